This is an optimization exercise on Yosys and OpenROAD, whose aim is small area, a short achievable clock period and few clock cycles, not a production implementation. At most, simulation tests tie the RTL to the original design; equivalence was not proved. Runs are listed by start time; runs that overlapped did not see each other's results, and the first one shown may already differ from the original design. Some runs may be left out. An edit can pass the tests and still lose a function that they never use. Only the layout flow was run in runs 2 to 6; the RTL was not checked for function there.

## flow/run.sh

```bash
#!/bin/bash
# synth_recipe.tcl (not shown) runs the flow's synth.tcl, then flattens the netlist and writes it again
# the make line also repeats each setting of config.mk as NAME=value (left out here)
make -C /OpenROAD-flow-scripts/flow DESIGN_CONFIG=/design/flow/config.mk WORK_HOME=/design/flow/orfs CLKGATE_MAP_FILE= SYNTH_SCRIPT=/design/flow/synth_recipe.tcl finish
```

## flow/config.mk

```make
export PLATFORM = sky130hd
export DESIGN_NAME = fft_radix4_top
export DESIGN_NICKNAME = fft_radix4_top
export VERILOG_FILES = /design/flow/design.v
export SDC_FILE = /design/flow/constraint.sdc
export NUM_CORES = 8
export LEC_CHECK = 0
export CAP_MARGIN = 20
export CORE_MARGIN = 2
export CORE_UTILIZATION = 40
export SLEW_MARGIN = 20
```

## flow/constraint.sdc

```tcl
create_clock -name core_clock -period 20.0 [get_ports {clk}]
set_input_delay 4.0000 -clock core_clock [delete_from_list [all_inputs] [get_ports {clk}]]
set_output_delay 4.0000 -clock core_clock [all_outputs]
set_load 0.01 [all_outputs]
```

## flow/design.v

```verilog
module complex_adder #(
    parameter WIDTH = 16
)(
    input  signed [WIDTH-1:0] a_real,
    input  signed [WIDTH-1:0] a_imag,
    input  signed [WIDTH-1:0] b_real,
    input  signed [WIDTH-1:0] b_imag,
    output signed [WIDTH-1:0] sum_real,
    output signed [WIDTH-1:0] sum_imag,
    output                    overflow
);
    wire signed [WIDTH:0] temp_real;
    wire signed [WIDTH:0] temp_imag;
    assign temp_real = {a_real[WIDTH-1], a_real} + {b_real[WIDTH-1], b_real};
    assign temp_imag = {a_imag[WIDTH-1], a_imag} + {b_imag[WIDTH-1], b_imag};
    wire overflow_real = (temp_real > 17'sd32767) | (temp_real < -17'sd32768);
    wire overflow_imag = (temp_imag > 17'sd32767) | (temp_imag < -17'sd32768);
    assign overflow = overflow_real | overflow_imag;
    assign sum_real = overflow_real ? 
                      (temp_real[WIDTH] ? 16'sh8000 : 16'sh7FFF) :
                      temp_real[WIDTH-1:0];
    assign sum_imag = overflow_imag ? 
                      (temp_imag[WIDTH] ? 16'sh8000 : 16'sh7FFF) :
                      temp_imag[WIDTH-1:0];
endmodule
module complex_subtractor #(
    parameter WIDTH = 16
)(
    input  signed [WIDTH-1:0] a_real,
    input  signed [WIDTH-1:0] a_imag,
    input  signed [WIDTH-1:0] b_real,
    input  signed [WIDTH-1:0] b_imag,
    output signed [WIDTH-1:0] diff_real,
    output signed [WIDTH-1:0] diff_imag,
    output                    overflow
);
    wire signed [WIDTH:0] temp_real;
    wire signed [WIDTH:0] temp_imag;
    assign temp_real = {a_real[WIDTH-1], a_real} - {b_real[WIDTH-1], b_real};
    assign temp_imag = {a_imag[WIDTH-1], a_imag} - {b_imag[WIDTH-1], b_imag};
    wire overflow_real = (temp_real > 17'sd32767) | (temp_real < -17'sd32768);
    wire overflow_imag = (temp_imag > 17'sd32767) | (temp_imag < -17'sd32768);
    assign overflow = overflow_real | overflow_imag;
    assign diff_real = overflow_real ? 
                       (temp_real[WIDTH] ? 16'sh8000 : 16'sh7FFF) :
                       temp_real[WIDTH-1:0];
    assign diff_imag = overflow_imag ? 
                       (temp_imag[WIDTH] ? 16'sh8000 : 16'sh7FFF) :
                       temp_imag[WIDTH-1:0];
endmodule
module complex_multiplier #(
    parameter WIDTH = 16
)(
    input                     clk,
    input                     rst_n,
    input                     enable,
    input  signed [WIDTH-1:0] a_real,
    input  signed [WIDTH-1:0] a_imag,
    input  signed [WIDTH-1:0] b_real,
    input  signed [WIDTH-1:0] b_imag,
    output signed [WIDTH-1:0] result_real,
    output signed [WIDTH-1:0] result_imag,
    output reg                valid
);
    wire signed [31:0] ac, bd, ad, bc;
    assign ac = a_real * b_real;
    assign bd = a_imag * b_imag;
    assign ad = a_real * b_imag;
    assign bc = a_imag * b_real;
    wire signed [32:0] real_temp, imag_temp;
    assign real_temp = ac - bd;
    assign imag_temp = ad + bc;
    wire signed [WIDTH-1:0] real_scaled, imag_scaled;
    assign real_scaled = real_temp[30:15];   
    assign imag_scaled = imag_temp[30:15];
    reg signed [WIDTH-1:0] result_real_reg;
    reg signed [WIDTH-1:0] result_imag_reg;
    always @(posedge clk or negedge rst_n) begin
        if (!rst_n) begin
            result_real_reg <= 16'sd0;
            result_imag_reg <= 16'sd0;
            valid <= 1'b0;
        end else if (enable) begin
            result_real_reg <= real_scaled;
            result_imag_reg <= imag_scaled;
            valid <= 1'b1;
        end else begin
            valid <= 1'b0;
        end
    end
    assign result_real = result_real_reg;
    assign result_imag = result_imag_reg;
endmodule
module register_bank #(
    parameter WIDTH = 16,
    parameter DEPTH = 16
)(
    input wire clk,
    input wire rst_n,
    input wire we,           
    input wire signed [WIDTH*DEPTH-1:0] data_in_real,    
    input wire signed [WIDTH*DEPTH-1:0] data_in_imag,
    output wire signed [WIDTH*DEPTH-1:0] data_out_real,
    output wire signed [WIDTH*DEPTH-1:0] data_out_imag
);
    reg signed [WIDTH-1:0] regs_real [0:DEPTH-1];
    reg signed [WIDTH-1:0] regs_imag [0:DEPTH-1];
    integer i;
    always @(posedge clk or negedge rst_n) begin
        if (!rst_n) begin
            for (i = 0; i < DEPTH; i = i + 1) begin
                regs_real[i] <= {WIDTH{1'b0}};
                regs_imag[i] <= {WIDTH{1'b0}};
            end
        end else if (we) begin
            for (i = 0; i < DEPTH; i = i + 1) begin
                regs_real[i] <= data_in_real[(i+1)*WIDTH-1 -: WIDTH];
                regs_imag[i] <= data_in_imag[(i+1)*WIDTH-1 -: WIDTH];
            end
        end
    end
    genvar j;
    generate
        for (j = 0; j < DEPTH; j = j + 1) begin : flatten_output
            assign data_out_real[(j+1)*WIDTH-1 -: WIDTH] = regs_real[j];
            assign data_out_imag[(j+1)*WIDTH-1 -: WIDTH] = regs_imag[j];
        end
    endgenerate
endmodule
`timescale 1ns / 1ps
module twiddle_rom_radix4 #(
    parameter WIDTH = 16
)(
    input wire [3:0] addr,
    output reg signed [WIDTH-1:0] tw_real,
    output reg signed [WIDTH-1:0] tw_imag
);
    always @(*) begin
        case(addr)
            4'd0: begin   
                tw_real = 16'sd32767;
                tw_imag = 16'sd0;
            end
            4'd1: begin   
                tw_real = 16'sd30273;
                tw_imag = -16'sd12540;
            end
            4'd2: begin   
                tw_real = 16'sd23170;
                tw_imag = -16'sd23170;
            end
            4'd3: begin   
                tw_real = 16'sd12540;
                tw_imag = -16'sd30273;
            end
            4'd4: begin   
                tw_real = 16'sd0;
                tw_imag = -16'sd32767;
            end
            4'd5: begin   
                tw_real = -16'sd12540;
                tw_imag = -16'sd30273;
            end
            4'd6: begin   
                tw_real = -16'sd23170;
                tw_imag = -16'sd23170;
            end
            4'd7: begin   
                tw_real = -16'sd30273;
                tw_imag = -16'sd12540;
            end
            4'd8: begin   
                tw_real = -16'sd32767;
                tw_imag = 16'sd0;
            end
            4'd9: begin   
                tw_real = -16'sd30273;
                tw_imag = 16'sd12540;
            end
            4'd10: begin   
                tw_real = -16'sd23170;
                tw_imag = 16'sd23170;
            end
            4'd11: begin   
                tw_real = -16'sd12540;
                tw_imag = 16'sd30273;
            end
            4'd12: begin   
                tw_real = 16'sd0;
                tw_imag = 16'sd32767;
            end
            4'd13: begin   
                tw_real = 16'sd12540;
                tw_imag = 16'sd30273;
            end
            4'd14: begin   
                tw_real = 16'sd23170;
                tw_imag = 16'sd23170;
            end
            4'd15: begin   
                tw_real = 16'sd30273;
                tw_imag = 16'sd12540;
            end
        endcase
    end
endmodule
`timescale 1ns / 1ps
module butterfly_radix4 #(
    parameter WIDTH = 16
)(
    input wire clk,
    input wire rst_n,
    input wire enable,
    input wire signed [WIDTH-1:0] x0_real, x0_imag,
    input wire signed [WIDTH-1:0] x1_real, x1_imag,
    input wire signed [WIDTH-1:0] x2_real, x2_imag,
    input wire signed [WIDTH-1:0] x3_real, x3_imag,
    input wire signed [WIDTH-1:0] w1_real, w1_imag,
    input wire signed [WIDTH-1:0] w2_real, w2_imag,
    input wire signed [WIDTH-1:0] w3_real, w3_imag,
    output wire signed [WIDTH-1:0] y0_real, y0_imag,
    output wire signed [WIDTH-1:0] y1_real, y1_imag,
    output wire signed [WIDTH-1:0] y2_real, y2_imag,
    output wire signed [WIDTH-1:0] y3_real, y3_imag,
    output wire valid
);
    wire signed [WIDTH-1:0] a_real, a_imag;
    wire signed [WIDTH-1:0] b_real, b_imag;
    wire signed [WIDTH-1:0] c_real, c_imag;
    wire signed [WIDTH-1:0] d_real, d_imag;
    complex_adder #(.WIDTH(WIDTH)) add_a (
        .a_real(x0_real), .a_imag(x0_imag),
        .b_real(x2_real), .b_imag(x2_imag),
        .sum_real(a_real), .sum_imag(a_imag),
        .overflow()
    );
    complex_subtractor #(.WIDTH(WIDTH)) sub_b (
        .a_real(x0_real), .a_imag(x0_imag),
        .b_real(x2_real), .b_imag(x2_imag),
        .diff_real(b_real), .diff_imag(b_imag),
        .overflow()
    );
    complex_adder #(.WIDTH(WIDTH)) add_c (
        .a_real(x1_real), .a_imag(x1_imag),
        .b_real(x3_real), .b_imag(x3_imag),
        .sum_real(c_real), .sum_imag(c_imag),
        .overflow()
    );
    complex_subtractor #(.WIDTH(WIDTH)) sub_d (
        .a_real(x1_real), .a_imag(x1_imag),
        .b_real(x3_real), .b_imag(x3_imag),
        .diff_real(d_real), .diff_imag(d_imag),
        .overflow()
    );
    wire signed [WIDTH-1:0] sum0_real, sum0_imag;     
    wire signed [WIDTH-1:0] diff2_real, diff2_imag;   
    wire signed [WIDTH-1:0] b_jd_real, b_jd_imag;     
    wire signed [WIDTH-1:0] b_njd_real, b_njd_imag;   
    wire signed [WIDTH-1:0] jd_real = -d_imag;
    wire signed [WIDTH-1:0] jd_imag = d_real;
    complex_adder #(.WIDTH(WIDTH)) add_y0 (
        .a_real(a_real), .a_imag(a_imag),
        .b_real(c_real), .b_imag(c_imag),
        .sum_real(sum0_real), .sum_imag(sum0_imag),
        .overflow()
    );
    complex_subtractor #(.WIDTH(WIDTH)) sub_y2 (
        .a_real(a_real), .a_imag(a_imag),
        .b_real(c_real), .b_imag(c_imag),
        .diff_real(diff2_real), .diff_imag(diff2_imag),
        .overflow()
    );
    complex_adder #(.WIDTH(WIDTH)) add_bjd (
        .a_real(b_real), .a_imag(b_imag),
        .b_real(jd_real), .b_imag(jd_imag),
        .sum_real(b_jd_real), .sum_imag(b_jd_imag),
        .overflow()
    );
    complex_subtractor #(.WIDTH(WIDTH)) sub_bnjd (
        .a_real(b_real), .a_imag(b_imag),
        .b_real(jd_real), .b_imag(jd_imag),
        .diff_real(b_njd_real), .diff_imag(b_njd_imag),
        .overflow()
    );
    wire signed [WIDTH-1:0] mult1_real, mult1_imag;
    wire signed [WIDTH-1:0] mult2_real, mult2_imag;
    wire signed [WIDTH-1:0] mult3_real, mult3_imag;
    wire mult1_valid, mult2_valid, mult3_valid;
    assign y0_real = sum0_real;
    assign y0_imag = sum0_imag;
    complex_multiplier #(.WIDTH(WIDTH)) mult_y1 (
        .clk(clk),
        .rst_n(rst_n),
        .enable(enable),
        .a_real(b_njd_real),
        .a_imag(b_njd_imag),
        .b_real(w1_real),
        .b_imag(w1_imag),
        .result_real(mult1_real),
        .result_imag(mult1_imag),
        .valid(mult1_valid)
    );
    assign y1_real = mult1_real;
    assign y1_imag = mult1_imag;
    complex_multiplier #(.WIDTH(WIDTH)) mult_y2 (
        .clk(clk),
        .rst_n(rst_n),
        .enable(enable),
        .a_real(diff2_real),
        .a_imag(diff2_imag),
        .b_real(w2_real),
        .b_imag(w2_imag),
        .result_real(mult2_real),
        .result_imag(mult2_imag),
        .valid(mult2_valid)
    );
    assign y2_real = mult2_real;
    assign y2_imag = mult2_imag;
    complex_multiplier #(.WIDTH(WIDTH)) mult_y3 (
        .clk(clk),
        .rst_n(rst_n),
        .enable(enable),
        .a_real(b_jd_real),
        .a_imag(b_jd_imag),
        .b_real(w3_real),
        .b_imag(w3_imag),
        .result_real(mult3_real),
        .result_imag(mult3_imag),
        .valid(mult3_valid)
    );
    assign y3_real = mult3_real;
    assign y3_imag = mult3_imag;
    assign valid = mult1_valid & mult2_valid & mult3_valid;
endmodule
`timescale 1ns / 1ps
module control_radix4 #(
    parameter WIDTH = 16
)(
    input wire clk,
    input wire rst_n,
    input wire start,
    output reg stage,           
    output reg bf_enable,       
    output reg reg_we,          
    output reg mux_sel,         
    output reg done,
    output reg valid
);
    localparam IDLE      = 4'd0;
    localparam STAGE_0   = 4'd1;
    localparam WAIT_0    = 4'd2;
    localparam STAGE_1   = 4'd3;
    localparam WAIT_1    = 4'd4;
    localparam DONE      = 4'd5;
    reg [3:0] state, next_state;
    always @(posedge clk or negedge rst_n) begin
        if (!rst_n)
            state <= IDLE;
        else
            state <= next_state;
    end
    always @(*) begin
        next_state = state;
        case (state)
            IDLE: begin
                if (start)
                    next_state = STAGE_0;
            end
            STAGE_0: next_state = WAIT_0;
            WAIT_0:  next_state = STAGE_1;
            STAGE_1: next_state = WAIT_1;
            WAIT_1:  next_state = DONE;
            DONE:    next_state = IDLE;
            default: next_state = IDLE;
        endcase
    end
    always @(*) begin
        stage = 1'b0;
        bf_enable = 1'b0;
        reg_we = 1'b0;
        mux_sel = 1'b0;
        done = 1'b0;
        valid = 1'b0;
        case (state)
            IDLE: begin
                stage = 1'b0;
                mux_sel = 1'b0;
            end
            STAGE_0: begin
                stage = 1'b0;
                bf_enable = 1'b1;
                mux_sel = 1'b0;   
            end
            WAIT_0: begin
                stage = 1'b0;
                reg_we = 1'b1;    
                mux_sel = 1'b0;
            end
            STAGE_1: begin
                stage = 1'b1;
                bf_enable = 1'b1;
                mux_sel = 1'b1;   
            end
            WAIT_1: begin
                stage = 1'b1;
                reg_we = 1'b1;    
                mux_sel = 1'b1;
            end
            DONE: begin
                done = 1'b1;
                valid = 1'b1;
            end
            default: begin
                stage = 1'b0;
                bf_enable = 1'b0;
                reg_we = 1'b0;
                mux_sel = 1'b0;
                done = 1'b0;
                valid = 1'b0;
            end
        endcase
    end
endmodule
`timescale 1ns / 1ps
module fft_radix4_top #(
    parameter WIDTH = 16
)(
    input wire clk,
    input wire rst_n,
    input wire start,
    input wire signed [WIDTH*16-1:0] data_in_real,
    input wire signed [WIDTH*16-1:0] data_in_imag,
    output wire signed [WIDTH*16-1:0] data_out_real,
    output wire signed [WIDTH*16-1:0] data_out_imag,
    output wire done,
    output wire valid
);
    wire stage;
    wire bf_enable;
    wire reg_we;
    wire mux_sel;
    control_radix4 #(.WIDTH(WIDTH)) ctrl (
        .clk(clk),
        .rst_n(rst_n),
        .start(start),
        .stage(stage),
        .bf_enable(bf_enable),
        .reg_we(reg_we),
        .mux_sel(mux_sel),
        .done(done),
        .valid(valid)
    );
    wire signed [WIDTH*16-1:0] reg_out_real;
    wire signed [WIDTH*16-1:0] reg_out_imag;
    reg  signed [WIDTH*16-1:0] bf_out_real;
    reg  signed [WIDTH*16-1:0] bf_out_imag;
    wire signed [WIDTH-1:0] y0_real_arr [0:3];
    wire signed [WIDTH-1:0] y0_imag_arr [0:3];
    wire signed [WIDTH-1:0] y1_real_arr [0:3];
    wire signed [WIDTH-1:0] y1_imag_arr [0:3];
    wire signed [WIDTH-1:0] y2_real_arr [0:3];
    wire signed [WIDTH-1:0] y2_imag_arr [0:3];
    wire signed [WIDTH-1:0] y3_real_arr [0:3];
    wire signed [WIDTH-1:0] y3_imag_arr [0:3];
    register_bank #(.WIDTH(WIDTH)) reg_bank (
        .clk(clk),
        .rst_n(rst_n),
        .we(reg_we),
        .data_in_real(bf_out_real),
        .data_in_imag(bf_out_imag),
        .data_out_real(reg_out_real),
        .data_out_imag(reg_out_imag)
    );
    wire signed [WIDTH*16-1:0] mux_out_real = mux_sel ? reg_out_real : data_in_real;
    wire signed [WIDTH*16-1:0] mux_out_imag = mux_sel ? reg_out_imag : data_in_imag;
    wire signed [WIDTH-1:0] tw_real, tw_imag;
    genvar i;
    generate
        for (i = 0; i < 4; i = i + 1) begin : butterfly_array
            wire signed [WIDTH-1:0] x0_real, x0_imag;
            wire signed [WIDTH-1:0] x1_real, x1_imag;
            wire signed [WIDTH-1:0] x2_real, x2_imag;
            wire signed [WIDTH-1:0] x3_real, x3_imag;
            wire signed [WIDTH-1:0] w1_real, w1_imag;
            wire signed [WIDTH-1:0] w2_real, w2_imag;
            wire signed [WIDTH-1:0] w3_real, w3_imag;
            wire signed [WIDTH-1:0] y0_real, y0_imag;
            wire signed [WIDTH-1:0] y1_real, y1_imag;
            wire signed [WIDTH-1:0] y2_real, y2_imag;
            wire signed [WIDTH-1:0] y3_real, y3_imag;
            reg [3:0] idx0, idx1, idx2, idx3;
            always @(*) begin
                if (stage == 0) begin
                    idx0 = i[3:0];           
                    idx1 = i[3:0] + 4'd4;    
                    idx2 = i[3:0] + 4'd8;    
                    idx3 = i[3:0] + 4'd12;   
                end else begin
                    idx0 = {i[1:0], 2'd0};          
                    idx1 = {i[1:0], 2'd0} + 4'd1;   
                    idx2 = {i[1:0], 2'd0} + 4'd2;   
                    idx3 = {i[1:0], 2'd0} + 4'd3;   
                end
            end
            assign x0_real = mux_out_real[(idx0+1)*WIDTH-1 -: WIDTH];
            assign x0_imag = mux_out_imag[(idx0+1)*WIDTH-1 -: WIDTH];
            assign x1_real = mux_out_real[(idx1+1)*WIDTH-1 -: WIDTH];
            assign x1_imag = mux_out_imag[(idx1+1)*WIDTH-1 -: WIDTH];
            assign x2_real = mux_out_real[(idx2+1)*WIDTH-1 -: WIDTH];
            assign x2_imag = mux_out_imag[(idx2+1)*WIDTH-1 -: WIDTH];
            assign x3_real = mux_out_real[(idx3+1)*WIDTH-1 -: WIDTH];
            assign x3_imag = mux_out_imag[(idx3+1)*WIDTH-1 -: WIDTH];
            reg [3:0] tw1_addr, tw2_addr, tw3_addr;
            always @(*) begin
                if (stage == 0) begin
                    tw1_addr = i[3:0];            
                    tw2_addr = (i*2) & 4'hF;      
                    tw3_addr = (i*3) & 4'hF;      
                end else begin
                    tw1_addr = 4'd0;
                    tw2_addr = 4'd0;
                    tw3_addr = 4'd0;
                end
            end
            twiddle_rom_radix4 #(.WIDTH(WIDTH)) tw_rom1 (
                .addr(tw1_addr),
                .tw_real(w1_real),
                .tw_imag(w1_imag)
            );
            twiddle_rom_radix4 #(.WIDTH(WIDTH)) tw_rom2 (
                .addr(tw2_addr),
                .tw_real(w2_real),
                .tw_imag(w2_imag)
            );
            twiddle_rom_radix4 #(.WIDTH(WIDTH)) tw_rom3 (
                .addr(tw3_addr),
                .tw_real(w3_real),
                .tw_imag(w3_imag)
            );
            butterfly_radix4 #(.WIDTH(WIDTH)) butterfly (
                .clk(clk),
                .rst_n(rst_n),
                .enable(bf_enable),
                .x0_real(x0_real), .x0_imag(x0_imag),
                .x1_real(x1_real), .x1_imag(x1_imag),
                .x2_real(x2_real), .x2_imag(x2_imag),
                .x3_real(x3_real), .x3_imag(x3_imag),
                .w1_real(w1_real), .w1_imag(w1_imag),
                .w2_real(w2_real), .w2_imag(w2_imag),
                .w3_real(w3_real), .w3_imag(w3_imag),
                .y0_real(y0_real), .y0_imag(y0_imag),
                .y1_real(y1_real), .y1_imag(y1_imag),
                .y2_real(y2_real), .y2_imag(y2_imag),
                .y3_real(y3_real), .y3_imag(y3_imag),
                .valid()
            );
            assign y0_real_arr[i] = y0_real;
            assign y0_imag_arr[i] = y0_imag;
            assign y1_real_arr[i] = y1_real;
            assign y1_imag_arr[i] = y1_imag;
            assign y2_real_arr[i] = y2_real;
            assign y2_imag_arr[i] = y2_imag;
            assign y3_real_arr[i] = y3_real;
            assign y3_imag_arr[i] = y3_imag;
        end
    endgenerate
    integer k;
    always @(*) begin
        bf_out_real = {(WIDTH*16){1'b0}};
        bf_out_imag = {(WIDTH*16){1'b0}};
        for (k = 0; k < 4; k = k + 1) begin : map_outputs
            reg [3:0] out_idx0, out_idx1, out_idx2, out_idx3;
            if (stage == 0) begin
                out_idx0 = k[3:0];          
                out_idx1 = k[3:0] + 4'd4;   
                out_idx2 = k[3:0] + 4'd8;   
                out_idx3 = k[3:0] + 4'd12;  
            end else begin
                out_idx0 = {k[1:0], 2'd0};          
                out_idx1 = {k[1:0], 2'd0} + 4'd1;   
                out_idx2 = {k[1:0], 2'd0} + 4'd2;   
                out_idx3 = {k[1:0], 2'd0} + 4'd3;   
            end
            bf_out_real[(out_idx0+1)*WIDTH-1 -: WIDTH] = y0_real_arr[k];
            bf_out_imag[(out_idx0+1)*WIDTH-1 -: WIDTH] = y0_imag_arr[k];
            bf_out_real[(out_idx1+1)*WIDTH-1 -: WIDTH] = y1_real_arr[k];
            bf_out_imag[(out_idx1+1)*WIDTH-1 -: WIDTH] = y1_imag_arr[k];
            bf_out_real[(out_idx2+1)*WIDTH-1 -: WIDTH] = y2_real_arr[k];
            bf_out_imag[(out_idx2+1)*WIDTH-1 -: WIDTH] = y2_imag_arr[k];
            bf_out_real[(out_idx3+1)*WIDTH-1 -: WIDTH] = y3_real_arr[k];
            bf_out_imag[(out_idx3+1)*WIDTH-1 -: WIDTH] = y3_imag_arr[k];
        end
    end
    assign data_out_real = reg_out_real;
    assign data_out_imag = reg_out_imag;
endmodule
```

==> results.sh, run 1 <==
export IMPL_gr_total_overflow=0
export IMPL_num_vias=267015
export IMPL_hold_viol=0
export IMPL_cts_root_buf="clkbuf_16"
export IMPL_ys_ff_latch=899
export IMPL_synthArstFlopShare_pct=100.0
export IMPL_min_path_cells=2
export IMPL_grt_pass1_vias=279900
export IMPL_wl_mm=1435
export IMPL_layoutNonFillerInstCount=51541
export IMPL_syn_instance_count=38279
export IMPL_finClkSkew_ps=100.8
export IMPL_tightest_slew_ps=1260
export IMPL_max_slew_margin_pct=15.70
export IMPL_regArea_um2=22500
export IMPL_rsz0062_at_grt="false"
export IMPL_insertion_delay_ps=1010
export IMPL_initial_core_util_pct=40.14
export IMPL_hold_path_class="reg2reg"
export IMPL_port_buffers=1028
export IMPL_design_core_area_um2=867400
export IMPL_clkTransAtPathRegs_ps=70
export IMPL_synth_flop_cell="dfrtp_1"
export IMPL_ys_warnings_count=7
export IMPL_htreeDepth=4
export IMPL_yosysTopAreaCellShare_pct=41.46
export IMPL_area_growth_pct=10.61
export IMPL_multi_input_area_um2=282200
export IMPL_synth_edff_count=0
export IMPL_cpPeakStageDelay_ps=590
export IMPL_crit_required_ps=20830
export IMPL_wl_per_cell_um=27.85
export IMPL_postCtsHoldBufs=0
export IMPL_synthTopCellsByArea="fa_1 41%, ha_1 18%, inv_1 12%"
export IMPL_netlist_area_um2=348200
export IMPL_period_minus_slack_ps=19390
export IMPL_grt_pass1_wl_mm=2045
export IMPL_arrival_ps=20220
export IMPL_hpwl_mm=1298
export IMPL_cts_resized=0
export IMPL_numCtsBuffers=140
export IMPL_crit_type="in2reg"
export IMPL_cp_top_family="compound AO/OA/AOI/OAI gates"
export IMPL_synth_area_leader_cell="fa_1"
export IMPL_final_util_pct=44.40
export IMPL_ant_nets=0
export IMPL_cp_num_buf_inv=13
export IMPL_gp_congestion=1.049
export IMPL_hold_end="reg_bank.regs_real[15][1]$_DFFE_PN0P_"
export IMPL_first_pass_iters=9
export IMPL_setup_viol=0
export IMPL_critPathLaunchType="input pin"
export IMPL_syn_area_per_cell_um2=9.097
export IMPL_design_portCount=1029
export IMPL_max_freq_ghz=0.05157
export IMPL_grt_use_total_pct=32.73
export IMPL_finalMaxSlewViolations=0
export IMPL_num_fill_cells=84924
export IMPL_netlist_cell_type_count=110
export IMPL_largest_registers="reg_bank.regs_imag (256), reg_bank.regs_real (256)"
export IMPL_drt_iter0_markers=23310
export IMPL_regToRegStartpoint="ctrl.state[2]$_DFFE_PN0P_"
export IMPL_min_period_over_period_pct=96.96
export IMPL_die_h_um=937.0
export IMPL_cts_tree="yes"
export IMPL_grt_max_degree=153
export IMPL_layout_drive_gt1_share_pct=4.501
export IMPL_clock_path_buffers=4
export IMPL_cts_sinks=899
export IMPL_row_count=342
export IMPL_final_nets=52447
export IMPL_path_max_fanout=14
export IMPL_crit_slowest_cell="a211oi_1"
export IMPL_rrSetupSlack_ps=1430
export IMPL_vias_per_cell=5.181
export IMPL_drc=0
export IMPL_maxCapViolCount=0
export IMPL_status="timing/DRC/antenna clean"
export IMPL_die_w_um=937.0
export IMPL_die_area_um2=878000
export IMPL_ys_seq_area_share_pct=6.461
export IMPL_place_inst=51153
export IMPL_cp_end_kind="flip-flop"
export IMPL_antenna_found_initial=183
export IMPL_post_cts_setup_buffer_count=0
export IMPL_ff2ff_path_depth=67
[final cells by class]
type                            instances  share of cell area (%)
Inverter                            10784                   10.51
Antenna cell                          138                 0.08966
Timing Repair Buffer                 2287                   5.248
Clock buffer                          172                  0.9902
Tap cell                            11524                   3.744
Multi-Input combinational cell      25661                   73.28
Sequential cell                       899                   5.842
Clock inverter                         76                  0.2950
[layout by cell type, fill, tap and decap left out, drive strengths merged, types with 54 or more instances in the layout]
master	instances
inv	10791
fa	7211
ha	4948
nand2	3805
nor2	1669
xnor2	1380
a21oi	1318
buf	1264
o21ai	1234
clkdlybuf4s50	1021
dfrtp	899
a21o	386
xor2	342
o21bai	311
o21a	295
nor3	286
a31oi	274
nand2b	192
clkbuf	173
nor2b	162
a22oi	157
nand3	148
diode	138
or3	118
o31ai	103
and2	99
and3	92
or2	85
a211oi	74
o211ai	66
mux2i	54
[through the flow]
stage / setup WS [ps] / instance area, um^2 / setup TNS (ps) / hold WS (ps)
6_report: 607.7 / 385100 / 0 / 461.4
5_1_grt: 1.920 / 384900 / 0 / 473.7
4_1_cts: 719.6 / 384600 / 0 / 468.5
3_5_place_dp: -253.3 / 379600 / -2078 / 456.3
3_3_place_gp: -282.5 / 379500 / -2000 / 451.0
2_1_floorplan: 1101 / 348300 / 0 / 434.8
[worst reg2reg max path: cells and delay by family, from the launching register on]
kind,cells,cell delay (ps)
buffers and inverters,13,2700
adders and majority gates,12,5120
DFF,1,560
xor gates and xnor gates,2,250
and+or+nand+nor,12,3220
AOI/OAI and AO/OA,28,6540
[cell usage after synthesis (all sizes together), types with 25 or more instances]
cell type	n
inv	10772
fa	7211
ha	4948
nand2	3805
nor2	1669
xnor2	1380
a21oi	1318
o21ai	1234
dfrtp	899
clkbuf	868
a21o	386
xor2	342
o21bai	311
o21a	295
nor3	286
a31oi	274
nand2b	192
nor2b	162
a22oi	157
nand3	148
or3	118
o31ai	103
and2	99
and3	92
buf	88
or2	85
a211oi	74
o211ai	66
mux2i	54
nor4	45
nor3b	42
o22ai	38
o41ai	38
nand4	36
a2111oi	33
a221oi	33
a211o	30
a21boi	30
a22o	28
a311oi	28
o2111ai	27
a31o	25
[how the worst max path moves through the flow]
| stage | cells past startpoint | to | slack [ps] | startpoint |
|---|---|---|---|---|
| after detailed placement | 61 | flip-flop | -250 | data_in_imag[128] |
| after CTS | 58 | flip-flop | 720 | data_in_real[3] |
| after global routing | 65 | flip-flop | 2 | data_in_imag[96] |
| final | 62 | flip-flop | 610 | data_in_imag[225] |
| after global placement | 57 | flip-flop | -280 | data_in_real[97] |
| after floorplan | 63 | flip-flop | 1100 | data_in_imag[64] |
[layer usage]
metal,global-route usage [%],up-vias,routed length [um]
li1,-,118672,-
met1,44.35,137140,604800
met2,48.54,9476,611200
met3,9.151,1653,134800
met4,15.28,74,84200
met5,0.1580,-,503
[cells by family (layout without fill, tap and decap cells)]
| kind of cell | count (synthesis) | count (layout) | share of synthesized area (%) |
|---|---|---|---|
| fa+ha+maj | 12182 | 12182 | 59.30 |
| buf+inv | 11740 | 13319 | 12.67 |
| simple gates | 6869 | 6869 | 8.322 |
| compound gates | 4791 | 4791 | 8.684 |
| xor+xnor | 1724 | 1724 | 4.346 |
| flops | 899 | 899 | 6.461 |
| mux | 72 | 72 | 0.2134 |
| other cells | 2 | 161 | 0.002157 |
Testbench counts, summed over its fixed seeds: cycles 3,064.
Power of run 1 is left out: the tool's default activity adds up to more than one toggle a clock period on the data nets, which glitch-free logic cannot reach.
==> run 2, diff against run 1 <==
==> flow/design.v (replaced) <==
module complex_adder (
    input  wire [15:0] a,
    input  wire [15:0] b,
    output wire [15:0] y
);
    wire [16:0] t = {a[15], a} + {b[15], b};
    assign y = (t[16] != t[15]) ? {t[16], {15{~t[16]}}} : t[15:0];
endmodule
module complex_subtractor (
    input  wire [15:0] a,
    input  wire [15:0] b,
    output wire [15:0] y
);
    wire [16:0] t = {a[15], a} - {b[15], b};
    assign y = (t[16] != t[15]) ? {t[16], {15{~t[16]}}} : t[15:0];
endmodule
module complex_multiplier #(
    parameter K = 0
)(
    input  wire [15:0] a_real,
    input  wire [15:0] a_imag,
    output wire [15:0] result_real,
    output wire [15:0] result_imag
);
    wire signed [31:0] r = {{16{a_real[15]}}, a_real};
    wire signed [31:0] i = {{16{a_imag[15]}}, a_imag};
    function [15:0] w0;   
        input [15:0] x;
        w0 = (!x[15] && x != 16'd0) ? x - 16'd1 : (x == 16'h8000) ? 16'h8001 : x;
    endfunction
    wire signed [31:0] er, ei;
    generate
        if (K == 0) begin : k0
            assign result_real = w0(a_real);
            assign result_imag = w0(a_imag);
        end else begin : kx
            if (K == 1) begin : k1
                assign er = (r <<< 15) - (r <<< 11) - (r <<< 9) + (r <<< 6) + r
                          + (i <<< 14) - (i <<< 12) + (i <<< 8) - (i <<< 2);
                assign ei = (i <<< 15) - (i <<< 11) - (i <<< 9) + (i <<< 6) + i
                          - (r <<< 14) + (r <<< 12) - (r <<< 8) + (r <<< 2);
            end else if (K == 3) begin : k3
                assign er = (i <<< 15) - (i <<< 11) - (i <<< 9) + (i <<< 6) + i
                          + (r <<< 14) - (r <<< 12) + (r <<< 8) - (r <<< 2);
                assign ei = - (r <<< 15) + (r <<< 11) + (r <<< 9) - (r <<< 6) - r
                          + (i <<< 14) - (i <<< 12) + (i <<< 8) - (i <<< 2);
            end else if (K == 9) begin : k9
                assign er = - (r <<< 15) + (r <<< 11) + (r <<< 9) - (r <<< 6) - r
                          - (i <<< 14) + (i <<< 12) - (i <<< 8) + (i <<< 2);
                assign ei = - (i <<< 15) + (i <<< 11) + (i <<< 9) - (i <<< 6) - i
                          + (r <<< 14) - (r <<< 12) + (r <<< 8) - (r <<< 2);
            end else if (K == 2) begin : k2
                wire signed [31:0] u = r + i;
                wire signed [31:0] v = i - r;
                assign er = (u <<< 14) + (u <<< 13) - (u <<< 11) + (u <<< 9) + (u <<< 7) + (u <<< 1);
                assign ei = (v <<< 14) + (v <<< 13) - (v <<< 11) + (v <<< 9) + (v <<< 7) + (v <<< 1);
            end else if (K == 6) begin : k6
                wire signed [31:0] u = i - r;
                wire signed [31:0] v = - r - i;
                assign er = (u <<< 14) + (u <<< 13) - (u <<< 11) + (u <<< 9) + (u <<< 7) + (u <<< 1);
                assign ei = (v <<< 14) + (v <<< 13) - (v <<< 11) + (v <<< 9) + (v <<< 7) + (v <<< 1);
            end else begin : k4
                assign er = 32'sd0;
                assign ei = 32'sd0;
            end
            if (K == 4) begin : o4
                assign result_real = w0(a_imag);
                assign result_imag = a_real[15] ? ~a_real : -a_real;
            end else begin : ox
                assign result_real = er[30:15];
                assign result_imag = ei[30:15];
            end
        end
    endgenerate
endmodule
module register_bank (
    input wire clk,
    input wire [255:0] data_in_real,
    input wire [255:0] data_in_imag,
    output reg [255:0] data_out_real,
    output reg [255:0] data_out_imag
);
    always @(posedge clk) begin
        data_out_real <= data_in_real;
        data_out_imag <= data_in_imag;
    end
endmodule
`timescale 1ns / 1ps
module twiddle_rom_radix4 #(
    parameter WIDTH = 16
)(
    input wire [3:0] addr,
    output reg signed [WIDTH-1:0] tw_real,
    output reg signed [WIDTH-1:0] tw_imag
);
    always @(*) begin
        case(addr)
            4'd0: begin   
                tw_real = 16'sd32767;
                tw_imag = 16'sd0;
            end
            4'd1: begin   
                tw_real = 16'sd30273;
                tw_imag = -16'sd12540;
            end
            4'd2: begin   
                tw_real = 16'sd23170;
                tw_imag = -16'sd23170;
            end
            4'd3: begin   
                tw_real = 16'sd12540;
                tw_imag = -16'sd30273;
            end
            4'd4: begin   
                tw_real = 16'sd0;
                tw_imag = -16'sd32767;
            end
            4'd5: begin   
                tw_real = -16'sd12540;
                tw_imag = -16'sd30273;
            end
            4'd6: begin   
                tw_real = -16'sd23170;
                tw_imag = -16'sd23170;
            end
            4'd7: begin   
                tw_real = -16'sd30273;
                tw_imag = -16'sd12540;
            end
            4'd8: begin   
                tw_real = -16'sd32767;
                tw_imag = 16'sd0;
            end
            4'd9: begin   
                tw_real = -16'sd30273;
                tw_imag = 16'sd12540;
            end
            4'd10: begin   
                tw_real = -16'sd23170;
                tw_imag = 16'sd23170;
            end
            4'd11: begin   
                tw_real = -16'sd12540;
                tw_imag = 16'sd30273;
            end
            4'd12: begin   
                tw_real = 16'sd0;
                tw_imag = 16'sd32767;
            end
            4'd13: begin   
                tw_real = 16'sd12540;
                tw_imag = 16'sd30273;
            end
            4'd14: begin   
                tw_real = 16'sd23170;
                tw_imag = 16'sd23170;
            end
            4'd15: begin   
                tw_real = 16'sd30273;
                tw_imag = 16'sd12540;
            end
        endcase
    end
endmodule
module butterfly_radix4 (
    input  wire [15:0] x0_real, x0_imag, x1_real, x1_imag,
    input  wire [15:0] x2_real, x2_imag, x3_real, x3_imag,
    output wire [15:0] y0_real, y0_imag, y1_real, y1_imag,
    output wire [15:0] y2_real, y2_imag, y3_real, y3_imag
);
    wire [15:0] ar, ai, br, bi, cr, ci, dr, di;
    complex_adder      a_r (.a(x0_real), .b(x2_real), .y(ar));
    complex_adder      a_i (.a(x0_imag), .b(x2_imag), .y(ai));
    complex_subtractor b_r (.a(x0_real), .b(x2_real), .y(br));
    complex_subtractor b_i (.a(x0_imag), .b(x2_imag), .y(bi));
    complex_adder      c_r (.a(x1_real), .b(x3_real), .y(cr));
    complex_adder      c_i (.a(x1_imag), .b(x3_imag), .y(ci));
    complex_subtractor d_r (.a(x1_real), .b(x3_real), .y(dr));
    complex_subtractor d_i (.a(x1_imag), .b(x3_imag), .y(di));
    wire [15:0] jdr = -di;
    complex_adder      y0r (.a(ar), .b(cr), .y(y0_real));
    complex_adder      y0i (.a(ai), .b(ci), .y(y0_imag));
    complex_subtractor y2r (.a(ar), .b(cr), .y(y2_real));
    complex_subtractor y2i (.a(ai), .b(ci), .y(y2_imag));
    complex_subtractor y1r (.a(br), .b(jdr), .y(y1_real));
    complex_subtractor y1i (.a(bi), .b(dr), .y(y1_imag));
    complex_adder      y3r (.a(br), .b(jdr), .y(y3_real));
    complex_adder      y3i (.a(bi), .b(dr), .y(y3_imag));
endmodule
`timescale 1ns / 1ps
module control_radix4 (
    input wire clk,
    input wire rst_n,
    input wire start,
    output wire stage,
    output wire done,
    output wire valid
);
    reg busy;
    always @(posedge clk or negedge rst_n) begin
        if (!rst_n)
            busy <= 1'b0;
        else
            busy <= start;
    end
    assign stage = busy;
    assign done = busy;
    assign valid = busy;
endmodule
`timescale 1ns / 1ps
module fft_radix4_top #(
    parameter WIDTH = 16
)(
    input wire clk,
    input wire rst_n,
    input wire start,
    input wire signed [WIDTH*16-1:0] data_in_real,
    input wire signed [WIDTH*16-1:0] data_in_imag,
    output wire signed [WIDTH*16-1:0] data_out_real,
    output wire signed [WIDTH*16-1:0] data_out_imag,
    output wire done,
    output wire valid
);
    wire stage;
    control_radix4 ctrl (.clk(clk), .rst_n(rst_n), .start(start), .stage(stage), .done(done), .valid(valid));
    wire [255:0] s_real, s_imag;    
    reg  [255:0] p1_real, p1_imag;  
    genvar b;
    generate
        for (b = 0; b < 4; b = b + 1) begin : bf
            wire [15:0] x0r = stage ? s_real[16*(4*b+0) +: 16] : data_in_real[16*(b+0) +: 16];
            wire [15:0] x1r = stage ? s_real[16*(4*b+1) +: 16] : data_in_real[16*(b+4) +: 16];
            wire [15:0] x2r = stage ? s_real[16*(4*b+2) +: 16] : data_in_real[16*(b+8) +: 16];
            wire [15:0] x3r = stage ? s_real[16*(4*b+3) +: 16] : data_in_real[16*(b+12) +: 16];
            wire [15:0] x0i = stage ? s_imag[16*(4*b+0) +: 16] : data_in_imag[16*(b+0) +: 16];
            wire [15:0] x1i = stage ? s_imag[16*(4*b+1) +: 16] : data_in_imag[16*(b+4) +: 16];
            wire [15:0] x2i = stage ? s_imag[16*(4*b+2) +: 16] : data_in_imag[16*(b+8) +: 16];
            wire [15:0] x3i = stage ? s_imag[16*(4*b+3) +: 16] : data_in_imag[16*(b+12) +: 16];
            wire [15:0] t0r, t0i, t1r, t1i, t2r, t2i, t3r, t3i;
            butterfly_radix4 u (
                .x0_real(x0r), .x0_imag(x0i), .x1_real(x1r), .x1_imag(x1i),
                .x2_real(x2r), .x2_imag(x2i), .x3_real(x3r), .x3_imag(x3i),
                .y0_real(t0r), .y0_imag(t0i), .y1_real(t1r), .y1_imag(t1i),
                .y2_real(t2r), .y2_imag(t2i), .y3_real(t3r), .y3_imag(t3i));
            wire [15:0] o1r, o1i, o2r, o2i, o3r, o3i;
            complex_multiplier #(.K(0)) w01 (.a_real(t1r), .a_imag(t1i), .result_real(o1r), .result_imag(o1i));
            complex_multiplier #(.K(0)) w02 (.a_real(t2r), .a_imag(t2i), .result_real(o2r), .result_imag(o2i));
            complex_multiplier #(.K(0)) w03 (.a_real(t3r), .a_imag(t3i), .result_real(o3r), .result_imag(o3i));
            assign data_out_real[16*(4*b+0) +: 16] = t0r;
            assign data_out_imag[16*(4*b+0) +: 16] = t0i;
            assign data_out_real[16*(4*b+1) +: 16] = o1r;
            assign data_out_imag[16*(4*b+1) +: 16] = o1i;
            assign data_out_real[16*(4*b+2) +: 16] = o2r;
            assign data_out_imag[16*(4*b+2) +: 16] = o2i;
            assign data_out_real[16*(4*b+3) +: 16] = o3r;
            assign data_out_imag[16*(4*b+3) +: 16] = o3i;
            wire [15:0] q1r, q1i, q2r, q2i, q3r, q3i;
            if (b == 0) begin : w0
                assign {q1r, q1i, q2r, q2i, q3r, q3i} = {o1r, o1i, o2r, o2i, o3r, o3i};
            end else begin : wk
                complex_multiplier #(.K(b))   m1 (.a_real(t1r), .a_imag(t1i), .result_real(q1r), .result_imag(q1i));
                complex_multiplier #(.K(2*b)) m2 (.a_real(t2r), .a_imag(t2i), .result_real(q2r), .result_imag(q2i));
                complex_multiplier #(.K(3*b)) m3 (.a_real(t3r), .a_imag(t3i), .result_real(q3r), .result_imag(q3i));
            end
            always @(*) begin
                p1_real[16*(b+0) +: 16] = t0r;  p1_imag[16*(b+0) +: 16] = t0i;
                p1_real[16*(b+4) +: 16] = q1r;  p1_imag[16*(b+4) +: 16] = q1i;
                p1_real[16*(b+8) +: 16] = q2r;  p1_imag[16*(b+8) +: 16] = q2i;
                p1_real[16*(b+12) +: 16] = q3r; p1_imag[16*(b+12) +: 16] = q3i;
            end
        end
    endgenerate
    register_bank bank (.clk(clk), .data_in_real(p1_real), .data_in_imag(p1_imag),
                        .data_out_real(s_real), .data_out_imag(s_imag));
endmodule
==> run 2 against run 1 <==
Compared with the run above: final cell count shrank 54%; via count decreased by 50%; still clean; die area decreased by 57%.
==> results.sh, run 2 <==
export IMPL_wl_per_cell_um=26.54
export IMPL_htreeDepth=3
export IMPL_synth_most_common_cell="inv_1"
export IMPL_numCtsBuffers=82
export IMPL_regToRegStartpoint="ctrl.busy$_DFF_PN0_"
export IMPL_num_vias=132365
export IMPL_die_area_um2=375800
export IMPL_gr_total_overflow=0
export IMPL_num_fill_cells=36805
export IMPL_crit_required_ps=16000
export IMPL_max_slew_margin_pct=10.42
export IMPL_hold_path_class="reg2reg"
export IMPL_finClkSkew_ps=107.7
export IMPL_grt_use_total_pct=32.77
export IMPL_ant_nets=0
export IMPL_drc=0
export IMPL_crit_path_frequent_cell="ha_1"
export IMPL_finalMaxSlewViolations=0
export IMPL_initial_core_util_pct=40.19
export IMPL_ys_warnings_count=5
export IMPL_gp_congestion=1.060
export IMPL_first_pass_iters=6
export IMPL_path_max_fanout=17
export IMPL_mostFrequentLayoutCell="inv_1"
export IMPL_insertion_delay_ps=880
export IMPL_min_period_over_period_pct=97.55
export IMPL_design_core_area_um2=369100
export IMPL_synthTopCellsByArea="fa_1 20%, ha_1 20%, inv_1 7.7%"
export IMPL_final_nets=23087
export IMPL_maxCapViolCount=0
export IMPL_cpPeakStageDelay_ps=630
export IMPL_syn_area_per_cell_um2=8.200
export IMPL_layout_common_cells="3046 x inv_1, 2324 x ha_1, 1461 x fa_1"
export IMPL_wl_mm=633.3
export IMPL_crit_type="in2out"
export IMPL_hold_start="bank.data_out_real[15]$_DFF_P_"
export IMPL_cts_sinks=513
export IMPL_antenna_found_initial=135
export IMPL_critPathLaunchType="input pin"
export IMPL_ys_ff_latch=513
export IMPL_vias_per_cell=5.548
export IMPL_netlist_area_um2=148400
export IMPL_regArea_um2=10280
export IMPL_port_buffers=1028
export IMPL_cts_tree="yes"
export IMPL_status="timing/DRC/antenna clean"
export IMPL_setup_tns_ps=0
export IMPL_multi_input_area_um2=122900
export IMPL_yosysTopAreaCellShare_pct=19.71
export IMPL_netlist_cell_type_count=121
export IMPL_final_setup_worst_slack_ps=490.3
export IMPL_grt_pass1_vias=125649
export IMPL_post_cts_setup_buffer_count=0
export IMPL_hold_viol=0
export IMPL_drt_iter0_markers=13309
export IMPL_dpl_worst_slack_ps=488.6
export IMPL_cp_end_kind="output port"
export IMPL_ys_top_cells_by_count="3046 x inv_1, 2327 x ha_1, 1461 x fa_1"
export IMPL_synthArstFlopShare_pct=0.1949
export IMPL_arrival_ps=15510
export IMPL_tightest_slew_ps=1334
export IMPL_largest_registers="bank.data_out_imag (256), bank.data_out_real (256), ctrl.busy (1)"
export IMPL_grt_max_degree=81
export IMPL_die_h_um=613.0
export IMPL_area_growth_pct=12.49
export IMPL_grt_pass1_wl_mm=888.8
export IMPL_setup_viol=0
export IMPL_design_portCount=1029
export IMPL_layout_drive_gt1_share_pct=5.583
export IMPL_clock_path_buffers=4
export IMPL_rrSetupSlack_ps=3000
export IMPL_max_freq_ghz=0.05126
export IMPL_row_count=223
export IMPL_final_util_pct=45.21
export IMPL_synth_edff_count=0
export IMPL_die_w_um=613.0
export IMPL_period_minus_slack_ps=19510
export IMPL_syn_instance_count=18094
export IMPL_clkTransAtPathRegs_ps=70
export IMPL_crit_start="data_in_imag[80]"
export IMPL_synth_flop_cell="dfxtp_1"
export IMPL_ys_seq_area_share_pct=6.925
export IMPL_cts_root_buf="clkbuf_16"
export IMPL_crit_slowest_cell="clkdlybuf4s50_1"
export IMPL_synth_area_leader_cell="fa_1"
export IMPL_hpwl_mm=556.4
run 2: critical path, delay by kind of cell:
kind            cells  cell delay (ps)
buf+inv             5             1820
mux                 1              450
fa+ha+maj           7             2110
xor+xnor            3              740
simple gates        9             2040
compound gates     17             4360
run 2: area by class of cell:
cell class,count,area share (%)
clock buffers,105,1.366
diodes,64,0.09596
inverters,3061,6.884
well taps,4950,3.711
multi-input cells,13736,73.65
clock inverters,39,0.3089
flip-flops and latches,513,6.158
repair buffers,1390,7.826
run 2: routing by layer:
metal  GRT usage, %  routed length (um)  part of all wire (%)
met5              0                 342                 0.054
met1          43.54              266700                    42
met4          20.90               46990                   7.4
met2          48.23              264500                    42
met3          6.674               54750                   8.6
run 2: per-stage QoR:
| stage | instances | hold slack (ps) | area [um^2] |
|---|---|---|---|
| 2_1_floorplan | 18094 | 1122 | 148400 |
| 4_1_cts | 23793 | 1357 | 166600 |
| 5_1_grt | 23828 | 1473 | 166800 |
| 3_3_place_gp | 23647 | 1322 | 163800 |
| 6_report | 23858 | 1382 | 166900 |
| 3_5_place_dp | 23649 | 1330 | 163800 |
run 2: kinds of logic (layout without fill, tap and decap cells):
| logic type | Yosys count | in the layout | synth area share [%] |
|---|---|---|---|
| other | 0 | 64 | 0 |
| muxes | 583 | 583 | 4.164 |
| xor gates and xnor gates | 1500 | 1500 | 8.880 |
| DFF | 513 | 513 | 6.925 |
| buffers and inverters | 3845 | 4595 | 10.39 |
| AOI/OAI and AO/OA | 4087 | 4087 | 17.67 |
| adders and majority gates | 3828 | 3828 | 39.61 |
| and+or+nand+nor | 3738 | 3738 | 12.37 |
run 2: final timing paths:
| path | to | cells past startpoint |
|---|---|---|
| worst max register to register | bank.data_out_real[239]$_DFF_P_ | 60 |
| max in group asynchronous | ctrl.busy$_DFF_PN0_ | 1 |
| min in group asynchronous | ctrl.busy$_DFF_PN0_ | 1 |
| worst max-delay path | data_out_real[125] | 42 |
| worst min-delay path | bank.data_out_real[15]$_DFF_P_ | 8 |
| worst min register to register | bank.data_out_real[15]$_DFF_P_ | 8 |
run 2: what timing repair did:
action	in CTS	in global routing
gates resized for setup	0	19
hold buffers	0	0
setup endpoints to repair	0	83
Power of run 2 is left out for the same reason.
==> run 3, diff against run 2 <==
--- a/flow/config.mk
+++ b/flow/config.mk
@@ -7,5 +7,6 @@
 export LEC_CHECK = 0
 export CAP_MARGIN = 20
 export CORE_MARGIN = 2
-export CORE_UTILIZATION = 40
+export CORE_UTILIZATION = 55
+export SETUP_SLACK_MARGIN = 5
 export SLEW_MARGIN = 20
==> run 3 against run 2 <==
Compared with the run above: setup slack improved by 3000 ps; non-clock buffer count is 2597 higher; sequential cell count unchanged; maximum frequency rose by 18%; clock-buffer cell count is 17 lower; cell area grew 28%; critical path depth increased by 3; clock skew decreased by 33 ps; global-route usage rose by 13 points; sequential share of layout area is 1.3 points lower; first-iteration DRC count is 32% higher; core utilization rose by 34 points; highest routed layer unchanged.
==> results.sh, run 3 <==
export IMPL_status="timing/DRC/antenna clean"
export IMPL_clock_path_buffers=4
export IMPL_ys_seq_area_share_pct=6.925
export IMPL_layout_drive_gt1_share_pct=35.07
export IMPL_row_count=190
export IMPL_synth_compound_area_share_pct=17.67
export IMPL_syn_area_per_cell_um2=8.200
export IMPL_initial_core_util_pct=55.33
export IMPL_postCtsHoldBufs=0
export IMPL_die_w_um=523.4
export IMPL_gr_total_overflow=0
export IMPL_crit_required_ps=16000
export IMPL_grt_max_degree=81
export IMPL_min_period_over_period_pct=82.66
export IMPL_crit_type="in2out"
export IMPL_ys_ff_latch=513
export IMPL_crit_start="data_in_imag[116]"
export IMPL_cts_root_buf="clkbuf_16"
export IMPL_drc=0
export IMPL_arrival_ps=12530
export IMPL_gp_congestion=1.068
export IMPL_synthArstFlopShare_pct=0.1949
export IMPL_synth_flop_cell="dfxtp_1"
export IMPL_maxCapViolCount=0
export IMPL_grt_pass1_wl_mm=933.6
export IMPL_synth_xor_area_share_pct=8.880
export IMPL_rrSetupSlack_ps=5360
export IMPL_grt_use_total_pct=45.71
export IMPL_hold_viol=0
export IMPL_die_area_um2=273900
export IMPL_port_buffers=1028
export IMPL_cpPeakStageDelay_ps=500
export IMPL_synth_mux_area_share_pct=4.164
export IMPL_antenna_found_initial=103
export IMPL_reg2reg_to="bank.data_out_imag[190]$_DFF_P_"
export IMPL_setup_viol=0
export IMPL_mostFrequentLayoutCell="inv_1"
export IMPL_drt_iter0_markers=17508
export IMPL_ys_top_cells_by_count="3046 x inv_1, 2327 x ha_1, 1461 x fa_1"
export IMPL_insertion_delay_ps=870
export IMPL_vias_per_cell=6.188
export IMPL_endpoint="data_out_real[223]"
export IMPL_numCtsBuffers=75
export IMPL_synthAdderAreaFrac_pct=39.61
export IMPL_syn_instance_count=18094
export IMPL_max_freq_ghz=0.06049
export IMPL_cts_tree="yes"
export IMPL_die_h_um=523.4
export IMPL_synth_most_common_cell="inv_1"
export IMPL_yosysTopAreaCellShare_pct=19.71
export IMPL_regToRegStartpoint="ctrl.busy$_DFF_PN0_"
export IMPL_cp_end_kind="output port"
export IMPL_layout_common_cells="2785 x inv_1, 2369 x buf_4, 1834 x ha_1"
export IMPL_period_minus_slack_ps=16530
export IMPL_synth_top_family_by_area="adder cells"
export IMPL_crit_slowest_cell="clkdlybuf4s50_1"
export IMPL_ys_warnings_count=5
export IMPL_setup_tns_ps=0
export IMPL_design_core_area_um2=268200
export IMPL_num_vias=155085
export IMPL_ant_nets=0
export IMPL_final_nets=25698
export IMPL_yosys_area_share_simple_pct=12.37
export IMPL_design_portCount=1029
export IMPL_largest_registers="bank.data_out_imag (256), bank.data_out_real (256), ctrl.busy (1)"
export IMPL_first_pass_iters=10
export IMPL_area_growth_pct=43.83
export IMPL_finClkSkew_ps=75.00
export IMPL_synth_area_leader_cell="fa_1"
export IMPL_cts_sinks=513
export IMPL_synth_edff_count=0
export IMPL_htreeDepth=3
export IMPL_min_path_cells=6
export IMPL_place_area_um2=165600
export IMPL_grt_pass1_vias=145185
export IMPL_path_max_fanout=6
export IMPL_tightest_slew_ps=1304
export IMPL_critPathLaunchType="input pin"
export IMPL_hpwl_mm=504.5
export IMPL_ff2ff_path_depth=61
export IMPL_netlist_cell_type_count=121
export IMPL_hold_path_class="reg2reg"
export IMPL_netlist_area_um2=148400
export IMPL_max_slew_margin_pct=12.88
export IMPL_wl_mm=688.2
export IMPL_fin_area_um2=213400
export IMPL_rsz0062_at_grt="true"
export IMPL_synthTopCellsByArea="fa_1 20%, ha_1 20%, inv_1 7.7%"
export IMPL_wl_per_cell_um=27.46
export IMPL_clkTransAtPathRegs_ps=60
export IMPL_finalMaxSlewViolations=0
export IMPL_num_fill_cells=17387
-- run 3: cell counts after synthesis --
Identical to the previous run, type by type.
-- run 3: metal layers --
layer	wire, um	track usage [%]
met5	353	0
met4	65630	32.52
met3	84420	13.26
met2	288400	67.57
met1	249400	57.01
-- run 3: cell type report --
type | count | area (um^2) | area share (%)
Sequential cell | 513 | 10280 | 4.817
Timing Repair Buffer | 3987 | 35080 | 16.44
Tap cell | 3552 | 4444 | 2.083
Multi-Input combinational cell | 13756 | 148900 | 69.76
Timing Repair inverter | 1 | 6.256 | 0.002932
Clock inverter | 42 | 528.0 | 0.2474
Antenna cell | 64 | 160.2 | 0.07505
Clock buffer | 88 | 2027 | 0.9498
Inverter | 3061 | 12010 | 5.626
-- run 3: how the worst min path moves through the flow --
stage	startpoint	endpoint	slack, ps
after floorplan	bank.data_out_imag[208]$_DFF_P_	bank.data_out_imag[48]$_DFF_P_	1080
after global placement	bank.data_out_imag[82]$_DFF_P_	bank.data_out_imag[19]$_DFF_P_	1440
after detailed placement	bank.data_out_imag[81]$_DFF_P_	bank.data_out_imag[17]$_DFF_P_	1460
after CTS	bank.data_out_imag[80]$_DFF_P_	bank.data_out_imag[16]$_DFF_P_	1450
after global routing	bank.data_out_imag[32]$_DFF_P_	bank.data_out_imag[0]$_DFF_P_	1580
final	bank.data_out_imag[0]$_DFF_P_	bank.data_out_imag[0]$_DFF_P_	1490
-- run 3: cells by family after synthesis --
| logic type | Yosys count |
|---|---|
| AOI/OAI and AO/OA | 4087 |
| buffers and inverters | 3845 |
| adders and majority gates | 3828 |
| and+or+nand+nor | 3738 |
| xor gates and xnor gates | 1500 |
| muxes | 583 |
| DFF | 513 |
-- run 3: timing repair --
| item | in CTS | in global routing |
|---|---|---|
| setup buffers | 1885 | 866 |
| setup endpoints to repair | 768 | 733 |
| gates resized for setup | 4906 | 2180 |
| gates cloned | 43 | 4 |
| pin swaps | 1429 | 1299 |
-- run 3: through the flow --
stage | std cells | setup WS (ps) | utilization [%] | hold WS [ps]
2_1_floorplan | 18094 | 3834 | - | 1078
3_3_place_gp | 22072 | 1174 | 61.77 | 1440
3_5_place_dp | 22072 | 999.2 | 61.77 | 1455
4_1_cts | 24130 | 3841 | 73.80 | 1451
5_1_grt | 25036 | 3251 | 79.55 | 1575
6_report | 25064 | 3468 | 79.58 | 1492
-- run 3: worst max-delay path: cells and delay by family --
family / cells / cell delay [ps]
compound gates: 13 / 2090
xor+xnor: 3 / 340
fa+ha+maj: 5 / 1470
buf+inv: 9 / 1550
mux: 1 / 340
simple gates: 14 / 2720
Power of run 3 is left out for the same reason.
==> run 4: too many edits to list; what changed since run 3 <==
flow/design.v: 275 -> 3051 lines; modules unchanged: 2
  complex_adder: edited, 8 -> 16 lines
  complex_subtractor: edited, 8 -> 34 lines
  cmul_w1: new, 475 lines, not shown
  cmul_w2: new, 683 lines, not shown
  cmul_w3: new, 475 lines, not shown
  cmul_w6: new, 697 lines, shown in part
  cmul_w9: new, 463 lines, not shown
  ks_carry: new, 70 lines
  butterfly_radix4: edited, 25 -> 39 lines
  fft_radix4_top: edited, 65 -> 66 lines
  removed: complex_multiplier, twiddle_rom_radix4
  code outside the modules changed too, not shown
==> module complex_adder as of run 4 <==
module complex_adder #(
    parameter SUB = 0,
    parameter STYLE = 0
)(
    input  wire [15:0] a,
    input  wire [15:0] b,
    output wire [15:0] y
);
    wire [15:0] bb = SUB ? ~b : b;
    wire [15:0] p = a ^ bb;
    wire [15:0] c;
    ks_carry #(.N(16), .STYLE(STYLE)) kc (.p(p), .g(a & bb), .cin(SUB != 0), .c(c));
    wire [15:0] s = p ^ c;
    wire ovf = ~(a[15] ^ bb[15]) & (c[15] ^ a[15]);
    assign y = ovf ? {a[15], {15{~a[15]}}} : s;
endmodule
==> module complex_subtractor as of run 4 <==
module complex_subtractor #(
    parameter STYLE = 0
)(
    input  wire [16:0] a,
    input  wire [16:0] b,
    input  wire        cin,
    output wire [15:0] y,
    output wire [15:0] f,
    output wire [15:0] g
);
    wire [16:0] p = a ^ b;
    wire [16:0] c;
    ks_carry #(.N(17), .STYLE(STYLE)) kc (.p(p), .g(a & b), .cin(cin), .c(c));
    wire [16:0] t = p ^ c;
    wire ovf = t[16] ^ t[15];
    wire [16:0] k = {a[15:0] | b[15:0], cin};
    wire [16:0] e = ~(p ^ k);
    wire [16:0] z;
    assign z[0] = 1'b1;
    genvar i;
    generate
        for (i = 1; i < 17; i = i + 1) begin : zm
            assign z[i] = &e[i-1:0];
        end
    endgenerate
    wire pos = ~t[16] & ~(z[16] & ~ovf) ;   
    wire [15:0] tm1 = t[15:0] ^ z[15:0];     
    wire is_min = t[15] & z[15];             
    assign y = ovf ? {t[16], {15{~t[16]}}} : t[15:0];
    assign f = ovf ? (t[16] ? 16'h8001 : 16'h7ffe) :
               pos ? tm1 : {t[15:1], t[0] | is_min};
    assign g = ovf ? (t[16] ? 16'h7fff : 16'h8001) :
               t[15] ? ~t[15:0] : ~tm1;
endmodule
==> module cmul_w6 as of run 4, first 38 of 697 lines <==
module cmul_w6 #(parameter CSTYLE = 2) (
    input  wire [15:0] a_real,
    input  wire [15:0] a_imag,
    output wire [15:0] result_real,
    output wire [15:0] result_imag
);
    wire [15:0] pr = {~a_real[15], a_real[14:0]};
    wire [15:0] nr = {a_real[15], ~a_real[14:0]};
    wire [15:0] pi = {~a_imag[15], a_imag[14:0]};
    wire [15:0] ni = {a_imag[15], ~a_imag[14:0]};
    wire re_0 = 1'b1 ^ nr[12] ^ nr[6];
    wire re_1 = (1'b1 & nr[12]) | (1'b1 & nr[6]) | (nr[12] & nr[6]);
    wire re_2 = nr[13] ^ nr[7] ^ nr[5];
    wire re_3 = (nr[13] & nr[7]) | (nr[13] & nr[5]) | (nr[7] & nr[5]);
    wire re_4 = 1'b1 ^ nr[14] ^ nr[8];
    wire re_5 = (1'b1 & nr[14]) | (1'b1 & nr[8]) | (nr[14] & nr[8]);
    wire re_6 = nr[6] ^ pr[4] ^ pr[2];
    wire re_7 = (nr[6] & pr[4]) | (nr[6] & pr[2]) | (pr[4] & pr[2]);
    wire re_8 = nr[0] ^ pi[14];
    wire re_9 = nr[0] & pi[14];
    wire re_10 = nr[15] ^ nr[9] ^ nr[7];
    wire re_11 = (nr[15] & nr[9]) | (nr[15] & nr[7]) | (nr[9] & nr[7]);
    wire re_12 = pr[5] ^ pr[3] ^ nr[1];
    wire re_13 = (pr[5] & pr[3]) | (pr[5] & nr[1]) | (pr[3] & nr[1]);
    wire re_14 = pi[15] ^ pi[9] ^ pi[7];
    wire re_15 = (pi[15] & pi[9]) | (pi[15] & pi[7]) | (pi[9] & pi[7]);
    wire re_16 = 1'b1 ^ nr[10] ^ nr[8];
    wire re_17 = (1'b1 & nr[10]) | (1'b1 & nr[8]) | (nr[10] & nr[8]);
    wire re_18 = pr[6] ^ pr[4] ^ nr[2];
    wire re_19 = (pr[6] & pr[4]) | (pr[6] & nr[2]) | (pr[4] & nr[2]);
    wire re_20 = pi[10] ^ pi[8];
    wire re_21 = pi[10] & pi[8];
    wire re_22 = 1'b1 ^ nr[11] ^ nr[9];
    wire re_23 = (1'b1 & nr[11]) | (1'b1 & nr[9]) | (nr[11] & nr[9]);
    wire re_24 = pr[7] ^ pr[5] ^ nr[3];
    wire re_25 = (pr[7] & pr[5]) | (pr[7] & nr[3]) | (pr[5] & nr[3]);
    wire re_26 = pi[11] ^ pi[9];
    wire re_27 = pi[11] & pi[9];
==> module ks_carry as of run 4 <==
module ks_carry #(
    parameter N = 16,
    parameter STYLE = 0
)(
    input  wire [N-1:0] p,
    input  wire [N-1:0] g,
    input  wire         cin,
    output wire [N-1:0] c
);
    localparam M = N + 1;
    localparam L = $clog2(M);
    wire [M-1:0] G [0:2*L];
    wire [M-1:0] P [0:2*L];
    assign G[0] = {g, cin};
    assign P[0] = {p, 1'b0};
    genvar l, i;
    generate
        if (STYLE == 0) begin : kogge_stone
            for (l = 0; l < L; l = l + 1) begin : lv
                for (i = 0; i < M; i = i + 1) begin : bt
                    if (i >= (1 << l)) begin : op
                        assign G[l+1][i] = G[l][i] | (P[l][i] & G[l][i-(1<<l)]);
                        assign P[l+1][i] = P[l][i] & P[l][i-(1<<l)];
                    end else begin : th
                        assign G[l+1][i] = G[l][i];
                        assign P[l+1][i] = P[l][i];
                    end
                end
            end
            assign c = G[L][N-1:0];
        end else if (STYLE == 1) begin : sklansky
            for (l = 0; l < L; l = l + 1) begin : lv
                for (i = 0; i < M; i = i + 1) begin : bt
                    if ((i >> l) & 1) begin : op
                        assign G[l+1][i] = G[l][i] | (P[l][i] & G[l][((i >> l) << l) - 1]);
                        assign P[l+1][i] = P[l][i] & P[l][((i >> l) << l) - 1];
                    end else begin : th
                        assign G[l+1][i] = G[l][i];
                        assign P[l+1][i] = P[l][i];
                    end
                end
            end
            assign c = G[L][N-1:0];
        end else begin : brent_kung
            for (l = 0; l < L; l = l + 1) begin : up
                for (i = 0; i < M; i = i + 1) begin : bt
                    if (((i + 1) % (2 << l)) == 0) begin : op
                        assign G[l+1][i] = G[l][i] | (P[l][i] & G[l][i-(1<<l)]);
                        assign P[l+1][i] = P[l][i] & P[l][i-(1<<l)];
                    end else begin : th
                        assign G[l+1][i] = G[l][i];
                        assign P[l+1][i] = P[l][i];
                    end
                end
            end
            for (l = L - 1; l >= 0; l = l - 1) begin : dn
                for (i = 0; i < M; i = i + 1) begin : bt
                    if (((i + 1) % (2 << l)) == (1 << l) && i > (1 << l)) begin : op
                        assign G[2*L-l][i] = G[2*L-l-1][i] | (P[2*L-l-1][i] & G[2*L-l-1][i-(1<<l)]);
                        assign P[2*L-l][i] = P[2*L-l-1][i] & P[2*L-l-1][i-(1<<l)];
                    end else begin : th
                        assign G[2*L-l][i] = G[2*L-l-1][i];
                        assign P[2*L-l][i] = P[2*L-l-1][i];
                    end
                end
            end
            assign c = G[2*L][N-1:0];
        end
    endgenerate
endmodule
==> module butterfly_radix4 as of run 4 <==
module butterfly_radix4 (
    input  wire [15:0] x0_real, x0_imag, x1_real, x1_imag,
    input  wire [15:0] x2_real, x2_imag, x3_real, x3_imag,
    output wire [15:0] y0_real, y0_imag, y1_real, y1_imag,
    output wire [15:0] y2_real, y2_imag, y3_real, y3_imag,
    output wire [15:0] f1_real, f1_imag, f2_real, f2_imag,
    output wire [15:0] f3_real, f3_imag, g2_real
);
    wire [15:0] ar, ai, br, bi, cr, ci, dr, di;
    complex_adder #(0) a_r (.a(x0_real), .b(x2_real), .y(ar));
    complex_adder #(0) a_i (.a(x0_imag), .b(x2_imag), .y(ai));
    complex_adder #(1) b_r (.a(x0_real), .b(x2_real), .y(br));
    complex_adder #(1) b_i (.a(x0_imag), .b(x2_imag), .y(bi));
    complex_adder #(0) c_r (.a(x1_real), .b(x3_real), .y(cr));
    complex_adder #(0) c_i (.a(x1_imag), .b(x3_imag), .y(ci));
    complex_adder #(1) d_r (.a(x1_real), .b(x3_real), .y(dr));
    complex_adder #(1) d_i (.a(x1_imag), .b(x3_imag), .y(di));
    wire di_min = (di == 16'h8000);
    wire [16:0] sx_ar = {ar[15], ar}, sx_ai = {ai[15], ai};
    wire [16:0] sx_br = {br[15], br}, sx_bi = {bi[15], bi};
    wire [15:0] unused0, unused1, unused2, unused3, unused4, unused5, unused6;
    wire [15:0] unused7, unused8, unused9;
    complex_subtractor y0r (.a(sx_ar), .b({cr[15], cr}), .cin(1'b0),
                            .y(y0_real), .f(unused0), .g(unused1));
    complex_subtractor y0i (.a(sx_ai), .b({ci[15], ci}), .cin(1'b0),
                            .y(y0_imag), .f(unused2), .g(unused3));
    complex_subtractor y2r (.a(sx_ar), .b({~cr[15], ~cr}), .cin(1'b1),
                            .y(y2_real), .f(f2_real), .g(g2_real));
    complex_subtractor y2i (.a(sx_ai), .b({~ci[15], ~ci}), .cin(1'b1),
                            .y(y2_imag), .f(f2_imag), .g(unused4));
    complex_subtractor y1r (.a(sx_br), .b({di[15] & ~di_min, di}), .cin(1'b0),
                            .y(y1_real), .f(f1_real), .g(unused5));
    complex_subtractor y1i (.a(sx_bi), .b({~dr[15], ~dr}), .cin(1'b1),
                            .y(y1_imag), .f(f1_imag), .g(unused6));
    complex_subtractor y3r (.a(sx_br), .b({~di[15] | di_min, ~di}), .cin(1'b1),
                            .y(y3_real), .f(f3_real), .g(unused7));
    complex_subtractor y3i (.a(sx_bi), .b({dr[15], dr}), .cin(1'b0),
                            .y(y3_imag), .f(f3_imag), .g(unused8));
endmodule
==> module fft_radix4_top as of run 4 <==
module fft_radix4_top #(
    parameter WIDTH = 16
)(
    input wire clk,
    input wire rst_n,
    input wire start,
    input wire signed [WIDTH*16-1:0] data_in_real,
    input wire signed [WIDTH*16-1:0] data_in_imag,
    output wire signed [WIDTH*16-1:0] data_out_real,
    output wire signed [WIDTH*16-1:0] data_out_imag,
    output wire done,
    output wire valid
);
    wire stage;
    control_radix4 ctrl (.clk(clk), .rst_n(rst_n), .start(start), .stage(stage),
                         .done(done), .valid(valid));
    wire [255:0] s_real, s_imag;    
    wire [255:0] p1_real, p1_imag;
    genvar b;
    generate
        for (b = 0; b < 4; b = b + 1) begin : bf
            wire [15:0] x0r = stage ? s_real[16*(4*b+0) +: 16] : data_in_real[16*(b+0) +: 16];
            wire [15:0] x1r = stage ? s_real[16*(4*b+1) +: 16] : data_in_real[16*(b+4) +: 16];
            wire [15:0] x2r = stage ? s_real[16*(4*b+2) +: 16] : data_in_real[16*(b+8) +: 16];
            wire [15:0] x3r = stage ? s_real[16*(4*b+3) +: 16] : data_in_real[16*(b+12) +: 16];
            wire [15:0] x0i = stage ? s_imag[16*(4*b+0) +: 16] : data_in_imag[16*(b+0) +: 16];
            wire [15:0] x1i = stage ? s_imag[16*(4*b+1) +: 16] : data_in_imag[16*(b+4) +: 16];
            wire [15:0] x2i = stage ? s_imag[16*(4*b+2) +: 16] : data_in_imag[16*(b+8) +: 16];
            wire [15:0] x3i = stage ? s_imag[16*(4*b+3) +: 16] : data_in_imag[16*(b+12) +: 16];
            wire [15:0] y0r, y0i, y1r, y1i, y2r, y2i, y3r, y3i;
            wire [15:0] f1r, f1i, f2r, f2i, f3r, f3i, g2r;
            butterfly_radix4 u (
                .x0_real(x0r), .x0_imag(x0i), .x1_real(x1r), .x1_imag(x1i),
                .x2_real(x2r), .x2_imag(x2i), .x3_real(x3r), .x3_imag(x3i),
                .y0_real(y0r), .y0_imag(y0i), .y1_real(y1r), .y1_imag(y1i),
                .y2_real(y2r), .y2_imag(y2i), .y3_real(y3r), .y3_imag(y3i),
                .f1_real(f1r), .f1_imag(f1i), .f2_real(f2r), .f2_imag(f2i),
                .f3_real(f3r), .f3_imag(f3i), .g2_real(g2r));
            assign data_out_real[16*(4*b) +: 64] = {f3r, f2r, f1r, y0r};
            assign data_out_imag[16*(4*b) +: 64] = {f3i, f2i, f1i, y0i};
            wire [15:0] q1r, q1i, q2r, q2i, q3r, q3i;
            if (b == 0) begin : w0
                assign {q1r, q1i, q2r, q2i, q3r, q3i} = {f1r, f1i, f2r, f2i, f3r, f3i};
            end else if (b == 1) begin : w123
                cmul_w1 m1 (.a_real(y1r), .a_imag(y1i), .result_real(q1r), .result_imag(q1i));
                cmul_w2 m2 (.a_real(y2r), .a_imag(y2i), .result_real(q2r), .result_imag(q2i));
                cmul_w3 m3 (.a_real(y3r), .a_imag(y3i), .result_real(q3r), .result_imag(q3i));
            end else if (b == 2) begin : w246
                cmul_w2 m1 (.a_real(y1r), .a_imag(y1i), .result_real(q1r), .result_imag(q1i));
                assign q2r = f2i;
                assign q2i = g2r;
                cmul_w6 m3 (.a_real(y3r), .a_imag(y3i), .result_real(q3r), .result_imag(q3i));
            end else begin : w369
                cmul_w3 m1 (.a_real(y1r), .a_imag(y1i), .result_real(q1r), .result_imag(q1i));
                cmul_w6 m2 (.a_real(y2r), .a_imag(y2i), .result_real(q2r), .result_imag(q2i));
                cmul_w9 m3 (.a_real(y3r), .a_imag(y3i), .result_real(q3r), .result_imag(q3i));
            end
            assign p1_real[16*(b+0) +: 16] = y0r;  assign p1_imag[16*(b+0) +: 16] = y0i;
            assign p1_real[16*(b+4) +: 16] = q1r;  assign p1_imag[16*(b+4) +: 16] = q1i;
            assign p1_real[16*(b+8) +: 16] = q2r;  assign p1_imag[16*(b+8) +: 16] = q2i;
            assign p1_real[16*(b+12) +: 16] = q3r; assign p1_imag[16*(b+12) +: 16] = q3i;
        end
    endgenerate
    register_bank bank (.clk(clk), .data_in_real(p1_real), .data_in_imag(p1_imag),
                        .data_out_real(s_real), .data_out_imag(s_imag));
endmodule
--- a/flow/config.mk
+++ b/flow/config.mk
@@ -5,8 +5,8 @@
 export SDC_FILE = /design/flow/constraint.sdc
 export NUM_CORES = 8
 export LEC_CHECK = 0
+export ABC_AREA = 1
 export CAP_MARGIN = 20
 export CORE_MARGIN = 2
-export CORE_UTILIZATION = 55
-export SETUP_SLACK_MARGIN = 5
+export CORE_UTILIZATION = 40
 export SLEW_MARGIN = 20
==> run 4 against run 3 <==
Compared with the run above: sequential cell count did not move; register-to-register slack got worse by 790 ps; clock skew rose by 6.2 ps; critical endpoint is now data_out_imag[202]; sequential share of layout area rose by 1.3 points; synthesized cell count rose by 7.6%; non-clock buffer count fell by 2726; area after synthesis rose by 0.58%; die area rose by 38%; wire length fell by 5.1%; hold slack got worse by 210 ps; critical path type unchanged.
==> results.sh, run 4 <==
export IMPL_status="timing/DRC/antenna clean"
export IMPL_layoutNonFillerInstCount=25177
export IMPL_synth_area_leader_cell="fa_1"
export IMPL_htreeDepth=3
export IMPL_tightest_slew_ps=1374
export IMPL_postCtsHoldBufs=0
export IMPL_mostFrequentLayoutCell="inv_1"
export IMPL_cts_tree="yes"
export IMPL_period_minus_slack_ps=18040
export IMPL_setup_tns_ps=0
export IMPL_insertion_delay_ps=880
export IMPL_port_buffers=1028
export IMPL_clock_path_buffers=4
export IMPL_synth_flop_cell="dfxtp_1"
export IMPL_synth_most_common_cell="inv_1"
export IMPL_num_vias=130727
export IMPL_post_cts_setup_buffer_count=0
export IMPL_max_freq_ghz=0.05543
export IMPL_place_inst=24978
export IMPL_cts_root_buf="clkbuf_16"
export IMPL_dpl_worst_slack_ps=1998
export IMPL_ys_warnings_count=5
export IMPL_final_setup_worst_slack_ps=1960
export IMPL_hold_viol=0
export IMPL_cpPeakStageDelay_ps=750
export IMPL_area_growth_pct=11.76
export IMPL_crit_type="in2out"
export IMPL_numCtsBuffers=81
export IMPL_final_nets=24639
export IMPL_grt_pass1_vias=128028
export IMPL_clkTransAtPathRegs_ps=60
export IMPL_gr_total_overflow=0
export IMPL_path_max_fanout=16
export IMPL_row_count=224
export IMPL_antenna_found_initial=92
export IMPL_layout_common_cells="4633 x inv_1, 2541 x nand2_1, 2226 x ha_1"
export IMPL_drc=0
export IMPL_netlist_cell_type_count=84
export IMPL_layout_drive_gt1_share_pct=4.883
export IMPL_grt_pass1_wl_mm=919.9
export IMPL_ys_seq_area_share_pct=6.885
export IMPL_design_core_area_um2=371900
export IMPL_arrival_ps=14040
export IMPL_min_period_over_period_pct=90.20
export IMPL_grt_max_degree=111
export IMPL_max_slew_margin_pct=7.446
export IMPL_wl_mm=652.9
export IMPL_die_h_um=614.8
export IMPL_finalMaxSlewViolations=0
export IMPL_ys_top_cells_by_count="4633 x inv_1, 2541 x nand2_1, 2226 x ha_1"
export IMPL_die_area_um2=378000
export IMPL_setup_viol=0
export IMPL_final_util_pct=44.84
export IMPL_design_portCount=1029
export IMPL_synthTopCellsByArea="fa_1 24%, ha_1 19%, inv_1 12%"
export IMPL_ys_ff_latch=513
export IMPL_finClkSkew_ps=81.15
export IMPL_ant_nets=0
export IMPL_cts_resized=0
export IMPL_first_pass_iters=8
export IMPL_wl_per_cell_um=25.93
export IMPL_largest_registers="bank.data_out_imag (256), bank.data_out_real (256), ctrl.busy (1)"
export IMPL_critPathLaunchType="input pin"
export IMPL_maxCapViolCount=0
export IMPL_synth_edff_count=0
export IMPL_cts_sinks=513
export IMPL_initial_core_util_pct=40.13
export IMPL_crit_required_ps=16000
export IMPL_drt_iter0_markers=11773
export IMPL_yosysTopAreaCellShare_pct=24.25
export IMPL_syn_area_per_cell_um2=7.665
export IMPL_hpwl_mm=580.3
export IMPL_crit_slowest_cell="nor2_1"
export IMPL_netlist_area_um2=149200
export IMPL_vias_per_cell=5.192
export IMPL_die_w_um=614.8
export IMPL_gp_congestion=1.073
export IMPL_cp_end_kind="output port"
export IMPL_rsz0062_at_grt="false"
export IMPL_grt_use_total_pct=33.75
export IMPL_syn_instance_count=19469
export IMPL_hold_path_class="reg2reg"
export IMPL_crit_path_frequent_cell="a21oi_1"
export IMPL_synthArstFlopShare_pct=0.1949
run 4: changes by cell type in the layout (fill, tap and decap cells not counted), sizes merged, moves of 258 or more:
cell | previous run | this run
clkdlybuf4s50 | 362 | 1028
o21a | 298 | 17
xor2 | 329 | 1118
inv | 2993 | 4714
nor2 | 1236 | 861
xnor2 | 1171 | 346
mux2i | 309 | 7
nand2 | 661 | 2626
buf | 3305 | 233
a21o | 307 | 49
fa | 1461 | 1808
run 4: through the flow:
step	cell area, um^2	hold WS, ps
4_1_cts	166600	1269
5_1_grt	166700	1385
2_1_floorplan	149200	1013
6_report	166800	1280
3_5_place_dp	163800	1244
3_3_place_gp	163700	1238
run 4: cell families after synthesis:
logic type | after synthesis | share of synthesized area, %
flops | 513 | 6.885
xor+xnor | 1464 | 8.615
mux | 232 | 1.745
fa+ha+maj | 4036 | 42.93
simple gates | 4423 | 12.68
buf+inv | 5439 | 14.47
compound gates | 3362 | 12.68
run 4: layer usage:
metal | vias to the layer above | track usage (%) | share of wire (%)
met5 | - | 0 | 0.035
met4 | 38 | 21.43 | 7.7
met3 | 1009 | 4.903 | 6.7
met2 | 4919 | 52.13 | 43
met1 | 63710 | 44.21 | 42
li1 | 61051 | - | -
run 4: area by class of cell:
cell class,instances,area [um^2]
fillers,37972,205100
diodes,54,135.1
clock inverters,42,603.1
well taps,4972,6221
clock buffers,102,2228
multi-input cells,13517,117500
inverters,4716,17700
flip-flops and latches,513,10280
repair buffers,1261,12080
run 4: path summary, 6_finish.rpt:
check / startpoint / endpoint / slack (ps) / depth (start not counted)
min in group asynchronous: rst_n / ctrl.busy$_DFF_PN0_ / 3320 / 1
setup / recovery: data_in_imag[48] / data_out_imag[202] / 1960 / 41
hold reg to reg: bank.data_out_imag[15]$_DFF_P_ / bank.data_out_imag[15]$_DFF_P_ / 1280 / 9
hold / removal: bank.data_out_imag[15]$_DFF_P_ / bank.data_out_imag[15]$_DFF_P_ / 1280 / 9
max in group asynchronous: rst_n / ctrl.busy$_DFF_PN0_ / 16560 / 1
setup reg to reg: ctrl.busy$_DFF_PN0_ / bank.data_out_real[95]$_DFF_P_ / 4570 / 55
run 4: worst max-delay path: cells and delay by family:
kind	cells	cell delay, ps
AOI/OAI and AO/OA	20	4860
xor gates and xnor gates	1	100
adders and majority gates	2	680
buffers and inverters	7	1650
and+or+nand+nor	11	2690
Power of run 4 is left out for the same reason.
==> run 5, diff against run 4 <==
--- a/flow/design.v
+++ b/flow/design.v
@@ -1,6 +1,6 @@
 module complex_adder #(
     parameter SUB = 0,
-    parameter STYLE = 0
+    parameter STYLE = 1
 )(
     input  wire [15:0] a,
     input  wire [15:0] b,
@@ -15,7 +15,7 @@
     assign y = ovf ? {a[15], {15{~a[15]}}} : s;
 endmodule
 module complex_subtractor #(
-    parameter STYLE = 0
+    parameter STYLE = 2
 )(
     input  wire [16:0] a,
     input  wire [16:0] b,
==> run 5 against run 4 <==
Compared with the run above: cell area shrank 3.7%; die area shrank 5.0%; highest routed layer unchanged; register-to-register slack lost 670 ps; final cell count shrank 8.2%; critical path type unchanged; critical path depth grew 12; first-iteration DRC count shrank 22%; synthesized cell count shrank 11%; area after synthesis shrank 5.1%; non-clock buffer count grew 120; core utilization grew 0.69 points; via count shrank 11%; global-route usage grew 0.29 points.
==> results.sh, run 5 <==
export IMPL_design_portCount=1029
export IMPL_netlist_cell_type_count=77
export IMPL_crit_path_frequent_cell="nand2_1"
export IMPL_largest_registers="bank.data_out_imag (256), bank.data_out_real (256), ctrl.busy (1)"
export IMPL_cpPeakStageDelay_ps=810
export IMPL_clock_path_buffers=4
export IMPL_layout_common_cells="4488 x inv_1, 2261 x nand2_1, 2164 x ha_1"
export IMPL_reg2reg_to="bank.data_out_imag[159]$_DFF_P_"
export IMPL_num_fill_cells=35540
export IMPL_tightest_slew_ps=1313
export IMPL_period_minus_slack_ps=19120
export IMPL_cts_sinks=513
export IMPL_arrival_ps=15120
export IMPL_maxCapViolCount=0
export IMPL_mostFrequentLayoutCell="inv_1"
export IMPL_netlist_area_um2=141700
export IMPL_critPathLaunchType="input pin"
export IMPL_grt_pass1_wl_mm=860.5
export IMPL_max_freq_ghz=0.05230
export IMPL_vias_per_cell=5.041
export IMPL_initial_core_util_pct=40.17
export IMPL_syn_area_per_cell_um2=8.144
export IMPL_min_path_cells=7
export IMPL_max_slew_margin_pct=11.57
export IMPL_wl_mm=614.6
export IMPL_crit_required_ps=16000
export IMPL_insertion_delay_ps=870
export IMPL_path_max_fanout=13
export IMPL_ys_ff_latch=513
export IMPL_synth_mux_area_share_pct=1.690
export IMPL_multi_input_area_um2=111400
export IMPL_regArea_um2=10280
export IMPL_hold_end="bank.data_out_imag[63]$_DFF_P_"
export IMPL_ys_top_cells_by_count="4488 x inv_1, 2264 x nand2_1, 2164 x ha_1"
export IMPL_synth_flop_cell="dfxtp_1"
export IMPL_drt_iter0_markers=9183
export IMPL_ff2ff_path_depth=79
export IMPL_syn_instance_count=17395
export IMPL_synth_most_common_cell="inv_1"
export IMPL_ant_nets=0
export IMPL_area_growth_pct=13.35
export IMPL_cts_tree="yes"
export IMPL_hold_path_class="reg2reg"
export IMPL_synth_edff_count=0
export IMPL_ys_seq_area_share_pct=7.253
export IMPL_synth_area_leader_cell="fa_1"
export IMPL_min_period_over_period_pct=95.61
export IMPL_clkTransAtPathRegs_ps=60
export IMPL_first_pass_iters=9
export IMPL_place_area_um2=157500
export IMPL_rrSetupSlack_ps=3900
export IMPL_design_core_area_um2=352700
export IMPL_drc=0
export IMPL_yosysTopAreaCellShare_pct=30.20
export IMPL_post_cts_setup_buffer_count=0
export IMPL_gr_total_overflow=0
export IMPL_synth_top_family_by_area="adder cells"
export IMPL_status="timing/DRC/antenna clean"
export IMPL_synth_compound_area_share_pct=9.182
export IMPL_setup_tns_ps=0
export IMPL_cp_end_kind="output port"
export IMPL_hold_start="bank.data_out_imag[255]$_DFF_P_"
export IMPL_gp_congestion=1.043
export IMPL_yosys_area_share_simple_pct=11.66
export IMPL_regToRegStartpoint="ctrl.busy$_DFF_PN0_"
export IMPL_fin_area_um2=160600
export IMPL_grt_pass1_vias=118096
export IMPL_antenna_found_initial=73
export IMPL_cts_root_buf="clkbuf_16"
export IMPL_final_nets=23096
export IMPL_wl_per_cell_um=26.58
export IMPL_die_area_um2=358900
export IMPL_synthAdderAreaFrac_pct=49.31
export IMPL_crit_type="in2out"
export IMPL_finClkSkew_ps=69.09
export IMPL_cp_num_buf_inv=9
export IMPL_row_count=218
export IMPL_die_h_um=599.1
export IMPL_grt_use_total_pct=34.03
export IMPL_finalMaxSlewViolations=0
export IMPL_port_buffers=1028
export IMPL_num_vias=116551
export IMPL_hold_viol=0
export IMPL_ys_warnings_count=5
export IMPL_synth_xor_area_share_pct=6.653
export IMPL_crit_slowest_cell="fa_1"
export IMPL_grt_max_degree=133
export IMPL_setup_viol=0
export IMPL_die_w_um=599.1
export IMPL_htreeDepth=3
export IMPL_crit_cells=53
export IMPL_layout_drive_gt1_share_pct=5.311
export IMPL_synthTopCellsByArea="fa_1 30%, ha_1 19%, inv_1 12%"
export IMPL_cp_top_family="compound AO/OA/AOI/OAI gates"
export IMPL_synthArstFlopShare_pct=0.1949
export IMPL_hpwl_mm=552.7
export IMPL_numCtsBuffers=85
[run 5: cell types whose count changed after synthesis, sizes merged, moves of 125 or more]
| cell | change |
|---|---|
| o21ai | -253 |
| inv | -191 |
| nor2 | -161 |
| nand2 | -297 |
| a21oi | -622 |
| xnor2 | +125 |
| xor2 | -518 |
| fa | +329 |
[run 5: tightest hold or removal path, stage by stage, from the launching register on]
cell     delay, ps
dfxtp_1        310
nand2_1         60
o21ai_0        210
nor2_1          80
inv_1           80
a21oi_1        160
inv_1          120
fa_1           300
[run 5: kinds of logic (layout without fill, tap and decap cells)]
logic type	Yosys count	after routing
simple gates	3884	3884
xor+xnor	1071	1071
compound gates	2305	2305
flops	513	513
buf+inv	5107	6052
mux	214	214
fa+ha+maj	4301	4301
other cells	0	52
[run 5: per-stage QoR]
stage               std cells  hold slack (ps)  utilization (%)  setup WS [ps]
global route            23098             1455            45.51         -16.39
finish                  23122             1389            45.53          878.0
floorplan               17395            971.1                -           3331
global placement        22922             1354            44.65          292.2
detailed placement      22923             1346            44.65         -10.17
CTS                     23070             1365            45.48          464.7
[run 5: what timing repair did]
action	4_1_cts	5_1_grt
resized for setup	0	35
hold buffers	0	0
setup endpoints to repair	0	79
[run 5: how the worst max path moves through the flow]
stage                            startpoint  slack [ps]                         endpoint
final                      data_in_imag[49]         880               data_out_imag[253]
after global routing       data_in_imag[33]         -20               data_out_imag[158]
after global placement    data_in_real[113]         290  bank.data_out_real[191]$_DFF_P_
after floorplan           data_in_real[241]        3330  bank.data_out_real[191]$_DFF_P_
after detailed placement  data_in_real[113]         -10  bank.data_out_real[191]$_DFF_P_
after CTS                 data_in_real[113]         460               data_out_real[234]
[run 5: layer usage]
metal	routed length, um	GRT usage, %	vias to the layer above
li1	-	-	54266
met1	241100	41.04	57380
met2	282500	55.58	3907
met3	36850	5.174	980
met4	54100	24.27	18
met5	115	0	-
[run 5: layout make-up]
type / instances / share of cell area (%)
inverters: 4524 / 10.58
repair buffers: 1381 / 8.089
clock buffers: 104 / 1.451
clock inverters: 43 / 0.3631
multi-input cells: 11775 / 69.35
well taps: 4730 / 3.686
flip-flops and latches: 513 / 6.401
diodes: 52 / 0.08103
Power of run 5 is left out for the same reason.
==> run 6, diff against run 5 <==
--- a/flow/design.v
+++ b/flow/design.v
@@ -1,6 +1,6 @@
 module complex_adder #(
     parameter SUB = 0,
-    parameter STYLE = 1
+    parameter STYLE = 0
 )(
     input  wire [15:0] a,
     input  wire [15:0] b,
@@ -15,7 +15,7 @@
     assign y = ovf ? {a[15], {15{~a[15]}}} : s;
 endmodule
 module complex_subtractor #(
-    parameter STYLE = 2
+    parameter STYLE = 0
 )(
     input  wire [16:0] a,
     input  wire [16:0] b,
--- a/flow/config.mk
+++ b/flow/config.mk
@@ -9,4 +9,6 @@
 export CAP_MARGIN = 20
 export CORE_MARGIN = 2
 export CORE_UTILIZATION = 40
+export SETUP_SLACK_MARGIN = 5
 export SLEW_MARGIN = 20
+export TNS_END_PERCENT = 0
==> run 6 against run 5 <==
Compared with the run above: clock skew grew 18 ps; core utilization increased by 2.8 points; synthesized cell count increased by 12%.
==> results.sh, run 6 <==
export IMPL_initial_core_util_pct=40.13
export IMPL_gp_congestion=1.073
export IMPL_yosysTopAreaCellShare_pct=24.25
export IMPL_finClkSkew_ps=86.66
export IMPL_antenna_found_initial=85
export IMPL_cp_end_kind="output port"
export IMPL_synth_most_common_cell="inv_1"
export IMPL_row_count=224
export IMPL_mostFrequentLayoutCell="inv_1"
export IMPL_syn_instance_count=19469
export IMPL_die_h_um=614.8
export IMPL_rsz0062_at_grt="true"
export IMPL_synth_area_leader_cell="fa_1"
export IMPL_crit_path_frequent_cell="buf_4"
export IMPL_crit_required_ps=16000
export IMPL_htreeDepth=3
export IMPL_area_growth_pct=20.39
export IMPL_cts_sinks=513
export IMPL_ant_nets=0
export IMPL_grt_pass1_vias=130854
export IMPL_synth_flop_cell="dfxtp_1"
export IMPL_drc=0
export IMPL_critPathLaunchType="input pin"
export IMPL_grt_max_degree=111
export IMPL_final_nets=25145
export IMPL_path_max_fanout=7
export IMPL_max_slew_margin_pct=12.95
export IMPL_hold_viol=0
export IMPL_clkTransAtPathRegs_ps=50
export IMPL_die_area_um2=378000
export IMPL_reg2reg_to="bank.data_out_real[239]$_DFF_P_"
export IMPL_largest_registers="bank.data_out_imag (256), bank.data_out_real (256), ctrl.busy (1)"
export IMPL_maxCapViolCount=0
export IMPL_setup_viol=0
export IMPL_synthArstFlopShare_pct=0.1949
export IMPL_numCtsBuffers=81
export IMPL_gr_total_overflow=0
export IMPL_ys_warnings_count=5
export IMPL_grt_use_total_pct=34.14
export IMPL_cpPeakStageDelay_ps=410
export IMPL_insertion_delay_ps=890
export IMPL_arrival_ps=11220
export IMPL_port_buffers=1028
export IMPL_status="timing/DRC/antenna clean"
export IMPL_hold_end="bank.data_out_imag[160]$_SDFF_PP1_"
export IMPL_layout_common_cells="4523 x inv_1, 2395 x nand2_1, 2034 x ha_1"
export IMPL_die_w_um=614.8
export IMPL_min_period_over_period_pct=76.12
export IMPL_postCtsHoldBufs=0
export IMPL_netlist_cell_type_count=84
export IMPL_vias_per_cell=5.223
export IMPL_regToRegStartpoint="ctrl.busy$_DFF_PN0_"
export IMPL_finalMaxSlewViolations=0
export IMPL_grt_pass1_wl_mm=933.2
export IMPL_hpwl_mm=580.3
export IMPL_crit_slowest_cell="clkdlybuf4s50_1"
export IMPL_max_freq_ghz=0.06569
export IMPL_synth_edff_count=0
export IMPL_rrSetupSlack_ps=6300
export IMPL_cts_root_buf="clkbuf_16"
export IMPL_ys_top_cells_by_count="4633 x inv_1, 2541 x nand2_1, 2226 x ha_1"
export IMPL_hold_path_class="reg2reg"
export IMPL_crit_type="in2out"
export IMPL_hold_start="bank.data_out_real[176]$_DFF_P_"
export IMPL_netlist_area_um2=149200
export IMPL_ff2ff_path_depth=51
export IMPL_design_core_area_um2=371900
export IMPL_syn_area_per_cell_um2=7.665
export IMPL_min_path_cells=10
export IMPL_layout_drive_gt1_share_pct=13.78
export IMPL_period_minus_slack_ps=15220
export IMPL_cts_tree="yes"
export IMPL_design_portCount=1029
export IMPL_wl_per_cell_um=25.94
export IMPL_num_fill_cells=36939
export IMPL_tightest_slew_ps=1301
export IMPL_num_vias=134128
export IMPL_ys_seq_area_share_pct=6.885
export IMPL_setup_tns_ps=0
export IMPL_first_pass_iters=7
export IMPL_wl_mm=666.0
export IMPL_synthTopCellsByArea="fa_1 24%, ha_1 19%, inv_1 12%"
export IMPL_drt_iter0_markers=11287
export IMPL_clock_path_buffers=4
export IMPL_ys_ff_latch=513
run 6: cell types whose count changed in the layout (fill, tap and decap cells not counted), sizes merged, moves of 85 or more:
cell,delta
dlymetal6s2s,+123
o21bai,+85
xor2,+518
inv,+166
nor2,+163
xnor2,-125
fa,-329
buf,+375
a21oi,+622
nand2,+299
o21ai,+256
clkdlybuf4s50,-262
run 6: critical path, delay by kind of cell:
kind,cells,cell delay (ps)
AOI/OAI and AO/OA,12,1770
adders and majority gates,2,570
buffers and inverters,33,4180
muxes,1,340
and+or+nand+nor,5,340
run 6: worst max-delay path by stage:
stage                       from                              end  slack (ps)  cells past startpoint
6_report       data_in_real[100]               data_out_real[131]        4780                     53
5_1_grt        data_in_real[102]               data_out_real[135]        4490                     51
4_1_cts        data_in_real[100]               data_out_real[135]        4720                     49
3_5_place_dp    data_in_imag[52]               data_out_imag[194]        2000                     43
3_3_place_gp    data_in_imag[52]               data_out_imag[192]        2080                     43
2_1_floorplan   data_in_real[18]  bank.data_out_real[223]$_DFF_P_        5080                     64
run 6: repair_timing:
| action | in CTS | in global routing |
|---|---|---|
| pin swaps | 151 | 266 |
| gates resized for setup | 1615 | 1085 |
| cloned | 9 | 6 |
| setup endpoints to repair | 764 | 733 |
| setup buffers | 249 | 242 |
run 6: layer usage:
layer | share of wire (%) | vias up | routed length, um | global-route usage (%)
met5 | 0.024 | - | 162 | 0
met4 | 8.2 | 24 | 54840 | 22.43
met3 | 7.1 | 1138 | 47240 | 5.186
met2 | 43 | 5334 | 288900 | 52.69
met1 | 41 | 65546 | 274900 | 44.36
li1 | - | 62086 | - | -
run 6: cell families after synthesis:
group | share of synthesized area [%]
buf+inv | 14.47
simple gates | 12.68
fa+ha+maj | 42.93
compound gates | 12.68
xor+xnor | 8.615
flops | 6.885
mux | 1.745
run 6: per-stage QoR:
stage / cells / instance area (um^2) / setup WS [ps] / hold slack (ps) / util [%]
5_1_grt: 25651 / 179600 / 4489 / 1393 / 48.29
2_1_floorplan: 19469 / 149200 / 5077 / 1013 / -
6_report: 25678 / 179700 / 4777 / 1290 / 48.31
4_1_cts: 25380 / 173500 / 4715 / 1386 / 46.66
3_3_place_gp: 24977 / 163700 / 2078 / 1238 / 44.03
3_5_place_dp: 24978 / 163800 / 1998 / 1244 / 44.04
run 6: area by class of cell:
type | count | area (um^2) | area share, %
Clock inverter | 42 | 603.1 | 0.3357
Timing Repair inverter | 7 | 45.04 | 0.02507
Inverter | 4716 | 17960 | 9.998
Antenna cell | 49 | 122.6 | 0.06825
Tap cell | 4972 | 6221 | 3.462
Timing Repair Buffer | 1753 | 16400 | 9.129
Sequential cell | 513 | 10280 | 5.721
Multi-Input combinational cell | 13524 | 125800 | 70.02
Clock buffer | 102 | 2228 | 1.240
Power of run 6 is left out for the same reason.
==> run 7, diff against run 6 <==
--- a/flow/design.v
+++ b/flow/design.v
@@ -15,40 +15,41 @@
     assign y = ovf ? {a[15], {15{~a[15]}}} : s;
 endmodule
 module complex_subtractor #(
+    parameter CIN = 0,
     parameter STYLE = 0
 )(
     input  wire [16:0] a,
     input  wire [16:0] b,
-    input  wire        cin,
     output wire [15:0] y,
     output wire [15:0] f,
     output wire [15:0] g
 );
     wire [16:0] p = a ^ b;
-    wire [16:0] c;
-    ks_carry #(.N(17), .STYLE(STYLE)) kc (.p(p), .g(a & b), .cin(cin), .c(c));
-    wire [16:0] t = p ^ c;
-    wire ovf = t[16] ^ t[15];
-    wire [16:0] k = {a[15:0] | b[15:0], cin};
-    wire [16:0] e = ~(p ^ k);
-    wire [16:0] z;
-    assign z[0] = 1'b1;
-    genvar i;
+    wire [16:0] gg, pp;
+    ks_gp #(.N(17), .STYLE(STYLE)) kt (.p(p), .g(a & b), .gg(gg), .pp(pp));
+    wire [16:0] t, u;
     generate
-        for (i = 1; i < 17; i = i + 1) begin : zm
-            assign z[i] = &e[i-1:0];
+        if (CIN != 0) begin : c1
+            assign t = p ^ {gg[15:0] | pp[15:0], 1'b1};
+            assign u = p ^ {gg[15:0], 1'b0};
+        end else begin : c0
+            assign t = p ^ {gg[15:0], 1'b0};
+            wire [16:0] s1 = ~p;
+            wire [16:0] k1 = {a[15:0] | b[15:0], 1'b0};
+            wire [16:0] pu = s1 ^ k1;
+            wire [16:0] gu, pq;
+            ks_gp #(.N(17), .STYLE(STYLE)) ku (.p(pu), .g(s1 & k1), .gg(gu), .pp(pq));
+            assign u = pu ^ {gu[15:0], 1'b0};
         end
     endgenerate
-    wire pos = ~t[16] & ~(z[16] & ~ovf) ;   
-    wire [15:0] tm1 = t[15:0] ^ z[15:0];     
-    wire is_min = t[15] & z[15];             
-    assign y = ovf ? {t[16], {15{~t[16]}}} : t[15:0];
-    assign f = ovf ? (t[16] ? 16'h8001 : 16'h7ffe) :
-               pos ? tm1 : {t[15:1], t[0] | is_min};
-    assign g = ovf ? (t[16] ? 16'h7fff : 16'h8001) :
-               t[15] ? ~t[15:0] : ~tm1;
+    wire pos_ovf = ~t[16] & t[15];                        
+    wire neg_ovf = t[16] & ~t[15];                        
+    wire le_min  = neg_ovf | (u[16] & ~u[15]);            
+    assign y = pos_ovf ? 16'h7fff : neg_ovf ? 16'h8000 : t[15:0];
+    assign f = le_min ? 16'h8001 : pos_ovf ? 16'h7ffe : ~u[16] ? u[15:0] : t[15:0];
+    assign g = neg_ovf ? 16'h7fff : pos_ovf ? 16'h8001 : ~t[16] ? ~u[15:0] : ~t[15:0];
 endmodule
-module cmul_w1 #(parameter CSTYLE = 2) (
+module cmul_w1 #(parameter CSTYLE = 0) (
     input  wire [15:0] a_real,
     input  wire [15:0] a_imag,
     output wire [15:0] result_real,
@@ -523,7 +524,7 @@
     assign im_s = im_a ^ im_b ^ im_c;
     assign result_imag = im_s[30:15];
 endmodule
-module cmul_w2 #(parameter CSTYLE = 2) (
+module cmul_w2 #(parameter CSTYLE = 0) (
     input  wire [15:0] a_real,
     input  wire [15:0] a_imag,
     output wire [15:0] result_real,
@@ -1206,7 +1207,7 @@
     assign im_s = im_a ^ im_b ^ im_c;
     assign result_imag = im_s[30:15];
 endmodule
-module cmul_w3 #(parameter CSTYLE = 2) (
+module cmul_w3 #(parameter CSTYLE = 0) (
     input  wire [15:0] a_real,
     input  wire [15:0] a_imag,
     output wire [15:0] result_real,
@@ -1681,7 +1682,7 @@
     assign im_s = im_a ^ im_b ^ im_c;
     assign result_imag = im_s[30:15];
 endmodule
-module cmul_w6 #(parameter CSTYLE = 2) (
+module cmul_w6 #(parameter CSTYLE = 0) (
     input  wire [15:0] a_real,
     input  wire [15:0] a_imag,
     output wire [15:0] result_real,
@@ -2378,7 +2379,7 @@
     assign im_s = im_a ^ im_b ^ im_c;
     assign result_imag = im_s[30:15];
 endmodule
-module cmul_w9 #(parameter CSTYLE = 2) (
+module cmul_w9 #(parameter CSTYLE = 0) (
     input  wire [15:0] a_real,
     input  wire [15:0] a_imag,
     output wire [15:0] result_real,
@@ -2843,36 +2844,33 @@
 endmodule
 module register_bank (
     input wire clk,
-    input wire [255:0] data_in_real,
-    input wire [255:0] data_in_imag,
-    output reg [255:0] data_out_real,
-    output reg [255:0] data_out_imag
+    input wire [511:0] d,
+    output reg [511:0] q
 );
     always @(posedge clk) begin
-        data_out_real <= data_in_real;
-        data_out_imag <= data_in_imag;
+        q <= d;
     end
 endmodule
-module ks_carry #(
+module ks_gp #(
     parameter N = 16,
     parameter STYLE = 0
 )(
     input  wire [N-1:0] p,
     input  wire [N-1:0] g,
-    input  wire         cin,
-    output wire [N-1:0] c
+    output wire [N-1:0] gg,
+    output wire [N-1:0] pp
 );
-    localparam M = N + 1;
-    localparam L = $clog2(M);
-    wire [M-1:0] G [0:2*L];
-    wire [M-1:0] P [0:2*L];
-    assign G[0] = {g, cin};
-    assign P[0] = {p, 1'b0};
+    localparam L = (N <= 2) ? 1 : (N <= 4) ? 2 : (N <= 8) ? 3 : (N <= 16) ? 4 :
+                   (N <= 32) ? 5 : (N <= 64) ? 6 : 7;
+    wire [N-1:0] G [0:2*L];
+    wire [N-1:0] P [0:2*L];
+    assign G[0] = g;
+    assign P[0] = p;
     genvar l, i;
     generate
         if (STYLE == 0) begin : kogge_stone
             for (l = 0; l < L; l = l + 1) begin : lv
-                for (i = 0; i < M; i = i + 1) begin : bt
+                for (i = 0; i < N; i = i + 1) begin : bt
                     if (i >= (1 << l)) begin : op
                         assign G[l+1][i] = G[l][i] | (P[l][i] & G[l][i-(1<<l)]);
                         assign P[l+1][i] = P[l][i] & P[l][i-(1<<l)];
@@ -2882,10 +2880,11 @@
                     end
                 end
             end
-            assign c = G[L][N-1:0];
+            assign gg = G[L];
+            assign pp = P[L];
         end else if (STYLE == 1) begin : sklansky
             for (l = 0; l < L; l = l + 1) begin : lv
-                for (i = 0; i < M; i = i + 1) begin : bt
+                for (i = 0; i < N; i = i + 1) begin : bt
                     if ((i >> l) & 1) begin : op
                         assign G[l+1][i] = G[l][i] | (P[l][i] & G[l][((i >> l) << l) - 1]);
                         assign P[l+1][i] = P[l][i] & P[l][((i >> l) << l) - 1];
@@ -2895,10 +2894,11 @@
                     end
                 end
             end
-            assign c = G[L][N-1:0];
+            assign gg = G[L];
+            assign pp = P[L];
         end else begin : brent_kung
             for (l = 0; l < L; l = l + 1) begin : up
-                for (i = 0; i < M; i = i + 1) begin : bt
+                for (i = 0; i < N; i = i + 1) begin : bt
                     if (((i + 1) % (2 << l)) == 0) begin : op
                         assign G[l+1][i] = G[l][i] | (P[l][i] & G[l][i-(1<<l)]);
                         assign P[l+1][i] = P[l][i] & P[l][i-(1<<l)];
@@ -2909,7 +2909,7 @@
                 end
             end
             for (l = L - 1; l >= 0; l = l - 1) begin : dn
-                for (i = 0; i < M; i = i + 1) begin : bt
+                for (i = 0; i < N; i = i + 1) begin : bt
                     if (((i + 1) % (2 << l)) == (1 << l) && i > (1 << l)) begin : op
                         assign G[2*L-l][i] = G[2*L-l-1][i] | (P[2*L-l-1][i] & G[2*L-l-1][i-(1<<l)]);
                         assign P[2*L-l][i] = P[2*L-l-1][i] & P[2*L-l-1][i-(1<<l)];
@@ -2919,47 +2919,66 @@
                     end
                 end
             end
-            assign c = G[2*L][N-1:0];
+            assign gg = G[2*L];
+            assign pp = P[2*L];
         end
     endgenerate
 endmodule
+module ks_carry #(
+    parameter N = 16,
+    parameter STYLE = 0
+)(
+    input  wire [N-1:0] p,
+    input  wire [N-1:0] g,
+    input  wire         cin,
+    output wire [N-1:0] c
+);
+    wire [N-1:0] gg, pp;
+    ks_gp #(.N(N), .STYLE(STYLE)) t (.p(p), .g(g), .gg(gg), .pp(pp));
+    assign c = {gg[N-2:0] | (pp[N-2:0] & {(N-1){cin}}), cin};
+endmodule
 module butterfly_radix4 (
     input  wire [15:0] x0_real, x0_imag, x1_real, x1_imag,
     input  wire [15:0] x2_real, x2_imag, x3_real, x3_imag,
+    output wire [15:0] a_real, a_imag, b_real, b_imag,
+    output wire [15:0] c_real, c_imag, d_real, d_imag
+);
+    complex_adder #(0) a_r (.a(x0_real), .b(x2_real), .y(a_real));
+    complex_adder #(0) a_i (.a(x0_imag), .b(x2_imag), .y(a_imag));
+    complex_adder #(1) b_r (.a(x0_real), .b(x2_real), .y(b_real));
+    complex_adder #(1) b_i (.a(x0_imag), .b(x2_imag), .y(b_imag));
+    complex_adder #(0) c_r (.a(x1_real), .b(x3_real), .y(c_real));
+    complex_adder #(0) c_i (.a(x1_imag), .b(x3_imag), .y(c_imag));
+    complex_adder #(1) d_r (.a(x1_real), .b(x3_real), .y(d_real));
+    complex_adder #(1) d_i (.a(x1_imag), .b(x3_imag), .y(d_imag));
+endmodule
+module butterfly_radix4_out (
+    input  wire [15:0] ar, ai, br, bi, cr, ci, dr, di,
     output wire [15:0] y0_real, y0_imag, y1_real, y1_imag,
     output wire [15:0] y2_real, y2_imag, y3_real, y3_imag,
     output wire [15:0] f1_real, f1_imag, f2_real, f2_imag,
     output wire [15:0] f3_real, f3_imag, g2_real
 );
-    wire [15:0] ar, ai, br, bi, cr, ci, dr, di;
-    complex_adder #(0) a_r (.a(x0_real), .b(x2_real), .y(ar));
-    complex_adder #(0) a_i (.a(x0_imag), .b(x2_imag), .y(ai));
-    complex_adder #(1) b_r (.a(x0_real), .b(x2_real), .y(br));
-    complex_adder #(1) b_i (.a(x0_imag), .b(x2_imag), .y(bi));
-    complex_adder #(0) c_r (.a(x1_real), .b(x3_real), .y(cr));
-    complex_adder #(0) c_i (.a(x1_imag), .b(x3_imag), .y(ci));
-    complex_adder #(1) d_r (.a(x1_real), .b(x3_real), .y(dr));
-    complex_adder #(1) d_i (.a(x1_imag), .b(x3_imag), .y(di));
     wire di_min = (di == 16'h8000);
     wire [16:0] sx_ar = {ar[15], ar}, sx_ai = {ai[15], ai};
     wire [16:0] sx_br = {br[15], br}, sx_bi = {bi[15], bi};
     wire [15:0] unused0, unused1, unused2, unused3, unused4, unused5, unused6;
-    wire [15:0] unused7, unused8, unused9;
-    complex_subtractor y0r (.a(sx_ar), .b({cr[15], cr}), .cin(1'b0),
+    wire [15:0] unused7, unused8;
+    complex_subtractor #(.CIN(0)) y0r (.a(sx_ar), .b({cr[15], cr}),
                             .y(y0_real), .f(unused0), .g(unused1));
-    complex_subtractor y0i (.a(sx_ai), .b({ci[15], ci}), .cin(1'b0),
+    complex_subtractor #(.CIN(0)) y0i (.a(sx_ai), .b({ci[15], ci}),
                             .y(y0_imag), .f(unused2), .g(unused3));
-    complex_subtractor y2r (.a(sx_ar), .b({~cr[15], ~cr}), .cin(1'b1),
+    complex_subtractor #(.CIN(1)) y2r (.a(sx_ar), .b({~cr[15], ~cr}),
                             .y(y2_real), .f(f2_real), .g(g2_real));
-    complex_subtractor y2i (.a(sx_ai), .b({~ci[15], ~ci}), .cin(1'b1),
+    complex_subtractor #(.CIN(1)) y2i (.a(sx_ai), .b({~ci[15], ~ci}),
                             .y(y2_imag), .f(f2_imag), .g(unused4));
-    complex_subtractor y1r (.a(sx_br), .b({di[15] & ~di_min, di}), .cin(1'b0),
+    complex_subtractor #(.CIN(0)) y1r (.a(sx_br), .b({di[15] & ~di_min, di}),
                             .y(y1_real), .f(f1_real), .g(unused5));
-    complex_subtractor y1i (.a(sx_bi), .b({~dr[15], ~dr}), .cin(1'b1),
+    complex_subtractor #(.CIN(1)) y1i (.a(sx_bi), .b({~dr[15], ~dr}),
                             .y(y1_imag), .f(f1_imag), .g(unused6));
-    complex_subtractor y3r (.a(sx_br), .b({~di[15] | di_min, ~di}), .cin(1'b1),
+    complex_subtractor #(.CIN(1)) y3r (.a(sx_br), .b({~di[15] | di_min, ~di}),
                             .y(y3_real), .f(f3_real), .g(unused7));
-    complex_subtractor y3i (.a(sx_bi), .b({dr[15], dr}), .cin(1'b0),
+    complex_subtractor #(.CIN(0)) y3i (.a(sx_bi), .b({dr[15], dr}),
                             .y(y3_imag), .f(f3_imag), .g(unused8));
 endmodule
 `timescale 1ns / 1ps
@@ -2967,20 +2986,23 @@
     input wire clk,
     input wire rst_n,
     input wire start,
-    output wire stage,
+    output wire stage1,
     output wire done,
     output wire valid
 );
-    reg busy;
+    reg s1, s2;
     always @(posedge clk or negedge rst_n) begin
-        if (!rst_n)
-            busy <= 1'b0;
-        else
-            busy <= start;
+        if (!rst_n) begin
+            s1 <= 1'b0;
+            s2 <= 1'b0;
+        end else begin
+            s1 <= start;
+            s2 <= s1;
+        end
     end
-    assign stage = busy;
-    assign done = busy;
-    assign valid = busy;
+    assign stage1 = s1;
+    assign done = s2;
+    assign valid = s2;
 endmodule
 `timescale 1ns / 1ps
 module fft_radix4_top #(
@@ -2996,56 +3018,60 @@
     output wire done,
     output wire valid
 );
-    wire stage;
-    control_radix4 ctrl (.clk(clk), .rst_n(rst_n), .start(start), .stage(stage),
+    wire stage1;
+    control_radix4 ctrl (.clk(clk), .rst_n(rst_n), .start(start), .stage1(stage1),
                          .done(done), .valid(valid));
-    wire [255:0] s_real, s_imag;    
-    wire [255:0] p1_real, p1_imag;
-    genvar b;
+    wire [511:0] bank_d, bank_q;
+    register_bank bank (.clk(clk), .d(bank_d), .q(bank_q));
+    wire [15:0] qr [0:3][0:3];
+    wire [15:0] qi [0:3][0:3];
+    genvar k, j;
     generate
-        for (b = 0; b < 4; b = b + 1) begin : bf
-            wire [15:0] x0r = stage ? s_real[16*(4*b+0) +: 16] : data_in_real[16*(b+0) +: 16];
-            wire [15:0] x1r = stage ? s_real[16*(4*b+1) +: 16] : data_in_real[16*(b+4) +: 16];
-            wire [15:0] x2r = stage ? s_real[16*(4*b+2) +: 16] : data_in_real[16*(b+8) +: 16];
-            wire [15:0] x3r = stage ? s_real[16*(4*b+3) +: 16] : data_in_real[16*(b+12) +: 16];
-            wire [15:0] x0i = stage ? s_imag[16*(4*b+0) +: 16] : data_in_imag[16*(b+0) +: 16];
-            wire [15:0] x1i = stage ? s_imag[16*(4*b+1) +: 16] : data_in_imag[16*(b+4) +: 16];
-            wire [15:0] x2i = stage ? s_imag[16*(4*b+2) +: 16] : data_in_imag[16*(b+8) +: 16];
-            wire [15:0] x3i = stage ? s_imag[16*(4*b+3) +: 16] : data_in_imag[16*(b+12) +: 16];
+        for (k = 0; k < 4; k = k + 1) begin : bf
+            wire [15:0] xr [0:3];
+            wire [15:0] xi [0:3];
+            for (j = 0; j < 4; j = j + 1) begin : in
+                assign xr[j] = stage1 ? qr[j][k] : data_in_real[16*(k+4*j) +: 16];
+                assign xi[j] = stage1 ? qi[j][k] : data_in_imag[16*(k+4*j) +: 16];
+            end
+            wire [127:0] h;
+            butterfly_radix4 u1 (
+                .x0_real(xr[0]), .x0_imag(xi[0]), .x1_real(xr[1]), .x1_imag(xi[1]),
+                .x2_real(xr[2]), .x2_imag(xi[2]), .x3_real(xr[3]), .x3_imag(xi[3]),
+                .a_real(h[0 +: 16]), .a_imag(h[16 +: 16]), .b_real(h[32 +: 16]), .b_imag(h[48 +: 16]),
+                .c_real(h[64 +: 16]), .c_imag(h[80 +: 16]), .d_real(h[96 +: 16]), .d_imag(h[112 +: 16]));
+            assign bank_d[128*k +: 128] = h;
+            wire [127:0] r = bank_q[128*k +: 128];
             wire [15:0] y0r, y0i, y1r, y1i, y2r, y2i, y3r, y3i;
             wire [15:0] f1r, f1i, f2r, f2i, f3r, f3i, g2r;
-            butterfly_radix4 u (
-                .x0_real(x0r), .x0_imag(x0i), .x1_real(x1r), .x1_imag(x1i),
-                .x2_real(x2r), .x2_imag(x2i), .x3_real(x3r), .x3_imag(x3i),
+            butterfly_radix4_out u2 (
+                .ar(r[0 +: 16]), .ai(r[16 +: 16]), .br(r[32 +: 16]), .bi(r[48 +: 16]),
+                .cr(r[64 +: 16]), .ci(r[80 +: 16]), .dr(r[96 +: 16]), .di(r[112 +: 16]),
                 .y0_real(y0r), .y0_imag(y0i), .y1_real(y1r), .y1_imag(y1i),
                 .y2_real(y2r), .y2_imag(y2i), .y3_real(y3r), .y3_imag(y3i),
                 .f1_real(f1r), .f1_imag(f1i), .f2_real(f2r), .f2_imag(f2i),
                 .f3_real(f3r), .f3_imag(f3i), .g2_real(g2r));
-            assign data_out_real[16*(4*b) +: 64] = {f3r, f2r, f1r, y0r};
-            assign data_out_imag[16*(4*b) +: 64] = {f3i, f2i, f1i, y0i};
-            wire [15:0] q1r, q1i, q2r, q2i, q3r, q3i;
-            if (b == 0) begin : w0
-                assign {q1r, q1i, q2r, q2i, q3r, q3i} = {f1r, f1i, f2r, f2i, f3r, f3i};
-            end else if (b == 1) begin : w123
-                cmul_w1 m1 (.a_real(y1r), .a_imag(y1i), .result_real(q1r), .result_imag(q1i));
-                cmul_w2 m2 (.a_real(y2r), .a_imag(y2i), .result_real(q2r), .result_imag(q2i));
-                cmul_w3 m3 (.a_real(y3r), .a_imag(y3i), .result_real(q3r), .result_imag(q3i));
-            end else if (b == 2) begin : w246
-                cmul_w2 m1 (.a_real(y1r), .a_imag(y1i), .result_real(q1r), .result_imag(q1i));
-                assign q2r = f2i;
-                assign q2i = g2r;
-                cmul_w6 m3 (.a_real(y3r), .a_imag(y3i), .result_real(q3r), .result_imag(q3i));
+            assign data_out_real[16*(4*k) +: 64] = {f3r, f2r, f1r, y0r};
+            assign data_out_imag[16*(4*k) +: 64] = {f3i, f2i, f1i, y0i};
+            assign qr[k][0] = y0r;
+            assign qi[k][0] = y0i;
+            if (k == 0) begin : w000
+                assign {qr[k][1], qi[k][1], qr[k][2], qi[k][2], qr[k][3], qi[k][3]} =
+                       {f1r, f1i, f2r, f2i, f3r, f3i};
+            end else if (k == 1) begin : w123
+                cmul_w1 m1 (.a_real(y1r), .a_imag(y1i), .result_real(qr[k][1]), .result_imag(qi[k][1]));
+                cmul_w2 m2 (.a_real(y2r), .a_imag(y2i), .result_real(qr[k][2]), .result_imag(qi[k][2]));
+                cmul_w3 m3 (.a_real(y3r), .a_imag(y3i), .result_real(qr[k][3]), .result_imag(qi[k][3]));
+            end else if (k == 2) begin : w246
+                cmul_w2 m1 (.a_real(y1r), .a_imag(y1i), .result_real(qr[k][1]), .result_imag(qi[k][1]));
+                assign qr[k][2] = f2i;
+                assign qi[k][2] = g2r;
+                cmul_w6 m3 (.a_real(y3r), .a_imag(y3i), .result_real(qr[k][3]), .result_imag(qi[k][3]));
             end else begin : w369
-                cmul_w3 m1 (.a_real(y1r), .a_imag(y1i), .result_real(q1r), .result_imag(q1i));
-                cmul_w6 m2 (.a_real(y2r), .a_imag(y2i), .result_real(q2r), .result_imag(q2i));
-                cmul_w9 m3 (.a_real(y3r), .a_imag(y3i), .result_real(q3r), .result_imag(q3i));
+                cmul_w3 m1 (.a_real(y1r), .a_imag(y1i), .result_real(qr[k][1]), .result_imag(qi[k][1]));
+                cmul_w6 m2 (.a_real(y2r), .a_imag(y2i), .result_real(qr[k][2]), .result_imag(qi[k][2]));
+                cmul_w9 m3 (.a_real(y3r), .a_imag(y3i), .result_real(qr[k][3]), .result_imag(qi[k][3]));
             end
-            assign p1_real[16*(b+0) +: 16] = y0r;  assign p1_imag[16*(b+0) +: 16] = y0i;
-            assign p1_real[16*(b+4) +: 16] = q1r;  assign p1_imag[16*(b+4) +: 16] = q1i;
-            assign p1_real[16*(b+8) +: 16] = q2r;  assign p1_imag[16*(b+8) +: 16] = q2i;
-            assign p1_real[16*(b+12) +: 16] = q3r; assign p1_imag[16*(b+12) +: 16] = q3i;
         end
     endgenerate
-    register_bank bank (.clk(clk), .data_in_real(p1_real), .data_in_imag(p1_imag),
-                        .data_out_real(s_real), .data_out_imag(s_imag));
 endmodule
==> flow/flow/run.sh (new file) <==
#!/bin/bash
# Own layout flow: the standard ORFS flow (standard.sh) with
#  - the standard flow's synthesis script plus flow/synth_hooks.tcl (no full-adder
#    extraction, ABC mapping with flow/abc.script);
#  - ports buffered with sky130_fd_sc_hd__buf_1;
#  - setup repair aiming at SETUP_SLACK_MARGIN ns of slack, worst path only.
# Runs in the standard flow's work folder; the make output goes to own_flow.log there and
# each ORFS step writes its own log under orfs/logs.
set -euo pipefail
W=$(pwd)
sed -e "s#^source \$::env(SCRIPTS_DIR)/synth.tcl#source $W/flow/synth_hooks.tcl\n&#" \
    synth_recipe.tcl > own_synth.tcl
grep -q synth_hooks own_synth.tcl
sed -e "s#SYNTH_SCRIPT=[^ ]*synth_recipe.tcl#SYNTH_SCRIPT=$W/own_synth.tcl#" standard.sh > own_standard.sh
grep -q own_synth.tcl own_standard.sh
export OWN_ABC_SCRIPT=$W/flow/abc.script
export BUFFER_PORTS_ARGS="-buffer_cell sky130_fd_sc_hd__buf_1"
export SETUP_SLACK_MARGIN=13
export TNS_END_PERCENT=0
bash own_standard.sh > own_flow.log 2>&1
==> flow/flow/abc.script (new file) <==
strash
dch
map -D 6000
topo
stime -c
buffer -c
upsize -c -D 6000
dnsize -c -D 6000
==> flow/flow/synth_hooks.tcl (new file) <==
# Sourced by own_synth.tcl (the standard flow's synth_recipe.tcl) just before ORFS's
# synth.tcl. Two changes to the standard flow's synthesis, neither touching registers:
#  - Yosys's full-adder extraction is skipped, so ABC maps the adders;
#  - ABC maps with flow/abc.script (delay target) instead of ORFS's script.
proc extract_fa {args} {
  puts "own flow: full-adder extraction skipped"
}
proc abc {args} {
  set i [lsearch -exact $args -script]
  if { $i >= 0 && [info exists ::env(OWN_ABC_SCRIPT)] } {
    set args [lreplace $args [expr {$i + 1}] [expr {$i + 1}] $::env(OWN_ABC_SCRIPT)]
  }
  puts "own flow: abc $args"
  yosys abc {*}$args
}
==> flow/standard.sh (new file) <==
#!/bin/bash
# synth_recipe.tcl (not shown) runs the flow's synth.tcl, then flattens the netlist and writes it again
# the make line also repeats each setting of config.mk as NAME=value (left out here)
make -C /OpenROAD-flow-scripts/flow DESIGN_CONFIG=/design/flow/config.mk WORK_HOME=/design/flow/orfs CLKGATE_MAP_FILE= SYNTH_SCRIPT=/design/flow/synth_recipe.tcl "${@:-finish}"
--- a/flow/config.mk
+++ b/flow/config.mk
@@ -9,6 +9,4 @@
 export CAP_MARGIN = 20
 export CORE_MARGIN = 2
 export CORE_UTILIZATION = 40
-export SETUP_SLACK_MARGIN = 5
 export SLEW_MARGIN = 20
-export TNS_END_PERCENT = 0
removed: flow/run.sh
==> run 7 against run 6 <==
Compared with the run above: clock skew fell by 7.2 ps; final cell count increased by 35%; core utilization is 0.49 points lower; global-route usage grew 6.7 points; highest routed layer unchanged.
==> results.sh, run 7 <==
export IMPL_design_core_area_um2=359800
export IMPL_finClkSkew_ps=79.46
export IMPL_clock_path_buffers=3
export IMPL_crit_path_frequent_cell="nor2_1"
export IMPL_regToRegStartpoint="bank.q[233]$_DFF_P_"
export IMPL_ys_ff_latch=514
export IMPL_ant_nets=0
export IMPL_min_path_cells=0
export IMPL_grt_use_total_pct=40.88
export IMPL_wl_mm=797.1
export IMPL_synthTopCellsByArea="nand2_1 17%, nor2_1 14%, xor2_1 12%"
export IMPL_arrival_ps=5180
export IMPL_yosysTopAreaCellShare_pct=17.07
export IMPL_synth_area_leader_cell="nand2_1"
export IMPL_status="timing/DRC/antenna clean"
export IMPL_num_vias=187602
export IMPL_hpwl_mm=675.7
export IMPL_largest_registers="bank.q (512), ctrl.s1 (1), ctrl.s2 (1)"
export IMPL_cts_tree="yes"
export IMPL_crit_slowest_cell="o211ai_1"
export IMPL_drc=0
export IMPL_grt_pass1_wl_mm=1110
export IMPL_rrSetupSlack_ps=10990
export IMPL_max_freq_ghz=0.1090
export IMPL_synth_most_common_cell="nand2_1"
export IMPL_cp_end_kind="output port"
export IMPL_min_period_over_period_pct=45.88
export IMPL_dpl_worst_slack_ps=8604
export IMPL_largest_reg_flops=512
export IMPL_design_portCount=1029
export IMPL_wl_per_cell_um=22.97
export IMPL_cts_root_buf="clkbuf_16"
export IMPL_period_minus_slack_ps=9176
export IMPL_setup_viol=0
export IMPL_first_pass_iters=10
export IMPL_hold_viol=0
export IMPL_maxCapViolCount=0
export IMPL_synthArstFlopShare_pct=0.3891
export IMPL_max_slew_margin_pct=15.03
export IMPL_die_area_um2=367000
export IMPL_layout_drive_gt1_share_pct=12.76
export IMPL_die_h_um=605.8
export IMPL_layout_common_cells="6383 x nand2_1, 4958 x nor2_1, 4286 x inv_1"
export IMPL_syn_instance_count=28209
export IMPL_critPathLaunchType="flip-flop"
export IMPL_reg2reg_to="bank.q[448]$_DFF_P_"
export IMPL_place_area_um2=154500
export IMPL_clkTransAtPathRegs_ps=60
export IMPL_path_max_fanout=8
export IMPL_hold_end="ctrl.s2$_DFF_PN0_"
export IMPL_gp_congestion=1.085
export IMPL_postCtsHoldBufs=0
export IMPL_layoutNonFillerInstCount=34702
export IMPL_vias_per_cell=5.406
export IMPL_cts_sinks=514
export IMPL_max_flop_register="bank.q"
export IMPL_hold_start="ctrl.s1$_DFF_PN0_"
export IMPL_finalMaxSlewViolations=0
export IMPL_drt_iter0_markers=19192
export IMPL_netlist_area_um2=144900
export IMPL_grt_pass1_vias=166671
export IMPL_antenna_found_initial=102
export IMPL_fin_area_um2=172000
export IMPL_gr_total_overflow=0
export IMPL_ys_seq_area_share_pct=7.110
export IMPL_initial_core_util_pct=40.27
export IMPL_rsz0062_at_grt="true"
export IMPL_ys_top_cells_by_count="6588 x nand2_1, 5365 x nor2_1, 4394 x inv_1"
export IMPL_htreeDepth=3
export IMPL_place_inst=33825
export IMPL_numCtsBuffers=74
export IMPL_port_buffers=1028
export IMPL_area_growth_pct=18.75
export IMPL_final_setup_worst_slack_ps=10820
export IMPL_mostFrequentLayoutCell="nand2_1"
export IMPL_grt_max_degree=94
export IMPL_synth_flop_cell="dfxtp_1"
export IMPL_hold_path_class="reg2reg"
export IMPL_cpPeakStageDelay_ps=540
export IMPL_num_fill_cells=40059
export IMPL_crit_start="bank.q[39]$_DFF_P_"
export IMPL_tightest_slew_ps=1261
export IMPL_synth_edff_count=0
export IMPL_setup_tns_ps=0
export IMPL_syn_area_per_cell_um2=5.136
export IMPL_final_nets=30185
export IMPL_ys_warnings_count=6
export IMPL_netlist_cell_type_count=122
export IMPL_die_w_um=605.8
export IMPL_crit_required_ps=16000
export IMPL_insertion_delay_ps=760
export IMPL_row_count=220
export IMPL_crit_type="reg2out"
export IMPL_ff2ff_path_depth=43
-- run 7: final cells by class --
type / instances / area [um^2] / share of cell area, %
Inverter: 4607 / 17680 / 10.28
Sequential cell: 514 / 10450 / 6.072
Multi-Input combinational cell: 22719 / 124700 / 72.46
Tap cell: 4773 / 5972 / 3.471
Timing Repair inverter: 6 / 42.54 / 0.02473
Antenna cell: 197 / 493.0 / 0.2866
Timing Repair Buffer: 1748 / 10080 / 5.861
Clock inverter: 54 / 715.7 / 0.4160
Clock buffer: 84 / 1941 / 1.128
-- run 7: critical path: cells and delay by family, from the launching register on --
| family | cells | cell delay, ps |
|---|---|---|
| flip-flops | 1 | 470 |
| AND/OR/NAND/NOR | 12 | 1860 |
| buffers and inverters | 8 | 970 |
| AO/OA/AOI/OAI | 5 | 1110 |
-- run 7: worst max path at each step --
| stage | to | slack (ps) | depth (start not counted) |
|---|---|---|---|
| floorplan | data_out_real[195] | 12250 | 27 |
| global placement | bank.q[195]$_DFF_P_ | 8540 | 48 |
| detailed placement | bank.q[195]$_DFF_P_ | 8600 | 47 |
| CTS | data_out_imag[184] | 10960 | 32 |
| global route | bank.q[249]$_DFF_P_ | 10420 | 56 |
| finish | data_out_real[19] | 10820 | 25 |
-- run 7: per-layer routing --
metal	part of all wire, %	GRT usage, %
met1	39	49.44
met2	42	63.43
met3	8.0	6.043
met4	10	35.36
met5	0.022	0
-- run 7: logic make-up (layout without fill, tap and decap cells) --
logic type	count (synthesis)	count (layout)	synth area share, %
XOR/XNOR	2576	2576	15.65
other	0	197	0
AO/OA/AOI/OAI	5534	5535	21.81
flip-flops	514	514	7.110
buffers and inverters	4995	6499	13.37
AND/OR/NAND/NOR	14515	14533	41.54
multiplexers	34	34	0.2349
adder cells (fa/ha/maj)	41	41	0.2841
-- run 7: through the flow --
stage | utilization, % | hold WS, ps
3_5_place_dp | 42.95 | 740.9
4_1_cts | 45.71 | 750.1
6_report | 47.82 | 758.2
5_1_grt | 47.80 | 755.4
3_3_place_gp | 42.94 | 739.7
2_1_floorplan | - | 372.1
-- run 7: timing repair --
action | 4_1_cts | 5_1_grt
setup buffers | 242 | 274
setup endpoints to repair | 1023 | 1024
resized for setup | 1317 | 1257
pin swaps | 132 | 238
gates cloned | 14 | 11
Testbench counts for the RTL of run 7, summed over its fixed seeds: cycles 1,528.
Power of run 7 is left out for the same reason.
==> run 8: too many edits to list; what changed since run 7 <==
flow/design.v: 3077 -> 2355 lines; modules unchanged: 7
  complex_adder: edited, 16 -> 16 lines
  complex_subtractor: edited, 35 -> 35 lines
  cmul_w1: edited, 475 -> 475 lines
  cmul_w2: edited, 683 -> 327 lines
  cmul_w3: edited, 475 -> 475 lines
  cmul_w6: edited, 697 -> 331 lines, shown in part
  cmul_w9: edited, 463 -> 463 lines
==> module complex_adder, changes in run 8 <==
@@ -1,6 +1,6 @@
 module complex_adder #(
     parameter SUB = 0,
-    parameter STYLE = 0
+    parameter STYLE = 1
 )(
     input  wire [15:0] a,
     input  wire [15:0] b,
==> module complex_subtractor, changes in run 8 <==
@@ -1,6 +1,6 @@
 module complex_subtractor #(
     parameter CIN = 0,
-    parameter STYLE = 0
+    parameter STYLE = 1
 )(
     input  wire [16:0] a,
     input  wire [16:0] b,
==> module cmul_w1, changes in run 8 <==
@@ -1,4 +1,4 @@
-module cmul_w1 #(parameter CSTYLE = 0) (
+module cmul_w1 #(parameter CSTYLE = 1) (
     input  wire [15:0] a_real,
     input  wire [15:0] a_imag,
     output wire [15:0] result_real,
==> module cmul_w2 as of run 8 <==
module cmul_w2 #(parameter CSTYLE = 1) (
    input  wire [15:0] a_real,
    input  wire [15:0] a_imag,
    output wire [15:0] result_real,
    output wire [15:0] result_imag
);
    wire [15:0] pr = {~a_real[15], a_real[14:0]};
    wire [15:0] nr = {a_real[15], ~a_real[14:0]};
    wire [15:0] pi = {~a_imag[15], a_imag[14:0]};
    wire [15:0] ni = {a_imag[15], ~a_imag[14:0]};
    wire [16:0] u = {a_real[15], a_real} + {a_imag[15], a_imag};
    wire [16:0] v = {a_imag[15], a_imag} - {a_real[15], a_real};
    wire [16:0] pu = {~u[16], u[15:0]};
    wire [16:0] nu = {u[16], ~u[15:0]};
    wire [16:0] pv = {~v[16], v[15:0]};
    wire [16:0] nv = {v[16], ~v[15:0]};
    wire re_0 = 1'b1 ^ pu[16];
    wire re_1 = 1'b1 & pu[16];
    wire re_2 = 1'b1 ^ pu[11];
    wire re_3 = 1'b1 & pu[11];
    wire re_4 = 1'b1 ^ pu[12];
    wire re_5 = 1'b1 & pu[12];
    wire re_6 = 1'b1 ^ pu[13];
    wire re_7 = 1'b1 & pu[13];
    wire re_8 = 1'b1 ^ pu[14];
    wire re_9 = 1'b1 & pu[14];
    wire re_10 = 1'b1 ^ pu[15];
    wire re_11 = 1'b1 & pu[15];
    wire re_12 = 1'b1 ^ pu[10];
    wire re_13 = 1'b1 & pu[10];
    wire re_14 = pu[11] ^ pu[5];
    wire re_15 = pu[11] & pu[5];
    wire re_16 = 1'b1 ^ pu[12] ^ pu[6];
    wire re_17 = (1'b1 & pu[12]) | (1'b1 & pu[6]) | (pu[12] & pu[6]);
    wire re_18 = pu[4] ^ nu[2];
    wire re_19 = pu[4] & nu[2];
    wire re_20 = pu[13] ^ pu[7] ^ pu[5];
    wire re_21 = (pu[13] & pu[7]) | (pu[13] & pu[5]) | (pu[7] & pu[5]);
    wire re_22 = nu[3] ^ nu[1];
    wire re_23 = nu[3] & nu[1];
    wire re_24 = pu[14] ^ pu[8] ^ pu[6];
    wire re_25 = (pu[14] & pu[8]) | (pu[14] & pu[6]) | (pu[8] & pu[6]);
    wire re_26 = nu[4] ^ nu[2] ^ pu[0];
    wire re_27 = (nu[4] & nu[2]) | (nu[4] & pu[0]) | (nu[2] & pu[0]);
    wire re_28 = pu[15] ^ pu[9] ^ pu[7];
    wire re_29 = (pu[15] & pu[9]) | (pu[15] & pu[7]) | (pu[9] & pu[7]);
    wire re_30 = nu[5] ^ nu[3] ^ pu[1];
    wire re_31 = (nu[5] & nu[3]) | (nu[5] & pu[1]) | (nu[3] & pu[1]);
    wire re_32 = re_0 ^ pu[10] ^ pu[8];
    wire re_33 = (re_0 & pu[10]) | (re_0 & pu[8]) | (pu[10] & pu[8]);
    wire re_34 = nu[6] ^ nu[4] ^ pu[2];
    wire re_35 = (nu[6] & nu[4]) | (nu[6] & pu[2]) | (nu[4] & pu[2]);
    wire re_36 = re_2 ^ pu[9] ^ nu[7];
    wire re_37 = (re_2 & pu[9]) | (re_2 & nu[7]) | (pu[9] & nu[7]);
    wire re_38 = nu[5] ^ pu[3] ^ re_1;
    wire re_39 = (nu[5] & pu[3]) | (nu[5] & re_1) | (pu[3] & re_1);
    wire re_40 = re_4 ^ pu[10] ^ nu[8];
    wire re_41 = (re_4 & pu[10]) | (re_4 & nu[8]) | (pu[10] & nu[8]);
    wire re_42 = nu[6] ^ pu[4] ^ re_3;
    wire re_43 = (nu[6] & pu[4]) | (nu[6] & re_3) | (pu[4] & re_3);
    wire re_44 = re_6 ^ pu[11] ^ nu[9];
    wire re_45 = (re_6 & pu[11]) | (re_6 & nu[9]) | (pu[11] & nu[9]);
    wire re_46 = nu[7] ^ pu[5] ^ re_5;
    wire re_47 = (nu[7] & pu[5]) | (nu[7] & re_5) | (pu[5] & re_5);
    wire re_48 = re_8 ^ pu[12] ^ nu[10];
    wire re_49 = (re_8 & pu[12]) | (re_8 & nu[10]) | (pu[12] & nu[10]);
    wire re_50 = nu[8] ^ pu[6] ^ re_7;
    wire re_51 = (nu[8] & pu[6]) | (nu[8] & re_7) | (pu[6] & re_7);
    wire re_52 = re_10 ^ pu[13] ^ nu[11];
    wire re_53 = (re_10 & pu[13]) | (re_10 & nu[11]) | (pu[13] & nu[11]);
    wire re_54 = nu[9] ^ pu[7] ^ re_9;
    wire re_55 = (nu[9] & pu[7]) | (nu[9] & re_9) | (pu[7] & re_9);
    wire re_56 = pu[16] ^ pu[14] ^ nu[12];
    wire re_57 = (pu[16] & pu[14]) | (pu[16] & nu[12]) | (pu[14] & nu[12]);
    wire re_58 = nu[10] ^ pu[8] ^ re_11;
    wire re_59 = (nu[10] & pu[8]) | (nu[10] & re_11) | (pu[8] & re_11);
    wire re_60 = 1'b1 ^ pu[15] ^ nu[13];
    wire re_61 = (1'b1 & pu[15]) | (1'b1 & nu[13]) | (pu[15] & nu[13]);
    wire re_62 = nu[11] ^ pu[9];
    wire re_63 = nu[11] & pu[9];
    wire re_64 = pu[16] ^ nu[14] ^ nu[12];
    wire re_65 = (pu[16] & nu[14]) | (pu[16] & nu[12]) | (nu[14] & nu[12]);
    wire re_66 = 1'b1 ^ nu[15];
    wire re_67 = 1'b1 & nu[15];
    wire re_68 = re_12 ^ pu[4];
    wire re_69 = re_12 & pu[4];
    wire re_70 = re_14 ^ pu[3] ^ nu[1];
    wire re_71 = (re_14 & pu[3]) | (re_14 & nu[1]) | (pu[3] & nu[1]);
    wire re_72 = re_16 ^ re_18 ^ nu[0];
    wire re_73 = (re_16 & re_18) | (re_16 & nu[0]) | (re_18 & nu[0]);
    wire re_74 = re_20 ^ re_22 ^ re_17;
    wire re_75 = (re_20 & re_22) | (re_20 & re_17) | (re_22 & re_17);
    wire re_76 = re_24 ^ re_26 ^ re_21;
    wire re_77 = (re_24 & re_26) | (re_24 & re_21) | (re_26 & re_21);
    wire re_78 = re_28 ^ re_30 ^ re_25;
    wire re_79 = (re_28 & re_30) | (re_28 & re_25) | (re_30 & re_25);
    wire re_80 = re_32 ^ re_34 ^ re_29;
    wire re_81 = (re_32 & re_34) | (re_32 & re_29) | (re_34 & re_29);
    wire re_82 = re_36 ^ re_38 ^ re_33;
    wire re_83 = (re_36 & re_38) | (re_36 & re_33) | (re_38 & re_33);
    wire re_84 = re_40 ^ re_42 ^ re_37;
    wire re_85 = (re_40 & re_42) | (re_40 & re_37) | (re_42 & re_37);
    wire re_86 = re_44 ^ re_46 ^ re_41;
    wire re_87 = (re_44 & re_46) | (re_44 & re_41) | (re_46 & re_41);
    wire re_88 = re_48 ^ re_50 ^ re_45;
    wire re_89 = (re_48 & re_50) | (re_48 & re_45) | (re_50 & re_45);
    wire re_90 = re_52 ^ re_54 ^ re_49;
    wire re_91 = (re_52 & re_54) | (re_52 & re_49) | (re_54 & re_49);
    wire re_92 = re_56 ^ re_58 ^ re_53;
    wire re_93 = (re_56 & re_58) | (re_56 & re_53) | (re_58 & re_53);
    wire re_94 = re_60 ^ re_62 ^ re_57;
    wire re_95 = (re_60 & re_62) | (re_60 & re_57) | (re_62 & re_57);
    wire re_96 = re_64 ^ pu[10] ^ re_61;
    wire re_97 = (re_64 & pu[10]) | (re_64 & re_61) | (pu[10] & re_61);
    wire re_98 = re_66 ^ nu[13] ^ pu[11];
    wire re_99 = (re_66 & nu[13]) | (re_66 & pu[11]) | (nu[13] & pu[11]);
    wire re_100 = nu[16] ^ nu[14] ^ pu[12];
    wire re_101 = (nu[16] & nu[14]) | (nu[16] & pu[12]) | (nu[14] & pu[12]);
    wire re_102 = 1'b1 ^ nu[15];
    wire re_103 = 1'b1 & nu[15];
    wire re_104 = pu[8] ^ pu[2];
    wire re_105 = pu[8] & pu[2];
    wire re_106 = pu[9] ^ pu[3] ^ pu[1];
    wire re_107 = (pu[9] & pu[3]) | (pu[9] & pu[1]) | (pu[3] & pu[1]);
    wire re_108 = re_68 ^ pu[2] ^ nu[0];
    wire re_109 = (re_68 & pu[2]) | (re_68 & nu[0]) | (pu[2] & nu[0]);
    wire re_110 = re_70 ^ re_13 ^ re_69;
    wire re_111 = (re_70 & re_13) | (re_70 & re_69) | (re_13 & re_69);
    wire re_112 = re_72 ^ re_15 ^ re_71;
    wire re_113 = (re_72 & re_15) | (re_72 & re_71) | (re_15 & re_71);
    wire re_114 = re_74 ^ re_19 ^ re_73;
    wire re_115 = (re_74 & re_19) | (re_74 & re_73) | (re_19 & re_73);
    wire re_116 = re_76 ^ re_23 ^ re_75;
    wire re_117 = (re_76 & re_23) | (re_76 & re_75) | (re_23 & re_75);
    wire re_118 = re_78 ^ re_27 ^ re_77;
    wire re_119 = (re_78 & re_27) | (re_78 & re_77) | (re_27 & re_77);
    wire re_120 = re_80 ^ re_31 ^ re_79;
    wire re_121 = (re_80 & re_31) | (re_80 & re_79) | (re_31 & re_79);
    wire re_122 = re_82 ^ re_35 ^ re_81;
    wire re_123 = (re_82 & re_35) | (re_82 & re_81) | (re_35 & re_81);
    wire re_124 = re_84 ^ re_39 ^ re_83;
    wire re_125 = (re_84 & re_39) | (re_84 & re_83) | (re_39 & re_83);
    wire re_126 = re_86 ^ re_43 ^ re_85;
    wire re_127 = (re_86 & re_43) | (re_86 & re_85) | (re_43 & re_85);
    wire re_128 = re_88 ^ re_47 ^ re_87;
    wire re_129 = (re_88 & re_47) | (re_88 & re_87) | (re_47 & re_87);
    wire re_130 = re_90 ^ re_51 ^ re_89;
    wire re_131 = (re_90 & re_51) | (re_90 & re_89) | (re_51 & re_89);
    wire re_132 = re_92 ^ re_55 ^ re_91;
    wire re_133 = (re_92 & re_55) | (re_92 & re_91) | (re_55 & re_91);
    wire re_134 = re_94 ^ re_59 ^ re_93;
    wire re_135 = (re_94 & re_59) | (re_94 & re_93) | (re_59 & re_93);
    wire re_136 = re_96 ^ re_63 ^ re_95;
    wire re_137 = (re_96 & re_63) | (re_96 & re_95) | (re_63 & re_95);
    wire re_138 = re_98 ^ re_65 ^ re_97;
    wire re_139 = (re_98 & re_65) | (re_98 & re_97) | (re_65 & re_97);
    wire re_140 = re_100 ^ re_67 ^ re_99;
    wire re_141 = (re_100 & re_67) | (re_100 & re_99) | (re_67 & re_99);
    wire re_142 = re_102 ^ pu[13] ^ re_101;
    wire re_143 = (re_102 & pu[13]) | (re_102 & re_101) | (pu[13] & re_101);
    wire re_144 = nu[16] ^ pu[14] ^ re_103;
    wire re_145 = (nu[16] & pu[14]) | (nu[16] & re_103) | (pu[14] & re_103);
    wire re_146 = 1'b1 ^ pu[15];
    wire re_147 = 1'b1 & pu[15];
    wire [30:0] re_a = {re_146, re_144, re_142, re_140, re_138, re_136, re_134, re_132, re_130, re_128, re_126, re_124, re_122, re_120, re_118, re_116, re_114, re_112, re_110, re_108, re_106, re_104, pu[7], pu[6], pu[5], pu[4], pu[3], pu[2], pu[1], pu[0], 1'b0};
    wire [30:0] re_b = {re_145, re_143, re_141, re_139, re_137, re_135, re_133, re_131, re_129, re_127, re_125, re_123, re_121, re_119, re_117, re_115, re_113, re_111, re_109, re_107, re_105, pu[0], pu[1], pu[0], 1'b0, 1'b0, 1'b0, 1'b0, 1'b0, 1'b0, 1'b0};
    wire [30:0] re_s;
    wire [30:0] re_c;
    ks_carry #(.N(31), .STYLE(CSTYLE)) re_add (.p(re_a ^ re_b), .g(re_a & re_b), .cin(1'b0), .c(re_c));
    assign re_s = re_a ^ re_b ^ re_c;
    assign result_real = re_s[30:15];
    wire im_0 = 1'b1 ^ pv[16];
    wire im_1 = 1'b1 & pv[16];
    wire im_2 = 1'b1 ^ pv[11];
    wire im_3 = 1'b1 & pv[11];
    wire im_4 = 1'b1 ^ pv[12];
    wire im_5 = 1'b1 & pv[12];
    wire im_6 = 1'b1 ^ pv[13];
    wire im_7 = 1'b1 & pv[13];
    wire im_8 = 1'b1 ^ pv[14];
    wire im_9 = 1'b1 & pv[14];
    wire im_10 = 1'b1 ^ pv[15];
    wire im_11 = 1'b1 & pv[15];
    wire im_12 = 1'b1 ^ pv[10];
    wire im_13 = 1'b1 & pv[10];
    wire im_14 = pv[11] ^ pv[5];
    wire im_15 = pv[11] & pv[5];
    wire im_16 = 1'b1 ^ pv[12] ^ pv[6];
    wire im_17 = (1'b1 & pv[12]) | (1'b1 & pv[6]) | (pv[12] & pv[6]);
    wire im_18 = pv[4] ^ nv[2];
    wire im_19 = pv[4] & nv[2];
    wire im_20 = pv[13] ^ pv[7] ^ pv[5];
    wire im_21 = (pv[13] & pv[7]) | (pv[13] & pv[5]) | (pv[7] & pv[5]);
    wire im_22 = nv[3] ^ nv[1];
    wire im_23 = nv[3] & nv[1];
    wire im_24 = pv[14] ^ pv[8] ^ pv[6];
    wire im_25 = (pv[14] & pv[8]) | (pv[14] & pv[6]) | (pv[8] & pv[6]);
    wire im_26 = nv[4] ^ nv[2] ^ pv[0];
    wire im_27 = (nv[4] & nv[2]) | (nv[4] & pv[0]) | (nv[2] & pv[0]);
    wire im_28 = pv[15] ^ pv[9] ^ pv[7];
    wire im_29 = (pv[15] & pv[9]) | (pv[15] & pv[7]) | (pv[9] & pv[7]);
    wire im_30 = nv[5] ^ nv[3] ^ pv[1];
    wire im_31 = (nv[5] & nv[3]) | (nv[5] & pv[1]) | (nv[3] & pv[1]);
    wire im_32 = im_0 ^ pv[10] ^ pv[8];
    wire im_33 = (im_0 & pv[10]) | (im_0 & pv[8]) | (pv[10] & pv[8]);
    wire im_34 = nv[6] ^ nv[4] ^ pv[2];
    wire im_35 = (nv[6] & nv[4]) | (nv[6] & pv[2]) | (nv[4] & pv[2]);
    wire im_36 = im_2 ^ pv[9] ^ nv[7];
    wire im_37 = (im_2 & pv[9]) | (im_2 & nv[7]) | (pv[9] & nv[7]);
    wire im_38 = nv[5] ^ pv[3] ^ im_1;
    wire im_39 = (nv[5] & pv[3]) | (nv[5] & im_1) | (pv[3] & im_1);
    wire im_40 = im_4 ^ pv[10] ^ nv[8];
    wire im_41 = (im_4 & pv[10]) | (im_4 & nv[8]) | (pv[10] & nv[8]);
    wire im_42 = nv[6] ^ pv[4] ^ im_3;
    wire im_43 = (nv[6] & pv[4]) | (nv[6] & im_3) | (pv[4] & im_3);
    wire im_44 = im_6 ^ pv[11] ^ nv[9];
    wire im_45 = (im_6 & pv[11]) | (im_6 & nv[9]) | (pv[11] & nv[9]);
    wire im_46 = nv[7] ^ pv[5] ^ im_5;
    wire im_47 = (nv[7] & pv[5]) | (nv[7] & im_5) | (pv[5] & im_5);
    wire im_48 = im_8 ^ pv[12] ^ nv[10];
    wire im_49 = (im_8 & pv[12]) | (im_8 & nv[10]) | (pv[12] & nv[10]);
    wire im_50 = nv[8] ^ pv[6] ^ im_7;
    wire im_51 = (nv[8] & pv[6]) | (nv[8] & im_7) | (pv[6] & im_7);
    wire im_52 = im_10 ^ pv[13] ^ nv[11];
    wire im_53 = (im_10 & pv[13]) | (im_10 & nv[11]) | (pv[13] & nv[11]);
    wire im_54 = nv[9] ^ pv[7] ^ im_9;
    wire im_55 = (nv[9] & pv[7]) | (nv[9] & im_9) | (pv[7] & im_9);
    wire im_56 = pv[16] ^ pv[14] ^ nv[12];
    wire im_57 = (pv[16] & pv[14]) | (pv[16] & nv[12]) | (pv[14] & nv[12]);
    wire im_58 = nv[10] ^ pv[8] ^ im_11;
    wire im_59 = (nv[10] & pv[8]) | (nv[10] & im_11) | (pv[8] & im_11);
    wire im_60 = 1'b1 ^ pv[15] ^ nv[13];
    wire im_61 = (1'b1 & pv[15]) | (1'b1 & nv[13]) | (pv[15] & nv[13]);
    wire im_62 = nv[11] ^ pv[9];
    wire im_63 = nv[11] & pv[9];
    wire im_64 = pv[16] ^ nv[14] ^ nv[12];
    wire im_65 = (pv[16] & nv[14]) | (pv[16] & nv[12]) | (nv[14] & nv[12]);
    wire im_66 = 1'b1 ^ nv[15];
    wire im_67 = 1'b1 & nv[15];
    wire im_68 = im_12 ^ pv[4];
    wire im_69 = im_12 & pv[4];
    wire im_70 = im_14 ^ pv[3] ^ nv[1];
    wire im_71 = (im_14 & pv[3]) | (im_14 & nv[1]) | (pv[3] & nv[1]);
    wire im_72 = im_16 ^ im_18 ^ nv[0];
    wire im_73 = (im_16 & im_18) | (im_16 & nv[0]) | (im_18 & nv[0]);
    wire im_74 = im_20 ^ im_22 ^ im_17;
    wire im_75 = (im_20 & im_22) | (im_20 & im_17) | (im_22 & im_17);
    wire im_76 = im_24 ^ im_26 ^ im_21;
    wire im_77 = (im_24 & im_26) | (im_24 & im_21) | (im_26 & im_21);
    wire im_78 = im_28 ^ im_30 ^ im_25;
    wire im_79 = (im_28 & im_30) | (im_28 & im_25) | (im_30 & im_25);
    wire im_80 = im_32 ^ im_34 ^ im_29;
    wire im_81 = (im_32 & im_34) | (im_32 & im_29) | (im_34 & im_29);
    wire im_82 = im_36 ^ im_38 ^ im_33;
    wire im_83 = (im_36 & im_38) | (im_36 & im_33) | (im_38 & im_33);
    wire im_84 = im_40 ^ im_42 ^ im_37;
    wire im_85 = (im_40 & im_42) | (im_40 & im_37) | (im_42 & im_37);
    wire im_86 = im_44 ^ im_46 ^ im_41;
    wire im_87 = (im_44 & im_46) | (im_44 & im_41) | (im_46 & im_41);
    wire im_88 = im_48 ^ im_50 ^ im_45;
    wire im_89 = (im_48 & im_50) | (im_48 & im_45) | (im_50 & im_45);
    wire im_90 = im_52 ^ im_54 ^ im_49;
    wire im_91 = (im_52 & im_54) | (im_52 & im_49) | (im_54 & im_49);
    wire im_92 = im_56 ^ im_58 ^ im_53;
    wire im_93 = (im_56 & im_58) | (im_56 & im_53) | (im_58 & im_53);
    wire im_94 = im_60 ^ im_62 ^ im_57;
    wire im_95 = (im_60 & im_62) | (im_60 & im_57) | (im_62 & im_57);
    wire im_96 = im_64 ^ pv[10] ^ im_61;
    wire im_97 = (im_64 & pv[10]) | (im_64 & im_61) | (pv[10] & im_61);
    wire im_98 = im_66 ^ nv[13] ^ pv[11];
    wire im_99 = (im_66 & nv[13]) | (im_66 & pv[11]) | (nv[13] & pv[11]);
    wire im_100 = nv[16] ^ nv[14] ^ pv[12];
    wire im_101 = (nv[16] & nv[14]) | (nv[16] & pv[12]) | (nv[14] & pv[12]);
    wire im_102 = 1'b1 ^ nv[15];
    wire im_103 = 1'b1 & nv[15];
    wire im_104 = pv[8] ^ pv[2];
    wire im_105 = pv[8] & pv[2];
    wire im_106 = pv[9] ^ pv[3] ^ pv[1];
    wire im_107 = (pv[9] & pv[3]) | (pv[9] & pv[1]) | (pv[3] & pv[1]);
    wire im_108 = im_68 ^ pv[2] ^ nv[0];
    wire im_109 = (im_68 & pv[2]) | (im_68 & nv[0]) | (pv[2] & nv[0]);
    wire im_110 = im_70 ^ im_13 ^ im_69;
    wire im_111 = (im_70 & im_13) | (im_70 & im_69) | (im_13 & im_69);
    wire im_112 = im_72 ^ im_15 ^ im_71;
    wire im_113 = (im_72 & im_15) | (im_72 & im_71) | (im_15 & im_71);
    wire im_114 = im_74 ^ im_19 ^ im_73;
    wire im_115 = (im_74 & im_19) | (im_74 & im_73) | (im_19 & im_73);
    wire im_116 = im_76 ^ im_23 ^ im_75;
    wire im_117 = (im_76 & im_23) | (im_76 & im_75) | (im_23 & im_75);
    wire im_118 = im_78 ^ im_27 ^ im_77;
    wire im_119 = (im_78 & im_27) | (im_78 & im_77) | (im_27 & im_77);
    wire im_120 = im_80 ^ im_31 ^ im_79;
    wire im_121 = (im_80 & im_31) | (im_80 & im_79) | (im_31 & im_79);
    wire im_122 = im_82 ^ im_35 ^ im_81;
    wire im_123 = (im_82 & im_35) | (im_82 & im_81) | (im_35 & im_81);
    wire im_124 = im_84 ^ im_39 ^ im_83;
    wire im_125 = (im_84 & im_39) | (im_84 & im_83) | (im_39 & im_83);
    wire im_126 = im_86 ^ im_43 ^ im_85;
    wire im_127 = (im_86 & im_43) | (im_86 & im_85) | (im_43 & im_85);
    wire im_128 = im_88 ^ im_47 ^ im_87;
    wire im_129 = (im_88 & im_47) | (im_88 & im_87) | (im_47 & im_87);
    wire im_130 = im_90 ^ im_51 ^ im_89;
    wire im_131 = (im_90 & im_51) | (im_90 & im_89) | (im_51 & im_89);
    wire im_132 = im_92 ^ im_55 ^ im_91;
    wire im_133 = (im_92 & im_55) | (im_92 & im_91) | (im_55 & im_91);
    wire im_134 = im_94 ^ im_59 ^ im_93;
    wire im_135 = (im_94 & im_59) | (im_94 & im_93) | (im_59 & im_93);
    wire im_136 = im_96 ^ im_63 ^ im_95;
    wire im_137 = (im_96 & im_63) | (im_96 & im_95) | (im_63 & im_95);
    wire im_138 = im_98 ^ im_65 ^ im_97;
    wire im_139 = (im_98 & im_65) | (im_98 & im_97) | (im_65 & im_97);
    wire im_140 = im_100 ^ im_67 ^ im_99;
    wire im_141 = (im_100 & im_67) | (im_100 & im_99) | (im_67 & im_99);
    wire im_142 = im_102 ^ pv[13] ^ im_101;
    wire im_143 = (im_102 & pv[13]) | (im_102 & im_101) | (pv[13] & im_101);
    wire im_144 = nv[16] ^ pv[14] ^ im_103;
    wire im_145 = (nv[16] & pv[14]) | (nv[16] & im_103) | (pv[14] & im_103);
    wire im_146 = 1'b1 ^ pv[15];
    wire im_147 = 1'b1 & pv[15];
    wire [30:0] im_a = {im_146, im_144, im_142, im_140, im_138, im_136, im_134, im_132, im_130, im_128, im_126, im_124, im_122, im_120, im_118, im_116, im_114, im_112, im_110, im_108, im_106, im_104, pv[7], pv[6], pv[5], pv[4], pv[3], pv[2], pv[1], pv[0], 1'b0};
    wire [30:0] im_b = {im_145, im_143, im_141, im_139, im_137, im_135, im_133, im_131, im_129, im_127, im_125, im_123, im_121, im_119, im_117, im_115, im_113, im_111, im_109, im_107, im_105, pv[0], pv[1], pv[0], 1'b0, 1'b0, 1'b0, 1'b0, 1'b0, 1'b0, 1'b0};
    wire [30:0] im_s;
    wire [30:0] im_c;
    ks_carry #(.N(31), .STYLE(CSTYLE)) im_add (.p(im_a ^ im_b), .g(im_a & im_b), .cin(1'b0), .c(im_c));
    assign im_s = im_a ^ im_b ^ im_c;
    assign result_imag = im_s[30:15];
endmodule
==> module cmul_w3, changes in run 8 <==
@@ -1,4 +1,4 @@
-module cmul_w3 #(parameter CSTYLE = 0) (
+module cmul_w3 #(parameter CSTYLE = 1) (
     input  wire [15:0] a_real,
     input  wire [15:0] a_imag,
     output wire [15:0] result_real,
==> module cmul_w6 as of run 8, first 45 of 331 lines <==
module cmul_w6 #(parameter CSTYLE = 1) (
    input  wire [15:0] a_real,
    input  wire [15:0] a_imag,
    output wire [15:0] result_real,
    output wire [15:0] result_imag
);
    wire [15:0] pr = {~a_real[15], a_real[14:0]};
    wire [15:0] nr = {a_real[15], ~a_real[14:0]};
    wire [15:0] pi = {~a_imag[15], a_imag[14:0]};
    wire [15:0] ni = {a_imag[15], ~a_imag[14:0]};
    wire [16:0] u = {a_real[15], a_real} + {a_imag[15], a_imag};
    wire [16:0] v = {a_imag[15], a_imag} - {a_real[15], a_real};
    wire [16:0] pu = {~u[16], u[15:0]};
    wire [16:0] nu = {u[16], ~u[15:0]};
    wire [16:0] pv = {~v[16], v[15:0]};
    wire [16:0] nv = {v[16], ~v[15:0]};
    wire re_0 = 1'b1 ^ pv[16];
    wire re_1 = 1'b1 & pv[16];
    wire re_2 = 1'b1 ^ pv[11];
    wire re_3 = 1'b1 & pv[11];
    wire re_4 = 1'b1 ^ pv[12];
    wire re_5 = 1'b1 & pv[12];
    wire re_6 = 1'b1 ^ pv[13];
    wire re_7 = 1'b1 & pv[13];
    wire re_8 = 1'b1 ^ pv[14];
    wire re_9 = 1'b1 & pv[14];
    wire re_10 = 1'b1 ^ pv[15];
    wire re_11 = 1'b1 & pv[15];
    wire re_12 = 1'b1 ^ pv[10];
    wire re_13 = 1'b1 & pv[10];
    wire re_14 = pv[11] ^ pv[5];
    wire re_15 = pv[11] & pv[5];
    wire re_16 = 1'b1 ^ pv[12] ^ pv[6];
    wire re_17 = (1'b1 & pv[12]) | (1'b1 & pv[6]) | (pv[12] & pv[6]);
    wire re_18 = pv[4] ^ nv[2];
    wire re_19 = pv[4] & nv[2];
    wire re_20 = pv[13] ^ pv[7] ^ pv[5];
    wire re_21 = (pv[13] & pv[7]) | (pv[13] & pv[5]) | (pv[7] & pv[5]);
    wire re_22 = nv[3] ^ nv[1];
    wire re_23 = nv[3] & nv[1];
    wire re_24 = pv[14] ^ pv[8] ^ pv[6];
    wire re_25 = (pv[14] & pv[8]) | (pv[14] & pv[6]) | (pv[8] & pv[6]);
    wire re_26 = nv[4] ^ nv[2] ^ pv[0];
    wire re_27 = (nv[4] & nv[2]) | (nv[4] & pv[0]) | (nv[2] & pv[0]);
    wire re_28 = pv[15] ^ pv[9] ^ pv[7];
==> module cmul_w9, changes in run 8 <==
@@ -1,4 +1,4 @@
-module cmul_w9 #(parameter CSTYLE = 0) (
+module cmul_w9 #(parameter CSTYLE = 1) (
     input  wire [15:0] a_real,
     input  wire [15:0] a_imag,
     output wire [15:0] result_real,
==> run 8 against run 7 <==
Compared with the run above: final cell count is 14% lower; sequential share of layout area is 0.95 points higher; clock skew is 18 ps lower; cell area is 14% lower; wire length is 8.0% lower; non-clock buffer count is 92 lower; area after synthesis is 14% lower; register-to-register slack worse by 510 ps; maximum frequency is 5.3% lower; global-route usage is 2.7 points higher; sequential cell count stayed put; core utilization is 0.34 points lower.
==> results.sh, run 8 <==
export IMPL_drc=0
export IMPL_syn_instance_count=24199
export IMPL_htreeDepth=3
export IMPL_design_portCount=1029
export IMPL_ant_nets=0
export IMPL_synth_most_common_cell="nand2_1"
export IMPL_mostFrequentLayoutCell="nand2_1"
export IMPL_ff2ff_path_depth=50
export IMPL_netlist_area_um2=125300
export IMPL_max_freq_ghz=0.1032
export IMPL_rrSetupSlack_ps=10480
export IMPL_synth_flop_cell="dfxtp_1"
export IMPL_place_area_um2=135000
export IMPL_gr_total_overflow=0
export IMPL_die_area_um2=317700
export IMPL_max_slew_margin_pct=11.94
export IMPL_cts_tree="yes"
export IMPL_wl_per_cell_um=24.52
export IMPL_cp_end_kind="output port"
export IMPL_synth_compound_area_share_pct=22.39
export IMPL_netlist_cell_type_count=114
export IMPL_critical_path_cell_chain="inv_1 > nor2_2 > nor2_2 > buf_4 > buf_4 > nor2_1 > a221oi_1 > o22ai_1 > a21oi_1 > nor2_1 > nor2_1 > o21ai_0 > inv_1 > a21oi_1 > nor2_1 > nor2_1 > nor2_1 > o21ai_0 > nand2_1 > a21oi_1 > o21a_1 > or2_2 > a31oi_2 > buf_1"
export IMPL_ys_ff_latch=514
export IMPL_setup_viol=0
export IMPL_synthTopCellsByArea="nand2_1 20%, nor2_1 11%, xor2_1 11%"
export IMPL_hold_end="bank.q[31]$_DFF_P_"
export IMPL_hold_viol=0
export IMPL_cpPeakStageDelay_ps=740
export IMPL_largest_reg_flops=512
export IMPL_initial_core_util_pct=40.20
export IMPL_die_h_um=563.6
export IMPL_min_path_cells=7
export IMPL_hold_start="bank.q[30]$_DFF_P_"
export IMPL_finClkSkew_ps=61.58
export IMPL_gp_congestion=1.135
export IMPL_die_w_um=563.6
export IMPL_crit_cells=24
export IMPL_crit_path_frequent_cell="nor2_1"
export IMPL_row_count=205
export IMPL_final_nets=26087
export IMPL_min_period_over_period_pct=48.44
export IMPL_numCtsBuffers=75
export IMPL_yosysTopAreaCellShare_pct=19.97
export IMPL_tightest_slew_ps=1321
export IMPL_layout_drive_gt1_share_pct=11.71
export IMPL_crit_slowest_cell="a31oi_2"
export IMPL_vias_per_cell=5.502
export IMPL_largest_registers="bank.q (512), ctrl.s1 (1), ctrl.s2 (1)"
export IMPL_num_fill_cells=34724
export IMPL_layout_common_cells="6511 x nand2_1, 3647 x nor2_1, 3367 x inv_1"
export IMPL_period_minus_slack_ps=9689
export IMPL_synthArstFlopShare_pct=0.3891
export IMPL_synth_top_family_by_area="simple AND/OR/NAND/NOR gates"
export IMPL_cp_top_family="compound AO/OA/AOI/OAI gates"
export IMPL_grt_pass1_vias=141623
export IMPL_arrival_ps=5690
export IMPL_max_flop_register="bank.q"
export IMPL_port_buffers=1028
export IMPL_cp_num_buf_inv=5
export IMPL_first_pass_iters=10
export IMPL_setup_tns_ps=0
export IMPL_ys_seq_area_share_pct=8.222
export IMPL_insertion_delay_ps=860
export IMPL_wl_mm=733.7
export IMPL_reg2reg_to="bank.q[240]$_DFF_P_"
export IMPL_grt_use_total_pct=43.53
export IMPL_drt_iter0_markers=19182
export IMPL_maxCapViolCount=0
export IMPL_fin_area_um2=148000
export IMPL_synth_edff_count=0
export IMPL_synth_xor_area_share_pct=14.12
export IMPL_critPathLaunchType="flip-flop"
export IMPL_synth_mux_area_share_pct=0.1438
export IMPL_status="timing/DRC/antenna clean"
export IMPL_postCtsHoldBufs=0
export IMPL_rsz0062_at_grt="true"
export IMPL_synth_area_leader_cell="nand2_1"
export IMPL_num_vias=164605
export IMPL_grt_max_degree=150
export IMPL_clkTransAtPathRegs_ps=60
export IMPL_ys_top_cells_by_count="6665 x nand2_1, 3838 x nor2_1, 3444 x inv_1"
export IMPL_cts_sinks=514
export IMPL_ys_warnings_count=6
export IMPL_hold_path_class="reg2reg"
export IMPL_synthAdderAreaFrac_pct=0.2876
export IMPL_antenna_found_initial=115
export IMPL_design_core_area_um2=311600
export IMPL_crit_required_ps=16000
export IMPL_hpwl_mm=628.9
export IMPL_cts_root_buf="clkbuf_16"
export IMPL_finalMaxSlewViolations=0
export IMPL_crit_type="reg2out"
export IMPL_yosys_area_share_simple_pct=42.48
export IMPL_path_max_fanout=4
export IMPL_grt_pass1_wl_mm=997.6
export IMPL_regToRegStartpoint="bank.q[433]$_DFF_P_"
export IMPL_syn_area_per_cell_um2=5.177
export IMPL_area_growth_pct=18.11
export IMPL_clock_path_buffers=4
[run 8: cell families after synthesis]
kind of cell / Yosys count
AOI/OAI and AO/OA: 4811
xor gates and xnor gates: 2006
adders and majority gates: 36
buffers and inverters: 3995
DFF: 514
muxes: 18
and+or+nand+nor: 12819
[run 8: cell type report]
class,instances,area [um^2],area share (%)
clock inverter,32,337.8,0.2283
clock buffer,97,2102,1.421
tap,4140,5180,3.501
multi-input combinational,19698,106100,71.72
timing repair buffer,1656,9567,6.465
inverter,3624,13880,9.380
antenna,153,382.9,0.2587
sequential,514,10380,7.017
timing repair inverter,3,17.52,0.01184
[run 8: how the worst max path moves through the flow]
stage	startpoint	end	slack [ps]
3_5_place_dp	bank.q[249]$_DFF_P_	bank.q[498]$_DFF_P_	8560
6_report	bank.q[51]$_DFF_P_	data_out_imag[23]	10310
4_1_cts	bank.q[99]$_DFF_P_	data_out_imag[49]	10470
3_3_place_gp	bank.q[249]$_DFF_P_	bank.q[498]$_DFF_P_	8460
2_1_floorplan	bank.q[321]$_DFF_P_	data_out_real[136]	12180
5_1_grt	bank.q[369]$_DFF_P_	bank.q[132]$_DFF_P_	10120
[run 8: metrics by stage]
step / utilization (%) / hold WS [ps] / setup WS (ps) / std cells
3_3_place_gp: 43.28 / 1184 / 8456 / 29232
2_1_floorplan: - / 351.9 / 12180 / 24199
3_5_place_dp: 43.32 / 1186 / 8556 / 29236
6_report: 47.48 / 1265 / 10310 / 29917
4_1_cts: 45.48 / 1184 / 10470 / 29528
5_1_grt: 47.43 / 1310 / 10120 / 29853
[run 8: what timing repair did]
item	in CTS	in global routing
pin swaps	89	185
cloned	4	10
endpoints found under the setup margin	1023	1024
resized for setup	686	963
setup buffers	159	226
[run 8: layer usage]
| layer | wire length (um) | part of all wire (%) | GRT usage, % | vias up |
|---|---|---|---|---|
| met3 | 81120 | 11 | 10.20 | 1779 |
| met5 | 236 | 0.032 | 0 | - |
| met2 | 286800 | 39 | 61.48 | 8526 |
| met1 | 282200 | 38 | 53.52 | 74793 |
| li1 | - | - | - | 79471 |
| met4 | 83320 | 11 | 42.30 | 36 |
[run 8: worst min-delay path, stage by stage (launching register included)]
cell	delay [ps]
dfxtp_1	360
a21oi_1	90
inv_2	100
o21ai_0	240
nand2_1	150
nand2_1	90
nand2_1	100
o21ai_0	80
Testbench counts for the RTL of run 8, summed over its fixed seeds: cycles 1,528.
Power of run 8 is left out for the same reason.
==> run 9, diff against run 8 <==
==> flow/flow/run.sh (replaced) <==
#!/bin/bash
# Own layout flow: the standard ORFS flow (standard.sh, standard
# synthesis) with
#  - ports buffered with sky130_fd_sc_hd__buf_1;
#  - setup repair aiming at SETUP_SLACK_MARGIN ns of slack, worst path only.
# Runs in the standard flow's work folder; the make output goes to own_flow.log there and
# each ORFS step writes its own log under orfs/logs.
set -euo pipefail
export BUFFER_PORTS_ARGS="-buffer_cell sky130_fd_sc_hd__buf_1"
export SETUP_SLACK_MARGIN=13
export TNS_END_PERCENT=0
bash standard.sh > own_flow.log 2>&1
removed: flow/flow/abc.script
removed: flow/flow/synth_hooks.tcl
==> run 9 against run 8 <==
Compared with the run above: still clean; core utilization decreased by 1.6 points; clock skew down 6.7 ps; final cell count fell by 19%; sequential cell count unchanged; hold slack got worse by 450 ps; first-iteration DRC count decreased by 37%; maximum frequency fell by 15%; sequential share of layout area down 0.13 points; non-clock buffer count fell by 45; largest cell class unchanged.
==> results.sh, run 9 <==
export IMPL_synth_most_common_cell="inv_1"
export IMPL_max_freq_ghz=0.08806
export IMPL_row_count=210
export IMPL_synthTopCellsByArea="fa_1 21%, ha_1 19%, inv_1 12%"
export IMPL_synth_area_leader_cell="fa_1"
export IMPL_layout_common_cells="4174 x inv_1, 3571 x nand2_1, 1956 x ha_1"
export IMPL_max_slew_margin_pct=12.29
export IMPL_insertion_delay_ps=750
export IMPL_dr_wl_met2_mm=255.6
export IMPL_cts_root_buf="clkbuf_16"
export IMPL_die_w_um=577.1
export IMPL_reg2reg_to="bank.q[394]$_DFF_P_"
export IMPL_syn_area_per_cell_um2=7.108
export IMPL_crit_start="bank.q[374]$_DFF_P_"
export IMPL_gr_total_overflow=0
export IMPL_die_area_um2=333100
export IMPL_ys_top_cells_by_count="4269 x inv_1, 3666 x nand2_1, 2030 x ha_1"
export IMPL_synth_edff_count=0
export IMPL_ys_seq_area_share_pct=7.839
export IMPL_top_layer="met5"
export IMPL_htreeDepth=3
export IMPL_clkTransAtPathRegs_ps=60
export IMPL_arrival_ps=12020
export IMPL_layout_drive_gt1_share_pct=8.942
export IMPL_setup_tns_ps=0
export IMPL_drc=0
export IMPL_clock_path_buffers=3
export IMPL_num_fill_cells=34019
export IMPL_synthArstFlopShare_pct=0.3891
export IMPL_design_core_area_um2=327100
export IMPL_multi_input_area_um2=106700
export IMPL_antenna_found_initial=75
export IMPL_mostFrequentLayoutCell="inv_1"
export IMPL_regArea_um2=10350
export IMPL_rsz0062_at_grt="true"
export IMPL_ant_nets=0
export IMPL_hold_viol=0
export IMPL_ys_ff_latch=514
export IMPL_syn_instance_count=18486
export IMPL_area_growth_pct=14.26
export IMPL_grt_max_degree=110
export IMPL_first_pass_iters=7
export IMPL_endpoint="bank.q[394]$_DFF_P_"
export IMPL_cts_sinks=514
export IMPL_finalMaxSlewViolations=0
export IMPL_drt_iter0_markers=12077
export IMPL_final_nets=23676
export IMPL_crit_required_ps=20660
export IMPL_wl_mm=623.9
export IMPL_largest_registers="bank.q (512), ctrl.s1 (1), ctrl.s2 (1)"
export IMPL_hpwl_mm=547.9
export IMPL_wl_per_cell_um=25.75
export IMPL_wl_met1_mm=261.7
export IMPL_grt_pass1_vias=122265
export IMPL_die_h_um=577.1
export IMPL_hold_path_class="reg2reg"
export IMPL_finClkSkew_ps=54.88
export IMPL_largest_reg_flops=512
export IMPL_cp_end_kind="flip-flop"
export IMPL_vias_per_cell=5.273
export IMPL_numCtsBuffers=75
export IMPL_path_max_fanout=8
export IMPL_netlist_area_um2=131400
export IMPL_port_buffers=1028
export IMPL_min_period_over_period_pct=56.78
export IMPL_initial_core_util_pct=40.17
export IMPL_status="timing/DRC/antenna clean"
export IMPL_ys_warnings_count=6
export IMPL_grt_pass1_wl_mm=873.4
export IMPL_postCtsHoldBufs=0
export IMPL_grt_use_total_pct=36.53
export IMPL_crit_path_frequent_cell="nand2_2"
export IMPL_maxCapViolCount=0
export IMPL_synth_flop_cell="dfxtp_1"
export IMPL_gp_congestion=1.070
export IMPL_netlist_cell_type_count=79
export IMPL_dr_wl_met3_mm=51.96
export IMPL_yosysTopAreaCellShare_pct=20.93
export IMPL_crit_type="reg2reg"
export IMPL_crit_slowest_cell="fa_1"
export IMPL_cts_tree="yes"
export IMPL_num_vias=127763
export IMPL_rrSetupSlack_ps=8640
export IMPL_cpPeakStageDelay_ps=550
export IMPL_ff2ff_path_depth=70
export IMPL_max_flop_register="bank.q"
export IMPL_tightest_slew_ps=1307
export IMPL_period_minus_slack_ps=11360
export IMPL_critPathLaunchType="flip-flop"
export IMPL_regToRegStartpoint="bank.q[374]$_DFF_P_"
export IMPL_design_portCount=1029
export IMPL_setup_viol=0
[run 9: final cells by class]
cell class	instances	share of cell area (%)
timing repair inverter	5	0.01834
sequential	514	6.892
timing repair buffer	1611	5.626
inverter	4326	10.90
multi-input combinational	13224	71.10
clock inverter	44	0.3875
antenna	68	0.1133
tap	4346	3.622
clock buffer	92	1.346
[run 9: metrics by stage]
stage          cells  cell area, um^2  util [%]  worst slack (ps)  hold slack (ps)
3_3_place_gp   23639           141000     43.10              6983            809.6
3_5_place_dp   23642           141000     43.11              6916            807.1
2_1_floorplan  18486           131900         -              9271            412.3
5_1_grt        24208           150100     45.88              8193            850.1
6_report       24230           150100     45.89              8644            812.7
4_1_cts        24087           148500     45.39              9083            814.7
[run 9: how the worst min path moves through the flow]
stage | endpoint | startpoint | depth (start not counted)
6_report | ctrl.s2$_DFF_PN0_ | ctrl.s1$_DFF_PN0_ | 0
5_1_grt | ctrl.s2$_DFF_PN0_ | ctrl.s1$_DFF_PN0_ | 0
4_1_cts | ctrl.s2$_DFF_PN0_ | ctrl.s1$_DFF_PN0_ | 0
3_5_place_dp | ctrl.s2$_DFF_PN0_ | ctrl.s1$_DFF_PN0_ | 0
3_3_place_gp | ctrl.s2$_DFF_PN0_ | ctrl.s1$_DFF_PN0_ | 0
2_1_floorplan | ctrl.s2$_DFF_PN0_ | ctrl.s1$_DFF_PN0_ | 0
[run 9: logic make-up after synthesis]
| logic type | share of synthesized area, % |
|---|---|
| fa+ha+maj | 40.27 |
| flops | 7.839 |
| compound gates | 13.32 |
| simple gates | 18.11 |
| buf+inv | 13.77 |
| xor+xnor | 6.698 |
[run 9: what timing repair did]
| item | 4_1_cts | 5_1_grt |
|---|---|---|
| endpoints found under the setup margin | 1020 | 1024 |
| pin swaps | 248 | 152 |
| gates cloned | 13 | 4 |
| setup buffers | 296 | 71 |
| gates resized for setup | 586 | 222 |
[run 9: metal layers]
layer | vias to the layer above | track usage, %
li1 | 59710 | -
met1 | 61530 | 48.38
met2 | 5397 | 53.16
met3 | 1098 | 6.659
met4 | 28 | 26.77
met5 | - | 0
[run 9: worst max-delay path: cells and delay by family (launching register included)]
family	cells	cell delay, ps
fa+ha+maj	7	3110
simple gates	27	2430
flops	1	430
compound gates	21	3430
buf+inv	12	1290
xor+xnor	3	550
Power of run 9 is left out for the same reason.
==> run 10, diff against run 9 <==
--- a/flow/config.mk
+++ b/flow/config.mk
@@ -10,3 +10,5 @@
 export CORE_MARGIN = 2
 export CORE_UTILIZATION = 40
 export SLEW_MARGIN = 20
+export SYNTH_HIERARCHICAL = 1
+export SYNTH_MINIMUM_KEEP_SIZE = 1500
==> run 10 against run 9 <==
Compared with the run above: still clean on timing, DRC and antenna; core utilization fell by 0.22 points; via count grew 20%; final cell count rose by 25%; largest cell class unchanged.
==> results.sh, run 10 <==
export IMPL_status="timing/DRC/antenna clean"
export IMPL_cpPeakStageDelay_ps=570
export IMPL_largest_reg_flops=512
export IMPL_htreeDepth=3
export IMPL_finalMaxSlewViolations=0
export IMPL_final_util_pct=45.67
export IMPL_layout_common_cells="7482 x nand2_1, 4156 x inv_1, 1822 x ha_1"
export IMPL_hpwl_mm=569.4
export IMPL_layout_drive_gt1_share_pct=13.69
export IMPL_row_count=228
export IMPL_drc=0
export IMPL_max_slew_margin_pct=23.99
export IMPL_setup_viol=0
export IMPL_postCtsHoldBufs=0
export IMPL_critPathLaunchType="flip-flop"
export IMPL_top_layer="met5"
export IMPL_path_max_fanout=6
export IMPL_antenna_found_initial=36
export IMPL_netlist_area_um2=155400
export IMPL_initial_core_util_pct=40.24
export IMPL_crit_required_ps=20720
export IMPL_area_growth_pct=13.50
export IMPL_port_buffers=1028
export IMPL_first_pass_iters=9
export IMPL_syn_instance_count=23944
export IMPL_numCtsBuffers=77
export IMPL_final_nets=28938
export IMPL_finClkSkew_ps=105.6
export IMPL_dr_wl_met2_mm=296.3
export IMPL_crit_slowest_cell="fa_2"
export IMPL_cts_tree="yes"
export IMPL_gp_congestion=1.034
export IMPL_gr_total_overflow=0
export IMPL_arrival_ps=9490
export IMPL_ant_nets=0
export IMPL_hold_viol=0
export IMPL_die_h_um=627.3
export IMPL_tightest_slew_ps=1138
export IMPL_num_vias=153461
export IMPL_maxCapViolCount=0
export IMPL_wl_per_cell_um=21.63
export IMPL_max_freq_ghz=0.1140
export IMPL_grt_pass1_vias=145624
export IMPL_vias_per_cell=5.060
export IMPL_drt_iter0_markers=11620
export IMPL_grt_max_degree=153
export IMPL_clock_path_buffers=4
export IMPL_syn_area_per_cell_um2=6.491
export IMPL_clkTransAtPathRegs_ps=60
export IMPL_rsz0062_at_grt="true"
export IMPL_crit_type="reg2reg"
export IMPL_die_area_um2=393500
export IMPL_grt_pass1_wl_mm=943.6
export IMPL_die_w_um=627.3
export IMPL_cts_sinks=514
export IMPL_cp_end_kind="flip-flop"
export IMPL_insertion_delay_ps=870
export IMPL_min_period_over_period_pct=43.86
export IMPL_design_core_area_um2=386300
export IMPL_wl_met1_mm=263.7
export IMPL_hold_path_class="reg2reg"
export IMPL_setup_tns_ps=0
export IMPL_crit_path_frequent_cell="inv_1"
export IMPL_dr_wl_met3_mm=35.53
export IMPL_largest_registers="bank.q (512), ctrl.s1 (1), ctrl.s2 (1)"
export IMPL_cts_root_buf="clkbuf_16"
export IMPL_ys_warnings_count=12
export IMPL_grt_use_total_pct=32.32
export IMPL_max_flop_register="bank.q"
export IMPL_rrSetupSlack_ps=11230
export IMPL_mostFrequentLayoutCell="nand2_1"
export IMPL_wl_mm=655.8
export IMPL_period_minus_slack_ps=8773
export IMPL_design_portCount=1029
## run 10: cell count changes in the layout (fill, tap and decap cells not counted), sizes merged, moves of 83 or more
cell	before	now
a21oi	1207	1316
a31oi	195	29
inv	4299	4587
nand2	3739	8455
nand3	603	1380
nand3b	10	94
nor2	871	1595
o211ai	86	3
o21ai	1085	445
or2	189	64
xor2	885	567
## run 10: routing by layer
metal / vias to the layer above / track usage (%)
li1: 75084 / -
met1: 72341 / 39.41
met2: 4850 / 52.72
met3: 1180 / 3.555
met4: 6 / 23.75
met5: - / 0
## run 10: layout make-up
cell class | count | area [um^2]
fillers | 41120 | 209900
multi-input cells | 18262 | 131000
inverters | 4651 | 17800
flip-flops and latches | 514 | 10470
repair buffers | 1547 | 7991
well taps | 5175 | 6475
clock buffers | 93 | 2078
clock inverters | 41 | 480.5
diodes | 43 | 107.6
## run 10: worst paths after layout
check / startpoint / endpoint / cells past startpoint
max in group asynchronous: rst_n / ctrl.s1$_DFF_PN0_ / 1
worst max-delay path: bank.q[368]$_DFF_P_ / bank.q[392]$_DFF_P_ / 47
worst min-delay path: ctrl.s1$_DFF_PN0_ / ctrl.s2$_DFF_PN0_ / 1
worst min register to register: ctrl.s1$_DFF_PN0_ / ctrl.s2$_DFF_PN0_ / 1
min in group asynchronous: rst_n / ctrl.s1$_DFF_PN0_ / 1
worst max register to register: bank.q[368]$_DFF_P_ / bank.q[392]$_DFF_P_ / 47
## run 10: stage by stage
stage	std cells	hold slack [ps]	setup WS (ps)	cell area, um^2
2_1_floorplan	23944	374.5	11830	155800
3_3_place_gp	29697	1145	9542	162600
3_5_place_dp	29697	1126	9463	162600
4_1_cts	30111	1149	11260	172400
5_1_grt	30305	1198	10860	176400
6_report	30326	1189	11230	176400
## run 10: what timing repair did
| action | CTS | global route |
|---|---|---|
| setup endpoints to repair | 832 | 832 |
| gates resized for setup | 1136 | 587 |
| setup buffers | 265 | 161 |
| cloned | 15 | 11 |
| pin swaps | 260 | 235 |
## run 10: worst max-delay path, delay by kind of cell, from the launching register on
family          cells  cell delay (ps)
buf+inv            10              840
fa+ha+maj          11             4190
flops               1              350
xor+xnor            3              580
compound gates      7             1000
simple gates       16             1630
Power of run 10 is left out for the same reason.
==> run 11, diff against run 10 <==
--- a/flow/design.v
+++ b/flow/design.v
@@ -16,7 +16,7 @@
 endmodule
 module complex_subtractor #(
     parameter CIN = 0,
-    parameter STYLE = 1
+    parameter STYLE = 0
 )(
     input  wire [16:0] a,
     input  wire [16:0] b,
==> flow/flow/run.sh (replaced) <==
#!/bin/bash
# Own layout flow: the standard ORFS flow (standard.sh) with
#  - the standard flow's synthesis script plus flow/synth_hooks.tcl (no full-adder
#    extraction, ABC mapping with flow/abc.script);
#  - ports buffered with sky130_fd_sc_hd__buf_1;
#  - setup repair aiming at SETUP_SLACK_MARGIN ns of slack, worst path only.
# Runs in the standard flow's work folder; the make output goes to own_flow.log there and
# each ORFS step writes its own log under orfs/logs.
set -euo pipefail
W=$(pwd)
sed -e "s#^source \$::env(SCRIPTS_DIR)/synth.tcl#source $W/flow/synth_hooks.tcl\n&#" \
    synth_recipe.tcl > own_synth.tcl
grep -q synth_hooks own_synth.tcl
sed -e "s#SYNTH_SCRIPT=[^ ]*synth_recipe.tcl#SYNTH_SCRIPT=$W/own_synth.tcl#" standard.sh > own_standard.sh
grep -q own_synth.tcl own_standard.sh
export OWN_ABC_SCRIPT=$W/flow/abc.script
export BUFFER_PORTS_ARGS="-buffer_cell sky130_fd_sc_hd__buf_1"
export SETUP_SLACK_MARGIN=11
export TNS_END_PERCENT=0
bash own_standard.sh > own_flow.log 2>&1
==> flow/flow/abc.script (new file) <==
strash
dch
map -D 6000
topo
stime -c
buffer -c
upsize -c -D 6000
dnsize -c -D 6000
==> flow/flow/synth_hooks.tcl (new file) <==
# Sourced by own_synth.tcl (the standard flow's synth_recipe.tcl) just before ORFS's
# synth.tcl. Two changes to the standard flow's synthesis, neither touching registers:
#  - Yosys's full-adder extraction is skipped, so ABC maps the adders;
#  - ABC maps with flow/abc.script (delay target) instead of ORFS's script.
proc extract_fa {args} {
  puts "own flow: full-adder extraction skipped"
}
proc abc {args} {
  set i [lsearch -exact $args -script]
  if { $i >= 0 && [info exists ::env(OWN_ABC_SCRIPT)] } {
    set args [lreplace $args [expr {$i + 1}] [expr {$i + 1}] $::env(OWN_ABC_SCRIPT)]
  }
  puts "own flow: abc $args"
  yosys abc {*}$args
}
--- a/flow/config.mk
+++ b/flow/config.mk
@@ -10,5 +10,3 @@
 export CORE_MARGIN = 2
 export CORE_UTILIZATION = 40
 export SLEW_MARGIN = 20
-export SYNTH_HIERARCHICAL = 1
-export SYNTH_MINIMUM_KEEP_SIZE = 1500
==> run 11 against run 10 <==
Compared with the run above: clock-buffer cell count shrank 13; core utilization grew 2.9 points; clock skew shrank 46 ps; non-clock buffer count grew 195; die area shrank 17%; sequential cell count is the same; critical path depth shrank 15; wire length grew 5.4%; sequential share of layout area grew 0.78 points; global-route usage grew 7.2 points; first-iteration DRC count grew 46%; register-to-register slack lost 240 ps; critical endpoint is now data_out_real[213].
==> results.sh, run 11 <==
export IMPL_numCtsBuffers=72
export IMPL_initial_core_util_pct=40.15
export IMPL_setup_viol=0
export IMPL_finClkSkew_ps=59.73
export IMPL_layout_drive_gt1_share_pct=14.09
export IMPL_clkTransAtPathRegs_ps=60
export IMPL_rsz0062_at_grt="true"
export IMPL_synth_most_common_cell="nand2_1"
export IMPL_ys_ff_latch=514
export IMPL_drt_iter0_markers=16973
export IMPL_tightest_slew_ps=1357
export IMPL_ant_nets=0
export IMPL_syn_instance_count=24963
export IMPL_drc=0
export IMPL_cp_num_buf_inv=5
export IMPL_cts_sinks=514
export IMPL_crit_cells=32
export IMPL_multi_input_area_um2=111500
export IMPL_final_nets=26931
export IMPL_finalMaxSlewViolations=0
export IMPL_synth_edff_count=0
export IMPL_ff2ff_path_depth=50
export IMPL_synthArstFlopShare_pct=0.3891
export IMPL_cts_root_buf="clkbuf_16"
export IMPL_ys_warnings_count=6
export IMPL_cp_top_family="simple AND/OR/NAND/NOR gates"
export IMPL_grt_max_degree=122
export IMPL_clock_path_buffers=3
export IMPL_die_w_um=571.3
export IMPL_syn_area_per_cell_um2=5.157
export IMPL_wl_per_cell_um=22.37
export IMPL_wl_mm=690.9
export IMPL_synth_area_leader_cell="nand2_1"
export IMPL_num_fill_cells=35375
export IMPL_maxCapViolCount=0
export IMPL_hold_path_class="reg2reg"
export IMPL_hold_ws_ps=1133
export IMPL_netlist_cell_type_count=126
export IMPL_design_portCount=1029
export IMPL_first_pass_iters=7
export IMPL_final_util_pct=48.54
export IMPL_die_h_um=571.3
export IMPL_insertion_delay_ps=750
export IMPL_gp_congestion=1.095
export IMPL_area_growth_pct=20.91
export IMPL_gr_total_overflow=0
export IMPL_hold_viol=0
export IMPL_place_area_um2=137500
export IMPL_setup_tns_ps=0
export IMPL_synthTopCellsByArea="nand2_1 19%, nor2_1 12%, xor2_1 11%"
export IMPL_row_count=208
export IMPL_netlist_area_um2=128700
export IMPL_die_area_um2=326400
export IMPL_htreeDepth=3
export IMPL_antenna_found_initial=85
export IMPL_path_max_fanout=10
export IMPL_postCtsHoldBufs=0
export IMPL_synth_flop_cell="dfxtp_1"
export IMPL_yosysTopAreaCellShare_pct=19.21
export IMPL_design_core_area_um2=320600
export IMPL_min_path_cells=1
export IMPL_ys_top_cells_by_count="6587 x nand2_1, 4053 x nor2_1, 3800 x inv_1"
export IMPL_min_period_over_period_pct=45.60
export IMPL_status="timing/DRC/antenna clean"
export IMPL_max_flop_register="bank.q"
export IMPL_vias_per_cell=5.430
export IMPL_critPathLaunchType="flip-flop"
export IMPL_fin_area_um2=155600
export IMPL_cts_tree="yes"
export IMPL_largest_reg_flops=512
export IMPL_regArea_um2=10450
export IMPL_cp_end_kind="output port"
export IMPL_grt_pass1_wl_mm=954.8
export IMPL_grt_use_total_pct=39.53
export IMPL_period_minus_slack_ps=9121
export IMPL_crit_slowest_cell="dfxtp_4"
export IMPL_layout_common_cells="6278 x nand2_1, 3724 x nor2_1, 3712 x inv_1"
export IMPL_cpPeakStageDelay_ps=360
export IMPL_ys_seq_area_share_pct=8.002
export IMPL_arrival_ps=5120
export IMPL_mostFrequentLayoutCell="nand2_1"
export IMPL_largest_registers="bank.q (512), ctrl.s1 (1), ctrl.s2 (1)"
export IMPL_max_slew_margin_pct=8.903
export IMPL_port_buffers=1028
export IMPL_num_vias=167680
export IMPL_max_freq_ghz=0.1096
export IMPL_crit_type="reg2out"
export IMPL_grt_pass1_vias=145901
export IMPL_crit_required_ps=16000
export IMPL_hpwl_mm=582.5
==> run 11: cell count changes in the layout (fill, tap and decap cells not counted), sizes merged, moves of 1088 or more <==
cell	previous run	this run
fa	1322	0
o21ai	445	2061
nor2	1595	4174
xor2	567	1655
nand2	8455	6689
ha	2048	0
==> run 11: stage by stage <==
stage	worst slack (ps)	instances
finish	10880	30883
global route	10610	30835
CTS	10830	30339
detailed placement	8749	30067
global placement	8985	30063
floorplan	12040	24963
==> run 11: layout make-up <==
cell class	instances	share of cell area [%]
diodes	105	0.1688
clock buffers	80	1.196
clock inverters	51	0.5089
inverters	3981	9.834
multi-input cells	20102	71.64
flip-flops and latches	514	6.715
well taps	4305	3.461
repair buffers	1742	6.454
repair inverters	3	0.01769
==> run 11: final timing paths <==
kind,startpoint,endpoint,slack [ps]
setup / recovery,bank.q[417]$_DFF_P_,data_out_real[213],10880
hold / removal,ctrl.s1$_DFF_PN0_,ctrl.s2$_DFF_PN0_,1130
setup reg to reg,bank.q[193]$_DFF_P_,bank.q[357]$_DFF_P_,10990
hold reg to reg,ctrl.s1$_DFF_PN0_,ctrl.s2$_DFF_PN0_,1130
max in group asynchronous,rst_n,ctrl.s1$_DFF_PN0_,16800
min in group asynchronous,rst_n,ctrl.s1$_DFF_PN0_,3050
==> run 11: metal layers <==
| metal | GRT usage, % | part of all wire [%] |
|---|---|---|
| met5 | 0 | 0.024 |
| met4 | 34.01 | 10 |
| met3 | 8.037 | 9.6 |
| met2 | 59.32 | 41 |
| met1 | 48.09 | 39 |
==> run 11: cell families (layout without fill, tap and decap cells) <==
| family | count (synthesis) | after routing | synth area share [%] |
|---|---|---|---|
| AOI/OAI and AO/OA | 4987 | 4990 | 22.41 |
| xor gates and xnor gates | 2096 | 2096 | 14.40 |
| adders and majority gates | 31 | 31 | 0.2420 |
| buffers and inverters | 4373 | 5857 | 13.09 |
| DFF | 514 | 514 | 8.002 |
| muxes | 33 | 33 | 0.2566 |
| other | 0 | 105 | 0 |
| and+or+nand+nor | 12929 | 12952 | 41.61 |
==> run 11: repair_timing <==
item | CTS | global route
gates resized for setup | 890 | 1796
setup buffers | 131 | 416
cloned | 10 | 23
setup endpoints to repair | 698 | 794
pin swaps | 75 | 336
Testbench counts for the RTL of run 11, summed over its fixed seeds: cycles 1,528.
Power of run 11 is left out for the same reason.

[re-timing with driven ports]
In the flow no input, the clock included, has a driving cell. The finished layouts below were timed again as built, in two steps.
Step 1: set_driving_cell puts a clkbuf_16 on clk and a buf_2 on each other input, an assumption about the parent block.
Step 2 also shifts input and output timing later by t, the mid clock arrival at the registers, as if the neighbouring blocks saw the same clock.
a / b / c = ideal ports / drivers / drivers and shift; a / b = the first two.
run	t (ns)	setup slack, ns	clock arrival spread, ns	slew at the worst register clock pin (ns)	cell pins on the clock port's net
run 1	1.119	0.608 / 0.618 / -0.501	0.102 / 0.101	0.08 / 0.08	1
run 2	0.955	0.490 / 0.443 / 0.246	0.107 / 0.108	0.07 / 0.07	1
run 3	0.954	3.468 / 3.432 / 3.153	0.075 / 0.075	0.08 / 0.08	1
run 4	0.961	1.960 / 1.932 / 1.820	0.083 / 0.084	0.08 / 0.08	1
run 5	0.947	0.878 / 0.849 / 0.659	0.070 / 0.071	0.08 / 0.08	1
run 6	0.968	4.777 / 4.663 / 4.079	0.087 / 0.087	0.09 / 0.09	1
run 7	0.825	10.824 / 10.720 / 10.525	0.080 / 0.080	0.09 / 0.09	1
run 8	0.936	10.311 / 10.203 / 10.477	0.063 / 0.063	0.07 / 0.07	1
run 9	0.843	8.644 / 8.644 / 8.644	0.057 / 0.057	0.09 / 0.09	1
run 10	0.925	11.227 / 11.177 / 11.227	0.109 / 0.109	0.07 / 0.07	1
run 11	0.843	10.880 / 10.759 / 10.758	0.060 / 0.061	0.07 / 0.07	1
Met with ideal ports but missed after step 2: setup timing in run 1. For run 1, which loses most, drivers alone change the setup slack by +0.010 ns; drivers and shift together by -1.109 ns.
